What follows belongs to an exercise in optimizing a design on an open flow for small area and a short achievable clock period; a production flow would make more cautious choices.
At most, simulation tests tie the RTL to the original design; equivalence was not proved.
Runs are listed by start time; runs that overlapped did not see each other's results, and the first one shown may already differ from the original design.
The series may have gaps, and a smaller design here may also do less where the tests do not look.
The RTL of runs 8, 11, 18, 19, 21 and 25 was laid out without a check of its function.
Power figures rest on the tool's default switching activity, not on a simulated workload.

`design/flow/constraint.sdc`:
```
create_clock -name core_clock -period 32.0 [get_ports {clk}]
set_input_delay 6.4000 -clock core_clock [delete_from_list [all_inputs] [get_ports {clk}]]
set_output_delay 6.4000 -clock core_clock [all_outputs]
set_load 0.01 [all_outputs]
```
`design/flow/config.mk`:
```
export PLATFORM = sky130hd
export DESIGN_NAME = ALU_TOP
export DESIGN_NICKNAME = ALU_TOP
export VERILOG_FILES = /design/flow/design.v
export SDC_FILE = /design/flow/constraint.sdc
export NUM_CORES = 4
export LEC_CHECK = 0
export CAP_MARGIN = 20
export CORE_MARGIN = 2
export CORE_UTILIZATION = 40
export SLEW_MARGIN = 20
```
`design/flow/run.sh`:
```
#!/bin/bash
# synth_recipe.tcl (not shown) runs the flow's synth.tcl, then flattens the netlist and writes it again
# the make line also repeats each setting of config.mk as NAME=value (left out here)
make -C /OpenROAD-flow-scripts/flow DESIGN_CONFIG=/design/flow/config.mk WORK_HOME=/design/flow/orfs CLKGATE_MAP_FILE= SYNTH_SCRIPT=/design/flow/synth_recipe.tcl finish
```
`design/flow/design.v`:
```
module Decoder(
input       wire    [3:0]     ALU_FUN,
output      reg              Arith_EN,Logic_EN,CMP_EN,Shift_EN
);
always @(*)
begin
case (ALU_FUN[3:2])
2'b00:
begin
Arith_EN=1'b1;
Logic_EN=1'b0;
CMP_EN=1'b0;
Shift_EN=1'b0;
end
2'b01:
begin
Arith_EN=1'b0;
Logic_EN=1'b1;
CMP_EN=1'b0;
Shift_EN=1'b0;
end
2'b10:
begin
Arith_EN=1'b0;
Logic_EN=1'b0;
CMP_EN=1'b1;
Shift_EN=1'b0;
end
2'b11:
begin
Arith_EN=1'b0;
Logic_EN=1'b0;
CMP_EN=1'b0;
Shift_EN=1'b1;
end
endcase
end
endmodule
module Arithmetic_Unit(
input    wire     [15:0]    A,B,
input    wire               clk,Arith_EN,
input    wire     [3:0]     ALU_FUN,
input    wire               RST,
output   reg     [15:0]     Arith_OUT,
output   reg                ALU_Carry,
output   reg                Arith_Flag
);
reg [15:0] Arith_OUT_C;
reg        ALU_Carry_C;
reg        Arith_Flag_C;
always @(*)
begin
if(Arith_EN)
begin
case (ALU_FUN[1:0])
2'b00:
begin
{ALU_Carry_C,Arith_OUT_C}=A+B;
Arith_Flag_C=1'b1;
end
2'b01:
begin
Arith_OUT_C=A-B;
Arith_Flag_C=1'b1;
ALU_Carry_C=1'b0;
end
2'b10:
begin
Arith_OUT_C=A*B;
Arith_Flag_C=1'b1;
ALU_Carry_C=1'b0;
end
2'b11:
begin
Arith_OUT_C=(B==16'b0)?16'hFFFF:A/B;
Arith_Flag_C=1'b1;
ALU_Carry_C=1'b0;
end
endcase
end
else
begin
Arith_OUT_C=16'b0;
Arith_Flag_C=1'b0;
ALU_Carry_C=1'b0;
end
end
always @(posedge clk or negedge RST)
begin
if(!RST)
begin
Arith_OUT<=16'b0;
ALU_Carry<=1'b0;
Arith_Flag<=1'b0;
end
else
begin
Arith_OUT<=Arith_OUT_C;
ALU_Carry<=ALU_Carry_C;
Arith_Flag<=Arith_Flag_C;
end
end
endmodule
module Logic_Unit(
input    wire     [15:0]    A,B,
input    wire               clk,Logic_EN,
input    wire     [3:0]     ALU_FUN,
input    wire               RST,
output   reg     [15:0]     Logic_OUT,
output   reg                Logic_Flag
);
reg [15:0] Logic_OUT_C;
reg        Logic_Flag_C;
always @(*)
begin
if(Logic_EN)
begin
case (ALU_FUN[1:0])
2'b00:
begin
Logic_OUT_C=A&B;
Logic_Flag_C=1'b1;
end
2'b01:
begin
Logic_OUT_C=A|B;
Logic_Flag_C=1'b1;
end
2'b10:
begin
Logic_OUT_C=~(A&B);
Logic_Flag_C=1'b1;
end
2'b11:
begin
Logic_OUT_C=~(A|B);
Logic_Flag_C=1'b1;
end
endcase
end
else
begin
Logic_OUT_C=16'b0;
Logic_Flag_C=1'b0;
end
end
always @(posedge clk or negedge RST)
begin
if(!RST)
begin
Logic_OUT<=16'b0;
Logic_Flag<=1'b0;
end
else
begin
Logic_OUT<=Logic_OUT_C;
Logic_Flag<=Logic_Flag_C;
end
end
endmodule
module CMP_Unit(
input    wire     [15:0]     A,B,
input    wire                clk,CMP_EN,
input    wire     [3:0]      ALU_FUN,
input    wire                RST,
output   reg     [15:0]      CMP_OUT,
output   reg                 CMP_Flag
);
reg [15:0] CMP_OUT_C;
reg        CMP_Flag_C;
always @(*)
begin
if(CMP_EN)
begin
case (ALU_FUN[1:0])
2'b00:
begin
CMP_OUT_C=16'b0;
CMP_Flag_C=1'b1;
end
2'b01:
begin
CMP_OUT_C=(A==B)?16'b1:16'b0;
CMP_Flag_C=1'b1;
end
2'b10:
begin
CMP_OUT_C=(A>B)?16'b1:16'b0;
CMP_Flag_C=1'b1;
end
2'b11:
begin
CMP_OUT_C=(A<B)?16'b1:16'b0;
CMP_Flag_C=1'b1;
end
endcase
end
else
begin
CMP_OUT_C=16'b0;
CMP_Flag_C=1'b0;
end
end
always @(posedge clk or negedge RST)
begin
if(!RST)
begin
CMP_OUT<=16'b0;
CMP_Flag<=1'b0;
end
else
begin
CMP_OUT<=CMP_OUT_C;
CMP_Flag<=CMP_Flag_C;
end
end
endmodule
module Shift_Unit(
input    wire     [15:0]     A,B,
input    wire                clk,Shift_EN,
input    wire     [3:0]      ALU_FUN,
input    wire                RST,
output   reg      [15:0]     Shift_OUT,
output   reg                 Shift_Flag
);
reg [15:0] Shift_OUT_C;
reg        Shift_Flag_C;
always @(*)
begin
if(Shift_EN)
begin
case (ALU_FUN[1:0])
2'b00:
begin
Shift_OUT_C=(A>>1);
Shift_Flag_C=1'b1;
end
2'b01:
begin
Shift_OUT_C=(A<<1);
Shift_Flag_C=1'b1;
end
2'b10:
begin
Shift_OUT_C=(B>>1);
Shift_Flag_C=1'b1;
end
2'b11:
begin
Shift_OUT_C=(B<<1);
Shift_Flag_C=1'b1;
end
endcase
end
else
begin
Shift_OUT_C=16'b0;
Shift_Flag_C=1'b0;
end
end
always @(posedge clk or negedge RST)
begin
if(!RST)
begin
Shift_OUT<=16'b0;
Shift_Flag<=1'b0;
end
else
begin
Shift_OUT<=Shift_OUT_C;
Shift_Flag<=Shift_Flag_C;
end
end
endmodule
module ALU_TOP(
input    wire     [15:0]     A,B,
input    wire     [3:0]      ALU_FUN,
input    wire                clk,
input    wire                RST,
output   wire      [15:0]    Arith_OUT,Logic_OUT,CMP_OUT,Shift_OUT,
output   wire                Carry_OUT,
output   wire                Arith_Flag,Logic_Flag,CMP_Flag,Shift_Flag                
);
wire Arith_EN,Logic_EN,CMP_EN,Shift_EN;
Arithmetic_Unit U_Arith(
.A(A),
.B(B),
.RST(RST),
.clk(clk),
.Arith_EN(Arith_EN),
.ALU_FUN(ALU_FUN),
.Arith_OUT(Arith_OUT),
.ALU_Carry(Carry_OUT),
.Arith_Flag(Arith_Flag)
);
Logic_Unit U_logic(
.A(A),
.B(B),
.RST(RST),
.clk(clk),
.Logic_EN(Logic_EN),
.ALU_FUN(ALU_FUN),
.Logic_OUT(Logic_OUT),
.Logic_Flag(Logic_Flag)
);
CMP_Unit U_CMP(
.A(A),
.B(B),
.RST(RST),
.clk(clk),
.CMP_EN(CMP_EN),
.ALU_FUN(ALU_FUN),
.CMP_OUT(CMP_OUT),
.CMP_Flag(CMP_Flag)
);
Shift_Unit U_Shift(
.A(A),
.B(B),
.RST(RST),
.clk(clk),
.Shift_EN(Shift_EN),
.ALU_FUN(ALU_FUN),
.Shift_OUT(Shift_OUT),
.Shift_Flag(Shift_Flag)
);
Decoder U_Decoder(
.ALU_FUN(ALU_FUN),
.Arith_EN(Arith_EN),
.Shift_EN(Shift_EN),
.CMP_EN(CMP_EN),
.Logic_EN(Logic_EN)
);
endmodule
```
==> impl_metrics.env, run 1 <==
export IMPL_avgSynthCellArea_um2=7.829
export IMPL_layout_cells_non_filler=2620
export IMPL_grt_use_met2_pct=47.99
export IMPL_die_w_um=198.4
export IMPL_drv_slew=0
export IMPL_synth_seq_cells=54
export IMPL_grt_overflow=0
export IMPL_ant_nets=0
export IMPL_ir_drop_mv=0.07664
export IMPL_n_fill_cell=3678
export IMPL_top_usage_layer="met2"
export IMPL_critPathCaptureType="register"
export IMPL_maxCapViolCount=0
export IMPL_start_util_pct=40.42
export IMPL_synth_main_ff_cell="dfrtp_1"
export IMPL_first_pass_iters=6
export IMPL_crit_path_top_delay_cell="or4b_2"
export IMPL_setup_viol=0
export IMPL_finalInstanceArea_um2=18210
export IMPL_grt_usage_pct=28.56
export IMPL_vias_per_cell=5.902
export IMPL_drc=0
export IMPL_finalHoldViolCount=0
export IMPL_grt_max_degree=69
export IMPL_antenna_found_initial=0
export IMPL_cts_sinks=54
export IMPL_placed_area_um2=17260
export IMPL_cts_hold_fix_buffers=0
export IMPL_power_total_mw=0.8095
export IMPL_numPlacedInstances=2586
export IMPL_synth_compound_area_share_pct=21.02
export IMPL_critical_path_class="input pin to register"
export IMPL_leakage_nw=8.473
export IMPL_synth_warnings=5
export IMPL_crit_fanout=9
export IMPL_synth_edf_count=0
export IMPL_wl_per_cell_um=21.99
export IMPL_post_synth_xor_area_fraction_pct=7.680
export IMPL_row_count=71
export IMPL_final_cell_mix="222 x ha_1, 204 x nor2_1, 187 x nand2_1"
export IMPL_ys_seq_area_share_pct=8.938
export IMPL_powerDensity_nw_per_um2=44.45
export IMPL_crit_required_ns=32.18
export IMPL_num_io_pins=107
export IMPL_io_buffer_count=91
export IMPL_hold_class="input pin to asynchronous set/reset pin"
export IMPL_dieArea_um2=39370
export IMPL_nets=2464
export IMPL_clk_path_buf_depth=2
export IMPL_max_slew_margin_pct=34.23
export IMPL_finalCriticalPeriod_ns=31.00
export IMPL_largest_registers="U_Arith.Arith_OUT (16), U_Shift.Shift_OUT (16), U_logic.Logic_OUT (16)"
export IMPL_path_clk_slew_ns=0.08
export IMPL_drive_above_1_share_pct=15.50
export IMPL_die_height_um=198.4
export IMPL_diodes=0
export IMPL_grt_pass1_vias=14890
export IMPL_area_delta_synth_final_pct=20.46
export IMPL_vias=15460
export IMPL_cts_tree="built"
export IMPL_synth_cell_type_count=102
export IMPL_finish_utilization_pct=48.69
export IMPL_async_flop_share_pct=100.0
export IMPL_fin_ws_ns=0.9995
export IMPL_tightest_slew_ns=0.9855
export IMPL_synthAdderAreaFrac_pct=30.39
export IMPL_final_common_cell="ha_1"
export IMPL_syn_inst=1931
export IMPL_dpl_hpwl_mm=44.33
export IMPL_drtIter0Drc=1238
export IMPL_cp_data_arrival_time_ns=31.18
export IMPL_startpoint_type="input pin"
export IMPL_gp_congestion=0.9761
export IMPL_synth_top_family_by_area="adder cells"
export IMPL_grt_pass1_wl_mm=85.73
export IMPL_yosys_mux_area_fraction_pct=5.115
export IMPL_met3_usage_pct=2.798
export IMPL_grtUsageMet1_pct=36.26
export IMPL_cts_root_buf="clkbuf_16"
export IMPL_synthSimpleGateAreaFrac_pct=19.62
export IMPL_fmax_mhz=32.26
export IMPL_routed_wl_mm=57.61
export IMPL_numCtsBuffers=5
export IMPL_place_ws_ns=-0.9485
export IMPL_fp_coreArea_um2=37400
export IMPL_status="complete, no violations"
export IMPL_cpMostUsedCell="ha_1"
export IMPL_slowest_delay_ns=0.62
export IMPL_htreeDepth=2
export IMPL_netlist_area_um2=15120
export IMPL_period_share_pct=96.88
==> layout make-up <==
cell class | count | area, um^2 | area share, %
multi-input combinational | 1625 | 13310 | 73.10
timing repair buffer | 250 | 2115 | 11.61
sequential | 54 | 1351 | 7.420
inverter | 172 | 645.6 | 3.545
tap | 511 | 639.4 | 3.511
clock buffer | 5 | 125.1 | 0.6870
clock inverter | 3 | 23.77 | 0.1305
==> report_power, final <==
group	switching (mW)	internal, mW
Clock	0.0267	0.0293
Sequential	0.00141	0.0736
Combinational	0.386	0.293
Total	0.414	0.396
==> cell usage after synthesis (all sizes together) (7+ instances only) <==
master  count  area, um^2
nand3      37       185.2
o22ai      14       87.58
nand2     189       709.4
or3        17       106.4
mux2i      21       210.2
o21bai      7       52.55
a21oi     122       629.4
inv       167       626.9
o211ai     27       207.7
mux4       14       319.1
nor4        7       50.05
ha        236        2953
nor2      213       804.5
buf        33       215.2
nor2b      28       175.2
fa         82        1642
a21boi     12       93.84
xor2       37       324.1
dfrtp      54        1351
nor3       56       296.5
a211oi     20       150.1
and3       18       112.6
or2        10       62.56
nand4      10       68.81
a31oi      17       106.4
and2       13       81.33
xnor2      93       814.5
clkbuf     61       229.0
a21o       37       277.8
mux2       21       244.0
o21a       40       307.8
o21ai      83       419.2
nand2b     13       81.33
o31ai      13       131.4
==> per-layer routing <==
layer	share of wire [%]	routed length [um]
met3	7.0	4042
met1	41	23700
met4	6.3	3611
met2	46	26250
met5	0	0
==> cells by family (layout without fill, tap and decap cells) <==
kind of cell             after synthesis  count (layout)
XOR/XNOR                             131             131
multiplexers                          56              56
flip-flops                            54              54
AND/OR/NAND/NOR                      639             639
adder cells (fa/ha/maj)              318             318
buffers and inverters                266             430
AO/OA/AOI/OAI                        466             466
other                                  1              15
==> repair_timing <==
item                       CTS  global route
pin swaps                    3            42
setup endpoints to repair    1             2
gates cloned                 0             2
gates resized for setup     17           114
setup buffers                2            22
==> metrics by stage <==
step	hold WS, ns	TNS [ns]
after CTS	6.251	0
after detailed placement	6.573	-0.9485
after global placement	6.561	-0.5893
after floorplan	6.104	0
final	6.238	0
after global routing	6.292	-0.1896
==> path summary, 6_finish.rpt <==
check                           start                     to  slack (ns)  depth (start not counted)
worst min-delay path              RST  U_Shift.Shift_OUT[14]        6.24                          2
worst max-delay path            B[12]   U_Arith.Arith_OUT[0]         1.0                        115
min in group core_clock    ALU_FUN[0]   U_Shift.Shift_OUT[0]        6.50                          2
max in group asynchronous         RST     U_logic.Logic_Flag       25.31                          2
==> critical path, delay by kind of cell <==
family	cells	cell delay, ns
buffers and inverters	10	2.09
adder cells (fa/ha/maj)	15	4.42
multiplexers	6	1.89
AO/OA/AOI/OAI	51	10.35
AND/OR/NAND/NOR	33	6.02
==> inputs of run 2 (changes only) <==
==> design/flow/design.v (replaced) <==
module Decoder(
input       wire    [3:0]     ALU_FUN,
input       wire              VLD,
output      wire              Arith_EN,Logic_EN,CMP_EN,Shift_EN
);
assign Arith_EN = VLD & (ALU_FUN[3:2] == 2'b00);
assign Logic_EN = VLD & (ALU_FUN[3:2] == 2'b01);
assign CMP_EN   = VLD & (ALU_FUN[3:2] == 2'b10);
assign Shift_EN = VLD & (ALU_FUN[3:2] == 2'b11);
endmodule
module Arithmetic_Unit #(parameter W = 16) (
input    wire     [W-1:0]   X,Y,
input    wire               CI,
output   wire     [W-1:0]   S,
output   wire               CO
);
assign {CO,S} = {1'b0,X} + {1'b0,Y} + {{W{1'b0}},CI};
endmodule
module Logic_Unit(
input    wire     [15:0]    A,B,
input    wire     [1:0]     FUN,
input    wire               Logic_EN,
output   wire     [15:0]    Logic_OUT,
output   wire               Logic_Flag
);
wire [15:0] r = FUN[0] ? (A | B) : (A & B);
assign Logic_OUT  = {16{Logic_EN}} & (r ^ {16{FUN[1]}});
assign Logic_Flag = Logic_EN;
endmodule
module CMP_Unit(
input    wire                GE,
input    wire     [15:0]     D,
input    wire     [1:0]      FUN,
input    wire                CMP_EN,
output   wire     [15:0]     CMP_OUT,
output   wire                CMP_Flag
);
wire eq = ~|D;
reg  r;
always @(*)
begin
  case (FUN)
    2'b00: r = 1'b0;
    2'b01: r = eq;
    2'b10: r = GE & ~eq;
    2'b11: r = ~GE;
  endcase
end
assign CMP_OUT  = {15'b0, CMP_EN & r};
assign CMP_Flag = CMP_EN;
endmodule
module Shift_Unit(
input    wire     [15:0]     A,B,
input    wire     [1:0]      FUN,
input    wire                Shift_EN,
output   wire     [15:0]     Shift_OUT,
output   wire                Shift_Flag
);
wire [15:0] v = FUN[1] ? B : A;
assign Shift_OUT  = {16{Shift_EN}} & (FUN[0] ? {v[14:0], 1'b0} : {1'b0, v[15:1]});
assign Shift_Flag = Shift_EN;
endmodule
module ALU_TOP(
input    wire     [15:0]     A,B,
input    wire     [3:0]      ALU_FUN,
input    wire                clk,
input    wire                RST,
output   wire      [15:0]    Arith_OUT,Logic_OUT,CMP_OUT,Shift_OUT,
output   wire                Carry_OUT,
output   wire                Arith_Flag,Logic_Flag,CMP_Flag,Shift_Flag
);
localparam M = 6;    
localparam QW = (16-M > M) ? 16-M : M;
wire is_mul = (ALU_FUN == 4'b0010);
wire is_div = (ALU_FUN == 4'b0011);
wire [15:0] x_in [16:M];
assign x_in[16] = is_mul ? 16'b0 : A;
wire [15:M] q_hi;
genvar i;
generate
for (i = 15; i >= M; i = i - 1) begin : g_row_in
  wire [15-i:0] y = is_mul ? (A[15-i:0] & {(16-i){B[i]}}) : ~B[15-i:0];
  wire          bz;
  if (i == 0) begin : g_bz0
    assign bz = 1'b1;
  end else begin : g_bz
    assign bz = ~|B[15:16-i];
  end
  wire          cout;
  wire [15-i:0] s;
  Arithmetic_Unit #(.W(16-i)) U_row (.X(x_in[i+1][15:i]), .Y(y), .CI(~is_mul), .S(s), .CO(cout));
  assign q_hi[i] = cout & bz;
  wire take = is_mul | (is_div & q_hi[i]);
  if (i == 0) begin : g_x0
    assign x_in[i] = take ? s : x_in[i+1];
  end else begin : g_x
    assign x_in[i] = {take ? s : x_in[i+1][15:i], x_in[i+1][i-1:0]};
  end
end
endgenerate
reg [15:0] X_r, Y_r;
reg [QW-1:0] Q_r;
reg [3:0]  fun_r;
reg        vld_r;
always @(posedge clk or negedge RST)
begin
  if (!RST)
    vld_r <= 1'b0;
  else
    vld_r <= 1'b1;
end
always @(posedge clk)
begin
  X_r   <= x_in[M];
  Y_r   <= is_mul ? A : B;
  Q_r   <= is_div ? q_hi : B[M-1:0];
  fun_r <= ALU_FUN;
end
wire arith_en, logic_en, cmp_en, shift_en;
Decoder U_Decoder (.ALU_FUN(fun_r), .VLD(vld_r),
  .Arith_EN(arith_en), .Logic_EN(logic_en), .CMP_EN(cmp_en), .Shift_EN(shift_en));
wire mul_r = (fun_r[1:0] == 2'b10);
wire div_r = (fun_r[1:0] == 2'b11);
wire add_r = (fun_r[3:2] == 2'b00) && (fun_r[1:0] == 2'b00);
wire sub_r = (fun_r[3:2] == 2'b00) && (fun_r[1:0] == 2'b01);
wire mul_a = (fun_r[3:2] == 2'b00) && mul_r;
wire div_a = (fun_r[3:2] == 2'b00) && div_r;
wire [15:0] x_out [M:0];
assign x_out[M] = X_r;
wire [M-1:0] q_lo;
wire [M-1:0] co;
wire [15:0]  s0;
generate
for (i = M-1; i >= 0; i = i - 1) begin : g_row_out
  wire [15-i:0] y = mul_a ? (Y_r[15-i:0] & {(16-i){Q_r[i]}}) :
                    add_r ? Y_r[15-i:0] : ~Y_r[15-i:0];
  wire          bz;
  if (i == 0) begin : g_bz0
    assign bz = 1'b1;
  end else begin : g_bz
    assign bz = ~|Y_r[15:16-i];
  end
  wire [15-i:0] s;
  Arithmetic_Unit #(.W(16-i)) U_row (.X(x_out[i+1][15:i]), .Y(y), .CI(~mul_a & ~add_r), .S(s), .CO(co[i]));
  assign q_lo[i] = co[i] & bz;
  wire take = mul_a | (div_a & q_lo[i]) | ((i == 0) & (add_r | sub_r));
  if (i == 0) begin : g_x0
    assign x_out[i] = take ? s : x_out[i+1];
    assign s0 = s;
  end else begin : g_x
    assign x_out[i] = {take ? s : x_out[i+1][15:i], x_out[i+1][i-1:0]};
  end
end
endgenerate
wire [15:0] quot = {Q_r[15-M:0], q_lo};
assign Arith_OUT  = {16{arith_en}} & (div_a ? quot : x_out[0]);
assign Carry_OUT  = arith_en & add_r & co[0];
assign Arith_Flag = arith_en;
CMP_Unit U_CMP (.GE(co[0]), .D(s0), .FUN(fun_r[1:0]), .CMP_EN(cmp_en),
  .CMP_OUT(CMP_OUT), .CMP_Flag(CMP_Flag));
Logic_Unit U_logic (.A(X_r), .B(Y_r), .FUN(fun_r[1:0]), .Logic_EN(logic_en),
  .Logic_OUT(Logic_OUT), .Logic_Flag(Logic_Flag));
Shift_Unit U_Shift (.A(X_r), .B(Y_r), .FUN(fun_r[1:0]), .Shift_EN(shift_en),
  .Shift_OUT(Shift_OUT), .Shift_Flag(Shift_Flag));
endmodule
==> run 2 against run 1 <==
  * Still clean
  * Core utilization fell by 3.2 points
  * Sequential share of layout area barely moved
  * Flip-flop and latch count shrank 7
  * Critical path type is now register to output port
  * Combinational power shrank 47%
  * Die area decreased by 24%
  * Cell count down 26%
  * Total power down 39%
==> impl_metrics.env, run 2 <==
export IMPL_status="complete, no violations"
export IMPL_cpMostUsedCell="a21oi_1"
export IMPL_clk_path_buf_depth=2
export IMPL_ys_seq_area_share_pct=8.312
export IMPL_io_buffer_count=91
export IMPL_ir_drop_mv=0.02042
export IMPL_dpl_hpwl_mm=29.86
export IMPL_avgSynthCellArea_um2=7.418
export IMPL_fmax_mhz=34.24
export IMPL_maxCapViolCount=0
export IMPL_grt_overflow=0
export IMPL_synth_seq_cells=47
export IMPL_synth_most_common_cell="nand2_1"
export IMPL_antenna_found_initial=1
export IMPL_first_pass_iters=6
export IMPL_max_slew_margin_pct=38.77
export IMPL_syn_inst=1534
export IMPL_setup_tns_ns=0
export IMPL_area_delta_synth_final_pct=11.72
export IMPL_grt_usage_pct=24.70
export IMPL_grt_pass1_vias=10820
export IMPL_drv_slew=0
export IMPL_htreeDepth=2
export IMPL_die_w_um=172.7
export IMPL_crit_required_ns=25.60
export IMPL_cts_tree="built"
export IMPL_startpoint_type="register"
export IMPL_synth_edf_count=0
export IMPL_synthTopCellsByCount="164 x nand2_1, 152 x a21o_1, 136 x a21oi_1"
export IMPL_die_height_um=172.7
export IMPL_critPathCaptureType="output port"
export IMPL_grt_max_degree=67
export IMPL_slowest_delay_ns=0.63
export IMPL_cts_root_buf="clkbuf_16"
export IMPL_n_fill_cell=2885
export IMPL_path_clk_slew_ns=0.06
export IMPL_start_util_pct=40.74
export IMPL_num_io_pins=107
export IMPL_largest_registers="X_r (16), Y_r (16), Q_r (10)"
export IMPL_numCtsBuffers=5
export IMPL_vias_per_cell=5.802
export IMPL_setup_viol=0
export IMPL_leakage_nw=5.926
export IMPL_rsz0062_at_grt="false"
export IMPL_gp_congestion=0.9505
export IMPL_async_flop_share_pct=2.128
export IMPL_synth_main_ff_cell="dfxtp_1"
export IMPL_crit_fanout=38
export IMPL_row_count=61
export IMPL_vias=11310
export IMPL_ys_top_cells_by_area="ha_1 12%, a21o_1 10%, dfxtp_1 8.1%"
export IMPL_routed_wl_mm=38.16
export IMPL_grt_pass1_wl_mm=59.00
export IMPL_multi_input_area_um2=9817
export IMPL_drc=0
export IMPL_finalHoldViolCount=0
export IMPL_final_cell_mix="164 x nand2_1, 152 x a21o_1, 135 x a21oi_1"
export IMPL_crit_buf_inv=6
export IMPL_drive_above_1_share_pct=6.875
export IMPL_crit_path_top_delay_cell="clkdlybuf4s50_1"
export IMPL_cp_top_family="compound AO/OA/AOI/OAI gates"
export IMPL_wl_per_cell_um=19.57
export IMPL_fp_coreArea_um2=27930
export IMPL_synth_warnings=2
export IMPL_cts_sinks=47
export IMPL_register_area_um2=947.2
export IMPL_finalCriticalPeriod_ns=29.21
export IMPL_nets=1744
export IMPL_synth_top_area_share_pct=12.09
export IMPL_powerDensity_nw_per_um2=38.99
export IMPL_period_share_pct=91.28
export IMPL_cp_data_arrival_time_ns=22.81
export IMPL_synth_cell_type_count=97
export IMPL_synth_top_cell_by_area="ha_1"
export IMPL_cts_hold_fix_buffers=0
export IMPL_critical_path_class="register to output port"
export IMPL_numPlacedInstances=1941
export IMPL_netlist_area_um2=11380
export IMPL_cp_startpoint="fun_r[0]"
export IMPL_dieArea_um2=29810
export IMPL_tightest_slew_ns=0.9151
export IMPL_final_common_cell="nand2_1"
export IMPL_hold_class="input pin to asynchronous set/reset pin"
export IMPL_layout_cells_non_filler=1950
export IMPL_drtIter0Drc=795
export IMPL_ant_nets=0
## run 2: cell types whose count changed in the layout (fill, tap and decap cells not counted), sizes merged, moves of 28 or more
cell / before / now
buf: 161 / 15
nor3: 56 / 16
ha: 236 / 110
o21a: 40 / 12
dfrtp: 54 / 1
dfxtp: 0 / 46
and2: 13 / 42
fa: 82 / 26
inv: 168 / 75
nor2: 213 / 124
a21o: 37 / 152
## run 2: cell families after synthesis
| logic type | share of synthesized area (%) |
|---|---|
| compound gates | 29.54 |
| xor+xnor | 9.676 |
| fa+ha+maj | 18.71 |
| buf+inv | 6.080 |
| flops | 8.312 |
| mux | 7.707 |
| other cells | 0.06599 |
| simple gates | 19.90 |
## run 2: final cells by class
| class | count | share of cell area (%) |
|---|---|---|
| Multi-Input combinational cell | 1336 | 77.22 |
| Timing Repair Buffer | 106 | 8.050 |
| Sequential cell | 47 | 7.450 |
| Tap cell | 378 | 3.720 |
| Inverter | 74 | 2.185 |
| Clock buffer | 5 | 0.9842 |
| Clock inverter | 3 | 0.3740 |
| Antenna cell | 1 | 0.01968 |
## run 2: metal layers
| layer | share of wire [%] | track usage (%) | up-vias |
|---|---|---|---|
| li1 | - | - | 5485 |
| met5 | 0 | 0 | - |
| met2 | 48 | 43.02 | 415 |
| met3 | 6.6 | 1.847 | 75 |
| met1 | 41 | 31.59 | 5339 |
| met4 | 3.8 | 10.17 | 0 |
## run 2: path summary, 6_finish.rpt
check,slack [ns],depth (start not counted),end
setup / recovery,2.79,121,CMP_OUT[0]
hold / removal,6.25,1,vld_r
max in group asynchronous,25.66,1,vld_r
min in group core_clock,6.71,1,fun_r[1]
## run 2: per-stage QoR
step | instance area [um^2] | hold WS [ns] | power [mW] | worst slack, ns | util [%]
3_3_place_gp | 12520 | 6.551 | 0.4285 | 3.455 | 44.84
5_1_grt | 12710 | 6.250 | 0.5403 | 0.1540 | 45.50
6_report | 12710 | 6.248 | 0.4957 | 2.792 | 45.51
2_1_floorplan | 11430 | 6.104 | 0.3483 | 5.491 | -
4_1_cts | 12700 | 6.244 | 0.4924 | 2.475 | 45.45
3_5_place_dp | 12520 | 6.553 | 0.4312 | 2.897 | 44.84
## run 2: power breakdown
part | leakage (nW) | internal, mW | switching, mW
logic | 5.44 | 0.161 | 0.201
clock network | 0.0844 | 0.0372 | 0.0214
registers | 0.398 | 0.0638 | 0.0118
## run 2: repair_timing
| action | 4_1_cts | 5_1_grt |
|---|---|---|
| setup buffers | 0 | 0 |
| resized for setup | 0 | 1 |
| setup endpoints to repair | 0 | 1 |
| hold endpoints to repair | 0 | 0 |
==> inputs of run 3 (changes only) <==
--- a/design/flow/config.mk
+++ b/design/flow/config.mk
@@ -7,5 +7,5 @@
 export LEC_CHECK = 0
 export CAP_MARGIN = 20
 export CORE_MARGIN = 2
-export CORE_UTILIZATION = 40
+export CORE_UTILIZATION = 65
 export SLEW_MARGIN = 20
==> run 3 against run 2 <==
  * Still clean
  * Core utilization up 27 points
  * Total power down 1.3%
  * Area after synthesis unchanged
  * Clock-buffer cell count up 1
  * Clock power down 17%
==> impl_metrics.env, run 3 <==
export IMPL_vias_per_cell=6.454
export IMPL_routed_wl_mm=35.84
export IMPL_crit_required_ns=25.60
export IMPL_largest_registers="X_r (16), Y_r (16), Q_r (10)"
export IMPL_die_w_um=136.3
export IMPL_drc=0
export IMPL_antenna_found_initial=0
export IMPL_grt_usage_pct=38.40
export IMPL_numCtsBuffers=5
export IMPL_cts_tree="built"
export IMPL_cts_hold_fix_buffers=0
export IMPL_place_ws_ns=2.832
export IMPL_grt_max_degree=67
export IMPL_drive_above_1_share_pct=6.820
export IMPL_multi_input_area_um2=9807
export IMPL_powerDensity_nw_per_um2=39.20
export IMPL_setup_viol=0
export IMPL_grt_pass1_vias=10790
export IMPL_register_area_um2=947.2
export IMPL_avgSynthCellArea_um2=7.418
export IMPL_final_common_cell="nand2_1"
export IMPL_critical_path_class="register to output port"
export IMPL_ir_drop_mv=0.02317
export IMPL_synth_edf_count=0
export IMPL_setup_tns_ns=0
export IMPL_htreeDepth=2
export IMPL_slowest_delay_ns=0.86
export IMPL_rsz0062_at_grt="false"
export IMPL_max_slew_margin_pct=33.01
export IMPL_leakage_nw=5.906
export IMPL_critPathCaptureType="output port"
export IMPL_netlist_area_um2=11380
export IMPL_vias=11580
export IMPL_synth_main_ff_cell="dfxtp_1"
export IMPL_num_io_pins=107
export IMPL_numPlacedInstances=1787
export IMPL_drv_slew=0
export IMPL_period_share_pct=92.72
export IMPL_finalHoldViolCount=0
export IMPL_cts_root_buf="clkbuf_16"
export IMPL_grt_use_met2_pct=65.49
export IMPL_async_flop_share_pct=2.128
export IMPL_fp_coreArea_um2=17180
export IMPL_final_cell_mix="164 x nand2_1, 152 x a21o_1, 134 x a21oi_1"
export IMPL_status="complete, no violations"
export IMPL_synthTopCellsByCount="164 x nand2_1, 152 x a21o_1, 136 x a21oi_1"
export IMPL_area_delta_synth_final_pct=9.610
export IMPL_hold_class="input pin to asynchronous set/reset pin"
export IMPL_io_buffer_count=91
export IMPL_tightest_slew_ns=0.9994
export IMPL_grtUsageMet1_pct=48.08
export IMPL_layout_cells_non_filler=1794
export IMPL_die_height_um=136.3
export IMPL_top_usage_layer="met2"
export IMPL_synth_cell_type_count=97
export IMPL_grt_overflow=0
export IMPL_crit_path_top_delay_cell="nor3_2"
export IMPL_fmax_mhz=33.70
export IMPL_ys_top_cells_by_area="ha_1 12%, a21o_1 10%, dfxtp_1 8.1%"
export IMPL_synth_top_area_share_pct=12.09
export IMPL_n_fill_cell=1473
export IMPL_syn_inst=1534
export IMPL_nets=1743
export IMPL_ant_nets=0
export IMPL_synth_top_cell_by_area="ha_1"
export IMPL_diodes=0
export IMPL_cts_sinks=47
export IMPL_fin_ws_ns=2.330
export IMPL_cts_resized=0
export IMPL_wl_per_cell_um=19.98
export IMPL_cp_data_arrival_time_ns=23.27
export IMPL_dieArea_um2=18580
export IMPL_grt_pass1_wl_mm=55.81
export IMPL_start_util_pct=66.25
export IMPL_path_clk_slew_ns=0.06
export IMPL_met3_usage_pct=3.057
export IMPL_synth_most_common_cell="nand2_1"
export IMPL_clk_path_buf_depth=2
export IMPL_ys_seq_area_share_pct=8.312
export IMPL_synth_seq_cells=47
export IMPL_dpl_hpwl_mm=28.09
export IMPL_synth_warnings=2
export IMPL_drtIter0Drc=1044
export IMPL_gp_congestion=0.9607
export IMPL_maxCapViolCount=0
export IMPL_post_cts_buffers=0
export IMPL_finalCriticalPeriod_ns=29.67
export IMPL_row_count=48
export IMPL_first_pass_iters=7
export IMPL_startpoint_type="register"
export IMPL_crit_fanout=38
[run 3: final cells by class]
type / count / area share, %
clock buffer: 6 / 1.113
clock inverter: 1 / 0.04012
inverter: 74 / 2.227
multi-input combinational: 1336 / 78.62
sequential: 47 / 7.594
tap: 225 / 2.257
timing repair buffer: 105 / 8.145
[run 3: through the flow]
stage	hold WS [ns]	util (%)	instance area [um^2]	power [mW]
2_1_floorplan	6.104	-	11430	0.3483
4_1_cts	6.259	72.60	12470	0.4812
3_5_place_dp	6.553	71.76	12330	0.4305
3_3_place_gp	6.549	71.76	12330	0.4230
5_1_grt	6.258	72.62	12470	0.5282
6_report	6.262	72.62	12470	0.4890
[run 3: metal layers]
| metal | vias to the layer above | part of all wire, % |
|---|---|---|
| li1 | 5480 | - |
| met1 | 5406 | 40 |
| met2 | 562 | 48 |
| met3 | 130 | 7.4 |
| met4 | 0 | 5.2 |
| met5 | - | 0 |
[run 3: where the power goes]
group          total, mW  internal [mW]  leakage (nW)  switching [mW]
clock             0.0489         0.0304        0.0727          0.0185
combinational      0.364          0.161          5.44           0.203
sequential        0.0760         0.0639         0.398          0.0121
total              0.489          0.255          5.91           0.234
[run 3: worst max-delay path by stage]
stage	to	cells past startpoint	slack [ns]	from
2_1_floorplan	CMP_OUT[0]	122	5.49	fun_r[0]
3_3_place_gp	CMP_OUT[0]	119	3.47	fun_r[0]
3_5_place_dp	CMP_OUT[0]	118	2.83	fun_r[0]
4_1_cts	CMP_OUT[0]	118	2.41	fun_r[0]
5_1_grt	CMP_OUT[0]	122	0.29	fun_r[0]
6_report	CMP_OUT[0]	118	2.33	fun_r[0]
[run 3: kinds of logic (layout without fill, tap and decap cells)]
logic type                 count (synthesis)  after routing  share of synthesized area, %
AOI/OAI and AO/OA                        502            502                         29.54
adders and majority gates                159            159                         18.71
other                                      2             16                       0.06599
xor gates and xnor gates                 124            124                         9.676
and+or+nand+nor                          468            468                         19.90
buffers and inverters                    165            186                         6.080
muxes                                     67             67                         7.707
DFF                                       47             47                         8.312
[run 3: worst max-delay path: cells and delay by family, from the launching register on]
family	cells	cell delay, ns
buffers and inverters	4	1.38
AND/OR/NAND/NOR	37	5.85
XOR/XNOR	1	0.10
flip-flops	1	0.30
adder cells (fa/ha/maj)	6	1.92
multiplexers	4	1.52
AO/OA/AOI/OAI	66	11.87
==> inputs of run 4 (changes only) <==
--- a/design/flow/design.v
+++ b/design/flow/design.v
@@ -14,7 +14,30 @@
 output   wire     [W-1:0]   S,
 output   wire               CO
 );
-assign {CO,S} = {1'b0,X} + {1'b0,Y} + {{W{1'b0}},CI};
+localparam L = (W <= 1) ? 1 : (W <= 2) ? 1 : (W <= 4) ? 2 : (W <= 8) ? 3 : 4;
+wire [W-1:0] p0 = X ^ Y;
+wire [W-1:0] g  [0:L];
+wire [W-1:0] p  [0:L];
+assign g[0] = (X & Y) | {{(W-1){1'b0}}, p0[0] & CI};
+assign p[0] = p0;
+genvar l, j;
+generate
+for (l = 0; l < L; l = l + 1) begin : g_lvl
+  for (j = 0; j < W; j = j + 1) begin : g_bit
+    if ((j >> l) & 1) begin : g_op
+      localparam integer K = ((j >> l) << l) - 1;
+      assign g[l+1][j] = g[l][j] | (p[l][j] & g[l][K]);
+      assign p[l+1][j] = p[l][j] & p[l][K];
+    end else begin : g_cp
+      assign g[l+1][j] = g[l][j];
+      assign p[l+1][j] = p[l][j];
+    end
+  end
+end
+endgenerate
+wire [W:0] c = {g[L], CI};
+assign S  = p0 ^ c[W-1:0];
+assign CO = g[L][W-1];
 endmodule
 module Logic_Unit(
 input    wire     [15:0]    A,B,
@@ -69,7 +92,7 @@
 output   wire                Carry_OUT,
 output   wire                Arith_Flag,Logic_Flag,CMP_Flag,Shift_Flag
 );
-localparam M = 6;    
+localparam M = 7;    
 localparam QW = (16-M > M) ? 16-M : M;
 wire is_mul = (ALU_FUN == 4'b0010);
 wire is_div = (ALU_FUN == 4'b0011);
--- a/design/flow/config.mk
+++ b/design/flow/config.mk
@@ -7,5 +7,5 @@
 export LEC_CHECK = 0
 export CAP_MARGIN = 20
 export CORE_MARGIN = 2
-export CORE_UTILIZATION = 65
+export CORE_UTILIZATION = 40
 export SLEW_MARGIN = 20
==> run 4 against run 3 <==
  * Largest cell class unchanged
  * Critical endpoint unchanged
  * Clock-buffer cell count is 1 lower
  * Setup slack better by 3.0 ns
  * Non-clock buffer count is 2 higher
  * Cell count is 2.7% lower
  * Still clean on timing, DRC and antenna
  * Sequential power is 5.8% lower
  * Routed wire length is 1.4% lower
  * Design area is 3.0% lower
  * Combinational power hardly changed
  * Highest routed layer unchanged
==> impl_metrics.env, run 4 <==
export IMPL_status="complete, no violations"
export IMPL_htreeDepth=2
export IMPL_grt_max_degree=60
export IMPL_ir_drop_mv=0.01971
export IMPL_num_io_pins=107
export IMPL_die_height_um=168.5
export IMPL_syn_inst=1356
export IMPL_cp_data_arrival_time_ns=20.28
export IMPL_drive_above_1_share_pct=8.405
export IMPL_setup_tns_ns=0
export IMPL_post_cts_buffers=0
export IMPL_leakage_nw=5.591
export IMPL_maxCapViolCount=0
export IMPL_crit_required_ns=25.60
export IMPL_nets=1608
export IMPL_worstSetupEndpoint="CMP_OUT[0]"
export IMPL_synth_cell_type_count=89
export IMPL_slowest_delay_ns=0.65
export IMPL_die_w_um=168.5
export IMPL_period_share_pct=83.37
export IMPL_synth_compound_area_share_pct=25.38
export IMPL_async_flop_share_pct=2.174
export IMPL_first_pass_iters=7
export IMPL_finalHoldViolCount=0
export IMPL_grtUsageMet1_pct=31.24
export IMPL_drc=0
export IMPL_met3_usage_pct=1.660
export IMPL_cp_top_family="compound AO/OA/AOI/OAI gates"
export IMPL_gp_congestion=0.9097
export IMPL_crit_buf_inv=9
export IMPL_cts_resized=0
export IMPL_power_total_mw=0.4877
export IMPL_yosys_mux_area_fraction_pct=10.34
export IMPL_drv_slew=0
export IMPL_crit_fanout=37
export IMPL_fp_coreArea_um2=26730
export IMPL_max_slew_margin_pct=35.34
export IMPL_start_util_pct=40.49
export IMPL_largest_registers="X_r (16), Y_r (16), Q_r (9)"
export IMPL_final_common_cell="a21o_1"
export IMPL_cts_sinks=46
export IMPL_finish_utilization_pct=45.28
export IMPL_avgSynthCellArea_um2=7.981
export IMPL_synth_top_area_share_pct=12.02
export IMPL_synth_most_common_cell="a21o_1"
export IMPL_clk_path_buf_depth=2
export IMPL_diodes=0
export IMPL_synthAdderAreaFrac_pct=24.74
export IMPL_synth_seq_cells=46
export IMPL_cts_root_buf="clkbuf_16"
export IMPL_synth_top_family_by_area="compound AO/OA/AOI/OAI gates"
export IMPL_synth_edf_count=0
export IMPL_final_cell_mix="123 x a21o_1, 115 x nand2_1, 104 x nor2_1"
export IMPL_wl_per_cell_um=20.26
export IMPL_cts_hold_fix_buffers=0
export IMPL_dpl_hpwl_mm=28.21
export IMPL_fmax_mhz=37.48
export IMPL_ys_top_cells_by_area="fa_1 12%, ha_1 12%, a21o_1 8.5%"
export IMPL_grt_pass1_wl_mm=55.19
export IMPL_grt_use_met2_pct=44.18
export IMPL_io_buffer_count=91
export IMPL_row_count=60
export IMPL_vias_per_cell=5.841
export IMPL_top_usage_layer="met2"
export IMPL_tightest_slew_ns=0.9634
export IMPL_startpoint_type="register"
export IMPL_critPathCaptureType="output port"
export IMPL_drtIter0Drc=737
export IMPL_cts_tree="built"
export IMPL_register_area_um2=927.1
export IMPL_ys_seq_area_share_pct=8.556
export IMPL_ant_nets=0
export IMPL_synthTopCellsByCount="123 x a21o_1, 115 x nand2_1, 104 x nor2_1"
export IMPL_cp_startpoint="fun_r[0]"
export IMPL_cp_depth=73
export IMPL_routed_wl_mm=35.35
export IMPL_numCtsBuffers=5
export IMPL_crit_path_top_delay_cell="o41ai_4"
export IMPL_synth_main_ff_cell="dfxtp_1"
export IMPL_multi_input_area_um2=9244
export IMPL_critical_path_class="register to output port"
export IMPL_antenna_found_initial=0
export IMPL_grt_overflow=0
export IMPL_path_clk_slew_ns=0.07
export IMPL_dieArea_um2=28390
export IMPL_netlist_area_um2=10820
export IMPL_synth_warnings=18
export IMPL_synthSimpleGateAreaFrac_pct=18.09
export IMPL_finalCriticalPeriod_ns=26.68
export IMPL_n_fill_cell=2759
export IMPL_area_delta_synth_final_pct=11.82
export IMPL_vias=10190
export IMPL_cpMostUsedCell="fa_1"
export IMPL_rsz0062_at_grt="false"
export IMPL_post_synth_xor_area_fraction_pct=6.313
export IMPL_grt_usage_pct=24.65
export IMPL_hold_class="input pin to asynchronous set/reset pin"
export IMPL_grt_pass1_vias=10170
export IMPL_powerDensity_nw_per_um2=40.31
export IMPL_setup_viol=0
export IMPL_synth_top_cell_by_area="fa_1"
==> run 4: changes by cell type after synthesis, moves of 14 or more <==
cell and change:
nor2_1 -18, o21a_1 +21, o21bai_1 -16, and2_1 -31
o21ai_0 -25, a21oi_1 -57, xnor2_1 -34, a21o_1 -29
fa_1 +39, mux2i_1 +16, o31ai_1 -14, nand2_1 -49
==> run 4: cells by family (layout without fill, tap and decap cells) <==
kind of cell | Yosys count | count (layout)
adder cells (fa/ha/maj) | 177 | 177
AND/OR/NAND/NOR | 395 | 395
other | 2 | 16
buffers and inverters | 167 | 201
multiplexers | 90 | 90
AO/OA/AOI/OAI | 401 | 401
XOR/XNOR | 78 | 78
flip-flops | 46 | 46
==> run 4: cell type report <==
| cell class | instances | area share [%] |
|---|---|---|
| clock buffer | 5 | 1.034 |
| timing repair buffer | 107 | 8.520 |
| inverter | 86 | 2.668 |
| tap | 341 | 3.526 |
| clock inverter | 3 | 0.1965 |
| sequential | 46 | 7.662 |
| multi-input combinational | 1157 | 76.39 |
==> run 4: worst min path at each step <==
| stage | slack (ns) | end | cells after the start | start |
|---|---|---|---|---|
| final | 6.25 | vld_r | 1 | RST |
| after global routing | 6.25 | vld_r | 1 | RST |
| after CTS | 6.25 | vld_r | 1 | RST |
| after detailed placement | 6.56 | vld_r | 1 | RST |
| after global placement | 6.55 | vld_r | 1 | RST |
| after floorplan | 6.10 | vld_r | 0 | RST |
==> run 4: power breakdown <==
part	leakage [nW]	switching (mW)	internal, mW
combinational	5.13	0.203	0.163
sequential	0.391	0.00946	0.0621
clock	0.0664	0.0214	0.0291
==> run 4: metrics by stage <==
step                      hold slack [ns]  worst slack, ns  instance area [um^2]  instances
after floorplan                     6.104            8.692                 10870       1370
after global placement              6.550            6.377                 11950       1737
after detailed placement            6.559            5.911                 11950       1737
after CTS                           6.247            5.531                 12100       1745
after global routing                6.250            3.740                 12100       1745
final                               6.252            5.320                 12100       1745
==> run 4: routing by layer <==
| metal | wire length, um | vias up |
|---|---|---|
| li1 | - | 4853 |
| met1 | 14810 | 4939 |
| met2 | 17560 | 329 |
| met3 | 1730 | 72 |
| met4 | 1241 | 0 |
| met5 | 0 | - |
==> inputs of run 5 (changes only) <==
--- a/design/flow/config.mk
+++ b/design/flow/config.mk
@@ -8,4 +8,5 @@
 export CAP_MARGIN = 20
 export CORE_MARGIN = 2
 export CORE_UTILIZATION = 40
+export SETUP_SLACK_MARGIN = 5
 export SLEW_MARGIN = 20
==> run 5 against run 4 <==
  * Global-route usage unchanged
  * Non-clock buffer count increased by 1
  * Cell count about the same
  * First-iteration DRC count increased by 7.1%
  * Setup slack improved by 0.98 ns
  * Design area increased by 0.49%
  * Critical path type unchanged
  * Critical endpoint unchanged
  * Largest power group unchanged
==> impl_metrics.env, run 5 <==
export IMPL_pwr_share_seq_pct=14.6
export IMPL_clk_path_buf_depth=2
export IMPL_ant_nets=0
export IMPL_setup_viol=0
export IMPL_largest_registers="X_r (16), Y_r (16), Q_r (9)"
export IMPL_cp_data_arrival_time_ns=19.30
export IMPL_power_internal_mw=0.2544
export IMPL_final_common_cell="a21o_1"
export IMPL_grt_overflow=0
export IMPL_start_util_pct=40.49
export IMPL_dpl_hpwl_mm=28.21
export IMPL_dieArea_um2=28390
export IMPL_drtIter0Drc=789
export IMPL_rsz0062_at_grt="false"
export IMPL_fmax_mhz=38.91
export IMPL_power_total_mw=0.4901
export IMPL_grt_pass1_vias=10170
export IMPL_fp_coreArea_um2=26730
export IMPL_cpMostUsedCell="inv_1"
export IMPL_powerDensity_nw_per_um2=40.31
export IMPL_slowest_delay_ns=0.53
export IMPL_finalCriticalPeriod_ns=25.70
export IMPL_leakage_nw=5.604
export IMPL_drc=0
export IMPL_gp_congestion=0.9097
export IMPL_cts_root_buf="clkbuf_16"
export IMPL_antenna_found_initial=0
export IMPL_path_clk_slew_ns=0.07
export IMPL_swShare_pct=48.09
export IMPL_grt_max_degree=60
export IMPL_crit_buf_inv=12
export IMPL_synth_main_ff_cell="dfxtp_1"
export IMPL_finalHoldViolCount=0
export IMPL_critical_path_class="register to output port"
export IMPL_critPathCaptureType="output port"
export IMPL_vias=10210
export IMPL_period_share_pct=80.31
export IMPL_cts_tree="built"
export IMPL_maxCapViolCount=0
export IMPL_ys_seq_area_share_pct=8.556
export IMPL_ys_top_cells_by_area="fa_1 12%, ha_1 12%, a21o_1 8.5%"
export IMPL_cts_sinks=46
export IMPL_hold_class="input pin to asynchronous set/reset pin"
export IMPL_async_flop_share_pct=2.174
export IMPL_synth_top_area_share_pct=12.02
export IMPL_finalInstanceArea_um2=12160
export IMPL_synth_seq_cells=46
export IMPL_diodes=0
export IMPL_drv_slew=0
export IMPL_p_comb_share_pct=75.1
export IMPL_ir_drop_mv=0.01977
export IMPL_synth_top_cell_by_area="fa_1"
export IMPL_max_slew_margin_pct=43.05
export IMPL_synthTopCellsByCount="123 x a21o_1, 115 x nand2_1, 104 x nor2_1"
export IMPL_crit_path_top_delay_cell="clkdlybuf4s50_1"
export IMPL_crit_fanout=37
export IMPL_die_height_um=168.5
export IMPL_grt_usage_pct=24.65
export IMPL_placed_area_um2=11950
export IMPL_drive_above_1_share_pct=9.110
export IMPL_die_w_um=168.5
export IMPL_finish_utilization_pct=45.50
export IMPL_syn_inst=1356
export IMPL_num_io_pins=107
export IMPL_status="complete, no violations"
export IMPL_io_buffer_count=91
export IMPL_p_switching_mw=0.2357
export IMPL_tightest_slew_ns=0.8512
export IMPL_synth_cell_type_count=89
export IMPL_clockPowerShare_pct=10.3
export IMPL_nets=1609
export IMPL_synth_most_common_cell="a21o_1"
export IMPL_synth_edf_count=0
export IMPL_htreeDepth=2
export IMPL_netlist_area_um2=10820
export IMPL_wl_per_cell_um=20.32
export IMPL_layout_cells_non_filler=1746
export IMPL_final_cell_mix="123 x a21o_1, 114 x nand2_1, 102 x ha_1"
export IMPL_numCtsBuffers=5
export IMPL_vias_per_cell=5.849
export IMPL_setup_tns_ns=0
export IMPL_grt_pass1_wl_mm=55.19
export IMPL_area_delta_synth_final_pct=12.36
export IMPL_routed_wl_mm=35.49
export IMPL_numPlacedInstances=1737
export IMPL_avgSynthCellArea_um2=7.981
export IMPL_startpoint_type="register"
export IMPL_n_fill_cell=2754
export IMPL_crit_required_ns=25.60
export IMPL_cp_top_family="compound AO/OA/AOI/OAI gates"
export IMPL_synth_warnings=18
export IMPL_first_pass_iters=6
export IMPL_row_count=60
## run 5: cell counts after synthesis
No cell type changed its count.
## run 5: layout make-up
type	instances	area, um^2	area share (%)
sequential	46	927.1	7.625
clock inverter	3	23.77	0.1955
clock buffer	5	125.1	1.029
multi-input combinational	1157	9293	76.42
tap	341	426.7	3.509
timing repair buffer	108	1039	8.541
inverter	86	325.3	2.675
## run 5: final timing paths
kind                            start         end  cells after the start
max                          fun_r[0]  CMP_OUT[0]                     75
min                               RST       vld_r                      1
max in group asynchronous         RST       vld_r                      1
min in group core_clock    ALU_FUN[3]    fun_r[3]                      1
## run 5: power by group through the flow
stage	registers (mW)	logic, mW	clock network (mW)
after floorplan	0.0667	0.279	0
after global placement	0.0727	0.358	0
after detailed placement	0.0727	0.360	0
after CTS	0.0714	0.363	0.0517
after global routing	0.0721	0.411	0.0534
final	0.0717	0.368	0.0505
## run 5: cells by family (layout without fill, tap and decap cells)
family / after synthesis / after routing / synth area share (%)
buf+inv: 167 / 202 / 6.509
compound gates: 401 / 401 / 25.38
flops: 46 / 46 / 8.556
xor+xnor: 78 / 78 / 6.313
fa+ha+maj: 177 / 177 / 24.74
mux: 90 / 90 / 10.34
other cells: 2 / 16 / 0.06940
simple gates: 395 / 395 / 18.09
## run 5: what timing repair did
action	in CTS	in global routing
gates resized for setup	0	15
hold buffers	0	0
setup endpoints to repair	0	12
setup buffers	0	1
## run 5: metrics by stage
step / hold WS, ns / setup slack, ns
after floorplan: 6.104 / 8.692
after global placement: 6.550 / 6.377
after detailed placement: 6.559 / 5.911
after CTS: 6.247 / 5.531
after global routing: 6.250 / 5.067
final: 6.252 / 6.301
## run 5: routing by layer
layer  routed length, um  global-route usage (%)  vias up
met1               15010                   31.24     4998
met5                   0                       0        -
met2               17720                   44.18      287
met3                1561                   1.660       63
met4                1195                   8.958        0
li1                    -                       -     4865
==> inputs of run 6 (changes only) <==
==> design/flow/design.v (replaced) <==
module Decoder(
input       wire    [3:0]     ALU_FUN,
input       wire              VLD,
output      wire              Arith_EN,Logic_EN,CMP_EN,Shift_EN
);
assign Arith_EN = VLD & (ALU_FUN[3:2] == 2'b00);
assign Logic_EN = VLD & (ALU_FUN[3:2] == 2'b01);
assign CMP_EN   = VLD & (ALU_FUN[3:2] == 2'b10);
assign Shift_EN = VLD & (ALU_FUN[3:2] == 2'b11);
endmodule
module Arithmetic_Unit #(parameter W = 16, parameter TOPO = 0) (
input    wire     [W-1:0]   X,Y,
input    wire               CI,
output   wire     [W-1:0]   S,
output   wire               CO,
output   wire               PP
);
localparam L = (W <= 2) ? 1 : (W <= 4) ? 2 : (W <= 8) ? 3 : 4;
wire [W-1:0] p0 = X ^ Y;
wire [W:0]   c;
genvar l, j;
generate
if (TOPO == 3) begin : g_plain
  assign {c[W], S} = {1'b0, X} + {1'b0, Y} + {{W{1'b0}}, CI};
end else if (TOPO == 2) begin : g_bk
  wire [W-1:0] g [0:2*L];
  wire [W-1:0] p [0:2*L];
  assign g[0] = (X & Y) | {{(W-1){1'b0}}, p0[0] & CI};
  assign p[0] = p0;
  for (l = 0; l < L; l = l + 1) begin : g_up
    for (j = 0; j < W; j = j + 1) begin : g_bit
      if (((j + 1) % (1 << (l + 1))) == 0) begin : g_op
        assign g[l+1][j] = g[l][j] | (p[l][j] & g[l][j - (1 << l)]);
        assign p[l+1][j] = p[l][j] & p[l][j - (1 << l)];
      end else begin : g_cp
        assign g[l+1][j] = g[l][j];
        assign p[l+1][j] = p[l][j];
      end
    end
  end
  for (l = L - 1; l >= 0; l = l - 1) begin : g_dn
    for (j = 0; j < W; j = j + 1) begin : g_bit
      if ((((j + 1) % (1 << (l + 1))) == (1 << l)) && (j >= (1 << (l + 1)))) begin : g_op
        assign g[2*L-l][j] = g[2*L-l-1][j] | (p[2*L-l-1][j] & g[2*L-l-1][j - (1 << l)]);
        assign p[2*L-l][j] = p[2*L-l-1][j] & p[2*L-l-1][j - (1 << l)];
      end else begin : g_cp
        assign g[2*L-l][j] = g[2*L-l-1][j];
        assign p[2*L-l][j] = p[2*L-l-1][j];
      end
    end
  end
  assign c = {g[2*L], CI};
end else begin : g_pp
  wire [W-1:0] g [0:L];
  wire [W-1:0] p [0:L];
  assign g[0] = (X & Y) | {{(W-1){1'b0}}, p0[0] & CI};
  assign p[0] = p0;
  for (l = 0; l < L; l = l + 1) begin : g_lvl
    for (j = 0; j < W; j = j + 1) begin : g_bit
      if (TOPO == 1) begin : g_ks
        if (j >= (1 << l)) begin : g_op
          assign g[l+1][j] = g[l][j] | (p[l][j] & g[l][j - (1 << l)]);
          assign p[l+1][j] = p[l][j] & p[l][j - (1 << l)];
        end else begin : g_cp
          assign g[l+1][j] = g[l][j];
          assign p[l+1][j] = p[l][j];
        end
      end else begin : g_sk
        if ((j >> l) & 1) begin : g_op
          assign g[l+1][j] = g[l][j] | (p[l][j] & g[l][((j >> l) << l) - 1]);
          assign p[l+1][j] = p[l][j] & p[l][((j >> l) << l) - 1];
        end else begin : g_cp
          assign g[l+1][j] = g[l][j];
          assign p[l+1][j] = p[l][j];
        end
      end
    end
  end
  assign c = {g[L], CI};
end
endgenerate
generate
if (TOPO != 3) begin : g_sum
  assign S = p0 ^ c[W-1:0];
end
endgenerate
assign CO = c[W];
assign PP = &p0;
endmodule
module Logic_Unit(
input    wire     [15:0]    A,NB,
input    wire     [1:0]     FUN,
input    wire               Logic_EN,
output   wire     [15:0]    Logic_OUT,
output   wire               Logic_Flag
);
wire [15:0] B = ~NB;
wire [15:0] r = FUN[0] ? (A | B) : (A & B);
assign Logic_OUT  = {16{Logic_EN}} & (r ^ {16{FUN[1]}});
assign Logic_Flag = Logic_EN;
endmodule
module CMP_Unit(
input    wire                GE,
input    wire                EQ,
input    wire     [1:0]      FUN,
input    wire                CMP_EN,
output   wire     [15:0]     CMP_OUT,
output   wire                CMP_Flag
);
wire eq = EQ;
reg  r;
always @(*)
begin
  case (FUN)
    2'b00: r = 1'b0;
    2'b01: r = eq;
    2'b10: r = GE & ~eq;
    2'b11: r = ~GE;
  endcase
end
assign CMP_OUT  = {15'b0, CMP_EN & r};
assign CMP_Flag = CMP_EN;
endmodule
module Shift_Unit(
input    wire     [15:0]     A,NB,
input    wire     [1:0]      FUN,
input    wire                Shift_EN,
output   wire     [15:0]     Shift_OUT,
output   wire                Shift_Flag
);
wire [15:0] v = FUN[1] ? ~NB : A;
assign Shift_OUT  = {16{Shift_EN}} & (FUN[0] ? {v[14:0], 1'b0} : {1'b0, v[15:1]});
assign Shift_Flag = Shift_EN;
endmodule
module ALU_TOP(
input    wire     [15:0]     A,B,
input    wire     [3:0]      ALU_FUN,
input    wire                clk,
input    wire                RST,
output   wire      [15:0]    Arith_OUT,Logic_OUT,CMP_OUT,Shift_OUT,
output   wire                Carry_OUT,
output   wire                Arith_Flag,Logic_Flag,CMP_Flag,Shift_Flag
);
localparam M = 7;       
localparam TOPO = 0;    
wire is_mul = (ALU_FUN == 4'b0010);
wire is_div = (ALU_FUN == 4'b0011);
wire is_add = (ALU_FUN == 4'b0000);
wire is_sub = (ALU_FUN == 4'b0001);
wire [15:0] x_in [16:M];
assign x_in[16] = is_mul ? 16'b0 : A;
wire [15:M] q_hi;
genvar i;
generate
for (i = 15; i >= M; i = i - 1) begin : g_row_in
  wire [15-i:0] y = is_mul ? (A[15-i:0] & {(16-i){B[i]}}) : ~B[15-i:0];
  wire          bz = ~|B[15:16-i];
  wire          cout;
  wire [15-i:0] s;
  Arithmetic_Unit #(.W(16-i), .TOPO(TOPO)) U_row (.X(x_in[i+1][15:i]), .Y(y), .CI(~is_mul), .S(s), .CO(cout), .PP());
  assign q_hi[i] = cout & bz;
  wire take = is_mul | (is_div & q_hi[i]);
  assign x_in[i] = {take ? s : x_in[i+1][15:i], x_in[i+1][i-1:0]};
end
endgenerate
reg [15:0]   X_r, Y_r;
reg [15:M]   Q_r;
reg [M-1:0]  G_r;
reg [3:0]    fun_r;
reg          mul_r, div_r, add_r, as_r, ci_r;
reg          vld_r;
always @(posedge clk or negedge RST)
begin
  if (!RST)
    vld_r <= 1'b0;
  else
    vld_r <= 1'b1;
end
always @(posedge clk)
begin
  X_r   <= x_in[M];
  Y_r   <= is_mul ? A : is_add ? B : ~B;
  Q_r   <= q_hi;
  G_r   <= is_mul ? B[M-1:0] : {M{1'b1}};
  fun_r <= ALU_FUN;
  mul_r <= is_mul;
  div_r <= is_div;
  add_r <= is_add;
  as_r  <= is_add | is_sub;
  ci_r  <= ~is_mul & ~is_add;
end
wire arith_en, logic_en, cmp_en, shift_en;
Decoder U_Decoder (.ALU_FUN(fun_r), .VLD(vld_r),
  .Arith_EN(arith_en), .Logic_EN(logic_en), .CMP_EN(cmp_en), .Shift_EN(shift_en));
wire [15:0] x_out [M:0];
assign x_out[M] = X_r;
wire [M-1:0] q_lo;
wire         co0;
wire         eq0;
generate
for (i = M-1; i >= 0; i = i - 1) begin : g_row_out
  wire [15-i:0] y = Y_r[15-i:0] & {(16-i){G_r[i]}};
  wire          bz;
  if (i == 0) begin : g_bz0
    assign bz = 1'b1;
  end else begin : g_bz
    assign bz = ~|(~Y_r[15:16-i]);
  end
  wire          cout, pp;
  wire [15-i:0] s;
  Arithmetic_Unit #(.W(16-i), .TOPO(TOPO)) U_row (.X(x_out[i+1][15:i]), .Y(y), .CI(ci_r), .S(s), .CO(cout), .PP(pp));
  assign q_lo[i] = cout & bz;
  if (i == 0) begin : g_x0
    wire take = mul_r | as_r;
    assign x_out[i] = take ? s : x_out[i+1];
    assign eq0 = pp;
    assign co0 = cout;
  end else begin : g_x
    wire take = mul_r | (div_r & q_lo[i]);
    assign x_out[i] = {take ? s : x_out[i+1][15:i], x_out[i+1][i-1:0]};
  end
end
endgenerate
wire [15:0] quot = {Q_r, q_lo};
assign Arith_OUT  = {16{arith_en}} & (div_r ? quot : x_out[0]);
assign Carry_OUT  = arith_en & add_r & co0;
assign Arith_Flag = arith_en;
CMP_Unit U_CMP (.GE(co0), .EQ(eq0), .FUN(fun_r[1:0]), .CMP_EN(cmp_en),
  .CMP_OUT(CMP_OUT), .CMP_Flag(CMP_Flag));
Logic_Unit U_logic (.A(X_r), .NB(Y_r), .FUN(fun_r[1:0]), .Logic_EN(logic_en),
  .Logic_OUT(Logic_OUT), .Logic_Flag(Logic_Flag));
Shift_Unit U_Shift (.A(X_r), .NB(Y_r), .FUN(fun_r[1:0]), .Shift_EN(shift_en),
  .Shift_OUT(Shift_OUT), .Shift_Flag(Shift_Flag));
endmodule
==> run 6 against run 5 <==
  * Core utilization rose by 0.13 points
  * Critical path depth fell by 17
  * Cell count rose by 6.6%
  * Sequential power is 26% higher
  * Synthesized cell count rose by 6.1%
  * Fmax increased by 3.2%
  * Global-route usage rose by 0.68 points
  * Via count rose by 4.7%
  * Non-clock buffer count fell by 9
  * Largest cell class unchanged
==> impl_metrics.env, run 6 <==
export IMPL_cp_data_arrival_time_ns=18.51
export IMPL_synth_edf_count=0
export IMPL_cts_tree="built"
export IMPL_drc=0
export IMPL_grt_overflow=0
export IMPL_worst_hold_slack_ns=6.213
export IMPL_row_count=61
export IMPL_io_buffer_count=91
export IMPL_n_fill_cell=2833
export IMPL_slowest_delay_ns=0.72
export IMPL_maxCapViolCount=0
export IMPL_setup_viol=0
export IMPL_cts_hold_fix_buffers=0
export IMPL_ir_drop_mv=0.02399
export IMPL_drv_slew=0
export IMPL_synth_most_common_cell="nor2_1"
export IMPL_post_cts_buffers=0
export IMPL_routed_wl_mm=36.56
export IMPL_setup_tns_ns=0
export IMPL_final_common_cell="nor2_1"
export IMPL_start_util_pct=40.49
export IMPL_cpMostUsedCell="a21o_1"
export IMPL_critPathCaptureType="output port"
export IMPL_synth_cell_type_count=93
export IMPL_placed_area_um2=12290
export IMPL_die_w_um=171.2
export IMPL_async_flop_share_pct=1.724
export IMPL_drive_above_1_share_pct=6.815
export IMPL_first_pass_iters=5
export IMPL_antenna_found_initial=1
export IMPL_netlist_area_um2=11190
export IMPL_power_total_mw=0.5207
export IMPL_hold_class="input pin to asynchronous set/reset pin"
export IMPL_largest_registers="X_r (16), Y_r (16), Q_r (9)"
export IMPL_cts_sinks=58
export IMPL_finalHoldViolCount=0
export IMPL_rsz0062_at_grt="false"
export IMPL_cts_root_buf="clkbuf_16"
export IMPL_grt_pass1_wl_mm=57.98
export IMPL_final_cell_mix="128 x nor2_1, 104 x and2_1, 104 x ha_1"
export IMPL_leakage_nw=5.580
export IMPL_tightest_slew_ns=1.051
export IMPL_crit_fanout=21
export IMPL_place_ws_ns=7.058
export IMPL_ys_top_cells_by_area="fa_1 12%, ha_1 12%, dfxtp_1 10%"
export IMPL_clk_path_buf_depth=2
export IMPL_status="complete, no violations"
export IMPL_numPlacedInstances=1845
export IMPL_synth_seq_cells=58
export IMPL_startpoint_type="register"
export IMPL_fin_ws_ns=7.094
export IMPL_register_area_um2=1167
export IMPL_powerDensity_nw_per_um2=41.31
export IMPL_dpl_hpwl_mm=29.44
export IMPL_finish_utilization_pct=45.63
export IMPL_htreeDepth=3
export IMPL_num_io_pins=107
export IMPL_area_delta_synth_final_pct=12.67
export IMPL_grt_pass1_vias=10360
export IMPL_syn_inst=1439
export IMPL_nets=1685
export IMPL_multi_input_area_um2=9330
export IMPL_numCtsBuffers=9
export IMPL_grt_max_degree=45
export IMPL_period_share_pct=77.83
export IMPL_synth_main_ff_cell="dfxtp_1"
export IMPL_synth_top_area_share_pct=11.63
export IMPL_synth_top_cell_by_area="fa_1"
export IMPL_path_clk_slew_ns=0.05
export IMPL_ant_nets=0
export IMPL_synthTopCellsByCount="129 x nor2_1, 104 x and2_1, 104 x ha_1"
export IMPL_dieArea_um2=29320
export IMPL_fmax_mhz=40.15
export IMPL_vias=10690
export IMPL_finalInstanceArea_um2=12610
export IMPL_grt_usage_pct=25.33
export IMPL_ys_seq_area_share_pct=10.42
export IMPL_avgSynthCellArea_um2=7.775
export IMPL_critical_path_class="register to output port"
export IMPL_fp_coreArea_um2=27630
export IMPL_gp_congestion=0.9002
export IMPL_drtIter0Drc=897
export IMPL_finalCriticalPeriod_ns=24.91
export IMPL_wl_per_cell_um=19.64
export IMPL_crit_required_ns=25.60
export IMPL_cts_resized=0
export IMPL_max_slew_margin_pct=29.94
export IMPL_vias_per_cell=5.744
export IMPL_die_height_um=171.2
export IMPL_layout_cells_non_filler=1861
export IMPL_synth_warnings=18
export IMPL_crit_path_top_delay_cell="a311oi_1"
run 6: cell count changes in the layout (fill, tap and decap cells not counted), moves of 10 or more:
cell      change
nand2_1      -12
and2_1       +94
a211oi_1     +11
o21ai_0      +12
dfxtp_1      +12
nor2b_1      -33
nor2_1       +27
o211ai_1     +11
and3_1       +10
a21o_1       -67
mux4_2       -10
run 6: cell type report:
type | count | share of cell area [%]
clock buffers | 10 | 1.816
repair buffers | 99 | 7.702
inverters | 94 | 2.799
clock inverters | 5 | 0.6352
flip-flops and latches | 58 | 9.261
well taps | 378 | 3.752
multi-input cells | 1216 | 74.02
diodes | 1 | 0.01985
run 6: layer usage:
metal	up-vias	wire (um)	track usage [%]
met5	-	0	0
met4	0	822	6.927
met3	59	1970	2.278
met2	365	17670	44.14
met1	5135	16100	33.50
li1	5131	-	-
run 6: power by group:
group	leakage [nW]	switching, mW	internal (mW)
Combinational	4.95	0.186	0.145
Clock	0.145	0.0325	0.0674
Sequential	0.486	0.0129	0.0773
Total	5.58	0.231	0.290
run 6: final timing paths:
path	startpoint	endpoint	slack (ns)	depth (start not counted)
setup / recovery	ci_r	Arith_OUT[15]	7.09	58
hold / removal	RST	vld_r	6.21	1
max in group asynchronous	RST	vld_r	25.69	1
min in group core_clock	ALU_FUN[2]	fun_r[2]	6.67	1
run 6: logic make-up after synthesis:
logic type	count (synthesis)	share of synthesized area, %
buffers and inverters	179	6.766
flip-flops	58	10.42
adder cells (fa/ha/maj)	177	23.98
multiplexers	70	7.112
AND/OR/NAND/NOR	484	22.12
AO/OA/AOI/OAI	404	24.45
other	2	0.06712
XOR/XNOR	65	5.088
run 6: critical path, delay by kind of cell, from the launching register on:
family | cells | cell delay, ns
xor+xnor | 1 | 0.14
buf+inv | 5 | 1.13
flops | 1 | 0.70
compound gates | 31 | 9.27
mux | 1 | 0.54
fa+ha+maj | 8 | 2.80
simple gates | 12 | 3.56
==> inputs of run 7 (changes only) <==
==> design/flow/flow/run.sh (new file) <==
#!/bin/bash
# Standard layout, with timing repair aiming for a larger setup margin.
set -euo pipefail
bash standard.sh SETUP_SLACK_MARGIN=10 finish > flow.log 2>&1
==> design/flow/standard.sh (new file) <==
#!/bin/bash
# synth_recipe.tcl (not shown) runs the flow's synth.tcl, then flattens the netlist and writes it again
# the make line also repeats each setting of config.mk as NAME=value (left out here)
make -C /OpenROAD-flow-scripts/flow DESIGN_CONFIG=/design/flow/config.mk WORK_HOME=/design/flow/orfs CLKGATE_MAP_FILE= SYNTH_SCRIPT=/design/flow/synth_recipe.tcl "${@:-finish}"
--- a/design/flow/config.mk
+++ b/design/flow/config.mk
@@ -8,5 +8,4 @@
 export CAP_MARGIN = 20
 export CORE_MARGIN = 2
 export CORE_UTILIZATION = 40
-export SETUP_SLACK_MARGIN = 5
 export SLEW_MARGIN = 20
removed: design/flow/run.sh
==> run 7 against run 6 <==
  * Area after synthesis is the same
  * Cell count grew 4.4%
  * Via count is 4.9% higher
  * Non-clock buffer count rose by 78
  * Sequential share of layout area down 0.78 points
  * First-iteration DRC count rose by 0.11%
  * Routed wire length rose by 7.7%
  * Hold slack better by 0.0048 ns
  * Critical endpoint is now Carry_OUT
==> impl_metrics.env, run 7 <==
export IMPL_ant_nets=0
export IMPL_layout_cells_non_filler=1942
export IMPL_n_fill_cell=2706
export IMPL_io_buffer_count=91
export IMPL_cts_tree="built"
export IMPL_area_delta_synth_final_pct=23.49
export IMPL_ys_top_cells_by_area="fa_1 12%, ha_1 12%, dfxtp_1 10%"
export IMPL_critical_path_class="register to output port"
export IMPL_drc=0
export IMPL_powerDensity_nw_per_um2=40.65
export IMPL_dpl_hpwl_mm=29.79
export IMPL_gp_congestion=0.9404
export IMPL_path_clk_slew_ns=0.05
export IMPL_setup_viol=0
export IMPL_start_util_pct=40.49
export IMPL_period_share_pct=67.07
export IMPL_cts_sinks=58
export IMPL_synth_cell_type_count=93
export IMPL_fp_coreArea_um2=27630
export IMPL_crit_fanout=13
export IMPL_async_flop_share_pct=1.724
export IMPL_row_count=61
export IMPL_syn_inst=1439
export IMPL_synth_most_common_cell="nor2_1"
export IMPL_synthTopCellsByCount="129 x nor2_1, 104 x and2_1, 104 x ha_1"
export IMPL_tightest_slew_ns=1.063
export IMPL_critPathCaptureType="output port"
export IMPL_leakage_nw=6.161
export IMPL_num_io_pins=107
export IMPL_power_total_mw=0.5617
export IMPL_grt_pass1_vias=10750
export IMPL_drv_slew=0
export IMPL_synth_main_ff_cell="dfxtp_1"
export IMPL_max_slew_margin_pct=29.15
export IMPL_clk_path_buf_depth=2
export IMPL_drive_above_1_share_pct=17.14
export IMPL_grt_overflow=0
export IMPL_ir_drop_mv=0.01974
export IMPL_setup_tns_ns=0
export IMPL_nets=1766
export IMPL_final_common_cell="nor2_1"
export IMPL_dieArea_um2=29320
export IMPL_numCtsBuffers=9
export IMPL_synth_warnings=18
export IMPL_grt_usage_pct=26.31
export IMPL_cts_root_buf="clkbuf_16"
export IMPL_status="complete, no violations"
export IMPL_grt_pass1_wl_mm=59.86
export IMPL_final_cell_mix="124 x nor2_1, 104 x ha_1, 102 x and2_1"
export IMPL_wl_per_cell_um=20.27
export IMPL_diodes=0
export IMPL_crit_required_ns=25.60
export IMPL_ys_seq_area_share_pct=10.42
export IMPL_netlist_area_um2=11190
export IMPL_avgSynthCellArea_um2=7.775
export IMPL_hold_class="input pin to asynchronous set/reset pin"
export IMPL_vias=11220
export IMPL_vias_per_cell=5.777
export IMPL_finalHoldViolCount=0
export IMPL_synth_edf_count=0
export IMPL_synth_seq_cells=58
export IMPL_worst_hold_slack_ns=6.218
export IMPL_numPlacedInstances=1846
export IMPL_slowest_delay_ns=0.48
export IMPL_finalCriticalPeriod_ns=21.46
export IMPL_die_w_um=171.2
export IMPL_maxCapViolCount=0
export IMPL_fmax_mhz=46.59
export IMPL_cp_data_arrival_time_ns=15.06
export IMPL_synth_top_area_share_pct=11.63
export IMPL_cts_hold_fix_buffers=0
export IMPL_htreeDepth=3
export IMPL_crit_path_top_delay_cell="clkdlybuf4s50_1"
export IMPL_startpoint_type="register"
export IMPL_cpMostUsedCell="a21o_1"
export IMPL_routed_wl_mm=39.37
export IMPL_first_pass_iters=7
export IMPL_die_height_um=171.2
export IMPL_largest_registers="X_r (16), Y_r (16), Q_r (9)"
export IMPL_grt_max_degree=45
export IMPL_synth_top_cell_by_area="fa_1"
export IMPL_antenna_found_initial=0
export IMPL_drtIter0Drc=898
export IMPL_rsz0062_at_grt="false"
[run 7: cell types whose count changed in the layout (fill, tap and decap cells not counted), sizes merged, moves of 4 or more]
cell	delta
clkdlybuf4s50	-7
buf	+78
clkbuf	+4
dlymetal6s2s	+4
[run 7: per-stage QoR]
stage	util (%)	instance area (um^2)	setup slack, ns
2_1_floorplan	-	11240	10.04
3_3_place_gp	44.52	12300	6.752
3_5_place_dp	44.52	12300	6.797
4_1_cts	47.49	13120	10.03
5_1_grt	50.00	13820	9.926
6_report	50.00	13820	10.54
[run 7: worst max-delay path: cells and delay by family, from the launching register on]
kind                     cells  cell delay [ns]
buffers and inverters        7             1.16
AO/OA/AOI/OAI               28             6.67
flip-flops                   1             0.37
adder cells (fa/ha/maj)     10             3.47
AND/OR/NAND/NOR             17             2.59
multiplexers                 1             0.29
XOR/XNOR                     1             0.17
[run 7: cells by family after synthesis]
kind of cell | after synthesis | share of synthesized area, %
simple gates | 484 | 22.12
fa+ha+maj | 177 | 23.98
xor+xnor | 65 | 5.088
buf+inv | 179 | 6.766
flops | 58 | 10.42
compound gates | 404 | 24.45
other cells | 2 | 0.06712
mux | 70 | 7.112
[run 7: layer usage]
metal / track usage, % / up-vias / part of all wire, %
met5: 0 / - / 0
met4: 9.285 / 0 / 3.3
met3: 1.910 / 91 / 5.7
met2: 43.57 / 464 / 47
met1: 36.14 / 5381 / 44
li1: - / 5282 / -
[run 7: power breakdown]
group / switching [mW] / internal (mW) / total (mW)
clock network: 0.0321 / 0.0723 / 0.104
registers: 0.0131 / 0.0774 / 0.0905
logic: 0.205 / 0.162 / 0.367
total: 0.250 / 0.311 / 0.562
[run 7: cell type report]
class,count,area (um^2),area share (%)
multi-input combinational,1219,9876,71.48
inverter,94,356.6,2.581
clock inverter,4,73.82,0.5343
sequential,58,1171,8.477
timing repair buffer,177,1609,11.65
clock buffer,12,256.5,1.857
tap,378,473.0,3.423
[run 7: how the worst max path moves through the flow]
stage / cells after the start / to / from / slack [ns]
global route: 63 / Arith_OUT[8] / G_r[6] / 9.93
CTS: 62 / Arith_OUT[15] / G_r[6] / 10.03
finish: 64 / Carry_OUT / G_r[6] / 10.54
global placement: 76 / X_r[12] / ALU_FUN[1] / 6.75
detailed placement: 76 / X_r[10] / ALU_FUN[1] / 6.80
floorplan: 77 / X_r[10] / ALU_FUN[3] / 10.04
[run 7: what timing repair did]
item	4_1_cts	5_1_grt
endpoints found under the hold margin	0	0
pin swaps	15	33
gates cloned	2	3
setup buffers	22	53
resized for setup	84	77
endpoints found under the setup margin	28	27
==> inputs of run 8 (changes only) <==
--- a/design/flow/design.v
+++ b/design/flow/design.v
@@ -142,7 +142,7 @@
 output   wire                Arith_Flag,Logic_Flag,CMP_Flag,Shift_Flag
 );
 localparam M = 7;       
-localparam TOPO = 0;    
+localparam TOPO = 2;    
 wire is_mul = (ALU_FUN == 4'b0010);
 wire is_div = (ALU_FUN == 4'b0011);
 wire is_add = (ALU_FUN == 4'b0000);
==> design/flow/flow/run.sh (replaced) <==
#!/bin/bash
# Standard layout, with timing repair aiming for a larger setup margin.
set -euo pipefail
bash standard.sh SETUP_SLACK_MARGIN=12 finish > flow.log 2>&1
--- a/design/flow/config.mk
+++ b/design/flow/config.mk
@@ -5,6 +5,7 @@
 export SDC_FILE = /design/flow/constraint.sdc
 export NUM_CORES = 4
 export LEC_CHECK = 0
+export ABC_AREA = 1
 export CAP_MARGIN = 20
 export CORE_MARGIN = 2
 export CORE_UTILIZATION = 40
==> run 8 against run 7 <==
  * Sequential share of layout area down 0.70 points
  * First-iteration DRC count down 6.6%
  * Combinational power grew about 10%
  * Critical path type unchanged
  * Largest cell class unchanged
  * Highest routed layer unchanged
==> impl_metrics.env, run 8 <==
export IMPL_status="complete, no violations"
export IMPL_finalCriticalPeriod_ns=20.79
export IMPL_start_util_pct=40.88
export IMPL_die_height_um=167.7
export IMPL_drc=0
export IMPL_synth_edf_count=0
export IMPL_grt_pass1_vias=11320
export IMPL_first_pass_iters=5
export IMPL_synth_seq_cells=58
export IMPL_period_share_pct=64.95
export IMPL_antenna_found_initial=0
export IMPL_synth_top_cell_by_area="fa_1"
export IMPL_gp_congestion=0.9453
export IMPL_vias=11700
export IMPL_setup_tns_ns=0
export IMPL_io_buffer_count=91
export IMPL_cts_root_buf="clkbuf_16"
export IMPL_diodes=0
export IMPL_vias_per_cell=5.319
export IMPL_setup_viol=0
export IMPL_drtIter0Drc=839
export IMPL_crit_required_ns=25.60
export IMPL_slowest_delay_ns=0.53
export IMPL_crit_fanout=8
export IMPL_dpl_hpwl_mm=28.52
export IMPL_largest_registers="X_r (16), Y_r (16), Q_r (9)"
export IMPL_clk_path_buf_depth=2
export IMPL_htreeDepth=3
export IMPL_fmax_mhz=48.11
export IMPL_synth_most_common_cell="nand2_1"
export IMPL_synth_cell_type_count=57
export IMPL_critical_path_class="register to output port"
export IMPL_grt_overflow=0
export IMPL_leakage_nw=7.772
export IMPL_grt_max_degree=50
export IMPL_dieArea_um2=28110
export IMPL_avgSynthCellArea_um2=6.626
export IMPL_cp_data_arrival_time_ns=14.39
export IMPL_cpMostUsedCell="nand2_2"
export IMPL_crit_path_top_delay_cell="fa_2"
export IMPL_fp_coreArea_um2=26210
export IMPL_die_w_um=167.7
export IMPL_synthTopCellsByCount="421 x nand2_1, 256 x inv_1, 100 x ha_1"
export IMPL_drv_slew=0
export IMPL_cp_startpoint="Y_r[0]"
export IMPL_netlist_area_um2=10710
export IMPL_startpoint_type="register"
export IMPL_tightest_slew_ns=1.236
export IMPL_synth_main_ff_cell="dfxtp_1"
export IMPL_cts_tree="built"
export IMPL_place_ws_ns=7.240
export IMPL_maxCapViolCount=0
export IMPL_ys_seq_area_share_pct=10.88
export IMPL_synth_top_area_share_pct=16.26
export IMPL_async_flop_share_pct=1.724
export IMPL_fin_ws_ns=11.21
export IMPL_routed_wl_mm=40.55
export IMPL_area_delta_synth_final_pct=43.69
export IMPL_ys_top_cells_by_area="fa_1 16%, nand2_1 15%, ha_1 12%"
export IMPL_hold_class="input pin to register"
export IMPL_grt_pass1_wl_mm=59.92
export IMPL_syn_inst=1617
export IMPL_ant_nets=0
export IMPL_num_io_pins=107
export IMPL_ir_drop_mv=0.02794
export IMPL_numCtsBuffers=9
export IMPL_powerDensity_nw_per_um2=37.99
export IMPL_cts_sinks=58
export IMPL_critPathCaptureType="output port"
export IMPL_worstSetupEndpoint="Arith_OUT[11]"
export IMPL_cts_hold_fix_buffers=0
export IMPL_row_count=59
export IMPL_finalHoldViolCount=0
export IMPL_nets=2085
export IMPL_synth_warnings=18
export IMPL_final_cell_mix="341 x nand2_1, 221 x inv_1, 164 x buf_4"
export IMPL_path_clk_slew_ns=0.05
export IMPL_drive_above_1_share_pct=33.91
export IMPL_n_fill_cell=2342
export IMPL_max_slew_margin_pct=17.54
export IMPL_grt_usage_pct=27.09
export IMPL_rsz0062_at_grt="true"
export IMPL_wl_per_cell_um=18.44
export IMPL_final_common_cell="nand2_1"
-- run 8: final cells by class --
type	count	area (um^2)	share of cell area [%]
Multi-Input combinational cell	1226	9869	64.11
Timing Repair Buffer	288	2526	16.41
Sequential cell	58	1197	7.778
Inverter	275	1082	7.030
Tap cell	335	419.2	2.723
Clock buffer	12	246.5	1.601
Clock inverter	3	40.04	0.2601
Timing Repair inverter	2	13.76	0.08940
-- run 8: cells by family (layout without fill, tap and decap cells) --
group	count (synthesis)	count (layout)	share of synthesized area (%)
mux	3	3	0.3970
compound gates	286	287	15.74
fa+ha+maj	187	187	27.93
xor+xnor	57	57	4.660
other cells	2	16	0.07010
simple gates	676	676	27.16
flops	58	58	10.88
buf+inv	348	580	13.15
-- run 8: what timing repair did --
item | 4_1_cts | 5_1_grt
cloned | 5 | 0
pin swaps | 58 | 191
gates resized for setup | 217 | 298
endpoints found under the hold margin | 0 | 0
endpoints found under the setup margin | 28 | 28
buffers inserted | 112 | 71
-- run 8: worst min path at each step --
| stage | start | to | cells past startpoint | slack, ns |
|---|---|---|---|---|
| finish | ALU_FUN[2] | fun_r[2] | 1 | 6.24 |
| CTS | RST | vld_r | 1 | 6.29 |
| detailed placement | RST | vld_r | 1 | 6.62 |
| global placement | RST | vld_r | 1 | 6.62 |
| global route | ALU_FUN[3] | fun_r[3] | 1 | 6.22 |
| floorplan | RST | vld_r | 0 | 6.10 |
-- run 8: per-layer routing --
metal | global-route usage [%] | part of all wire [%] | vias up
met5 | 0 | 0 | -
met4 | 12.10 | 4.8 | 0
met3 | 1.820 | 5.9 | 134
met2 | 48.55 | 50 | 476
met1 | 33.43 | 39 | 5501
li1 | - | - | 5585
-- run 8: through the flow --
stage	instance area [um^2]	util [%]	hold WS, ns	power [mW]	std cells
detailed placement	11860	45.26	6.618	0.3732	1996
finish	15390	58.74	6.243	0.5849	2199
global route	15390	58.74	6.217	0.6317	2199
floorplan	10840	-	6.104	0.2979	1631
CTS	13820	52.72	6.288	0.5189	2128
global placement	11860	45.26	6.621	0.3693	1996
-- run 8: worst max-delay path: cells and delay by family, from the launching register on --
| kind | cells | cell delay (ns) |
|---|---|---|
| xor gates and xnor gates | 1 | 0.15 |
| AOI/OAI and AO/OA | 25 | 3.77 |
| DFF | 1 | 0.34 |
| buffers and inverters | 24 | 2.77 |
| adders and majority gates | 12 | 3.47 |
| and+or+nand+nor | 40 | 3.52 |
-- run 8: power breakdown --
group | total [mW] | leakage (nW) | internal [mW] | switching, mW
Combinational | 0.404 | 7.14 | 0.185 | 0.219
Sequential | 0.0894 | 0.488 | 0.0772 | 0.0122
Clock | 0.0915 | 0.142 | 0.0615 | 0.0300
==> inputs of run 9 (changes only) <==
--- a/design/flow/design.v
+++ b/design/flow/design.v
@@ -142,7 +142,7 @@
 output   wire                Arith_Flag,Logic_Flag,CMP_Flag,Shift_Flag
 );
 localparam M = 7;       
-localparam TOPO = 2;    
+localparam TOPO = 0;    
 wire is_mul = (ALU_FUN == 4'b0010);
 wire is_div = (ALU_FUN == 4'b0011);
 wire is_add = (ALU_FUN == 4'b0000);
==> run 9 against run 8 <==
  * Still clean on timing, DRC and antenna
  * Area after synthesis up 1.7%
  * Setup slack better by 1.3 ns
  * Core utilization down 5.7 points
  * Global-route usage down 0.52 points
  * Hold slack worse by 0.040 ns
  * Synthesized cell count up 8.2%
  * Critical path type is now input pin to register
  * Largest cell class unchanged
==> impl_metrics.env, run 9 <==
export IMPL_gp_congestion=0.9719
export IMPL_power_total_mw=0.5534
export IMPL_drv_slew=0
export IMPL_vias=11890
export IMPL_grt_pass1_wl_mm=59.37
export IMPL_htreeDepth=3
export IMPL_place_ws_ns=8.667
export IMPL_synth_main_ff_cell="dfxtp_1"
export IMPL_cp_startpoint="ALU_FUN[3]"
export IMPL_crit_required_ns=32.25
export IMPL_cp_data_arrival_time_ns=19.76
export IMPL_cts_tree="built"
export IMPL_area_delta_synth_final_pct=30.93
export IMPL_synth_top_cell_by_area="nand2_1"
export IMPL_start_util_pct=40.54
export IMPL_drive_above_1_share_pct=19.97
export IMPL_synth_edf_count=0
export IMPL_critical_path_class="input pin to register"
export IMPL_powerDensity_nw_per_um2=38.79
export IMPL_grt_usage_pct=26.57
export IMPL_grt_max_degree=46
export IMPL_path_clk_slew_ns=0.06
export IMPL_synth_most_common_cell="nand2_1"
export IMPL_async_flop_share_pct=1.724
export IMPL_cts_sinks=58
export IMPL_worst_hold_slack_ns=6.202
export IMPL_cts_hold_fix_buffers=0
export IMPL_rsz0062_at_grt="false"
export IMPL_tightest_slew_ns=1.005
export IMPL_drtIter0Drc=921
export IMPL_num_io_pins=107
export IMPL_leakage_nw=7.506
export IMPL_io_buffer_count=91
export IMPL_numCtsBuffers=9
export IMPL_cp_top_family="simple AND/OR/NAND/NOR gates"
export IMPL_dpl_hpwl_mm=29.64
export IMPL_ys_seq_area_share_pct=10.70
export IMPL_synth_cell_type_count=53
export IMPL_crit_fanout=6
export IMPL_die_height_um=169.1
export IMPL_setup_viol=0
export IMPL_netlist_area_um2=10900
export IMPL_final_cell_mix="429 x nand2_1, 275 x inv_1, 119 x nand3_1"
export IMPL_grt_overflow=0
export IMPL_max_slew_margin_pct=32.77
export IMPL_synth_seq_cells=58
export IMPL_status="complete, no violations"
export IMPL_antenna_found_initial=0
export IMPL_vias_per_cell=5.250
export IMPL_dieArea_um2=28580
export IMPL_slowest_delay_ns=0.41
export IMPL_syn_inst=1749
export IMPL_crit_path_top_delay_cell="fa_2"
export IMPL_ys_top_cells_by_area="nand2_1 16%, fa_1 12%, ha_1 12%"
export IMPL_setup_tns_ns=0
export IMPL_cts_root_buf="clkbuf_16"
export IMPL_cpMostUsedCell="nand2_1"
export IMPL_ant_nets=0
export IMPL_crit_buf_inv=17
export IMPL_largest_registers="X_r (16), Y_r (16), Q_r (9)"
export IMPL_fp_coreArea_um2=26880
export IMPL_die_w_um=169.1
export IMPL_avgSynthCellArea_um2=6.230
export IMPL_critPathCaptureType="register"
export IMPL_finalHoldViolCount=0
export IMPL_fin_ws_ns=12.48
export IMPL_grt_pass1_vias=11120
export IMPL_period_share_pct=60.99
export IMPL_synth_top_area_share_pct=16.09
export IMPL_first_pass_iters=7
export IMPL_hold_class="input pin to asynchronous set/reset pin"
export IMPL_synth_warnings=18
export IMPL_clk_path_buf_depth=2
export IMPL_final_common_cell="nand2_1"
export IMPL_drc=0
export IMPL_fmax_mhz=51.24
export IMPL_synthTopCellsByCount="467 x nand2_1, 295 x inv_1, 131 x nand3_1"
export IMPL_routed_wl_mm=39.70
export IMPL_wl_per_cell_um=17.54
export IMPL_finalCriticalPeriod_ns=19.52
export IMPL_nets=2127
export IMPL_ir_drop_mv=0.02757
export IMPL_startpoint_type="input pin"
export IMPL_diodes=0
export IMPL_row_count=60
export IMPL_maxCapViolCount=0
## run 9: cell count changes after synthesis, moves of 6 or more
cell	change
fa_1	-22
inv_1	+39
inv_2	-7
nand2_1	+46
nand3_1	+37
nand3_2	-6
nor2_1	+25
nor3_1	+8
o21ai_0	+8
or2_1	-6
or2_2	+8
xor2_1	+9
## run 9: final timing paths
path / endpoint / slack [ns] / depth (start not counted)
min in group core_clock: fun_r[3] / 6.22 / 1
setup / recovery: X_r[10] / 12.48 / 99
max in group asynchronous: vld_r / 25.70 / 1
hold / removal: vld_r / 6.20 / 1
## run 9: routing by layer
| layer | part of all wire [%] | GRT usage [%] |
|---|---|---|
| met1 | 42 | 33.92 |
| met2 | 48 | 46.94 |
| met3 | 5.3 | 1.707 |
| met4 | 4.5 | 10.41 |
| met5 | 0 | 0 |
## run 9: cell type report
class / count / area, um^2
Sequential cell: 58 / 1179
Clock buffer: 11 / 242.7
Timing Repair Buffer: 214 / 1999
Tap cell: 341 / 426.7
Clock inverter: 3 / 65.06
Fill cell: 2642 / 12610
Timing Repair inverter: 2 / 16.27
Multi-Input combinational cell: 1329 / 9148
Inverter: 306 / 1191
## run 9: timing repair
action / CTS / global route
setup buffers: 54 / 57
gates resized for setup: 103 / 155
pin swaps: 25 / 87
setup endpoints to repair: 28 / 28
cloned: 6 / 1
hold endpoints to repair: 0 / 0
## run 9: stage by stage
stage / util, % / instances / cell area (um^2)
after floorplan: - / 1763 / 10970
after global placement: 44.67 / 2132 / 12010
after detailed placement: 44.67 / 2132 / 12010
after CTS: 49.05 / 2206 / 13180
after global routing: 53.09 / 2264 / 14270
final: 53.09 / 2264 / 14270
## run 9: power breakdown
part / switching, mW / total [mW] / internal (mW)
Combinational: 0.207 / 0.362 / 0.155
Sequential: 0.0116 / 0.0886 / 0.0770
Clock: 0.0340 / 0.103 / 0.0692
## run 9: cells by family after synthesis
family                     share of synthesized area [%]
AOI/OAI and AO/OA                                  15.13
DFF                                                10.70
muxes                                             0.3675
adders and majority gates                          23.88
xor gates and xnor gates                           5.225
other                                            0.06892
buffers and inverters                              13.81
and+or+nand+nor                                    30.81
==> inputs of run 10 (changes only) <==
==> design/flow/flow/run.sh (replaced) <==
#!/bin/bash
# Standard layout, with timing repair aiming for a larger setup margin.
set -euo pipefail
bash standard.sh SETUP_SLACK_MARGIN=15 finish > flow.log 2>&1
==> run 10 against run 9 <==
  * Die area unchanged
  * Critical path type unchanged
  * Routed wire length up 22%
  * Hold slack worse by 0.031 ns
  * Clock power about the same
  * First-iteration DRC count up 47%
  * Flip-flop and latch count unchanged
==> impl_metrics.env, run 10 <==
export IMPL_synth_top_cell_by_area="nand2_1"
export IMPL_synth_edf_count=0
export IMPL_num_io_pins=107
export IMPL_grt_overflow=0
export IMPL_final_common_cell="nand2_1"
export IMPL_drc=0
export IMPL_period_share_pct=61.00
export IMPL_layout_cells_non_filler=2431
export IMPL_gp_congestion=0.9135
export IMPL_synth_most_common_cell="nand2_1"
export IMPL_first_pass_iters=6
export IMPL_start_util_pct=40.54
export IMPL_setup_tns_ns=0
export IMPL_finalInstanceArea_um2=17640
export IMPL_clk_path_buf_depth=2
export IMPL_grt_pass1_wl_mm=66.74
export IMPL_antenna_found_initial=1
export IMPL_async_flop_share_pct=1.724
export IMPL_yosys_mux_area_fraction_pct=0.3674
export IMPL_synth_main_ff_cell="dfxtp_1"
export IMPL_synth_compound_area_share_pct=15.13
export IMPL_crit_fanout=7
export IMPL_vias_per_cell=5.579
export IMPL_cts_root_buf="clkbuf_16"
export IMPL_power_total_mw=0.7250
export IMPL_worst_hold_slack_ns=6.171
export IMPL_synth_cell_type_count=53
export IMPL_rsz0062_at_grt="true"
export IMPL_startpoint_type="input pin"
export IMPL_area_delta_synth_final_pct=61.87
export IMPL_row_count=60
export IMPL_powerDensity_nw_per_um2=41.10
export IMPL_crit_path_top_delay_cell="fa_2"
export IMPL_fmax_mhz=51.23
export IMPL_met2_wirelength_mm=23.38
export IMPL_drtIter0Drc=1358
export IMPL_finalHoldViolCount=0
export IMPL_routed_wl_mm=48.39
export IMPL_max_slew_margin_pct=12.70
export IMPL_die_w_um=169.1
export IMPL_vias=13560
export IMPL_fp_coreArea_um2=26880
export IMPL_drive_above_1_share_pct=42.92
export IMPL_synthTopCellsByCount="467 x nand2_1, 295 x inv_1, 131 x nand3_1"
export IMPL_drv_slew=0
export IMPL_cts_hold_fix_buffers=0
export IMPL_synth_warnings=18
export IMPL_leakage_nw=8.777
export IMPL_dpl_hpwl_mm=30.33
export IMPL_setup_viol=0
export IMPL_cpMostUsedCell="nand2_1"
export IMPL_dieArea_um2=28580
export IMPL_wl_per_cell_um=19.90
export IMPL_finish_utilization_pct=65.63
export IMPL_syn_inst=1749
export IMPL_crit_required_ns=32.27
export IMPL_cts_sinks=58
export IMPL_cts_tree="built"
export IMPL_post_synth_xor_area_fraction_pct=5.224
export IMPL_diodes=0
export IMPL_grt_usage_pct=29.88
export IMPL_synth_seq_cells=58
export IMPL_fin_ws_ns=12.48
export IMPL_m1WireLength_mm=18.48
export IMPL_maxCapViolCount=0
export IMPL_tightest_slew_ns=1.308
export IMPL_nets=2292
export IMPL_finalCriticalPeriod_ns=19.52
export IMPL_place_ws_ns=10.24
export IMPL_dr_wl_met3_mm=3.453
export IMPL_io_buffer_count=91
export IMPL_synth_top_area_share_pct=16.09
export IMPL_placed_area_um2=12430
export IMPL_ys_top_cells_by_area="nand2_1 16%, fa_1 12%, ha_1 12%"
export IMPL_critPathCaptureType="register"
export IMPL_ir_drop_mv=0.03584
export IMPL_grt_max_degree=46
export IMPL_avgSynthCellArea_um2=6.230
export IMPL_hold_class="input pin to register"
export IMPL_highest_layer="met4"
export IMPL_final_cell_mix="328 x nand2_1, 231 x inv_1, 214 x buf_4"
export IMPL_ys_seq_area_share_pct=10.70
export IMPL_critical_path_class="input pin to register"
export IMPL_largest_registers="X_r (16), Y_r (16), Q_r (9)"
export IMPL_n_fill_cell=2130
export IMPL_grt_pass1_vias=12430
export IMPL_die_height_um=169.1
export IMPL_slowest_delay_ns=0.38
export IMPL_cp_data_arrival_time_ns=19.79
export IMPL_numCtsBuffers=9
export IMPL_htreeDepth=3
export IMPL_status="complete, no violations"
export IMPL_synthSimpleGateAreaFrac_pct=30.81
export IMPL_synthAdderAreaFrac_pct=23.88
export IMPL_ant_nets=0
export IMPL_synth_top_family_by_area="simple AND/OR/NAND/NOR gates"
export IMPL_path_clk_slew_ns=0.06
export IMPL_numPlacedInstances=2133
export IMPL_netlist_area_um2=10900
## run 10: cell types whose count changed in the layout (fill, tap and decap cells not counted), sizes merged
| cell | delta |
|---|---|
| buf | +185 |
| bufbuf | -1 |
| bufinv | -1 |
| clkbuf | -1 |
| clkdlybuf4s15 | +1 |
| clkdlybuf4s50 | -18 |
| clkinv | +4 |
| clkinvlp | -3 |
| dlygate4sd2 | +4 |
| dlymetal6s2s | -6 |
| inv | +4 |
| o21ai | -1 |
## run 10: area by class of cell
type / count / area (um^2) / share of cell area, %
sequential: 58 / 1184 / 6.711
clock buffer: 11 / 252.7 / 1.433
timing repair inverter: 4 / 47.55 / 0.2696
tap: 341 / 426.7 / 2.419
multi-input combinational: 1328 / 11030 / 62.54
clock inverter: 5 / 62.56 / 0.3547
timing repair buffer: 378 / 3400 / 19.27
inverter: 306 / 1234 / 6.994
## run 10: per-layer routing
layer	up-vias	global-route usage, %
met5	-	0
met4	0	14.53
met3	212	3.227
met2	696	52.23
met1	6466	36.69
li1	6189	-
## run 10: report_power, final
group	switching (mW)	internal, mW	total, mW	leakage (nW)
Clock	0.0361	0.0647	0.101	0.148
Sequential	0.0114	0.0770	0.0884	0.486
Combinational	0.288	0.247	0.536	8.14
Total	0.336	0.389	0.725	8.78
## run 10: worst paths after layout
check                           start  depth (start not counted)        to  slack [ns]
max                        ALU_FUN[3]                         95   X_r[12]       12.48
min in group asynchronous         RST                          1     vld_r        6.20
max in group asynchronous         RST                          1     vld_r       25.70
min                        ALU_FUN[3]                          1  fun_r[3]        6.17
## run 10: critical path: cells and delay by family
kind | cells | cell delay (ns)
muxes | 1 | 0.25
buffers and inverters | 18 | 1.72
and+or+nand+nor | 41 | 4.43
adders and majority gates | 12 | 3.46
AOI/OAI and AO/OA | 23 | 3.49
## run 10: what timing repair did
item                                   in CTS  in global routing
pin swaps                                 192                207
cloned                                      7                  0
setup endpoints to repair                  29                 29
resized for setup                         438                301
endpoints found under the hold margin       0                  0
buffers inserted                          187                 88
## run 10: cells by family (layout without fill, tap and decap cells)
logic type | Yosys count | in the layout
xor gates and xnor gates | 65 | 65
buffers and inverters | 378 | 704
DFF | 58 | 58
adders and majority gates | 169 | 169
muxes | 4 | 4
other | 2 | 16
AOI/OAI and AO/OA | 284 | 284
and+or+nand+nor | 789 | 790
==> inputs of run 11 (changes only) <==
--- a/design/flow/design.v
+++ b/design/flow/design.v
@@ -88,16 +88,12 @@
 assign PP = &p0;
 endmodule
 module Logic_Unit(
-input    wire     [15:0]    A,NB,
+input    wire     [15:0]    A,B,
 input    wire     [1:0]     FUN,
-input    wire               Logic_EN,
-output   wire     [15:0]    Logic_OUT,
-output   wire               Logic_Flag
-);
-wire [15:0] B = ~NB;
+output   wire     [15:0]    Logic_C
+);
 wire [15:0] r = FUN[0] ? (A | B) : (A & B);
-assign Logic_OUT  = {16{Logic_EN}} & (r ^ {16{FUN[1]}});
-assign Logic_Flag = Logic_EN;
+assign Logic_C = r ^ {16{FUN[1]}};
 endmodule
 module CMP_Unit(
 input    wire                GE,
@@ -122,15 +118,12 @@
 assign CMP_Flag = CMP_EN;
 endmodule
 module Shift_Unit(
-input    wire     [15:0]     A,NB,
+input    wire     [15:0]     A,B,
 input    wire     [1:0]      FUN,
-input    wire                Shift_EN,
-output   wire     [15:0]     Shift_OUT,
-output   wire                Shift_Flag
-);
-wire [15:0] v = FUN[1] ? ~NB : A;
-assign Shift_OUT  = {16{Shift_EN}} & (FUN[0] ? {v[14:0], 1'b0} : {1'b0, v[15:1]});
-assign Shift_Flag = Shift_EN;
+output   wire     [15:0]     Shift_C
+);
+wire [15:0] v = FUN[1] ? B : A;
+assign Shift_C = FUN[0] ? {v[14:0], 1'b0} : {1'b0, v[15:1]};
 endmodule
 module ALU_TOP(
 input    wire     [15:0]     A,B,
@@ -147,8 +140,13 @@
 wire is_div = (ALU_FUN == 4'b0011);
 wire is_add = (ALU_FUN == 4'b0000);
 wire is_sub = (ALU_FUN == 4'b0001);
+wire is_logic = (ALU_FUN[3:2] == 2'b01);
+wire is_shift = (ALU_FUN[3:2] == 2'b11);
+wire [15:0] logic_c, shift_c;
+Logic_Unit U_logic (.A(A), .B(B), .FUN(ALU_FUN[1:0]), .Logic_C(logic_c));
+Shift_Unit U_Shift (.A(A), .B(B), .FUN(ALU_FUN[1:0]), .Shift_C(shift_c));
 wire [15:0] x_in [16:M];
-assign x_in[16] = is_mul ? 16'b0 : A;
+assign x_in[16] = is_mul ? 16'b0 : is_logic ? logic_c : is_shift ? shift_c : A;
 wire [15:M] q_hi;
 genvar i;
 generate
@@ -227,8 +225,8 @@
 assign Arith_Flag = arith_en;
 CMP_Unit U_CMP (.GE(co0), .EQ(eq0), .FUN(fun_r[1:0]), .CMP_EN(cmp_en),
   .CMP_OUT(CMP_OUT), .CMP_Flag(CMP_Flag));
-Logic_Unit U_logic (.A(X_r), .NB(Y_r), .FUN(fun_r[1:0]), .Logic_EN(logic_en),
-  .Logic_OUT(Logic_OUT), .Logic_Flag(Logic_Flag));
-Shift_Unit U_Shift (.A(X_r), .NB(Y_r), .FUN(fun_r[1:0]), .Shift_EN(shift_en),
-  .Shift_OUT(Shift_OUT), .Shift_Flag(Shift_Flag));
-endmodule
+assign Logic_OUT  = {16{logic_en}} & X_r;
+assign Logic_Flag = logic_en;
+assign Shift_OUT  = {16{shift_en}} & X_r;
+assign Shift_Flag = shift_en;
+endmodule
==> design/flow/flow/run.sh (replaced) <==
#!/bin/bash
# Standard layout, with timing repair aiming for a larger setup margin.
set -euo pipefail
bash standard.sh SETUP_SLACK_MARGIN=12 finish > flow.log 2>&1
==> run 11 against run 10 <==
  * Clock-buffer cell count is 2 higher
  * Via count fell by 8.0%
  * Fmax is 0.16% lower
  * Global-route usage decreased by 3.5 points
  * Synthesized cell count grew 3.5%
  * First-iteration DRC count is 18% lower
  * Flip-flop and latch count unchanged
  * Clock power is 16% lower
  * Non-clock buffer count down 155
  * Sequential power about the same
  * Setup slack worse by 0.032 ns
  * Cell count is 2.1% lower
  * Critical path type unchanged
  * Critical endpoint is now X_r[7]
  * Largest cell class unchanged
  * Largest power group unchanged
  * Highest routed layer unchanged
==> impl_metrics.env, run 11 <==
export IMPL_status="complete, no violations"
export IMPL_netlist_area_um2=11200
export IMPL_crit_buf_inv=19
export IMPL_path_clk_slew_ns=0.05
export IMPL_cp_data_arrival_time_ns=19.80
export IMPL_antenna_found_initial=0
export IMPL_startpoint_type="input pin"
export IMPL_wl_per_cell_um=16.84
export IMPL_largest_registers="X_r (16), Y_r (16), Q_r (9)"
export IMPL_diodes=0
export IMPL_vias_per_cell=5.242
export IMPL_grt_max_degree=32
export IMPL_drc=0
export IMPL_async_flop_share_pct=1.724
export IMPL_start_util_pct=40.42
export IMPL_drv_slew=0
export IMPL_ir_drop_mv=0.01985
export IMPL_drive_above_1_share_pct=19.23
export IMPL_synth_top_area_share_pct=17.03
export IMPL_synth_most_common_cell="nand2_1"
export IMPL_synth_edf_count=0
export IMPL_final_common_cell="nand2_1"
export IMPL_crit_required_ns=32.25
export IMPL_cp_top_family="simple AND/OR/NAND/NOR gates"
export IMPL_io_buffer_count=91
export IMPL_ys_top_cells_by_area="nand2_1 17%, fa_1 12%, ha_1 12%"
export IMPL_dieArea_um2=29350
export IMPL_cpMostUsedCell="nand2_1"
export IMPL_area_delta_synth_final_pct=29.42
export IMPL_htreeDepth=3
export IMPL_gp_congestion=0.9515
export IMPL_crit_fanout=7
export IMPL_grt_pass1_wl_mm=60.83
export IMPL_n_fill_cell=2754
export IMPL_critical_path_class="input pin to register"
export IMPL_grt_usage_pct=26.41
export IMPL_hold_class="input pin to asynchronous set/reset pin"
export IMPL_maxCapViolCount=0
export IMPL_multi_input_area_um2=9289
export IMPL_max_slew_margin_pct=39.41
export IMPL_powerDensity_nw_per_um2=40.82
export IMPL_crit_path_top_delay_cell="clkdlybuf4s50_1"
export IMPL_nets=2204
export IMPL_register_area_um2=1177
export IMPL_dpl_hpwl_mm=30.46
export IMPL_clk_path_buf_depth=2
export IMPL_fmax_mhz=51.14
export IMPL_die_w_um=171.3
export IMPL_final_cell_mix="476 x nand2_1, 283 x inv_1, 124 x nand3_1"
export IMPL_rsz0062_at_grt="true"
export IMPL_synth_cell_type_count=62
export IMPL_leakage_nw=7.716
export IMPL_synth_main_ff_cell="dfxtp_1"
export IMPL_cts_sinks=58
export IMPL_ys_seq_area_share_pct=10.41
export IMPL_finish_utilization_pct=52.31
export IMPL_synth_top_cell_by_area="nand2_1"
export IMPL_routed_wl_mm=40.08
export IMPL_num_io_pins=107
export IMPL_finalCriticalPeriod_ns=19.55
export IMPL_grt_pass1_vias=11640
export IMPL_avgSynthCellArea_um2=6.187
export IMPL_grt_overflow=0
export IMPL_row_count=61
export IMPL_finalHoldViolCount=0
export IMPL_synth_seq_cells=58
export IMPL_cts_root_buf="clkbuf_16"
export IMPL_setup_viol=0
export IMPL_first_pass_iters=6
export IMPL_period_share_pct=61.11
export IMPL_setup_tns_ns=0
export IMPL_vias=12480
export IMPL_synthTopCellsByCount="508 x nand2_1, 297 x inv_1, 133 x a21oi_1, 133 x nand3_1, 106 x nor2_1"
export IMPL_tightest_slew_ns=0.9020
export IMPL_drtIter0Drc=1118
export IMPL_die_height_um=171.3
export IMPL_synth_warnings=18
export IMPL_numCtsBuffers=9
export IMPL_critPathCaptureType="register"
export IMPL_syn_inst=1810
export IMPL_cts_tree="built"
export IMPL_fp_coreArea_um2=27710
export IMPL_slowest_delay_ns=0.61
export IMPL_ant_nets=0
## run 11: cell count changes after synthesis, sizes merged, moves of 6 or more
| cell | delta |
|---|---|
| a211oi | +6 |
| a21oi | +29 |
| a31oi | +6 |
| clkbuf | -11 |
| inv | +6 |
| nand2 | +43 |
| o21ai | -22 |
| o22ai | -7 |
| xor2 | -7 |
## run 11: path summary, 6_finish.rpt
check	cells past startpoint	slack (ns)	start	to
hold / removal	1	6.21	RST	vld_r
setup / recovery	97	12.45	B[0]	X_r[7]
min in group core_clock	1	6.31	ALU_FUN[3]	fun_r[3]
max in group asynchronous	1	25.69	RST	vld_r
## run 11: area by class of cell
class	instances	area share [%]
Clock buffer	13	1.727
Clock inverter	3	0.1036
Inverter	313	8.530
Multi-Input combinational cell	1389	64.09
Sequential cell	58	8.124
Tap cell	378	3.263
Timing Repair Buffer	223	14.00
Timing Repair inverter	3	0.1554
## run 11: repair_timing
item                       in CTS  in global routing
cloned                          6                  2
pin swaps                      22                 63
setup endpoints to repair      29                 28
gates resized for setup        94                162
buffers inserted               60                 61
hold buffers                    0                  0
## run 11: report_power, final
part | internal (mW) | switching [mW] | total, mW | leakage [nW]
clock network | 0.0540 | 0.0314 | 0.0853 | 0.133
registers | 0.0781 | 0.0106 | 0.0887 | 0.486
logic | 0.173 | 0.244 | 0.418 | 7.10
total | 0.305 | 0.286 | 0.592 | 7.72
## run 11: layer usage
metal	part of all wire, %	vias up	global-route usage, %
li1	-	6102	-
met1	41	5844	33.06
met2	50	428	47.35
met3	4.5	101	1.542
met4	4.2	0	10.57
met5	0	-	0
## run 11: kinds of logic (layout without fill, tap and decap cells)
group	Yosys count	after routing	share of synthesized area, %
simple gates	835	837	31.94
buf+inv	379	555	13.50
compound gates	311	311	16.45
fa+ha+maj	169	169	23.24
flops	58	58	10.41
xor+xnor	55	55	4.302
other cells	2	16	0.06706
mux	1	1	0.08939
## run 11: through the flow
stage	total power [mW]	cell area, um^2	setup slack [ns]	std cells	hold slack, ns
after floorplan	0.3579	11260	12.03	1824	6.104
after global placement	0.4450	12370	8.539	2235	6.551
after detailed placement	0.4471	12370	8.428	2235	6.555
after CTS	0.5511	13460	12.01	2317	6.211
after global routing	0.6446	14490	11.72	2380	6.215
final	0.5916	14490	12.45	2380	6.212
==> inputs of run 12 (changes only) <==
--- a/design/flow/design.v
+++ b/design/flow/design.v
@@ -88,12 +88,16 @@
 assign PP = &p0;
 endmodule
 module Logic_Unit(
-input    wire     [15:0]    A,B,
+input    wire     [15:0]    A,NB,
 input    wire     [1:0]     FUN,
-output   wire     [15:0]    Logic_C
-);
+input    wire               Logic_EN,
+output   wire     [15:0]    Logic_OUT,
+output   wire               Logic_Flag
+);
+wire [15:0] B = ~NB;
 wire [15:0] r = FUN[0] ? (A | B) : (A & B);
-assign Logic_C = r ^ {16{FUN[1]}};
+assign Logic_OUT  = {16{Logic_EN}} & (r ^ {16{FUN[1]}});
+assign Logic_Flag = Logic_EN;
 endmodule
 module CMP_Unit(
 input    wire                GE,
@@ -118,12 +122,15 @@
 assign CMP_Flag = CMP_EN;
 endmodule
 module Shift_Unit(
-input    wire     [15:0]     A,B,
+input    wire     [15:0]     A,NB,
 input    wire     [1:0]      FUN,
-output   wire     [15:0]     Shift_C
-);
-wire [15:0] v = FUN[1] ? B : A;
-assign Shift_C = FUN[0] ? {v[14:0], 1'b0} : {1'b0, v[15:1]};
+input    wire                Shift_EN,
+output   wire     [15:0]     Shift_OUT,
+output   wire                Shift_Flag
+);
+wire [15:0] v = FUN[1] ? ~NB : A;
+assign Shift_OUT  = {16{Shift_EN}} & (FUN[0] ? {v[14:0], 1'b0} : {1'b0, v[15:1]});
+assign Shift_Flag = Shift_EN;
 endmodule
 module ALU_TOP(
 input    wire     [15:0]     A,B,
@@ -140,13 +147,8 @@
 wire is_div = (ALU_FUN == 4'b0011);
 wire is_add = (ALU_FUN == 4'b0000);
 wire is_sub = (ALU_FUN == 4'b0001);
-wire is_logic = (ALU_FUN[3:2] == 2'b01);
-wire is_shift = (ALU_FUN[3:2] == 2'b11);
-wire [15:0] logic_c, shift_c;
-Logic_Unit U_logic (.A(A), .B(B), .FUN(ALU_FUN[1:0]), .Logic_C(logic_c));
-Shift_Unit U_Shift (.A(A), .B(B), .FUN(ALU_FUN[1:0]), .Shift_C(shift_c));
 wire [15:0] x_in [16:M];
-assign x_in[16] = is_mul ? 16'b0 : is_logic ? logic_c : is_shift ? shift_c : A;
+assign x_in[16] = is_mul ? 16'b0 : A;
 wire [15:M] q_hi;
 genvar i;
 generate
@@ -225,8 +227,8 @@
 assign Arith_Flag = arith_en;
 CMP_Unit U_CMP (.GE(co0), .EQ(eq0), .FUN(fun_r[1:0]), .CMP_EN(cmp_en),
   .CMP_OUT(CMP_OUT), .CMP_Flag(CMP_Flag));
-assign Logic_OUT  = {16{logic_en}} & X_r;
-assign Logic_Flag = logic_en;
-assign Shift_OUT  = {16{shift_en}} & X_r;
-assign Shift_Flag = shift_en;
-endmodule
+Logic_Unit U_logic (.A(X_r), .NB(Y_r), .FUN(fun_r[1:0]), .Logic_EN(logic_en),
+  .Logic_OUT(Logic_OUT), .Logic_Flag(Logic_Flag));
+Shift_Unit U_Shift (.A(X_r), .NB(Y_r), .FUN(fun_r[1:0]), .Shift_EN(shift_en),
+  .Shift_OUT(Shift_OUT), .Shift_Flag(Shift_Flag));
+endmodule
==> design/flow/flow/run.sh (replaced) <==
#!/bin/bash
# The standard layout (standard.sh), with these settings changed:
#   SETUP_SLACK_MARGIN: timing repair aims for this much setup slack
#   BUFFER_PORTS_ARGS: the port buffers are the smallest buffer cell
set -euo pipefail
bash standard.sh SETUP_SLACK_MARGIN=12 "BUFFER_PORTS_ARGS=-buffer_cell sky130_fd_sc_hd__buf_1" finish > flow.log 2>&1
==> run 12 against run 11 <==
  * Cell count fell by 5.1%
  * Fmax up 0.93%
  * Still clean on timing, DRC and antenna
  * Clock power rose by 25%
  * Total power decreased by 8.2%
  * Critical path type unchanged
==> impl_metrics.env, run 12 <==
export IMPL_die_w_um=169.1
export IMPL_post_synth_xor_area_fraction_pct=5.224
export IMPL_fp_coreArea_um2=26880
export IMPL_cp_top_family="simple AND/OR/NAND/NOR gates"
export IMPL_wl_per_cell_um=17.37
export IMPL_die_height_um=169.1
export IMPL_synth_top_area_share_pct=16.09
export IMPL_diodes=0
export IMPL_start_util_pct=40.54
export IMPL_cp_data_arrival_time_ns=19.63
export IMPL_final_cell_mix="427 x nand2_1, 277 x inv_1, 117 x nand3_1"
export IMPL_ys_top_cells_by_area="nand2_1 16%, fa_1 12%, ha_1 12%"
export IMPL_synthTopCellsByCount="467 x nand2_1, 295 x inv_1, 131 x nand3_1"
export IMPL_grt_overflow=0
export IMPL_synthSimpleGateAreaFrac_pct=30.81
export IMPL_ir_drop_mv=0.02819
export IMPL_area_delta_synth_final_pct=24.35
export IMPL_critPathCaptureType="register"
export IMPL_critical_path_class="input pin to register"
export IMPL_layout_cells_non_filler=2259
export IMPL_finalHoldViolCount=0
export IMPL_first_pass_iters=5
export IMPL_drv_slew=0
export IMPL_synth_compound_area_share_pct=15.13
export IMPL_setup_tns_ns=0
export IMPL_cts_tree="built"
export IMPL_antenna_found_initial=0
export IMPL_netlist_area_um2=10900
export IMPL_place_ws_ns=9.233
export IMPL_startpoint_type="input pin"
export IMPL_synth_seq_cells=58
export IMPL_cpMostUsedCell="nand2_1"
export IMPL_ant_nets=0
export IMPL_largest_registers="X_r (16), Y_r (16), Q_r (9)"
export IMPL_final_common_cell="nand2_1"
export IMPL_grt_pass1_vias=10780
export IMPL_setup_viol=0
export IMPL_maxCapViolCount=0
export IMPL_leakage_nw=7.180
export IMPL_io_buffer_count=91
export IMPL_drtIter0Drc=933
export IMPL_vias_per_cell=5.310
export IMPL_clk_path_buf_depth=2
export IMPL_powerDensity_nw_per_um2=40.10
export IMPL_tightest_slew_ns=1.087
export IMPL_synth_warnings=18
export IMPL_synth_most_common_cell="nand2_1"
export IMPL_htreeDepth=3
export IMPL_nets=2120
export IMPL_avgSynthCellArea_um2=6.230
export IMPL_row_count=60
export IMPL_crit_path_top_delay_cell="fa_2"
export IMPL_status="complete, no violations"
export IMPL_grt_max_degree=46
export IMPL_rsz0062_at_grt="false"
export IMPL_dpl_hpwl_mm=29.39
export IMPL_crit_required_ns=32.26
export IMPL_syn_inst=1749
export IMPL_num_io_pins=107
export IMPL_grt_pass1_wl_mm=57.86
export IMPL_synth_top_family_by_area="simple AND/OR/NAND/NOR gates"
export IMPL_numCtsBuffers=9
export IMPL_drive_above_1_share_pct=19.34
export IMPL_dieArea_um2=28580
export IMPL_drc=0
export IMPL_cts_sinks=58
export IMPL_fmax_mhz=51.62
export IMPL_routed_wl_mm=39.23
export IMPL_gp_congestion=0.9541
export IMPL_cts_root_buf="clkbuf_16"
export IMPL_synth_top_cell_by_area="nand2_1"
export IMPL_vias=12000
export IMPL_ys_seq_area_share_pct=10.70
export IMPL_max_slew_margin_pct=27.46
export IMPL_path_clk_slew_ns=0.06
export IMPL_synth_cell_type_count=53
export IMPL_period_share_pct=60.54
export IMPL_async_flop_share_pct=1.724
export IMPL_yosys_mux_area_fraction_pct=0.3674
export IMPL_power_total_mw=0.5434
export IMPL_finalCriticalPeriod_ns=19.37
export IMPL_slowest_delay_ns=0.43
export IMPL_synthAdderAreaFrac_pct=23.88
export IMPL_grt_usage_pct=25.95
export IMPL_hold_class="input pin to asynchronous set/reset pin"
export IMPL_crit_buf_inv=15
export IMPL_fin_ws_ns=12.63
export IMPL_numPlacedInstances=2129
export IMPL_synth_edf_count=0
export IMPL_crit_fanout=7
export IMPL_synth_main_ff_cell="dfxtp_1"
run 12: changes by cell type after synthesis, sizes merged, moves of 5 or more:
| cell | before | now |
|---|---|---|
| buf | 34 | 29 |
| clkbuf | 32 | 43 |
| a31oi | 8 | 2 |
| o22ai | 9 | 16 |
| nand2 | 525 | 482 |
| inv | 309 | 303 |
| xor2 | 30 | 37 |
| a21oi | 134 | 105 |
| o21ai | 93 | 115 |
| a211oi | 7 | 1 |
run 12: power breakdown:
group | internal [mW] | switching (mW) | total, mW
clock network | 0.0687 | 0.0388 | 0.107
registers | 0.0770 | 0.0132 | 0.0902
logic | 0.143 | 0.202 | 0.346
total | 0.289 | 0.254 | 0.543
run 12: cells by family (layout without fill, tap and decap cells):
kind of cell / after synthesis / in the layout
multiplexers: 4 / 4
buffers and inverters: 378 / 530
XOR/XNOR: 65 / 65
AND/OR/NAND/NOR: 789 / 792
AO/OA/AOI/OAI: 284 / 284
other: 2 / 16
flip-flops: 58 / 58
adder cells (fa/ha/maj): 169 / 169
run 12: worst paths after layout:
| check | startpoint | endpoint | slack [ns] | cells past startpoint |
|---|---|---|---|---|
| setup / recovery | ALU_FUN[1] | X_r[10] | 12.63 | 93 |
| hold / removal | RST | vld_r | 5.82 | 1 |
| max in group asynchronous | RST | vld_r | 26.08 | 1 |
| min in group core_clock | ALU_FUN[3] | fun_r[3] | 6.18 | 1 |
run 12: repair_timing:
action / CTS / global route
hold endpoints to repair: 0 / 0
resized for setup: 67 / 161
setup endpoints to repair: 28 / 28
pin swaps: 10 / 85
buffers inserted: 34 / 72
cloned: 3 / 5
hold buffers: 0 / 0
run 12: area by class of cell:
| type | instances | area (um^2) |
|---|---|---|
| Fill cell | 2815 | 13330 |
| Multi-Input combinational cell | 1330 | 9080 |
| Timing Repair Buffer | 205 | 1325 |
| Inverter | 306 | 1187 |
| Sequential cell | 58 | 1181 |
| Tap cell | 341 | 426.7 |
| Clock buffer | 9 | 225.2 |
| Clock inverter | 7 | 101.3 |
| Timing Repair inverter | 3 | 23.77 |
run 12: routing by layer:
layer,global-route usage (%),vias to the layer above,share of wire (%)
li1,-,5832,-
met5,0,-,0
met1,33.92,5680,42
met4,9.067,0,3.5
met3,2.268,80,5.7
met2,44.94,404,48
run 12: per-stage QoR:
stage          utilization, %  hold WS, ns  cell area, um^2
4_1_cts                 45.65        5.818            12270
6_report                50.42        5.819            13550
3_3_place_gp            42.47        6.168            11410
2_1_floorplan               -        6.104            10970
3_5_place_dp            42.47        6.171            11410
5_1_grt                 50.42        5.815            13550
==> inputs of run 13 (changes only) <==
--- a/design/flow/config.mk
+++ b/design/flow/config.mk
@@ -8,5 +8,5 @@
 export ABC_AREA = 1
 export CAP_MARGIN = 20
 export CORE_MARGIN = 2
-export CORE_UTILIZATION = 40
+export CORE_UTILIZATION = 60
 export SLEW_MARGIN = 20
==> run 13 against run 12 <==
  * Non-clock buffer count decreased by 15
  * Critical path depth increased by 1
  * First-iteration DRC count increased by 8.4%
  * Critical endpoint is now X_r[7]
  * Flip-flop and latch count unchanged
  * Core utilization increased by 23 points
  * Global-route usage increased by 9.5 points
  * Die area decreased by 33%
  * Synthesized cell count unchanged
  * Clock-buffer cell count increased by 2
  * Sequential share of layout area increased by 0.22 points
  * Hold slack got worse by 0.0031 ns
==> impl_metrics.env, run 13 <==
export IMPL_power_total_mw=0.5206
export IMPL_synth_warnings=18
export IMPL_synth_cell_type_count=53
export IMPL_nets=2104
export IMPL_worst_hold_slack_ns=5.816
export IMPL_n_fill_cell=1545
export IMPL_register_area_um2=1179
export IMPL_swShare_pct=47.79
export IMPL_finalInstanceArea_um2=13190
export IMPL_grt_usage_pct=35.47
export IMPL_cts_hold_fix_buffers=0
export IMPL_vias=12080
export IMPL_crit_required_ns=32.21
export IMPL_setup_viol=0
export IMPL_synth_top_cell_by_area="nand2_1"
export IMPL_antenna_found_initial=0
export IMPL_drc=0
export IMPL_crit_path_top_delay_cell="fa_2"
export IMPL_num_io_pins=107
export IMPL_final_common_cell="nand2_1"
export IMPL_grt_overflow=0
export IMPL_status="complete, no violations"
export IMPL_placed_area_um2=11260
export IMPL_multi_input_area_um2=9035
export IMPL_max_slew_margin_pct=30.49
export IMPL_power_internal_mw=0.2718
export IMPL_drv_slew=0
export IMPL_pwr_share_seq_pct=17.2
export IMPL_p_switching_mw=0.2488
export IMPL_diodes=0
export IMPL_ant_nets=0
export IMPL_drive_above_1_share_pct=18.09
export IMPL_area_delta_synth_final_pct=21.00
export IMPL_htreeDepth=3
export IMPL_synth_seq_cells=58
export IMPL_cts_tree="built"
export IMPL_row_count=49
export IMPL_slowest_delay_ns=0.38
export IMPL_avgSynthCellArea_um2=6.230
export IMPL_ir_drop_mv=0.02816
export IMPL_cts_sinks=58
export IMPL_setup_tns_ns=0
export IMPL_tightest_slew_ns=1.041
export IMPL_netlist_area_um2=10900
export IMPL_grt_pass1_wl_mm=54.81
export IMPL_fmax_mhz=50.79
export IMPL_cpMostUsedCell="nand2_2"
export IMPL_gp_congestion=0.9957
export IMPL_largest_registers="X_r (16), Y_r (16), Q_r (9)"
export IMPL_synth_most_common_cell="nand2_1"
export IMPL_syn_inst=1749
export IMPL_place_ws_ns=9.214
export IMPL_leakage_nw=7.070
export IMPL_path_clk_slew_ns=0.06
export IMPL_startpoint_type="input pin"
export IMPL_routed_wl_mm=37.38
export IMPL_critical_path_class="input pin to register"
export IMPL_numCtsBuffers=9
export IMPL_period_share_pct=61.53
export IMPL_final_cell_mix="430 x nand2_1, 276 x inv_1, 117 x nand3_1"
export IMPL_dieArea_um2=19260
export IMPL_io_buffer_count=91
export IMPL_vias_per_cell=5.670
export IMPL_ys_top_cells_by_area="nand2_1 16%, fa_1 12%, ha_1 12%"
export IMPL_grt_pass1_vias=10740
export IMPL_powerDensity_nw_per_um2=39.49
export IMPL_fp_coreArea_um2=17900
export IMPL_grt_max_degree=46
export IMPL_maxCapViolCount=0
export IMPL_cts_root_buf="clkbuf_16"
export IMPL_finalHoldViolCount=0
export IMPL_synthTopCellsByCount="467 x nand2_1, 295 x inv_1, 131 x nand3_1"
export IMPL_clockPowerShare_pct=16.9
export IMPL_numPlacedInstances=2015
export IMPL_first_pass_iters=6
export IMPL_ys_seq_area_share_pct=10.70
export IMPL_cp_data_arrival_time_ns=19.90
export IMPL_synth_edf_count=0
export IMPL_synth_top_area_share_pct=16.09
export IMPL_p_comb_share_pct=65.8
export IMPL_async_flop_share_pct=1.724
export IMPL_finish_utilization_pct=73.65
export IMPL_finalCriticalPeriod_ns=19.69
export IMPL_die_height_um=138.8
export IMPL_clk_path_buf_depth=2
export IMPL_hold_class="input pin to asynchronous set/reset pin"
export IMPL_layout_cells_non_filler=2131
export IMPL_fin_ws_ns=12.31
export IMPL_synth_main_ff_cell="dfxtp_1"
export IMPL_crit_fanout=6
export IMPL_rsz0062_at_grt="false"
export IMPL_die_w_um=138.8
export IMPL_wl_per_cell_um=17.54
export IMPL_start_util_pct=60.87
export IMPL_critPathCaptureType="register"
export IMPL_drtIter0Drc=1011
export IMPL_dpl_hpwl_mm=27.70
run 13: cell types whose count changed in the layout (fill, tap and decap cells not counted), sizes merged:
cell	previous run	this run
nand2	485	484
clkbuf	10	13
clkinv	7	8
inv	300	298
bufinv	2	0
clkinvlp	7	8
buf	203	187
run 13: path summary, 6_finish.rpt:
| kind | to | slack (ns) | depth (start not counted) | startpoint |
|---|---|---|---|---|
| hold / removal | vld_r | 5.82 | 1 | RST |
| min in group core_clock | fun_r[3] | 6.21 | 1 | ALU_FUN[3] |
| max in group asynchronous | vld_r | 26.09 | 1 | RST |
| setup / recovery | X_r[7] | 12.31 | 94 | ALU_FUN[1] |
run 13: critical path, delay by kind of cell:
| kind | cells | cell delay, ns |
|---|---|---|
| buffers and inverters | 16 | 1.85 |
| multiplexers | 1 | 0.26 |
| adder cells (fa/ha/maj) | 12 | 3.73 |
| AO/OA/AOI/OAI | 26 | 3.80 |
| AND/OR/NAND/NOR | 39 | 3.83 |
run 13: layout make-up:
cell class / instances / share of cell area, %
clock buffer: 11 / 1.841
sequential: 58 / 8.939
tap: 229 / 2.173
timing repair inverter: 3 / 0.1803
inverter: 306 / 9.034
multi-input combinational: 1329 / 68.52
clock inverter: 5 / 0.2277
timing repair buffer: 190 / 9.081
run 13: what timing repair did:
item / CTS / global route
gates resized for setup: 64 / 151
gates cloned: 3 / 4
pin swaps: 10 / 75
setup buffers: 23 / 70
endpoints found under the setup margin: 28 / 28
run 13: cells by family (layout without fill, tap and decap cells):
family                   after synthesis  count (layout)  synth area share (%)
AO/OA/AOI/OAI                        284             284                 15.13
buffers and inverters                378             515                 13.81
other                                  2              16               0.06892
XOR/XNOR                              65              65                 5.225
multiplexers                           4               4                0.3675
flip-flops                            58              58                 10.70
AND/OR/NAND/NOR                      789             791                 30.81
adder cells (fa/ha/maj)              169             169                 23.88
run 13: power groups by stage:
stage / Sequential, mW / Clock, mW / Combinational [mW]
2_1_floorplan: 0.0819 / 0 / 0.231
3_3_place_gp: 0.0907 / 0 / 0.281
3_5_place_dp: 0.0908 / 0 / 0.287
4_1_cts: 0.0892 / 0.0876 / 0.294
5_1_grt: 0.0900 / 0.0918 / 0.381
6_report: 0.0898 / 0.0882 / 0.343
run 13: routing by layer:
| metal | share of wire, % | up-vias | track usage, % |
|---|---|---|---|
| met5 | 0 | - | 0 |
| met4 | 5.3 | 0 | 15.68 |
| met3 | 7.4 | 128 | 2.831 |
| met2 | 49 | 552 | 61.68 |
| met1 | 39 | 5595 | 45.20 |
| li1 | - | 5808 | - |
==> inputs of run 14 (changes only) <==
==> design/flow/flow/run.sh (replaced) <==
#!/bin/bash
# The standard layout (standard.sh), with these settings changed:
#   ADDER_MAP_FILE empty: synthesis does not extract full/half adder cells
#   SETUP_SLACK_MARGIN: timing repair aims for this much setup slack
#   BUFFER_PORTS_ARGS: the port buffers are the smallest buffer cell
set -euo pipefail
bash standard.sh ADDER_MAP_FILE= SETUP_SLACK_MARGIN=14 "BUFFER_PORTS_ARGS=-buffer_cell sky130_fd_sc_hd__buf_1" finish > flow.log 2>&1
==> run 14 against run 13 <==
  * Still clean
  * Critical path depth down 14
  * Largest cell class unchanged
  * Sequential power down 2.9%
  * Core utilization down 11 points
  * Non-clock buffer count down 80
  * Highest routed layer unchanged
  * Clock power up 9.5%
  * Design area up 8.2%
==> impl_metrics.env, run 14 <==
export IMPL_htreeDepth=3
export IMPL_diodes=0
export IMPL_post_synth_xor_area_fraction_pct=3.898
export IMPL_power_internal_mw=0.2581
export IMPL_path_clk_slew_ns=0.06
export IMPL_place_ws_ns=14.91
export IMPL_vias_per_cell=5.645
export IMPL_ys_top_cells_by_area="nand2_1 22%, nand3_1 8.5%, dfxtp_1 8.2%"
export IMPL_highest_layer="met4"
export IMPL_area_delta_synth_final_pct=2.353
export IMPL_met2_wirelength_mm=20.54
export IMPL_grt_pass1_vias=13910
export IMPL_fin_ws_ns=14.84
export IMPL_synth_seq_cells=58
export IMPL_numCtsBuffers=9
export IMPL_final_cell_mix="823 x nand2_1, 300 x inv_1, 237 x nand3_1"
export IMPL_placed_area_um2=13800
export IMPL_grt_pass1_wl_mm=70.34
export IMPL_largest_registers="X_r (16), Y_r (16), Q_r (9)"
export IMPL_drv_slew=0
export IMPL_vias=15660
export IMPL_yosys_mux_area_fraction_pct=0
export IMPL_p_comb_share_pct=66.7
export IMPL_critical_path_class="register to output port"
export IMPL_drtIter0Drc=1337
export IMPL_slowest_delay_ns=0.54
export IMPL_drive_above_1_share_pct=16.67
export IMPL_ys_seq_area_share_pct=8.370
export IMPL_synthTopCellsByCount="823 x nand2_1, 301 x inv_1, 237 x nand3_1"
export IMPL_clockPowerShare_pct=17.5
export IMPL_dpl_hpwl_mm=35.32
export IMPL_cp_startpoint="Y_r[4]"
export IMPL_power_total_mw=0.5513
export IMPL_synthAdderAreaFrac_pct=0
export IMPL_netlist_area_um2=13930
export IMPL_synth_top_cell_by_area="nand2_1"
export IMPL_wl_per_cell_um=16.05
export IMPL_synth_main_ff_cell="dfxtp_1"
export IMPL_powerDensity_nw_per_um2=38.66
export IMPL_period_share_pct=53.62
export IMPL_cts_tree="built"
export IMPL_row_count=55
export IMPL_dieArea_um2=24450
export IMPL_finalCriticalPeriod_ns=17.16
export IMPL_start_util_pct=61.35
export IMPL_syn_inst=2445
export IMPL_crit_path_top_delay_cell="dfxtp_2"
export IMPL_pwr_share_seq_pct=15.8
export IMPL_setup_tns_ns=0
export IMPL_ir_drop_mv=0.02361
export IMPL_final_common_cell="nand2_1"
export IMPL_cts_root_buf="clkbuf_16"
export IMPL_gp_congestion=0.9909
export IMPL_avgSynthCellArea_um2=5.698
export IMPL_routed_wl_mm=44.54
export IMPL_finalInstanceArea_um2=14260
export IMPL_synth_edf_count=0
export IMPL_fmax_mhz=58.28
export IMPL_finish_utilization_pct=62.79
export IMPL_worst_hold_slack_ns=5.817
export IMPL_antenna_found_initial=0
export IMPL_grt_max_degree=72
export IMPL_grt_overflow=0
export IMPL_async_flop_share_pct=1.724
export IMPL_layout_cells_non_filler=2774
export IMPL_n_fill_cell=2319
export IMPL_cts_sinks=58
export IMPL_synth_most_common_cell="nand2_1"
export IMPL_die_height_um=156.4
export IMPL_first_pass_iters=6
export IMPL_m1WireLength_mm=18.70
export IMPL_synth_top_family_by_area="simple AND/OR/NAND/NOR gates"
export IMPL_cp_data_arrival_time_ns=10.76
export IMPL_cpMostUsedCell="nand2_1"
export IMPL_synthSimpleGateAreaFrac_pct=58.99
export IMPL_clk_path_buf_depth=2
export IMPL_synth_top_area_share_pct=22.17
export IMPL_crit_fanout=20
export IMPL_num_io_pins=107
export IMPL_critPathCaptureType="output port"
export IMPL_synth_compound_area_share_pct=12.65
export IMPL_drc=0
export IMPL_ant_nets=0
export IMPL_leakage_nw=8.250
export IMPL_p_switching_mw=0.2931
export IMPL_numPlacedInstances=2749
export IMPL_max_slew_margin_pct=24.35
export IMPL_setup_viol=0
export IMPL_die_w_um=156.4
export IMPL_tightest_slew_ns=1.126
export IMPL_swShare_pct=53.17
export IMPL_hold_class="input pin to asynchronous set/reset pin"
export IMPL_grt_usage_pct=35.95
export IMPL_fp_coreArea_um2=22710
export IMPL_status="complete, no violations"
export IMPL_io_buffer_count=91
export IMPL_maxCapViolCount=0
export IMPL_finalHoldViolCount=0
export IMPL_rsz0062_at_grt="false"
export IMPL_crit_required_ns=25.60
export IMPL_synth_cell_type_count=60
export IMPL_startpoint_type="register"
export IMPL_synth_warnings=18
export IMPL_dr_wl_met3_mm=3.241
export IMPL_cts_hold_fix_buffers=0
export IMPL_nets=2522
run 14: power groups by stage:
stage	registers, mW	clock network [mW]	logic, mW
2_1_floorplan	0.0813	0	0.301
6_report	0.0872	0.0966	0.367
4_1_cts	0.0865	0.0967	0.360
3_3_place_gp	0.0881	0	0.354
5_1_grt	0.0874	0.100	0.410
3_5_place_dp	0.0880	0	0.358
run 14: final cells by class:
cell class,count,area (um^2),area share [%]
Tap cell,285,356.6,2.501
Clock buffer,9,225.2,1.579
Clock inverter,7,77.57,0.5440
Timing Repair Buffer,110,513.0,3.597
Multi-Input combinational cell,1971,10640,74.64
Inverter,334,1271,8.915
Sequential cell,58,1172,8.221
run 14: cell families (layout without fill, tap and decap cells):
family	count (synthesis)	after routing
simple gates	1590	1591
buf+inv	431	460
compound gates	302	302
xor+xnor	62	62
flops	58	58
other cells	2	16
run 14: worst max-delay path by stage:
stage                     slack, ns  cells after the start    endpoint
final                         14.84                     80  CMP_OUT[0]
after detailed placement      14.91                     78  CMP_OUT[0]
after floorplan               17.58                     88  CMP_OUT[0]
after global placement        15.13                     78  CMP_OUT[0]
after global routing          14.02                     88  CMP_OUT[0]
after CTS                     14.47                     78  CMP_OUT[0]
run 14: metal layers:
| metal | track usage, % | vias up |
|---|---|---|
| met5 | 0 | - |
| met4 | 16.03 | 0 |
| met3 | 3.074 | 132 |
| met2 | 61.84 | 655 |
| met1 | 45.77 | 7034 |
| li1 | - | 7837 |
run 14: repair_timing:
action,CTS,global route
setup buffers,0,8
setup endpoints to repair,0,27
endpoints found under the hold margin,0,0
gates resized for setup,0,16
run 14: worst max-delay path, delay by kind of cell, from the launching register on:
kind                   cells  cell delay (ns)
AO/OA/AOI/OAI              7             1.47
buffers and inverters      7             0.85
flip-flops                 1             0.54
AND/OR/NAND/NOR           66             7.54
==> inputs of run 15 (changes only) <==
==> design/flow/flow/run.sh (replaced) <==
#!/bin/bash
# The standard layout (standard.sh), with these settings changed:
#   ADDER_MAP_FILE empty: synthesis does not extract full/half adder cells
#   SETUP_SLACK_MARGIN: timing repair aims for this much setup slack
#   BUFFER_PORTS_ARGS: the port buffers are the smallest buffer cell
set -euo pipefail
bash standard.sh ADDER_MAP_FILE= SETUP_SLACK_MARGIN=16 "BUFFER_PORTS_ARGS=-buffer_cell sky130_fd_sc_hd__buf_1" finish > flow.log 2>&1
==> run 15 against run 14 <==
  * Clock power hardly changed
  * Core utilization rose by 14 points
  * Hold slack barely moved
  * Non-clock buffer count rose by 139
  * Critical path type unchanged
==> impl_metrics.env, run 15 <==
export IMPL_status="complete, no violations"
export IMPL_first_pass_iters=6
export IMPL_syn_inst=2445
export IMPL_setup_tns_ns=0
export IMPL_grt_pass1_wl_mm=74.82
export IMPL_wl_per_cell_um=18.07
export IMPL_grt_usage_pct=38.14
export IMPL_maxCapViolCount=0
export IMPL_synth_edf_count=0
export IMPL_rsz0062_at_grt="true"
export IMPL_grt_max_degree=80
export IMPL_gp_congestion=0.9909
export IMPL_die_height_um=156.4
export IMPL_startpoint_type="register"
export IMPL_cts_sinks=58
export IMPL_register_area_um2=1202
export IMPL_finish_utilization_pct=76.83
export IMPL_htreeDepth=3
export IMPL_fp_coreArea_um2=22710
export IMPL_max_slew_margin_pct=15.39
export IMPL_slowest_delay_ns=0.49
export IMPL_crit_required_ns=25.60
export IMPL_fmax_mhz=61.47
export IMPL_n_fill_cell=1814
export IMPL_clk_path_buf_depth=2
export IMPL_finalHoldViolCount=0
export IMPL_netlist_area_um2=13930
export IMPL_ys_top_cells_by_area="nand2_1 22%, nand3_1 8.5%, dfxtp_1 8.2%"
export IMPL_crit_buf_inv=8
export IMPL_hold_class="input pin to asynchronous set/reset pin"
export IMPL_cp_top_family="simple AND/OR/NAND/NOR gates"
export IMPL_critPathCaptureType="output port"
export IMPL_dpl_hpwl_mm=35.32
export IMPL_cts_root_buf="clkbuf_16"
export IMPL_dieArea_um2=24450
export IMPL_ant_nets=0
export IMPL_grt_pass1_vias=14760
export IMPL_synth_most_common_cell="nand2_1"
export IMPL_cp_depth=77
export IMPL_num_io_pins=107
export IMPL_cpMostUsedCell="nand2_4"
export IMPL_synthTopCellsByCount="823 x nand2_1, 301 x inv_1, 237 x nand3_1"
export IMPL_grt_use_met2_pct=65.53
export IMPL_period_share_pct=50.84
export IMPL_ir_drop_mv=0.02440
export IMPL_crit_fanout=8
export IMPL_die_w_um=156.4
export IMPL_vias=17340
export IMPL_grtUsageMet1_pct=47.33
export IMPL_synth_top_cell_by_area="nand2_1"
export IMPL_synth_top_area_share_pct=22.17
export IMPL_synth_warnings=18
export IMPL_grt_overflow=0
export IMPL_async_flop_share_pct=1.724
export IMPL_top_usage_layer="met2"
export IMPL_start_util_pct=61.35
export IMPL_vias_per_cell=5.910
export IMPL_avgSynthCellArea_um2=5.698
export IMPL_synth_seq_cells=58
export IMPL_finalCriticalPeriod_ns=16.27
export IMPL_final_cell_mix="703 x nand2_1, 295 x inv_1, 199 x nand2_2"
export IMPL_setup_viol=0
export IMPL_leakage_nw=9.642
export IMPL_antenna_found_initial=0
export IMPL_critical_path_class="register to output port"
export IMPL_nets=2682
export IMPL_numCtsBuffers=9
export IMPL_synth_main_ff_cell="dfxtp_1"
export IMPL_met3_usage_pct=3.711
export IMPL_crit_path_top_delay_cell="dfxtp_1"
export IMPL_multi_input_area_um2=12550
export IMPL_row_count=55
export IMPL_ys_seq_area_share_pct=8.370
export IMPL_drive_above_1_share_pct=32.01
export IMPL_tightest_slew_ns=1.259
export IMPL_final_common_cell="nand2_1"
export IMPL_powerDensity_nw_per_um2=37.85
export IMPL_path_clk_slew_ns=0.06
export IMPL_synth_cell_type_count=60
export IMPL_cp_data_arrival_time_ns=9.87
export IMPL_worstSetupEndpoint="CMP_OUT[0]"
export IMPL_drtIter0Drc=1580
export IMPL_cts_hold_fix_buffers=0
export IMPL_routed_wl_mm=53.03
export IMPL_drv_slew=0
export IMPL_cts_tree="built"
export IMPL_area_delta_synth_final_pct=25.23
export IMPL_worst_hold_slack_ns=5.817
export IMPL_cp_startpoint="div_r"
export IMPL_largest_registers="X_r (16), Y_r (16), Q_r (9)"
export IMPL_drc=0
export IMPL_io_buffer_count=91
export IMPL_diodes=0
==> run 15: where the power goes <==
| part | total [mW] | internal (mW) | switching (mW) |
|---|---|---|---|
| sequential | 0.0868 | 0.0769 | 0.00990 |
| clock | 0.0969 | 0.0605 | 0.0363 |
| combinational | 0.477 | 0.168 | 0.308 |
==> run 15: how the worst min path moves through the flow <==
stage | to | slack [ns] | cells after the start
global placement | vld_r | 6.16 | 1
global route | vld_r | 5.82 | 1
floorplan | vld_r | 6.10 | 0
CTS | vld_r | 5.81 | 1
finish | vld_r | 5.82 | 1
detailed placement | vld_r | 6.16 | 1
==> run 15: layout make-up <==
class / instances / area share, %
tap: 285 / 2.044
inverter: 334 / 7.516
timing repair buffer: 249 / 9.897
multi-input combinational: 1992 / 71.92
clock buffer: 9 / 1.291
sequential: 58 / 6.892
clock inverter: 7 / 0.4446
==> run 15: per-stage QoR <==
step,total power [mW],area [um^2],setup slack (ns),instances
6_report,0.6604,17450,15.73,2934
5_1_grt,0.7023,17450,15.28,2934
4_1_cts,0.5711,15210,15.97,2841
3_5_place_dp,0.4461,13800,14.91,2749
3_3_place_gp,0.4422,13800,15.13,2749
2_1_floorplan,0.3819,13980,17.58,2459
==> run 15: kinds of logic after synthesis <==
family	after synthesis	synth area share, %
other	2	0.05390
and+or+nand+nor	1590	58.99
buffers and inverters	431	16.04
xor gates and xnor gates	62	3.898
AOI/OAI and AO/OA	302	12.65
DFF	58	8.370
==> run 15: routing by layer <==
metal  vias to the layer above  part of all wire (%)  wire length (um)
met5                         -                     0                 0
met4                         0                   6.4              3411
met3                       247                   9.1              4823
met2                       897                    47             24770
met1                      7975                    38             20020
li1                       8221                     -                 -
==> run 15: what timing repair did <==
action / in CTS / in global routing
resized for setup: 116 / 373
pin swaps: 46 / 121
setup endpoints to repair: 28 / 28
gates cloned: 16 / 8
setup buffers: 60 / 85
==> inputs of run 16 (changes only) <==
--- a/design/flow/config.mk
+++ b/design/flow/config.mk
@@ -10,3 +10,4 @@
 export CORE_MARGIN = 2
 export CORE_UTILIZATION = 60
 export SLEW_MARGIN = 20
+export TNS_END_PERCENT = 0
==> run 16 against run 15 <==
  * First-iteration DRC count fell by 5.8%
  * Fmax fell by 0.45%
  * Total power fell by 3.2%
==> impl_metrics.env, run 16 <==
export IMPL_status="complete, no violations"
export IMPL_htreeDepth=3
export IMPL_nets=2671
export IMPL_area_delta_synth_final_pct=20.89
export IMPL_cts_root_buf="clkbuf_16"
export IMPL_p_comb_share_pct=71.3
export IMPL_hold_class="input pin to asynchronous set/reset pin"
export IMPL_critical_path_class="register to output port"
export IMPL_drive_above_1_share_pct=29.08
export IMPL_wl_per_cell_um=17.35
export IMPL_worst_hold_slack_ns=5.817
export IMPL_swShare_pct=53.18
export IMPL_avgSynthCellArea_um2=5.698
export IMPL_powerDensity_nw_per_um2=37.95
export IMPL_clockPowerShare_pct=15.1
export IMPL_grt_pass1_vias=14760
export IMPL_ant_nets=0
export IMPL_finalHoldViolCount=0
export IMPL_antenna_found_initial=0
export IMPL_fmax_mhz=61.19
export IMPL_syn_inst=2445
export IMPL_vias=17050
export IMPL_crit_fanout=8
export IMPL_slowest_delay_ns=0.48
export IMPL_power_internal_mw=0.2993
export IMPL_cp_data_arrival_time_ns=9.94
export IMPL_final_common_cell="nand2_1"
export IMPL_die_height_um=156.4
export IMPL_max_slew_margin_pct=20.98
export IMPL_ir_drop_mv=0.02450
export IMPL_start_util_pct=61.35
export IMPL_period_share_pct=51.07
export IMPL_clk_path_buf_depth=2
export IMPL_grt_max_degree=80
export IMPL_async_flop_share_pct=1.724
export IMPL_path_clk_slew_ns=0.06
export IMPL_final_cell_mix="730 x nand2_1, 295 x inv_1, 209 x nand3_1"
export IMPL_numCtsBuffers=9
export IMPL_ys_seq_area_share_pct=8.370
export IMPL_fp_coreArea_um2=22710
export IMPL_rsz0062_at_grt="true"
export IMPL_die_w_um=156.4
export IMPL_setup_tns_ns=0
export IMPL_io_buffer_count=91
export IMPL_ys_top_cells_by_area="nand2_1 22%, nand3_1 8.5%, dfxtp_1 8.2%"
export IMPL_row_count=55
export IMPL_crit_path_top_delay_cell="dfxtp_1"
export IMPL_crit_required_ns=25.60
export IMPL_tightest_slew_ns=1.176
export IMPL_cts_sinks=58
export IMPL_synth_seq_cells=58
export IMPL_drc=0
export IMPL_synth_warnings=18
export IMPL_synth_cell_type_count=60
export IMPL_synth_top_cell_by_area="nand2_1"
export IMPL_critPathCaptureType="output port"
export IMPL_routed_wl_mm=50.72
export IMPL_num_io_pins=107
export IMPL_drtIter0Drc=1489
export IMPL_largest_registers="X_r (16), Y_r (16), Q_r (9)"
export IMPL_startpoint_type="register"
export IMPL_grt_overflow=0
export IMPL_finalCriticalPeriod_ns=16.34
export IMPL_setup_viol=0
export IMPL_synth_most_common_cell="nand2_1"
export IMPL_cts_hold_fix_buffers=0
export IMPL_vias_per_cell=5.832
export IMPL_p_switching_mw=0.3399
export IMPL_diodes=0
export IMPL_grt_pass1_wl_mm=74.85
export IMPL_dieArea_um2=24450
export IMPL_first_pass_iters=6
export IMPL_synthTopCellsByCount="823 x nand2_1, 301 x inv_1, 237 x nand3_1"
export IMPL_synth_edf_count=0
export IMPL_cts_tree="built"
export IMPL_maxCapViolCount=0
export IMPL_synth_top_area_share_pct=22.17
export IMPL_leakage_nw=9.378
export IMPL_netlist_area_um2=13930
export IMPL_grt_usage_pct=38.15
export IMPL_gp_congestion=0.9909
export IMPL_synth_main_ff_cell="dfxtp_1"
export IMPL_dpl_hpwl_mm=35.32
export IMPL_drv_slew=0
export IMPL_pwr_share_seq_pct=13.6
==> run 16: cell counts after synthesis <==
No cell type changed its count.
==> run 16: power groups by stage <==
| stage | Clock [mW] | Combinational [mW] | Sequential [mW] |
|---|---|---|---|
| floorplan | 0 | 0.301 | 0.0813 |
| global placement | 0 | 0.354 | 0.0881 |
| finish | 0.0968 | 0.456 | 0.0868 |
| detailed placement | 0 | 0.358 | 0.0880 |
| global route | 0.100 | 0.496 | 0.0869 |
| CTS | 0.0967 | 0.388 | 0.0865 |
==> run 16: final timing paths <==
| check | start | end |
|---|---|---|
| min in group core_clock | ALU_FUN[1] | fun_r[1] |
| min | RST | vld_r |
| max in group asynchronous | RST | vld_r |
| max | div_r | CMP_OUT[0] |
==> run 16: timing repair <==
action                     in CTS  in global routing
setup buffers                  60                 75
resized for setup             115                242
setup endpoints to repair      28                 28
pin swaps                      46                137
cloned                         16                  7
==> run 16: critical path: cells and delay by family, from the launching register on <==
kind	cells	cell delay, ns
AOI/OAI and AO/OA	3	0.46
and+or+nand+nor	64	7.69
DFF	1	0.48
buffers and inverters	7	0.96
==> run 16: kinds of logic (layout without fill, tap and decap cells) <==
| group | after synthesis | after routing | synth area share [%] |
|---|---|---|---|
| other | 2 | 16 | 0.05390 |
| AND/OR/NAND/NOR | 1590 | 1611 | 58.99 |
| AO/OA/AOI/OAI | 302 | 302 | 12.65 |
| flip-flops | 58 | 58 | 8.370 |
| XOR/XNOR | 62 | 62 | 3.898 |
| buffers and inverters | 431 | 589 | 16.04 |
==> run 16: metal layers <==
metal  vias up  global-route usage (%)  wire length, um
li1       8194                       -                -
met1      7782                   47.31            19600
met2       842                   65.39            23530
met3       229                   3.600             4372
met4         0                   20.18             3214
met5         -                       0                0
==> run 16: through the flow <==
stage | cell area [um^2] | cells | setup WS [ns] | power, mW | utilization (%)
2_1_floorplan | 13980 | 2459 | 17.58 | 0.3819 | -
3_5_place_dp | 13800 | 2749 | 14.91 | 0.4461 | 60.77
3_3_place_gp | 13800 | 2749 | 15.13 | 0.4422 | 60.77
4_1_cts | 15210 | 2841 | 15.97 | 0.5710 | 66.97
5_1_grt | 16840 | 2923 | 15.06 | 0.6832 | 74.17
6_report | 16840 | 2923 | 15.66 | 0.6392 | 74.17
==> run 16: area by class of cell <==
cell class	count	area (um^2)
Multi-Input combinational cell	1991	12060
Fill cell	1977	5867
Timing Repair Buffer	239	1618
Inverter	334	1309
Sequential cell	58	1200
Tap cell	285	356.6
Clock buffer	9	225.2
Clock inverter	7	77.57
==> inputs of run 17 (changes only) <==
--- a/design/flow/design.v
+++ b/design/flow/design.v
@@ -141,8 +141,8 @@
 output   wire                Carry_OUT,
 output   wire                Arith_Flag,Logic_Flag,CMP_Flag,Shift_Flag
 );
-localparam M = 7;       
-localparam TOPO = 0;    
+localparam M = 6;       
+localparam TOPO = 2;    
 wire is_mul = (ALU_FUN == 4'b0010);
 wire is_div = (ALU_FUN == 4'b0011);
 wire is_add = (ALU_FUN == 4'b0000);
==> design/flow/flow/run.sh (replaced) <==
#!/bin/bash
# The standard layout (standard.sh), with these settings changed:
#   ADDER_MAP_FILE empty: synthesis does not extract full/half adder cells
#   SETUP_SLACK_MARGIN: timing repair aims for this much setup slack
#   BUFFER_PORTS_ARGS: the port buffers are the smallest buffer cell
set -euo pipefail
bash standard.sh ADDER_MAP_FILE= SETUP_SLACK_MARGIN=15 "BUFFER_PORTS_ARGS=-buffer_cell sky130_fd_sc_hd__buf_1" finish > flow.log 2>&1
--- a/design/flow/config.mk
+++ b/design/flow/config.mk
@@ -10,4 +10,3 @@
 export CORE_MARGIN = 2
 export CORE_UTILIZATION = 60
 export SLEW_MARGIN = 20
-export TNS_END_PERCENT = 0
==> run 17 against run 16 <==
  * Combinational power decreased by 12%
  * Cell count fell by 10%
  * Sequential power increased by 4.3%
  * Synthesized cell count decreased by 11%
  * Critical path type unchanged
==> impl_metrics.env, run 17 <==
export IMPL_gp_congestion=1.028
export IMPL_drc=0
export IMPL_vias_per_cell=6.191
export IMPL_status="complete, no violations"
export IMPL_crit_required_ns=25.60
export IMPL_powerDensity_nw_per_um2=39.28
export IMPL_ys_seq_area_share_pct=9.638
export IMPL_power_total_mw=0.5952
export IMPL_ys_top_cells_by_area="nand2_1 20%, dfxtp_1 9.4%, nand3_1 8.1%"
export IMPL_fp_coreArea_um2=19650
export IMPL_htreeDepth=3
export IMPL_drive_above_1_share_pct=28.47
export IMPL_row_count=51
export IMPL_critical_path_class="register to output port"
export IMPL_grt_pass1_vias=13450
export IMPL_synth_most_common_cell="nand2_1"
export IMPL_crit_fanout=8
export IMPL_wl_per_cell_um=19.05
export IMPL_synthTopCellsByCount="660 x nand2_1, 256 x inv_1, 196 x nand3_1"
export IMPL_synth_main_ff_cell="dfxtp_1"
export IMPL_ir_drop_mv=0.03473
export IMPL_dieArea_um2=21320
export IMPL_critPathCaptureType="output port"
export IMPL_synth_seq_cells=58
export IMPL_vias=16300
export IMPL_period_share_pct=54.26
export IMPL_cp_data_arrival_time_ns=10.96
export IMPL_setup_tns_ns=0
export IMPL_final_cell_mix="544 x nand2_1, 247 x inv_1, 192 x nand2_2"
export IMPL_hold_class="input pin to asynchronous set/reset pin"
export IMPL_setup_viol=0
export IMPL_startpoint_type="register"
export IMPL_die_w_um=146.0
export IMPL_nets=2400
export IMPL_routed_wl_mm=50.14
export IMPL_cts_hold_fix_buffers=0
export IMPL_synth_edf_count=0
export IMPL_dpl_hpwl_mm=33.26
export IMPL_ant_nets=0
export IMPL_cp_top_family="simple AND/OR/NAND/NOR gates"
export IMPL_synth_top_area_share_pct=20.48
export IMPL_first_pass_iters=22
export IMPL_netlist_area_um2=12100
export IMPL_cts_tree="built"
export IMPL_numCtsBuffers=9
export IMPL_largest_registers="X_r (16), Y_r (16), Q_r (10)"
export IMPL_antenna_found_initial=0
export IMPL_syn_inst=2184
export IMPL_finalCriticalPeriod_ns=17.36
export IMPL_diodes=0
export IMPL_finalHoldViolCount=0
export IMPL_leakage_nw=7.984
export IMPL_crit_buf_inv=10
export IMPL_grt_max_degree=46
export IMPL_cpMostUsedCell="nand2_2"
export IMPL_die_height_um=146.0
export IMPL_clk_path_buf_depth=2
export IMPL_tightest_slew_ns=1.029
export IMPL_io_buffer_count=91
export IMPL_synth_warnings=18
export IMPL_drv_slew=0
export IMPL_grt_overflow=0
export IMPL_grt_pass1_wl_mm=67.30
export IMPL_crit_path_top_delay_cell="dfxtp_1"
export IMPL_cts_root_buf="clkbuf_16"
export IMPL_async_flop_share_pct=1.724
export IMPL_final_common_cell="nand2_1"
export IMPL_avgSynthCellArea_um2=5.540
export IMPL_cts_sinks=58
export IMPL_synth_top_cell_by_area="nand2_1"
export IMPL_grt_usage_pct=38.69
export IMPL_drtIter0Drc=2112
export IMPL_rsz0062_at_grt="true"
export IMPL_max_slew_margin_pct=31.12
export IMPL_slowest_delay_ns=0.61
export IMPL_path_clk_slew_ns=0.06
export IMPL_maxCapViolCount=0
export IMPL_synth_cell_type_count=56
export IMPL_num_io_pins=107
export IMPL_fmax_mhz=57.59
export IMPL_area_delta_synth_final_pct=25.22
export IMPL_start_util_pct=61.56
==> run 17: cell types whose count changed in the layout (fill, tap and decap cells not counted), moves of 28 or more <==
cell / previous run / this run
nand3_1: 209 / 165
o21ai_0: 80 / 110
inv_1: 295 / 247
nand2_1: 730 / 544
nor2_1: 92 / 120
nand2_4: 86 / 47
==> run 17: layout make-up <==
class	instances	area (um^2)
multi-input combinational	1779	10680
fill	1531	4503
timing repair buffer	221	1469
sequential	58	1197
inverter	292	1139
tap	265	331.6
clock buffer	9	225.2
clock inverter	7	101.3
timing repair inverter	1	11.26
==> run 17: repair_timing <==
item                       4_1_cts  5_1_grt
setup endpoints to repair       28       29
pin swaps                        1      141
resized for setup               31      357
buffers inserted                 1      116
hold endpoints to repair         0        0
gates cloned                     3       18
==> run 17: path summary, 6_finish.rpt <==
kind                             from       endpoint  slack [ns]  depth (start not counted)
min in group core_clock    ALU_FUN[3]       fun_r[3]        6.24                          1
max in group asynchronous         RST          vld_r       26.08                          1
hold / removal                    RST          vld_r        5.82                          1
setup / recovery               X_r[7]  Arith_OUT[15]       14.64                         95
==> run 17: through the flow <==
step / std cells / area (um^2) / setup slack [ns] / util [%] / hold WS [ns]
after floorplan: 2198 / 12150 / 17.15 / - / 6.104
after global placement: 2478 / 12250 / 14.33 / 62.32 / 6.163
after detailed placement: 2478 / 12250 / 14.13 / 62.34 / 6.165
after CTS: 2498 / 12760 / 15.01 / 64.90 / 5.819
after global routing: 2632 / 15150 / 14.04 / 77.09 / 5.826
final: 2632 / 15150 / 14.64 / 77.09 / 5.820
==> run 17: metal layers <==
| layer | GRT usage [%] | vias to the layer above | part of all wire, % |
|---|---|---|---|
| met5 | 0 | - | 0 |
| met4 | 23.11 | 0 | 9.4 |
| met3 | 4.232 | 430 | 11 |
| met2 | 69.13 | 1174 | 45 |
| met1 | 44.39 | 7270 | 35 |
| li1 | - | 7422 | - |
==> run 17: kinds of logic (layout without fill, tap and decap cells) <==
family | after synthesis | in the layout | share of synthesized area [%]
xor gates and xnor gates | 87 | 87 | 6.298
buffers and inverters | 378 | 530 | 14.53
other | 2 | 16 | 0.06207
DFF | 58 | 58 | 9.638
AOI/OAI and AO/OA | 372 | 372 | 18.01
adders and majority gates | 1 | 1 | 0.08273
and+or+nand+nor | 1286 | 1303 | 51.38
==> run 17: power by group <==
| part | leakage (nW) | switching (mW) | internal (mW) |
|---|---|---|---|
| clock network | 0.153 | 0.0361 | 0.0687 |
| registers | 0.488 | 0.0135 | 0.0770 |
| logic | 7.34 | 0.256 | 0.144 |
==> inputs of run 18 (changes only) <==
--- a/design/flow/design.v
+++ b/design/flow/design.v
@@ -8,25 +8,19 @@
 assign CMP_EN   = VLD & (ALU_FUN[3:2] == 2'b10);
 assign Shift_EN = VLD & (ALU_FUN[3:2] == 2'b11);
 endmodule
-module Arithmetic_Unit #(parameter W = 16, parameter TOPO = 0) (
-input    wire     [W-1:0]   X,Y,
+module Arithmetic_Unit #(parameter W = 16, parameter TOPO = 2) (
+input    wire     [W-1:0]   P,G,
 input    wire               CI,
-output   wire     [W-1:0]   S,
-output   wire               CO,
-output   wire               PP
+output   wire     [W:0]     C
 );
 localparam L = (W <= 2) ? 1 : (W <= 4) ? 2 : (W <= 8) ? 3 : 4;
-wire [W-1:0] p0 = X ^ Y;
-wire [W:0]   c;
 genvar l, j;
 generate
-if (TOPO == 3) begin : g_plain
-  assign {c[W], S} = {1'b0, X} + {1'b0, Y} + {{W{1'b0}}, CI};
-end else if (TOPO == 2) begin : g_bk
+if (TOPO == 2) begin : g_bk
   wire [W-1:0] g [0:2*L];
   wire [W-1:0] p [0:2*L];
-  assign g[0] = (X & Y) | {{(W-1){1'b0}}, p0[0] & CI};
-  assign p[0] = p0;
+  assign g[0] = G | {{(W-1){1'b0}}, P[0] & CI};
+  assign p[0] = P;
   for (l = 0; l < L; l = l + 1) begin : g_up
     for (j = 0; j < W; j = j + 1) begin : g_bit
       if (((j + 1) % (1 << (l + 1))) == 0) begin : g_op
@@ -49,12 +43,12 @@
       end
     end
   end
-  assign c = {g[2*L], CI};
+  assign C = {g[2*L], CI};
 end else begin : g_pp
   wire [W-1:0] g [0:L];
   wire [W-1:0] p [0:L];
-  assign g[0] = (X & Y) | {{(W-1){1'b0}}, p0[0] & CI};
-  assign p[0] = p0;
+  assign g[0] = G | {{(W-1){1'b0}}, P[0] & CI};
+  assign p[0] = P;
   for (l = 0; l < L; l = l + 1) begin : g_lvl
     for (j = 0; j < W; j = j + 1) begin : g_bit
       if (TOPO == 1) begin : g_ks
@@ -76,16 +70,9 @@
       end
     end
   end
-  assign c = {g[L], CI};
+  assign C = {g[L], CI};
 end
 endgenerate
-generate
-if (TOPO != 3) begin : g_sum
-  assign S = p0 ^ c[W-1:0];
-end
-endgenerate
-assign CO = c[W];
-assign PP = &p0;
 endmodule
 module Logic_Unit(
 input    wire     [15:0]    A,NB,
@@ -147,22 +134,33 @@
 wire is_div = (ALU_FUN == 4'b0011);
 wire is_add = (ALU_FUN == 4'b0000);
 wire is_sub = (ALU_FUN == 4'b0001);
-wire [15:0] x_in [16:M];
-assign x_in[16] = is_mul ? 16'b0 : A;
+wire [15:0] xs_in [16:M];
+wire [15:0] xx_in [16:M];
+wire        t_in  [16:M];
+assign xs_in[16] = is_mul ? 16'b0 : A;
+assign xx_in[16] = is_mul ? 16'b0 : A;
+assign t_in[16]  = 1'b0;
 wire [15:M] q_hi;
 genvar i;
 generate
 for (i = 15; i >= M; i = i - 1) begin : g_row_in
-  wire [15-i:0] y = is_mul ? (A[15-i:0] & {(16-i){B[i]}}) : ~B[15-i:0];
+  wire [15-i:0] y  = is_mul ? (A[15-i:0] & {(16-i){B[i]}}) : ~B[15-i:0];
+  wire [15-i:0] xs = xs_in[i+1][15:i];
+  wire [15-i:0] xx = xx_in[i+1][15:i];
+  wire          t  = t_in[i+1];
+  wire [15-i:0] x  = t ? xs : xx;
+  wire [15-i:0] p  = t ? (xs ^ y) : (xx ^ y);
+  wire [15-i:0] g  = t ? (xs & y) : (xx & y);
   wire          bz = ~|B[15:16-i];
-  wire          cout;
-  wire [15-i:0] s;
-  Arithmetic_Unit #(.W(16-i), .TOPO(TOPO)) U_row (.X(x_in[i+1][15:i]), .Y(y), .CI(~is_mul), .S(s), .CO(cout), .PP());
-  assign q_hi[i] = cout & bz;
-  wire take = is_mul | (is_div & q_hi[i]);
-  assign x_in[i] = {take ? s : x_in[i+1][15:i], x_in[i+1][i-1:0]};
+  wire [16-i:0] c;
+  Arithmetic_Unit #(.W(16-i), .TOPO(TOPO)) U_row (.P(p), .G(g), .CI(~is_mul), .C(c));
+  assign q_hi[i] = c[16-i] & bz;
+  assign t_in[i]  = is_mul | (is_div & q_hi[i]);
+  assign xs_in[i] = {p ^ c[15-i:0], xx_in[i+1][i-1:0]};
+  assign xx_in[i] = {x, xx_in[i+1][i-1:0]};
 end
 endgenerate
+wire [15:0] x_mid = t_in[M] ? xs_in[M] : xx_in[M];
 reg [15:0]   X_r, Y_r;
 reg [15:M]   Q_r;
 reg [M-1:0]  G_r;
@@ -178,7 +176,7 @@
 end
 always @(posedge clk)
 begin
-  X_r   <= x_in[M];
+  X_r   <= x_mid;
   Y_r   <= is_mul ? A : is_add ? B : ~B;
   Q_r   <= q_hi;
   G_r   <= is_mul ? B[M-1:0] : {M{1'b1}};
@@ -192,37 +190,49 @@
 wire arith_en, logic_en, cmp_en, shift_en;
 Decoder U_Decoder (.ALU_FUN(fun_r), .VLD(vld_r),
   .Arith_EN(arith_en), .Logic_EN(logic_en), .CMP_EN(cmp_en), .Shift_EN(shift_en));
-wire [15:0] x_out [M:0];
-assign x_out[M] = X_r;
+wire [15:0] xs_out [M:0];
+wire [15:0] xx_out [M:0];
+wire        t_out  [M:0];
+assign xs_out[M] = X_r;
+assign xx_out[M] = X_r;
+assign t_out[M]  = 1'b0;
 wire [M-1:0] q_lo;
 wire         co0;
 wire         eq0;
 generate
 for (i = M-1; i >= 0; i = i - 1) begin : g_row_out
-  wire [15-i:0] y = Y_r[15-i:0] & {(16-i){G_r[i]}};
+  wire [15-i:0] y  = Y_r[15-i:0] & {(16-i){G_r[i]}};
+  wire [15-i:0] xs = xs_out[i+1][15:i];
+  wire [15-i:0] xx = xx_out[i+1][15:i];
+  wire          t  = t_out[i+1];
+  wire [15-i:0] x  = t ? xs : xx;
+  wire [15-i:0] p  = t ? (xs ^ y) : (xx ^ y);
+  wire [15-i:0] g  = t ? (xs & y) : (xx & y);
   wire          bz;
   if (i == 0) begin : g_bz0
     assign bz = 1'b1;
   end else begin : g_bz
     assign bz = ~|(~Y_r[15:16-i]);
   end
-  wire          cout, pp;
-  wire [15-i:0] s;
-  Arithmetic_Unit #(.W(16-i), .TOPO(TOPO)) U_row (.X(x_out[i+1][15:i]), .Y(y), .CI(ci_r), .S(s), .CO(cout), .PP(pp));
-  assign q_lo[i] = cout & bz;
+  wire [16-i:0] c;
+  Arithmetic_Unit #(.W(16-i), .TOPO(TOPO)) U_row (.P(p), .G(g), .CI(ci_r), .C(c));
+  assign q_lo[i] = c[16-i] & bz;
   if (i == 0) begin : g_x0
-    wire take = mul_r | as_r;
-    assign x_out[i] = take ? s : x_out[i+1];
-    assign eq0 = pp;
-    assign co0 = cout;
+    assign t_out[i]  = mul_r | as_r;
+    assign xs_out[i] = p ^ c[15:0];
+    assign xx_out[i] = x;
+    assign eq0 = &p;
+    assign co0 = c[16];
   end else begin : g_x
-    wire take = mul_r | (div_r & q_lo[i]);
-    assign x_out[i] = {take ? s : x_out[i+1][15:i], x_out[i+1][i-1:0]};
+    assign t_out[i]  = mul_r | (div_r & q_lo[i]);
+    assign xs_out[i] = {p ^ c[15-i:0], xx_out[i+1][i-1:0]};
+    assign xx_out[i] = {x, xx_out[i+1][i-1:0]};
   end
 end
 endgenerate
-wire [15:0] quot = {Q_r, q_lo};
-assign Arith_OUT  = {16{arith_en}} & (div_r ? quot : x_out[0]);
+wire [15:0] x_fin = t_out[0] ? xs_out[0] : xx_out[0];
+wire [15:0] quot  = {Q_r, q_lo};
+assign Arith_OUT  = {16{arith_en}} & (div_r ? quot : x_fin);
 assign Carry_OUT  = arith_en & add_r & co0;
 assign Arith_Flag = arith_en;
 CMP_Unit U_CMP (.GE(co0), .EQ(eq0), .FUN(fun_r[1:0]), .CMP_EN(cmp_en),
==> design/flow/flow/run.sh (replaced) <==
#!/bin/bash
# The standard layout (standard.sh), with these settings changed:
#   ADDER_MAP_FILE empty: synthesis does not extract full/half adder cells
#   SETUP_SLACK_MARGIN: timing repair aims for this much setup slack
#   BUFFER_PORTS_ARGS: the port buffers are the smallest buffer cell
set -euo pipefail
bash standard.sh ADDER_MAP_FILE= SETUP_SLACK_MARGIN=14 "BUFFER_PORTS_ARGS=-buffer_cell sky130_fd_sc_hd__buf_1" finish > flow.log 2>&1
==> run 18 against run 17 <==
  * Critical path depth is 4 lower
  * Area after synthesis shrank 1.4%
  * Die area decreased by 1.4%
  * Hold slack better by 0.015 ns
  * Sequential power is 1% lower
  * Critical path type unchanged
  * Critical endpoint is now Arith_OUT[7]
  * Highest routed layer unchanged
==> impl_metrics.env, run 18 <==
export IMPL_numCtsBuffers=9
export IMPL_met2_wirelength_mm=20.25
export IMPL_status="complete, no violations"
export IMPL_fp_coreArea_um2=19460
export IMPL_finalCriticalPeriod_ns=17.38
export IMPL_synth_cell_type_count=54
export IMPL_die_height_um=145
export IMPL_powerDensity_nw_per_um2=38.89
export IMPL_diodes=0
export IMPL_num_io_pins=107
export IMPL_ys_top_cells_by_area="nand2_1 23%, dfxtp_1 9.6%, nand3_1 9.5%"
export IMPL_hold_class="input pin to asynchronous set/reset pin"
export IMPL_tightest_slew_ns=1.043
export IMPL_gp_congestion=1.113
export IMPL_grt_pass1_vias=13240
export IMPL_synth_top_cell_by_area="nand2_1"
export IMPL_final_cell_mix="719 x nand2_1, 270 x inv_1, 225 x nand3_1"
export IMPL_ant_nets=0
export IMPL_grt_usage_pct=38.99
export IMPL_critPathCaptureType="output port"
export IMPL_first_pass_iters=9
export IMPL_dr_wl_met3_mm=4.251
export IMPL_avgSynthCellArea_um2=5.425
export IMPL_fin_ws_ns=14.62
export IMPL_crit_fanout=10
export IMPL_setup_viol=0
export IMPL_netlist_area_um2=11930
export IMPL_cp_data_arrival_time_ns=10.98
export IMPL_async_flop_share_pct=1.724
export IMPL_clk_path_buf_depth=2
export IMPL_htreeDepth=3
export IMPL_crit_required_ns=25.60
export IMPL_max_slew_margin_pct=30.24
export IMPL_slowest_delay_ns=0.50
export IMPL_dpl_hpwl_mm=34.05
export IMPL_routed_wl_mm=44.15
export IMPL_cpMostUsedCell="nand2_1"
export IMPL_path_clk_slew_ns=0.05
export IMPL_highest_layer="met4"
export IMPL_die_w_um=145
export IMPL_synth_most_common_cell="nand2_1"
export IMPL_setup_tns_ns=0
export IMPL_dieArea_um2=21030
export IMPL_maxCapViolCount=0
export IMPL_synth_edf_count=0
export IMPL_grt_pass1_wl_mm=66.87
export IMPL_m1WireLength_mm=16.46
export IMPL_fmax_mhz=57.52
export IMPL_ys_seq_area_share_pct=9.776
export IMPL_cts_tree="built"
export IMPL_synth_seq_cells=58
export IMPL_vias_per_cell=5.901
export IMPL_startpoint_type="register"
export IMPL_critical_path_class="register to output port"
export IMPL_ir_drop_mv=0.02603
export IMPL_vias=15030
export IMPL_rsz0062_at_grt="false"
export IMPL_synth_warnings=18
export IMPL_leakage_nw=7.158
export IMPL_drv_slew=0
export IMPL_drc=0
export IMPL_final_common_cell="nand2_1"
export IMPL_cts_root_buf="clkbuf_16"
export IMPL_place_ws_ns=14.25
export IMPL_drive_above_1_share_pct=12.66
export IMPL_cts_sinks=58
export IMPL_area_delta_synth_final_pct=8.884
export IMPL_row_count=51
export IMPL_synthTopCellsByCount="735 x nand2_1, 272 x inv_1, 227 x nand3_1"
export IMPL_n_fill_cell=1974
export IMPL_wl_per_cell_um=17.33
export IMPL_drtIter0Drc=1589
export IMPL_worst_hold_slack_ns=5.835
export IMPL_period_share_pct=54.33
export IMPL_largest_registers="X_r (16), Y_r (16), Q_r (10)"
export IMPL_finalHoldViolCount=0
export IMPL_antenna_found_initial=1
export IMPL_synth_top_area_share_pct=23.13
export IMPL_crit_path_top_delay_cell="dfxtp_2"
export IMPL_grt_max_degree=64
export IMPL_synth_main_ff_cell="dfxtp_1"
export IMPL_io_buffer_count=91
export IMPL_nets=2315
export IMPL_syn_inst=2199
export IMPL_start_util_pct=61.29
export IMPL_grt_overflow=0
==> run 18: cell types whose count changed after synthesis, moves of 13 or more <==
cell,before,now
nand2_1,660,735
nand3_1,196,227
nand2_2,104,80
buf_6,14,30
inv_1,256,272
o21ai_2,24,10
nor2_1,138,125
==> run 18: cells by family (layout without fill, tap and decap cells) <==
group                     count (synthesis)  in the layout  synth area share [%]
and+or+nand+nor                        1324           1334                 51.99
buffers and inverters                   379            438                 14.90
AOI/OAI and AO/OA                       357            357                 17.46
xor gates and xnor gates                 79             79                 5.800
DFF                                      58             58                 9.775
other                                     2             16               0.06296
==> run 18: worst paths after layout <==
kind / from / endpoint / cells past startpoint
max in group asynchronous: RST / vld_r / 1
setup / recovery: ci_r / Arith_OUT[7] / 91
hold / removal: RST / vld_r / 1
min in group core_clock: ALU_FUN[1] / fun_r[1] / 1
==> run 18: where the power goes <==
part	switching, mW	total, mW	internal (mW)
combinational	0.208	0.312	0.104
clock	0.0313	0.104	0.0723
sequential	0.0121	0.0894	0.0772
==> run 18: routing by layer <==
| metal | GRT usage (%) | vias up |
|---|---|---|
| li1 | - | 7254 |
| met1 | 46.15 | 6659 |
| met2 | 66.14 | 909 |
| met3 | 4.874 | 207 |
| met4 | 25.94 | 0 |
| met5 | 0 | - |
==> run 18: worst max-delay path: cells and delay by family (launching register included) <==
| kind | cells | cell delay, ns |
|---|---|---|
| AOI/OAI and AO/OA | 15 | 2.56 |
| DFF | 1 | 0.50 |
| and+or+nand+nor | 69 | 6.68 |
| xor gates and xnor gates | 1 | 0.14 |
| buffers and inverters | 6 | 0.75 |
==> run 18: metrics by stage <==
stage	total power [mW]	cells	util [%]	cell area, um^2
floorplan	0.3175	2213	-	11980
global placement	0.3759	2493	61.97	12060
global route	0.5432	2547	66.74	12990
CTS	0.4831	2509	63.66	12390
finish	0.5051	2547	66.74	12990
detailed placement	0.3786	2493	61.97	12060
==> run 18: what timing repair did <==
item | CTS | global route
endpoints found under the hold margin | 0 | 0
endpoints found under the setup margin | 0 | 29
buffers inserted | 0 | 27
hold buffers | 0 | 0
gates resized for setup | 0 | 79
==> run 18: final cells by class <==
type / count / area [um^2] / area share, %
multi-input combinational: 1786 / 9379 / 72.21
sequential: 58 / 1179 / 9.074
inverter: 294 / 1131 / 8.708
timing repair buffer: 128 / 638.1 / 4.913
tap: 265 / 331.6 / 2.553
clock buffer: 12 / 256.5 / 1.975
clock inverter: 4 / 73.82 / 0.5683
==> inputs of run 19 (changes only) <==
--- a/design/flow/design.v
+++ b/design/flow/design.v
@@ -128,7 +128,7 @@
 output   wire                Carry_OUT,
 output   wire                Arith_Flag,Logic_Flag,CMP_Flag,Shift_Flag
 );
-localparam M = 6;       
+localparam M = 5;       
 localparam TOPO = 2;    
 wire is_mul = (ALU_FUN == 4'b0010);
 wire is_div = (ALU_FUN == 4'b0011);
==> design/flow/flow/run.sh (replaced) <==
#!/bin/bash
# The standard layout (standard.sh), with these settings changed:
#   ADDER_MAP_FILE empty: synthesis does not extract full/half adder cells
#   SETUP_SLACK_MARGIN: timing repair aims for this much setup slack
#   BUFFER_PORTS_ARGS: the port buffers are the smallest buffer cell
set -euo pipefail
bash standard.sh ADDER_MAP_FILE= SETUP_SLACK_MARGIN=13 "BUFFER_PORTS_ARGS=-buffer_cell sky130_fd_sc_hd__buf_1" finish > flow.log 2>&1
==> run 19 against run 18 <==
  * Sequential power hardly changed
  * Still clean
  * Largest power group unchanged
  * Synthesized cell count shrank 3.5%
  * Sequential share of layout area grew 0.20 points
  * Area after synthesis decreased by 3.4%
  * Flip-flop and latch count is the same
  * Core utilization increased by 0.94 points
  * Highest routed layer unchanged
  * Design area shrank 2.2%
  * Critical endpoint is now CMP_OUT[0]
==> impl_metrics.env, run 19 <==
export IMPL_status="complete, no violations"
export IMPL_synthTopCellsByCount="633 x nand2_1, 261 x inv_1, 218 x nand3_1"
export IMPL_grt_pass1_vias=12560
export IMPL_fmax_mhz=54.96
export IMPL_async_flop_share_pct=1.724
export IMPL_finalCriticalPeriod_ns=18.20
export IMPL_max_slew_margin_pct=23.62
export IMPL_vias=14670
export IMPL_clk_path_buf_depth=2
export IMPL_cts_root_buf="clkbuf_16"
export IMPL_placed_area_um2=11700
export IMPL_finalInstanceArea_um2=12700
export IMPL_vias_per_cell=6.005
export IMPL_crit_path_top_delay_cell="dfxtp_4"
export IMPL_io_buffer_count=91
export IMPL_num_io_pins=107
export IMPL_layout_cells_non_filler=2443
export IMPL_ys_seq_area_share_pct=10.12
export IMPL_synth_cell_type_count=55
export IMPL_slowest_delay_ns=0.43
export IMPL_cpMostUsedCell="nand2_1"
export IMPL_antenna_found_initial=0
export IMPL_grt_usage_pct=38.87
export IMPL_cts_hold_fix_buffers=0
export IMPL_maxCapViolCount=0
export IMPL_top_usage_layer="met2"
export IMPL_dpl_hpwl_mm=31.07
export IMPL_n_fill_cell=1885
export IMPL_met3_usage_pct=3.802
export IMPL_grtUsageMet1_pct=46.49
export IMPL_htreeDepth=3
export IMPL_hold_class="input pin to asynchronous set/reset pin"
export IMPL_final_cell_mix="626 x nand2_1, 259 x inv_1, 210 x nand3_1"
export IMPL_crit_fanout=11
export IMPL_tightest_slew_ns=1.144
export IMPL_gp_congestion=1.046
export IMPL_ys_top_cells_by_area="nand2_1 21%, dfxtp_1 9.9%, nand3_1 9.5%"
export IMPL_routed_wl_mm=42.69
export IMPL_die_w_um=142.6
export IMPL_syn_inst=2121
export IMPL_powerDensity_nw_per_um2=37.92
export IMPL_netlist_area_um2=11520
export IMPL_synth_most_common_cell="nand2_1"
export IMPL_synth_top_cell_by_area="nand2_1"
export IMPL_critical_path_class="register to output port"
export IMPL_period_share_pct=56.86
export IMPL_grt_max_degree=70
export IMPL_synth_seq_cells=58
export IMPL_setup_tns_ns=0
export IMPL_first_pass_iters=7
export IMPL_dieArea_um2=20320
export IMPL_worst_hold_slack_ns=5.821
export IMPL_final_common_cell="nand2_1"
export IMPL_drc=0
export IMPL_multi_input_area_um2=9112
export IMPL_fp_coreArea_um2=18770
export IMPL_row_count=50
export IMPL_path_clk_slew_ns=0.06
export IMPL_diodes=0
export IMPL_crit_required_ns=25.60
export IMPL_grt_pass1_wl_mm=62.99
export IMPL_finish_utilization_pct=67.68
export IMPL_fin_ws_ns=13.80
export IMPL_cp_data_arrival_time_ns=11.80
export IMPL_cts_tree="built"
export IMPL_area_delta_synth_final_pct=10.28
export IMPL_synth_warnings=18
export IMPL_grt_overflow=0
export IMPL_cts_sinks=58
export IMPL_start_util_pct=61.37
export IMPL_critPathCaptureType="output port"
export IMPL_startpoint_type="register"
export IMPL_ir_drop_mv=0.03053
export IMPL_power_total_mw=0.4817
export IMPL_finalHoldViolCount=0
export IMPL_synth_top_area_share_pct=20.63
export IMPL_drtIter0Drc=1419
export IMPL_nets=2242
export IMPL_wl_per_cell_um=17.47
export IMPL_numCtsBuffers=9
export IMPL_largest_registers="X_r (16), Y_r (16), Q_r (11)"
export IMPL_ant_nets=0
export IMPL_place_ws_ns=12.23
export IMPL_leakage_nw=6.819
export IMPL_die_height_um=142.6
export IMPL_drv_slew=0
export IMPL_drive_above_1_share_pct=13.54
export IMPL_rsz0062_at_grt="false"
export IMPL_synth_edf_count=0
export IMPL_setup_viol=0
export IMPL_grt_use_met2_pct=65.26
export IMPL_numPlacedInstances=2387
export IMPL_avgSynthCellArea_um2=5.431
export IMPL_register_area_um2=1179
export IMPL_synth_main_ff_cell="dfxtp_1"
[run 19: cell count changes in the layout (fill, tap and decap cells not counted), sizes merged, moves of 4 or more]
cell / previous run / this run
nand3: 256 / 247
nand2: 837 / 748
nand4: 26 / 17
inv: 290 / 278
a31oi: 5 / 9
o221ai: 15 / 11
xor2: 61 / 56
o21ai: 157 / 186
a21oi: 111 / 133
[run 19: cells by family after synthesis]
group | Yosys count | share of synthesized area [%]
other | 2 | 0.06520
buffers and inverters | 371 | 14.63
DFF | 58 | 10.12
and+or+nand+nor | 1216 | 50.35
AOI/OAI and AO/OA | 402 | 19.29
xor gates and xnor gates | 72 | 5.540
[run 19: layer usage]
metal / vias to the layer above / share of wire [%]
li1: 7054 / -
met2: 832 / 47
met4: 0 / 7.5
met1: 6561 / 37
met3: 222 / 8.6
met5: - / 0
[run 19: area by class of cell]
cell class,instances,share of cell area [%]
multi-input cells,1719,71.74
flip-flops and latches,58,9.279
inverters,283,8.520
repair buffers,133,5.565
well taps,234,2.305
clock buffers,10,1.881
clock inverters,6,0.7092
[run 19: critical path, delay by kind of cell (launching register included)]
| family | cells | cell delay, ns |
|---|---|---|
| AND/OR/NAND/NOR | 82 | 7.73 |
| AO/OA/AOI/OAI | 16 | 2.45 |
| buffers and inverters | 6 | 0.86 |
| flip-flops | 1 | 0.43 |
[run 19: worst max path at each step]
stage | from | endpoint | slack (ns) | cells past startpoint
6_report | G_r[4] | CMP_OUT[0] | 13.80 | 104
4_1_cts | G_r[4] | CMP_OUT[0] | 13.01 | 102
3_3_place_gp | G_r[4] | CMP_OUT[0] | 12.79 | 101
3_5_place_dp | G_r[4] | CMP_OUT[0] | 12.23 | 102
2_1_floorplan | Y_r[0] | CMP_OUT[0] | 16.18 | 106
5_1_grt | G_r[4] | CMP_OUT[0] | 12.74 | 104
[run 19: timing repair]
action / 4_1_cts / 5_1_grt
setup endpoints to repair: 18 / 30
pin swaps: 0 / 20
gates cloned: 0 / 14
gates resized for setup: 7 / 82
buffers inserted: 0 / 26
[run 19: report_power, final]
part,internal (mW),leakage (nW),switching [mW]
clock,0.0703,0.159,0.0339
sequential,0.0774,0.486,0.0117
combinational,0.0965,6.17,0.192
total,0.244,6.82,0.238
==> inputs of run 20 (changes only) <==
==> design/flow/design.v: back to that of run 17 <==
==> design/flow/flow/run.sh (replaced) <==
#!/bin/bash
# The standard layout (standard.sh), with these settings changed:
#   ADDER_MAP_FILE empty: synthesis does not extract full/half adder cells
#   SETUP_SLACK_MARGIN: timing repair aims for this much setup slack
#   BUFFER_PORTS_ARGS: the port buffers are the smallest buffer cell
set -euo pipefail
bash standard.sh ADDER_MAP_FILE= SETUP_SLACK_MARGIN=14 "BUFFER_PORTS_ARGS=-buffer_cell sky130_fd_sc_hd__buf_1" finish > flow.log 2>&1
==> run 20 against run 19 <==
  * Total power grew 4.8%
  * Core utilization is 2.0 points lower
  * Flip-flop and latch count unchanged
  * Sequential share of layout area is 0.13 points lower
  * First-iteration DRC count fell by 4.3%
  * Sequential power increased by 0.9%
  * Global-route usage decreased by 0.79 points
  * Highest routed layer unchanged
  * Die area grew 4.9%
  * Critical path depth shrank 28
  * Routed wire length up 0.19%
  * Setup slack improved by 1.0 ns
==> impl_metrics.env, run 20 <==
export IMPL_power_internal_mw=0.2510
export IMPL_synth_warnings=18
export IMPL_ys_seq_area_share_pct=9.638
export IMPL_grt_pass1_wl_mm=66.26
export IMPL_p_switching_mw=0.2537
export IMPL_power_total_mw=0.5048
export IMPL_p_comb_share_pct=61.5
export IMPL_final_common_cell="nand2_1"
export IMPL_finalCriticalPeriod_ns=17.18
export IMPL_cts_root_buf="clkbuf_16"
export IMPL_dieArea_um2=21320
export IMPL_synth_top_area_share_pct=20.48
export IMPL_avgSynthCellArea_um2=5.540
export IMPL_routed_wl_mm=42.76
export IMPL_cts_tree="built"
export IMPL_powerDensity_nw_per_um2=39.08
export IMPL_largest_registers="X_r (16), Y_r (16), Q_r (10)"
export IMPL_cts_sinks=58
export IMPL_pwr_share_seq_pct=17.8
export IMPL_grt_overflow=0
export IMPL_grtUsageMet1_pct=43.54
export IMPL_crit_required_ns=25.60
export IMPL_antenna_found_initial=0
export IMPL_slowest_delay_ns=0.68
export IMPL_grt_pass1_vias=13330
export IMPL_startpoint_type="register"
export IMPL_ir_drop_mv=0.03451
export IMPL_io_buffer_count=91
export IMPL_dpl_hpwl_mm=33.26
export IMPL_numPlacedInstances=2478
export IMPL_placed_area_um2=12250
export IMPL_row_count=51
export IMPL_vias=14580
export IMPL_cpMostUsedCell="nand2_1"
export IMPL_area_delta_synth_final_pct=6.743
export IMPL_clockPowerShare_pct=20.7
export IMPL_finalInstanceArea_um2=12910
export IMPL_tightest_slew_ns=1.011
export IMPL_synthTopCellsByCount="660 x nand2_1, 256 x inv_1, 196 x nand3_1"
export IMPL_die_height_um=146.0
export IMPL_period_share_pct=53.69
export IMPL_drtIter0Drc=1358
export IMPL_status="complete, no violations"
export IMPL_synth_main_ff_cell="dfxtp_1"
export IMPL_gp_congestion=1.028
export IMPL_top_usage_layer="met2"
export IMPL_synth_cell_type_count=56
export IMPL_drv_slew=0
export IMPL_rsz0062_at_grt="false"
export IMPL_drc=0
export IMPL_synth_most_common_cell="nand2_1"
export IMPL_vias_per_cell=5.815
export IMPL_cts_hold_fix_buffers=0
export IMPL_grt_usage_pct=38.09
export IMPL_synth_seq_cells=58
export IMPL_path_clk_slew_ns=0.06
export IMPL_met3_usage_pct=4.953
export IMPL_grt_max_degree=76
export IMPL_syn_inst=2184
export IMPL_diodes=0
export IMPL_finalHoldViolCount=0
export IMPL_synth_edf_count=0
export IMPL_maxCapViolCount=0
export IMPL_crit_path_top_delay_cell="dfxtp_1"
export IMPL_fp_coreArea_um2=19650
export IMPL_ant_nets=0
export IMPL_layout_cells_non_filler=2507
export IMPL_numCtsBuffers=9
export IMPL_leakage_nw=6.997
export IMPL_finish_utilization_pct=65.71
export IMPL_ys_top_cells_by_area="nand2_1 20%, dfxtp_1 9.4%, nand3_1 8.1%"
export IMPL_wl_per_cell_um=17.06
export IMPL_max_slew_margin_pct=32.34
export IMPL_clk_path_buf_depth=2
export IMPL_start_util_pct=61.56
export IMPL_num_io_pins=107
export IMPL_fmax_mhz=58.20
export IMPL_nets=2275
export IMPL_setup_viol=0
export IMPL_cp_startpoint="Y_r[3]"
export IMPL_cp_data_arrival_time_ns=10.78
export IMPL_grt_use_met2_pct=68.00
export IMPL_netlist_area_um2=12100
export IMPL_first_pass_iters=5
export IMPL_hold_class="input pin to asynchronous set/reset pin"
export IMPL_critPathCaptureType="output port"
export IMPL_synth_top_cell_by_area="nand2_1"
export IMPL_final_cell_mix="657 x nand2_1, 256 x inv_1, 194 x nand3_1"
export IMPL_setup_tns_ns=0
export IMPL_die_w_um=146.0
export IMPL_async_flop_share_pct=1.724
export IMPL_swShare_pct=50.27
export IMPL_htreeDepth=3
export IMPL_critical_path_class="register to output port"
export IMPL_drive_above_1_share_pct=14.90
export IMPL_crit_fanout=19
## run 20: changes by cell type after synthesis, moves of 8 or more
cell	previous run	this run
nand2_4	14	22
a21oi_1	132	115
nand3_1	218	196
nor2_1	115	138
nand2_1	633	660
buf_6	5	14
nand3_2	17	30
o21ai_1	15	24
nand2_2	90	104
o21ai_0	167	126
clkbuf_1	37	27
xnor2_1	16	25
inv_2	18	31
o21ai_2	4	24
## run 20: cell families (layout without fill, tap and decap cells)
kind of cell             Yosys count  count (layout)  share of synthesized area, %
XOR/XNOR                          87              87                         6.298
adder cells (fa/ha/maj)            1               1                       0.08273
other                              2              16                       0.06207
AND/OR/NAND/NOR                 1286            1290                         51.38
AO/OA/AOI/OAI                    372             372                         18.01
flip-flops                        58              58                         9.638
buffers and inverters            378             418                         14.53
## run 20: worst max path at each step
| stage | to | slack [ns] | cells after the start |
|---|---|---|---|
| after global placement | X_r[13] | 14.33 | 95 |
| after floorplan | CMP_OUT[0] | 17.15 | 97 |
| final | Arith_OUT[4] | 14.82 | 76 |
| after detailed placement | X_r[15] | 14.13 | 95 |
| after global routing | Arith_OUT[15] | 13.85 | 93 |
| after CTS | CMP_OUT[0] | 14.22 | 89 |
## run 20: repair_timing
item,CTS,global route
setup endpoints to repair,0,29
gates resized for setup,0,55
buffers inserted,0,8
## run 20: metal layers
layer / wire [um] / vias up / share of wire (%)
met3: 3207 / 200 / 7.5
met1: 16420 / 6552 / 38
met4: 2902 / 0 / 6.8
met2: 20230 / 702 / 47
met5: 0 / - / 0
li1: - / 7124 / -
## run 20: critical path, delay by kind of cell (launching register included)
family	cells	cell delay [ns]
flops	1	0.68
simple gates	54	5.86
compound gates	18	3.18
buf+inv	4	0.71
## run 20: final cells by class
| type | instances | area, um^2 |
|---|---|---|
| multi-input cells | 1766 | 9443 |
| clock buffers | 9 | 225.2 |
| flip-flops and latches | 58 | 1181 |
| fillers | 2001 | 6739 |
| well taps | 265 | 331.6 |
| clock inverters | 7 | 101.3 |
| repair buffers | 110 | 524.3 |
| inverters | 292 | 1109 |
## run 20: power by group through the flow
stage               Combinational, mW  Sequential, mW  Clock, mW
floorplan                       0.242          0.0818          0
global placement                0.293          0.0903          0
detailed placement              0.295          0.0902          0
CTS                             0.297          0.0887      0.105
global route                    0.345          0.0896      0.108
finish                          0.310          0.0899      0.105
## run 20: stage by stage
stage,setup slack (ns),hold slack [ns]
after global routing,13.85,5.828
after global placement,14.33,6.163
after CTS,14.22,5.819
final,14.82,5.819
after detailed placement,14.13,6.165
after floorplan,17.15,6.104
==> inputs of run 21 (changes only) <==
--- a/design/flow/design.v
+++ b/design/flow/design.v
@@ -141,7 +141,7 @@
 output   wire                Carry_OUT,
 output   wire                Arith_Flag,Logic_Flag,CMP_Flag,Shift_Flag
 );
-localparam M = 6;       
+localparam M = 5;       
 localparam TOPO = 2;    
 wire is_mul = (ALU_FUN == 4'b0010);
 wire is_div = (ALU_FUN == 4'b0011);
==> design/flow/flow/run.sh (replaced) <==
#!/bin/bash
# The standard layout (standard.sh), with these settings changed:
#   ADDER_MAP_FILE empty: synthesis does not extract full/half adder cells
#   SETUP_SLACK_MARGIN: timing repair aims for this much setup slack
#   BUFFER_PORTS_ARGS: the port buffers are the smallest buffer cell
set -euo pipefail
bash standard.sh ADDER_MAP_FILE= SETUP_SLACK_MARGIN=13 "BUFFER_PORTS_ARGS=-buffer_cell sky130_fd_sc_hd__buf_1" finish > flow.log 2>&1
==> run 21 against run 20 <==
  * Still clean on timing, DRC and antenna
  * Combinational power fell by about 10%
  * Clock-buffer cell count increased by 1
  * Design area fell by 5.5%
  * Setup slack got worse by 0.77 ns
  * Synthesized cell count down 4.8%
  * Sequential share of layout area rose by 0.46 points
  * Fmax down 4.3%
  * Routed wire length shrank 3.1%
  * Global-route usage rose by 1.2 points
  * Area after synthesis down 8.0%
  * First-iteration DRC count up 19%
  * Critical path type is now input pin to register
  * Largest cell class unchanged
==> impl_metrics.env, run 21 <==
export IMPL_status="complete, no violations"
export IMPL_slowest_delay_ns=0.29
export IMPL_grt_max_degree=68
export IMPL_nets=2188
export IMPL_cts_root_buf="clkbuf_16"
export IMPL_synth_seq_cells=58
export IMPL_startpoint_type="input pin"
export IMPL_grt_pass1_vias=12420
export IMPL_drv_slew=0
export IMPL_path_clk_slew_ns=0.05
export IMPL_maxCapViolCount=0
export IMPL_row_count=49
export IMPL_drive_above_1_share_pct=10.44
export IMPL_numPlacedInstances=2333
export IMPL_n_fill_cell=1796
export IMPL_num_io_pins=107
export IMPL_fin_ws_ns=14.05
export IMPL_ir_drop_mv=0.02599
export IMPL_cpMostUsedCell="nand2_1"
export IMPL_setup_tns_ns=0
export IMPL_critical_path_class="input pin to register"
export IMPL_synthTopCellsByCount="645 x nand2_1, 241 x nand3_1, 239 x inv_1"
export IMPL_drc=0
export IMPL_critPathCaptureType="register"
export IMPL_crit_path_top_delay_cell="o21ai_1"
export IMPL_io_buffer_count=91
export IMPL_grt_usage_pct=39.34
export IMPL_vias=14330
export IMPL_setup_viol=0
export IMPL_clk_path_buf_depth=2
export IMPL_placed_area_um2=11320
export IMPL_htreeDepth=3
export IMPL_grt_overflow=0
export IMPL_ys_seq_area_share_pct=10.48
export IMPL_fp_coreArea_um2=18090
export IMPL_cts_sinks=58
export IMPL_ant_nets=0
export IMPL_first_pass_iters=7
export IMPL_dpl_hpwl_mm=30.53
export IMPL_final_cell_mix="636 x nand2_1, 238 x nand3_1, 233 x inv_1"
export IMPL_crit_required_ns=32.26
export IMPL_leakage_nw=6.446
export IMPL_start_util_pct=61.54
export IMPL_place_ws_ns=12.31
export IMPL_avgSynthCellArea_um2=5.353
export IMPL_finalHoldViolCount=0
export IMPL_synth_main_ff_cell="dfxtp_1"
export IMPL_synth_warnings=18
export IMPL_gp_congestion=1.005
export IMPL_final_common_cell="nand2_1"
export IMPL_routed_wl_mm=41.43
export IMPL_finalCriticalPeriod_ns=17.95
export IMPL_hold_class="input pin to asynchronous set/reset pin"
export IMPL_netlist_area_um2=11130
export IMPL_area_delta_synth_final_pct=9.691
export IMPL_synth_top_area_share_pct=21.75
export IMPL_vias_per_cell=6.010
export IMPL_dieArea_um2=19650
export IMPL_finalInstanceArea_um2=12210
export IMPL_die_height_um=140.2
export IMPL_antenna_found_initial=1
export IMPL_largest_registers="X_r (16), Y_r (16), Q_r (11)"
export IMPL_powerDensity_nw_per_um2=38.69
export IMPL_synth_edf_count=0
export IMPL_synth_cell_type_count=50
export IMPL_drtIter0Drc=1610
export IMPL_syn_inst=2079
export IMPL_crit_fanout=14
export IMPL_cts_tree="built"
export IMPL_grt_pass1_wl_mm=62.68
export IMPL_fmax_mhz=55.70
export IMPL_wl_per_cell_um=17.38
export IMPL_cp_data_arrival_time_ns=18.22
export IMPL_rsz0062_at_grt="true"
export IMPL_synth_top_cell_by_area="nand2_1"
export IMPL_period_share_pct=56.10
export IMPL_cts_hold_fix_buffers=0
export IMPL_tightest_slew_ns=1.053
export IMPL_layout_cells_non_filler=2384
export IMPL_synth_most_common_cell="nand2_1"
export IMPL_ys_top_cells_by_area="nand2_1 22%, nand3_1 11%, dfxtp_1 10%"
export IMPL_die_w_um=140.2
export IMPL_max_slew_margin_pct=29.54
export IMPL_async_flop_share_pct=1.724
export IMPL_diodes=0
export IMPL_numCtsBuffers=9
[run 21: changes by cell type after synthesis, moves of 10 or more]
cell | previous run | this run
clkbuf_1 | 27 | 41
clkbuf_8 | 10 | 0
inv_1 | 256 | 239
inv_2 | 31 | 19
nand2_1 | 660 | 645
nand2_2 | 104 | 42
nand2_4 | 22 | 9
nand3_1 | 196 | 241
nand3_2 | 30 | 10
nand4_1 | 19 | 6
nor2_1 | 138 | 122
o21ai_0 | 126 | 167
o21ai_2 | 24 | 7
[run 21: cell type report]
class / count / area (um^2) / share of cell area [%]
Clock buffer: 10 / 239.0 / 1.958
Inverter: 260 / 1013 / 8.302
Tap cell: 229 / 286.5 / 2.347
Clock inverter: 6 / 88.84 / 0.7277
Multi-Input combinational cell: 1695 / 8776 / 71.89
Timing Repair inverter: 1 / 11.26 / 0.09224
Timing Repair Buffer: 125 / 620.6 / 5.084
Sequential cell: 58 / 1172 / 9.603
[run 21: report_power, final]
group          switching (mW)  internal [mW]  leakage, nW  total (mW)
Clock                  0.0333         0.0702        0.155       0.104
Sequential             0.0120         0.0774        0.486      0.0894
Combinational           0.185         0.0948         5.81       0.279
Total                   0.230          0.242         6.45       0.472
[run 21: layer usage]
metal	vias to the layer above	GRT usage [%]	share of wire, %
li1	6915	-	-
met1	6399	47.27	38
met2	810	68.73	47
met3	203	3.829	8.9
met4	2	22.17	6.4
met5	-	0	0.031
[run 21: critical path: cells and delay by family]
family	cells	cell delay, ns
AND/OR/NAND/NOR	101	10.06
AO/OA/AOI/OAI	6	0.94
buffers and inverters	7	0.76
[run 21: worst max-delay path by stage]
stage / from / endpoint / cells after the start
2_1_floorplan: Y_r[1] / Arith_OUT[15] / 88
3_3_place_gp: G_r[4] / CMP_OUT[0] / 91
3_5_place_dp: G_r[4] / CMP_OUT[0] / 92
4_1_cts: ALU_FUN[1] / X_r[5] / 114
5_1_grt: G_r[4] / Arith_OUT[15] / 94
6_report: ALU_FUN[1] / X_r[5] / 114
[run 21: stage by stage]
step	power, mW	hold WS (ns)	util [%]
2_1_floorplan	0.2953	6.104	-
3_3_place_gp	0.3493	6.163	62.61
3_5_place_dp	0.3519	6.166	62.61
4_1_cts	0.4553	5.826	64.49
5_1_grt	0.5064	5.834	67.50
6_report	0.4724	5.826	67.50
[run 21: cell families after synthesis]
family          count (synthesis)  synth area share, %
simple gates                 1175                48.16
xor+xnor                       86                6.835
buf+inv                       350                13.81
other cells                     2              0.06748
flops                          58                10.48
compound gates                407                20.56
mux                             1              0.08994
[run 21: repair_timing]
item,CTS,global route
gates cloned,0,11
pin swaps,0,8
gates resized for setup,5,78
buffers inserted,0,24
endpoints found under the setup margin,18,30
==> inputs of run 22 (changes only) <==
--- a/design/flow/design.v
+++ b/design/flow/design.v
@@ -141,7 +141,7 @@
 output   wire                Carry_OUT,
 output   wire                Arith_Flag,Logic_Flag,CMP_Flag,Shift_Flag
 );
-localparam M = 5;       
+localparam M = 6;       
 localparam TOPO = 2;    
 wire is_mul = (ALU_FUN == 4'b0010);
 wire is_div = (ALU_FUN == 4'b0011);
==> design/flow/flow/run.sh (replaced) <==
#!/bin/bash
# The standard layout (standard.sh), with these settings changed:
#   ADDER_MAP_FILE empty: synthesis does not extract full/half adder cells
#   SETUP_SLACK_MARGIN: timing repair aims for this much setup slack
#   BUFFER_PORTS_ARGS: the port buffers are the smallest buffer cell
set -euo pipefail
bash standard.sh ADDER_MAP_FILE= SETUP_SLACK_MARGIN=14 "BUFFER_PORTS_ARGS=-buffer_cell sky130_fd_sc_hd__buf_1" finish > flow.log 2>&1
--- a/design/flow/config.mk
+++ b/design/flow/config.mk
@@ -9,4 +9,5 @@
 export CAP_MARGIN = 20
 export CORE_MARGIN = 2
 export CORE_UTILIZATION = 60
+export PLACE_DENSITY = 0.75
 export SLEW_MARGIN = 20
==> run 22 against run 21 <==
  * First-iteration DRC count is 11% lower
  * Sequential share of layout area shrank 0.65 points
  * Setup slack better by 0.62 ns
  * Routed wire length up 5.4%
  * Global-route usage shrank 1.2 points
  * Flip-flop and latch count unchanged
  * Core utilization shrank 0.60 points
  * Largest power group unchanged
  * Clock power rose by 9.6%
  * Non-clock buffer count fell by 6
  * Hold slack worse by 0.010 ns
==> impl_metrics.env, run 22 <==
export IMPL_placed_area_um2=12240
export IMPL_cp_data_arrival_time_ns=10.94
export IMPL_synth_main_ff_cell="dfxtp_1"
export IMPL_grt_overflow=0
export IMPL_crit_fanout=13
export IMPL_power_total_mw=0.5201
export IMPL_numCtsBuffers=9
export IMPL_vias_per_cell=5.840
export IMPL_first_pass_iters=8
export IMPL_cpMostUsedCell="nand2_1"
export IMPL_grt_usage_pct=38.14
export IMPL_num_io_pins=107
export IMPL_io_buffer_count=91
export IMPL_row_count=51
export IMPL_nets=2287
export IMPL_area_delta_synth_final_pct=8.666
export IMPL_critPathCaptureType="output port"
export IMPL_start_util_pct=61.56
export IMPL_dpl_hpwl_mm=33.44
export IMPL_synth_cell_type_count=56
export IMPL_register_area_um2=1177
export IMPL_hold_class="input pin to asynchronous set/reset pin"
export IMPL_finalInstanceArea_um2=13150
export IMPL_setup_tns_ns=0
export IMPL_path_clk_slew_ns=0.06
export IMPL_tightest_slew_ns=1.165
export IMPL_numPlacedInstances=2477
export IMPL_syn_inst=2184
export IMPL_drtIter0Drc=1437
export IMPL_cp_startpoint="ci_r"
export IMPL_cts_root_buf="clkbuf_16"
export IMPL_slowest_delay_ns=0.60
export IMPL_final_cell_mix="654 x nand2_1, 256 x inv_1, 191 x nand3_1"
export IMPL_finalCriticalPeriod_ns=17.34
export IMPL_routed_wl_mm=43.67
export IMPL_ant_nets=0
export IMPL_fmax_mhz=57.68
export IMPL_fin_ws_ns=14.66
export IMPL_async_flop_share_pct=1.724
export IMPL_grt_pass1_wl_mm=66.19
export IMPL_ys_seq_area_share_pct=9.638
export IMPL_layout_cells_non_filler=2518
export IMPL_cts_sinks=58
export IMPL_diodes=0
export IMPL_die_height_um=146.0
export IMPL_crit_path_top_delay_cell="dfxtp_1"
export IMPL_grt_pass1_vias=13330
export IMPL_status="complete, no violations"
export IMPL_drc=0
export IMPL_powerDensity_nw_per_um2=39.56
export IMPL_multi_input_area_um2=9560
export IMPL_synth_edf_count=0
export IMPL_setup_viol=0
export IMPL_critical_path_class="register to output port"
export IMPL_worstSetupEndpoint="CMP_OUT[0]"
export IMPL_maxCapViolCount=0
export IMPL_wl_per_cell_um=17.34
export IMPL_gp_congestion=1.049
export IMPL_leakage_nw=7.113
export IMPL_synthTopCellsByCount="660 x nand2_1, 256 x inv_1, 196 x nand3_1"
export IMPL_ys_top_cells_by_area="nand2_1 20%, dfxtp_1 9.4%, nand3_1 8.1%"
export IMPL_cts_tree="built"
export IMPL_fp_coreArea_um2=19650
export IMPL_ir_drop_mv=0.02403
export IMPL_grt_max_degree=80
export IMPL_clk_path_buf_depth=2
export IMPL_synth_most_common_cell="nand2_1"
export IMPL_startpoint_type="register"
export IMPL_max_slew_margin_pct=22.07
export IMPL_die_w_um=146.0
export IMPL_n_fill_cell=1946
export IMPL_largest_registers="X_r (16), Y_r (16), Q_r (10)"
export IMPL_period_share_pct=54.18
export IMPL_rsz0062_at_grt="false"
export IMPL_final_common_cell="nand2_1"
export IMPL_synth_top_cell_by_area="nand2_1"
export IMPL_synth_warnings=18
export IMPL_dieArea_um2=21320
export IMPL_synth_seq_cells=58
export IMPL_avgSynthCellArea_um2=5.540
export IMPL_antenna_found_initial=1
export IMPL_place_ws_ns=13.62
export IMPL_drive_above_1_share_pct=15.76
export IMPL_crit_required_ns=25.60
export IMPL_drv_slew=0
export IMPL_finalHoldViolCount=0
export IMPL_vias=14710
export IMPL_netlist_area_um2=12100
export IMPL_synth_top_area_share_pct=20.48
export IMPL_htreeDepth=3
## run 22: changes by cell type after synthesis, sizes merged, moves of 5 or more
cell	delta
inv	+31
a21oi	-5
o211ai	-5
nor2	+24
nand3b	+9
nand2	+91
nand4	+13
o21ai	-20
nand3	-27
## run 22: area by class of cell
| cell class | instances | area share, % |
|---|---|---|
| Tap cell | 265 | 2.522 |
| Timing Repair Buffer | 119 | 4.644 |
| Multi-Input combinational cell | 1769 | 72.72 |
| Clock buffer | 11 | 1.922 |
| Sequential cell | 58 | 8.955 |
| Inverter | 292 | 8.489 |
| Clock inverter | 4 | 0.7518 |
## run 22: layer usage
| metal | global-route usage (%) | vias to the layer above | routed length [um] |
|---|---|---|---|
| li1 | - | 7141 | - |
| met3 | 4.922 | 188 | 3636 |
| met1 | 44.02 | 6585 | 16380 |
| met2 | 66.84 | 789 | 20770 |
| met5 | 0 | - | 7 |
| met4 | 23.69 | 2 | 2873 |
## run 22: logic make-up after synthesis
family | synth area share (%)
DFF | 9.638
AOI/OAI and AO/OA | 18.01
other | 0.06207
adders and majority gates | 0.08273
xor gates and xnor gates | 6.298
and+or+nand+nor | 51.38
buffers and inverters | 14.53
## run 22: power by group
part	internal (mW)	switching, mW	leakage, nW
clock	0.0799	0.0340	0.172
sequential	0.0772	0.0129	0.486
combinational	0.107	0.209	6.45
## run 22: through the flow
step / utilization (%) / hold WS [ns]
detailed placement: 62.29 / 6.166
floorplan: - / 6.104
finish: 66.90 / 5.816
global route: 66.90 / 5.825
CTS: 64.09 / 5.813
global placement: 62.29 / 6.164
## run 22: what timing repair did
item / CTS / global route
setup endpoints to repair: 10 / 29
gates resized for setup: 1 / 72
cloned: 0 / 9
hold buffers: 0 / 0
buffers inserted: 0 / 17
pin swaps: 0 / 11
## run 22: worst min path at each step
stage / start / to / slack [ns]
floorplan: RST / vld_r / 6.10
global placement: RST / vld_r / 6.16
detailed placement: RST / vld_r / 6.17
CTS: RST / vld_r / 5.81
global route: RST / vld_r / 5.83
finish: RST / vld_r / 5.82
## run 22: worst max-delay path, delay by kind of cell, from the launching register on
kind                      cells  cell delay (ns)
xor gates and xnor gates      1             0.35
and+or+nand+nor              57             6.59
AOI/OAI and AO/OA            14             2.09
buffers and inverters         7             0.93
DFF                           1             0.60
==> inputs of run 23 (changes only) <==
--- a/design/flow/config.mk
+++ b/design/flow/config.mk
@@ -8,6 +8,5 @@
 export ABC_AREA = 1
 export CAP_MARGIN = 20
 export CORE_MARGIN = 2
-export CORE_UTILIZATION = 60
-export PLACE_DENSITY = 0.75
+export CORE_UTILIZATION = 68
 export SLEW_MARGIN = 20
==> run 23 against run 22 <==
  * Die area shrank 11%
  * Routed wire length grew 2.7%
  * Synthesized cell count is the same
  * Setup slack lost 0.033 ns
  * Core utilization grew 8.2 points
  * Still clean on timing, DRC and antenna
  * Non-clock buffer count shrank 4
  * Flip-flop and latch count is the same
==> impl_metrics.env, run 23 <==
export IMPL_status="complete, no violations"
export IMPL_first_pass_iters=9
export IMPL_antenna_found_initial=0
export IMPL_die_height_um=137.4
export IMPL_placed_area_um2=12190
export IMPL_power_total_mw=0.5053
export IMPL_netlist_area_um2=12100
export IMPL_clk_path_buf_depth=2
export IMPL_gp_congestion=1.096
export IMPL_largest_registers="X_r (16), Y_r (16), Q_r (10)"
export IMPL_cp_data_arrival_time_ns=10.97
export IMPL_ir_drop_mv=0.02937
export IMPL_final_cell_mix="646 x nand2_1, 256 x inv_1, 188 x nand3_1"
export IMPL_synthTopCellsByCount="660 x nand2_1, 256 x inv_1, 196 x nand3_1"
export IMPL_async_flop_share_pct=1.724
export IMPL_cts_sinks=58
export IMPL_finalHoldViolCount=0
export IMPL_period_share_pct=54.28
export IMPL_powerDensity_nw_per_um2=38.74
export IMPL_grt_pass1_wl_mm=65.98
export IMPL_num_io_pins=107
export IMPL_final_common_cell="nand2_1"
export IMPL_drv_slew=0
export IMPL_max_slew_margin_pct=29.47
export IMPL_setup_tns_ns=0
export IMPL_ys_top_cells_by_area="nand2_1 20%, dfxtp_1 9.4%, nand3_1 8.1%"
export IMPL_start_util_pct=69.71
export IMPL_clockPowerShare_pct=17.7
export IMPL_pwr_share_seq_pct=18.0
export IMPL_path_clk_slew_ns=0.06
export IMPL_crit_fanout=11
export IMPL_nets=2284
export IMPL_synth_main_ff_cell="dfxtp_1"
export IMPL_critical_path_class="register to output port"
export IMPL_synth_cell_type_count=56
export IMPL_rsz0062_at_grt="false"
export IMPL_htreeDepth=3
export IMPL_cts_root_buf="clkbuf_16"
export IMPL_cts_tree="built"
export IMPL_synth_edf_count=0
export IMPL_row_count=48
export IMPL_syn_inst=2184
export IMPL_finalInstanceArea_um2=13040
export IMPL_tightest_slew_ns=1.054
export IMPL_dieArea_um2=18880
export IMPL_drtIter0Drc=2170
export IMPL_drive_above_1_share_pct=16.13
export IMPL_slowest_delay_ns=0.38
export IMPL_p_switching_mw=0.2656
export IMPL_routed_wl_mm=44.85
export IMPL_grt_pass1_vias=13040
export IMPL_fp_coreArea_um2=17360
export IMPL_grt_max_degree=67
export IMPL_cpMostUsedCell="nand2_1"
export IMPL_critPathCaptureType="output port"
export IMPL_die_w_um=137.4
export IMPL_ant_nets=0
export IMPL_grt_overflow=0
export IMPL_crit_required_ns=25.60
export IMPL_wl_per_cell_um=18.11
export IMPL_cts_hold_fix_buffers=0
export IMPL_io_buffer_count=91
export IMPL_avgSynthCellArea_um2=5.540
export IMPL_hold_class="input pin to asynchronous set/reset pin"
export IMPL_swShare_pct=52.57
export IMPL_crit_path_top_delay_cell="dfxtp_2"
export IMPL_numCtsBuffers=9
export IMPL_maxCapViolCount=0
export IMPL_grt_usage_pct=44.89
export IMPL_fmax_mhz=57.58
export IMPL_synth_most_common_cell="nand2_1"
export IMPL_area_delta_synth_final_pct=7.797
export IMPL_synth_seq_cells=58
export IMPL_ys_seq_area_share_pct=9.638
export IMPL_startpoint_type="register"
export IMPL_finalCriticalPeriod_ns=17.37
export IMPL_dpl_hpwl_mm=32.52
export IMPL_synth_top_cell_by_area="nand2_1"
export IMPL_vias_per_cell=6.203
export IMPL_setup_viol=0
export IMPL_diodes=0
export IMPL_p_comb_share_pct=64.3
export IMPL_power_internal_mw=0.2397
export IMPL_leakage_nw=7.063
export IMPL_vias=15360
export IMPL_synth_warnings=18
export IMPL_synth_top_area_share_pct=20.48
export IMPL_drc=0
==> run 23: cell count changes in the layout (fill, tap and decap cells not counted), sizes merged <==
cell,previous run,this run
buf,114,113
bufinv,3,0
clkbuf,16,12
clkinvlp,0,3
inv,288,290
nand2,794,795
==> run 23: metal layers <==
metal  track usage [%]  share of wire (%)
met5                 0                  0
met1             50.66                 35
met4             34.08                9.1
met2             72.22                 44
met3             11.92                 12
==> run 23: timing repair <==
item,CTS,global route
setup endpoints to repair,0,29
resized for setup,0,87
setup buffers,0,14
==> run 23: stage by stage <==
stage	utilization (%)	cells	hold slack, ns	setup slack [ns]
floorplan	-	2198	6.104	17.15
global placement	70.24	2437	6.164	14.44
detailed placement	70.24	2437	6.165	14.28
CTS	71.86	2453	5.826	14.28
global route	75.14	2476	5.831	13.79
finish	75.14	2476	5.825	14.63
==> run 23: area by class of cell <==
cell class,instances,area [um^2]
fill,1499,4314
sequential,58,1184
timing repair buffer,115,574.3
inverter,292,1109
clock buffer,10,239.0
tap,225,281.5
multi-input combinational,1770,9614
clock inverter,6,41.29
==> run 23: worst max-delay path by stage <==
| stage | start | end | slack [ns] | cells after the start |
|---|---|---|---|---|
| floorplan | Y_r[0] | CMP_OUT[0] | 17.15 | 97 |
| global placement | ALU_FUN[1] | X_r[11] | 14.44 | 97 |
| detailed placement | ALU_FUN[1] | X_r[11] | 14.28 | 97 |
| CTS | G_r[5] | Carry_OUT | 14.28 | 87 |
| global route | G_r[5] | Arith_OUT[15] | 13.79 | 96 |
| finish | Y_r[0] | Carry_OUT | 14.63 | 94 |
==> run 23: power groups by stage <==
stage	combinational [mW]	sequential, mW	clock [mW]
2_1_floorplan	0.242	0.0818	0
3_3_place_gp	0.290	0.0903	0
3_5_place_dp	0.294	0.0902	0
4_1_cts	0.296	0.0887	0.0888
5_1_grt	0.358	0.0907	0.0916
6_report	0.325	0.0908	0.0896
==> run 23: cell families (layout without fill, tap and decap cells) <==
logic type	Yosys count	after routing	synth area share, %
adders and majority gates	1	1	0.08273
buffers and inverters	378	423	14.53
AOI/OAI and AO/OA	372	372	18.01
other	2	16	0.06207
and+or+nand+nor	1286	1294	51.38
DFF	58	58	9.638
xor gates and xnor gates	87	87	6.298
==> run 23: critical path, delay by kind of cell (launching register included) <==
family / cells / cell delay [ns]
buffers and inverters: 9 / 0.99
and+or+nand+nor: 70 / 7.08
DFF: 1 / 0.38
AOI/OAI and AO/OA: 15 / 2.18
==> inputs of run 24 (changes only) <==
==> design/flow/flow/run.sh (replaced) <==
#!/bin/bash
# The standard layout (standard.sh), with these settings changed:
#   ADDER_MAP_FILE empty: synthesis does not extract full/half adder cells
#   SETUP_SLACK_MARGIN: timing repair aims for this much setup slack
#   ABC_LOAD_IN_FF: load synthesis assumes on each gate output (fF)
#   BUFFER_PORTS_ARGS: the port buffers are the smallest buffer cell
set -euo pipefail
bash standard.sh ADDER_MAP_FILE= ABC_LOAD_IN_FF=1 SETUP_SLACK_MARGIN=14 "BUFFER_PORTS_ARGS=-buffer_cell sky130_fd_sc_hd__buf_1" finish > flow.log 2>&1
--- a/design/flow/config.mk
+++ b/design/flow/config.mk
@@ -8,5 +8,5 @@
 export ABC_AREA = 1
 export CAP_MARGIN = 20
 export CORE_MARGIN = 2
-export CORE_UTILIZATION = 68
+export CORE_UTILIZATION = 60
 export SLEW_MARGIN = 20
==> run 24 against run 23 <==
  * Combinational power decreased by 6.8%
  * Fmax grew 0.78%
  * Core utilization fell by 10 points
  * Area after synthesis is 3.2% lower
  * Non-clock buffer count fell by 11
  * Die area increased by 9.4%
  * Sequential power about the same
  * Via count decreased by 4.6%
  * Flip-flop and latch count did not move
  * Routed wire length decreased by 5.9%
  * Global-route usage decreased by 5.5 points
  * Setup slack improved by 0.13 ns
  * Critical endpoint is now Arith_OUT[4]
  * Largest cell class unchanged
==> impl_metrics.env, run 24 <==
export IMPL_num_io_pins=107
export IMPL_critPathCaptureType="output port"
export IMPL_synth_cell_type_count=53
export IMPL_synth_warnings=18
export IMPL_dieArea_um2=20650
export IMPL_largest_registers="X_r (16), Y_r (16), Q_r (10)"
export IMPL_synth_seq_cells=58
export IMPL_fmax_mhz=58.03
export IMPL_cpMostUsedCell="nand2_1"
export IMPL_netlist_area_um2=11710
export IMPL_cp_data_arrival_time_ns=10.83
export IMPL_crit_fanout=19
export IMPL_critical_path_class="register to output port"
export IMPL_worst_hold_slack_ns=5.828
export IMPL_crit_path_top_delay_cell="a21oi_1"
export IMPL_drc=0
export IMPL_dpl_hpwl_mm=32.62
export IMPL_area_delta_synth_final_pct=7.458
export IMPL_wl_per_cell_um=16.88
export IMPL_htreeDepth=3
export IMPL_final_cell_mix="725 x nand2_1, 242 x inv_1, 202 x nand3_1"
export IMPL_path_clk_slew_ns=0.05
export IMPL_finalHoldViolCount=0
export IMPL_die_w_um=143.7
export IMPL_synth_top_area_share_pct=23.24
export IMPL_routed_wl_mm=42.22
export IMPL_start_util_pct=60.57
export IMPL_cts_sinks=58
export IMPL_gp_congestion=1.066
export IMPL_crit_required_ns=25.60
export IMPL_syn_inst=2184
export IMPL_fin_ws_ns=14.77
export IMPL_fp_coreArea_um2=19330
export IMPL_async_flop_share_pct=1.724
export IMPL_synth_most_common_cell="nand2_1"
export IMPL_hold_class="input pin to asynchronous set/reset pin"
export IMPL_n_fill_cell=2002
export IMPL_vias_per_cell=5.857
export IMPL_nets=2269
export IMPL_crit_buf_inv=3
export IMPL_vias=14650
export IMPL_row_count=51
export IMPL_ys_seq_area_share_pct=9.957
export IMPL_synthTopCellsByCount="725 x nand2_1, 243 x inv_1, 204 x nand3_1"
export IMPL_finalCriticalPeriod_ns=17.23
export IMPL_antenna_found_initial=0
export IMPL_slowest_delay_ns=0.59
export IMPL_drv_slew=0
export IMPL_final_common_cell="nand2_1"
export IMPL_grt_overflow=0
export IMPL_synth_main_ff_cell="dfxtp_1"
export IMPL_diodes=0
export IMPL_first_pass_iters=8
export IMPL_grt_max_degree=59
export IMPL_rsz0062_at_grt="false"
export IMPL_setup_viol=0
export IMPL_layout_cells_non_filler=2501
export IMPL_max_slew_margin_pct=33.40
export IMPL_place_ws_ns=14.18
export IMPL_powerDensity_nw_per_um2=39.53
export IMPL_maxCapViolCount=0
export IMPL_leakage_nw=6.864
export IMPL_ir_drop_mv=0.03191
export IMPL_drtIter0Drc=1580
export IMPL_grt_pass1_vias=12820
export IMPL_startpoint_type="register"
export IMPL_io_buffer_count=91
export IMPL_drive_above_1_share_pct=11.09
export IMPL_synth_edf_count=0
export IMPL_period_share_pct=53.86
export IMPL_ys_top_cells_by_area="nand2_1 23%, dfxtp_1 9.7%, nand3_1 8.7%"
export IMPL_ant_nets=0
export IMPL_cts_tree="built"
export IMPL_numCtsBuffers=9
export IMPL_tightest_slew_ns=0.9954
export IMPL_clk_path_buf_depth=2
export IMPL_grt_pass1_wl_mm=64.12
export IMPL_setup_tns_ns=0
export IMPL_avgSynthCellArea_um2=5.362
export IMPL_cp_top_family="simple AND/OR/NAND/NOR gates"
export IMPL_die_height_um=143.7
export IMPL_numPlacedInstances=2474
export IMPL_synth_top_cell_by_area="nand2_1"
export IMPL_grt_usage_pct=39.38
export IMPL_status="complete, no violations"
export IMPL_cts_root_buf="clkbuf_16"
-- run 24: changes by cell type after synthesis, moves of 12 or more --
cell	change
nand2_1	+65
nand2_2	-61
o21ai_1	+23
o21ai_0	-18
inv_2	+16
inv_1	-13
nor2_1	+12
-- run 24: through the flow --
step | total power [mW] | cell area [um^2] | util (%)
after floorplan | 0.3175 | 11760 | -
final | 0.4975 | 12580 | 65.09
after global routing | 0.5343 | 12580 | 65.09
after detailed placement | 0.3778 | 11910 | 61.61
after CTS | 0.4821 | 12240 | 63.31
after global placement | 0.3752 | 11910 | 61.61
-- run 24: kinds of logic after synthesis --
| logic type | share of synthesized area [%] |
|---|---|
| buffers and inverters | 14.23 |
| flip-flops | 9.957 |
| other | 0.06413 |
| AO/OA/AOI/OAI | 18.52 |
| XOR/XNOR | 6.506 |
| AND/OR/NAND/NOR | 50.64 |
| adder cells (fa/ha/maj) | 0.08547 |
-- run 24: how the worst max path moves through the flow --
stage	from	to	slack, ns	cells after the start
6_report	X_r[5]	Arith_OUT[4]	14.77	81
5_1_grt	G_r[5]	Arith_OUT[15]	13.90	98
4_1_cts	ALU_FUN[3]	X_r[9]	14.40	97
3_5_place_dp	ALU_FUN[3]	X_r[9]	14.18	97
3_3_place_gp	ALU_FUN[1]	X_r[13]	14.32	98
2_1_floorplan	Y_r[0]	CMP_OUT[0]	17.16	95
-- run 24: repair_timing --
action                                 CTS  global route
setup buffers                            0             7
resized for setup                        0            53
hold buffers                             0             0
setup endpoints to repair                0            27
endpoints found under the hold margin    0             0
-- run 24: final cells by class --
class	count	area [um^2]	share of cell area [%]
Clock buffer	12	256.5	2.038
Clock inverter	4	73.82	0.5866
Tap cell	265	331.6	2.635
Sequential cell	58	1180	9.376
Multi-Input combinational cell	1766	9169	72.86
Inverter	292	1105	8.779
Timing Repair Buffer	104	469.2	3.728
-- run 24: routing by layer --
metal | track usage, % | wire length, um | vias to the layer above
met5 | 0 | 0 | -
met4 | 27.45 | 3226 | 0
met3 | 4.932 | 3542 | 207
met2 | 66.54 | 19360 | 764
met1 | 46.23 | 16090 | 6556
li1 | - | - | 7122
-- run 24: report_power, final --
part	internal (mW)	total (mW)	leakage, nW	switching [mW]
registers	0.0772	0.0905	0.486	0.0133
logic	0.102	0.303	6.22	0.201
clock network	0.0723	0.104	0.163	0.0317
total	0.252	0.498	6.86	0.246
==> inputs of run 25 (changes only) <==
--- a/design/flow/design.v
+++ b/design/flow/design.v
@@ -141,7 +141,7 @@
 output   wire                Carry_OUT,
 output   wire                Arith_Flag,Logic_Flag,CMP_Flag,Shift_Flag
 );
-localparam M = 6;       
+localparam M = 5;       
 localparam TOPO = 2;    
 wire is_mul = (ALU_FUN == 4'b0010);
 wire is_div = (ALU_FUN == 4'b0011);
==> design/flow/flow/run.sh (replaced) <==
#!/bin/bash
# The standard layout (standard.sh), with these settings changed:
#   ADDER_MAP_FILE empty: synthesis does not extract full/half adder cells
#   SETUP_SLACK_MARGIN: timing repair aims for this much setup slack
#   ABC_LOAD_IN_FF: load synthesis assumes on each gate output (fF)
#   BUFFER_PORTS_ARGS: the port buffers are the smallest buffer cell
set -euo pipefail
bash standard.sh ADDER_MAP_FILE= ABC_LOAD_IN_FF=1 SETUP_SLACK_MARGIN=13 "BUFFER_PORTS_ARGS=-buffer_cell sky130_fd_sc_hd__buf_1" finish > flow.log 2>&1
==> run 25 against run 24 <==
  * Sequential power down 1%
  * Routed wire length down 2.8%
  * Non-clock buffer count up 15
  * Critical path depth up 4
  * Combinational power down 6%
==> impl_metrics.env, run 25 <==
export IMPL_status="complete, no violations"
export IMPL_synth_cell_type_count=58
export IMPL_grt_overflow=0
export IMPL_layout_cells_non_filler=2379
export IMPL_crit_fanout=13
export IMPL_nets=2178
export IMPL_netlist_area_um2=11500
export IMPL_routed_wl_mm=41.03
export IMPL_dieArea_um2=20290
export IMPL_antenna_found_initial=0
export IMPL_start_util_pct=61.28
export IMPL_path_clk_slew_ns=0.05
export IMPL_die_height_um=142.5
export IMPL_synth_top_cell_by_area="nand2_1"
export IMPL_finalCriticalPeriod_ns=18.03
export IMPL_grt_pass1_vias=12210
export IMPL_first_pass_iters=8
export IMPL_fp_coreArea_um2=18770
export IMPL_finalInstanceArea_um2=12330
export IMPL_synth_edf_count=0
export IMPL_num_io_pins=107
export IMPL_period_share_pct=56.36
export IMPL_syn_inst=2079
export IMPL_grt_pass1_wl_mm=62.35
export IMPL_max_slew_margin_pct=24.40
export IMPL_avgSynthCellArea_um2=5.532
export IMPL_htreeDepth=3
export IMPL_synth_warnings=18
export IMPL_cts_tree="built"
export IMPL_tightest_slew_ns=1.130
export IMPL_rsz0062_at_grt="false"
export IMPL_numCtsBuffers=9
export IMPL_clk_path_buf_depth=2
export IMPL_numPlacedInstances=2334
export IMPL_grt_usage_pct=38.46
export IMPL_hold_class="input pin to asynchronous set/reset pin"
export IMPL_setup_viol=0
export IMPL_drive_above_1_share_pct=13.47
export IMPL_fmax_mhz=55.45
export IMPL_slowest_delay_ns=0.44
export IMPL_final_cell_mix="579 x nand2_1, 232 x inv_1, 232 x nand3_1"
export IMPL_dpl_hpwl_mm=30.96
export IMPL_crit_required_ns=25.60
export IMPL_leakage_nw=6.450
export IMPL_wl_per_cell_um=17.25
export IMPL_powerDensity_nw_per_um2=38.49
export IMPL_placed_area_um2=11600
export IMPL_grt_max_degree=73
export IMPL_final_common_cell="nand2_1"
export IMPL_fin_ws_ns=13.97
export IMPL_ys_seq_area_share_pct=10.14
export IMPL_cts_root_buf="clkbuf_16"
export IMPL_async_flop_share_pct=1.724
export IMPL_synth_most_common_cell="nand2_1"
export IMPL_synthTopCellsByCount="585 x nand2_1, 237 x inv_1, 233 x nand3_1"
export IMPL_die_w_um=142.5
export IMPL_drv_slew=0
export IMPL_row_count=50
export IMPL_area_delta_synth_final_pct=7.202
export IMPL_place_ws_ns=12.34
export IMPL_largest_registers="X_r (16), Y_r (16), Q_r (11)"
export IMPL_io_buffer_count=91
export IMPL_vias=14090
export IMPL_drtIter0Drc=1367
export IMPL_finalHoldViolCount=0
export IMPL_drc=0
export IMPL_startpoint_type="register"
export IMPL_setup_tns_ns=0
export IMPL_synth_seq_cells=58
export IMPL_ant_nets=0
export IMPL_critical_path_class="register to output port"
export IMPL_maxCapViolCount=0
export IMPL_synth_top_area_share_pct=19.09
export IMPL_cp_data_arrival_time_ns=11.63
export IMPL_ir_drop_mv=0.02888
export IMPL_synth_main_ff_cell="dfxtp_1"
export IMPL_diodes=0
export IMPL_cts_sinks=58
export IMPL_cpMostUsedCell="nand2_1"
export IMPL_gp_congestion=1.009
export IMPL_critPathCaptureType="output port"
export IMPL_ys_top_cells_by_area="nand2_1 19%, nand3_1 10%, dfxtp_1 9.9%"
export IMPL_vias_per_cell=5.923
export IMPL_crit_path_top_delay_cell="o21ai_1"
run 25: per-layer routing:
metal / wire length [um] / part of all wire [%] / global-route usage [%]
met5: 0 / 0 / 0
met4: 2375 / 5.8 / 19.33
met3: 3380 / 8.2 / 4.576
met2: 19150 / 47 / 67.00
met1: 16120 / 39 / 46.64
run 25: worst max-delay path, delay by kind of cell (launching register included):
family / cells / cell delay [ns]
buf+inv: 5 / 0.68
simple gates: 59 / 5.92
compound gates: 20 / 4.03
xor+xnor: 1 / 0.28
flops: 1 / 0.38
run 25: logic make-up (layout without fill, tap and decap cells):
logic type | after synthesis | count (layout) | synth area share (%)
AND/OR/NAND/NOR | 1175 | 1182 | 48.85
AO/OA/AOI/OAI | 407 | 407 | 20.13
buffers and inverters | 350 | 395 | 14.12
XOR/XNOR | 86 | 86 | 6.615
flip-flops | 58 | 58 | 10.14
other | 2 | 16 | 0.06530
multiplexers | 1 | 1 | 0.08704
run 25: final cells by class:
| cell class | instances | area, um^2 |
|---|---|---|
| clock buffer | 11 | 242.7 |
| clock inverter | 5 | 78.83 |
| fill | 1881 | 6439 |
| inverter | 260 | 1021 |
| multi-input combinational | 1692 | 8964 |
| sequential | 58 | 1172 |
| tap | 234 | 292.8 |
| timing repair buffer | 119 | 558.0 |
run 25: repair_timing:
item | in CTS | in global routing
resized for setup | 5 | 55
hold buffers | 0 | 0
pin swaps | 0 | 6
buffers inserted | 0 | 22
endpoints found under the hold margin | 0 | 0
setup endpoints to repair | 18 | 30
gates cloned | 0 | 7
run 25: worst max path at each step:
| stage | startpoint | endpoint | slack (ns) |
|---|---|---|---|
| floorplan | G_r[4] | Arith_OUT[15] | 16.19 |
| global placement | G_r[4] | CMP_OUT[0] | 12.84 |
| detailed placement | G_r[4] | CMP_OUT[0] | 12.34 |
| CTS | G_r[4] | Arith_OUT[15] | 13.18 |
| global route | G_r[4] | Arith_OUT[15] | 12.91 |
| finish | Y_r[1] | Arith_OUT[15] | 13.97 |
run 25: report_power, final:
part	total, mW	switching, mW	internal (mW)
Combinational	0.284	0.186	0.0975
Sequential	0.0896	0.0122	0.0775
Clock	0.101	0.0312	0.0700
run 25: per-stage QoR:
stage	power [mW]	hold WS, ns	utilization (%)
after floorplan	0.3037	6.104	-
after global placement	0.3572	6.163	61.83
after detailed placement	0.3595	6.165	61.83
after CTS	0.4608	5.823	63.61
after global routing	0.5098	5.824	65.69
final	0.4745	5.828	65.69
==> inputs of run 26 (changes only) <==
--- a/design/flow/design.v
+++ b/design/flow/design.v
@@ -141,7 +141,7 @@
 output   wire                Carry_OUT,
 output   wire                Arith_Flag,Logic_Flag,CMP_Flag,Shift_Flag
 );
-localparam M = 5;       
+localparam M = 6;       
 localparam TOPO = 2;    
 wire is_mul = (ALU_FUN == 4'b0010);
 wire is_div = (ALU_FUN == 4'b0011);
==> design/flow/flow/run.sh (replaced) <==
#!/bin/bash
# The standard layout (standard.sh), with these settings changed:
#   ADDER_MAP_FILE empty: synthesis does not extract full/half adder cells
#   SETUP_SLACK_MARGIN: timing repair aims for this much setup slack
#   ABC_LOAD_IN_FF: load synthesis assumes on each gate output (fF)
#   BUFFER_PORTS_ARGS: the port buffers are the smallest buffer cell
set -euo pipefail
bash standard.sh ADDER_MAP_FILE= ABC_LOAD_IN_FF=1 SETUP_SLACK_MARGIN=14 "BUFFER_PORTS_ARGS=-buffer_cell sky130_fd_sc_hd__buf_1" finish > flow.log 2>&1
--- a/design/flow/config.mk
+++ b/design/flow/config.mk
@@ -6,7 +6,7 @@
 export NUM_CORES = 4
 export LEC_CHECK = 0
 export ABC_AREA = 1
-export CAP_MARGIN = 20
+export CAP_MARGIN = 0
 export CORE_MARGIN = 2
 export CORE_UTILIZATION = 60
-export SLEW_MARGIN = 20
+export SLEW_MARGIN = 0
==> run 26 against run 25 <==
  * Non-clock buffer count shrank 15
  * Routed wire length rose by 2.8%
  * Setup slack improved by 0.80 ns
  * Cell count increased by 5.1%
  * Critical path type unchanged
==> impl_metrics.env, run 26 <==
export IMPL_routed_wl_mm=42.19
export IMPL_ir_drop_mv=0.03182
export IMPL_synth_warnings=18
export IMPL_io_buffer_count=91
export IMPL_drive_above_1_share_pct=11.05
export IMPL_die_w_um=143.7
export IMPL_finalCriticalPeriod_ns=17.23
export IMPL_drtIter0Drc=1573
export IMPL_leakage_nw=6.864
export IMPL_dieArea_um2=20650
export IMPL_synth_seq_cells=58
export IMPL_drc=0
export IMPL_cts_root_buf="clkbuf_16"
export IMPL_status="complete, no violations"
export IMPL_netlist_area_um2=11710
export IMPL_setup_viol=0
export IMPL_p_switching_mw=0.2458
export IMPL_cp_startpoint="X_r[5]"
export IMPL_path_clk_slew_ns=0.05
export IMPL_vias=14620
export IMPL_die_height_um=143.7
export IMPL_finalHoldViolCount=0
export IMPL_largest_registers="X_r (16), Y_r (16), Q_r (10)"
export IMPL_finish_utilization_pct=65.07
export IMPL_fin_ws_ns=14.77
export IMPL_final_common_cell="nand2_1"
export IMPL_crit_fanout=19
export IMPL_worstSetupEndpoint="Arith_OUT[4]"
export IMPL_crit_path_top_delay_cell="a21oi_1"
export IMPL_worst_hold_slack_ns=5.829
export IMPL_num_io_pins=107
export IMPL_dpl_hpwl_mm=32.62
export IMPL_synthTopCellsByCount="725 x nand2_1, 243 x inv_1, 204 x nand3_1"
export IMPL_grt_overflow=0
export IMPL_synth_cell_type_count=53
export IMPL_first_pass_iters=8
export IMPL_numPlacedInstances=2474
export IMPL_maxCapViolCount=0
export IMPL_hold_class="input pin to asynchronous set/reset pin"
export IMPL_fmax_mhz=58.03
export IMPL_wl_per_cell_um=16.87
export IMPL_clk_path_buf_depth=2
export IMPL_fp_coreArea_um2=19330
export IMPL_critPathCaptureType="output port"
export IMPL_grt_pass1_vias=12820
export IMPL_numCtsBuffers=9
export IMPL_setup_tns_ns=0
export IMPL_cts_sinks=58
export IMPL_clockPowerShare_pct=20.9
export IMPL_slowest_delay_ns=0.59
export IMPL_grt_max_degree=59
export IMPL_vias_per_cell=5.846
export IMPL_diodes=0
export IMPL_startpoint_type="register"
export IMPL_crit_required_ns=25.60
export IMPL_power_internal_mw=0.2515
export IMPL_critical_path_class="register to output port"
export IMPL_antenna_found_initial=0
export IMPL_synth_top_cell_by_area="nand2_1"
export IMPL_grt_usage_pct=39.38
export IMPL_cpMostUsedCell="nand2_1"
export IMPL_gp_congestion=1.066
export IMPL_ant_nets=0
export IMPL_syn_inst=2184
export IMPL_nets=2269
export IMPL_cts_tree="built"
export IMPL_cp_data_arrival_time_ns=10.83
export IMPL_tightest_slew_ns=1.145
export IMPL_swShare_pct=49.43
export IMPL_max_slew_margin_pct=23.38
export IMPL_synth_edf_count=0
export IMPL_drv_slew=0
export IMPL_start_util_pct=60.57
export IMPL_synth_most_common_cell="nand2_1"
export IMPL_p_comb_share_pct=60.9
export IMPL_ys_top_cells_by_area="nand2_1 23%, dfxtp_1 9.7%, nand3_1 8.7%"
export IMPL_async_flop_share_pct=1.724
export IMPL_synth_main_ff_cell="dfxtp_1"
export IMPL_pwr_share_seq_pct=18.2
export IMPL_rsz0062_at_grt="false"
export IMPL_powerDensity_nw_per_um2=39.53
export IMPL_ys_seq_area_share_pct=9.957
export IMPL_period_share_pct=53.85
export IMPL_area_delta_synth_final_pct=7.436
export IMPL_avgSynthCellArea_um2=5.362
export IMPL_grt_pass1_wl_mm=64.12
export IMPL_htreeDepth=3
export IMPL_row_count=51
export IMPL_synth_top_area_share_pct=23.24
export IMPL_final_cell_mix="725 x nand2_1, 242 x inv_1, 202 x nand3_1"
export IMPL_layout_cells_non_filler=2501
export IMPL_place_ws_ns=14.18
==> run 26: timing repair <==
action / CTS / global route
setup endpoints to repair: 0 / 27
resized for setup: 0 / 53
hold buffers: 0 / 0
buffers inserted: 0 / 7
==> run 26: worst max-delay path, delay by kind of cell (launching register included) <==
family,cells,cell delay [ns]
AOI/OAI and AO/OA,19,2.97
DFF,1,0.48
and+or+nand+nor,59,6.45
buffers and inverters,3,0.57
==> run 26: cell type report <==
class / count / area, um^2
clock buffer: 12 / 256.5
clock inverter: 4 / 73.82
fill: 2001 / 6753
inverter: 292 / 1105
multi-input combinational: 1766 / 9166
sequential: 58 / 1180
tap: 265 / 331.6
timing repair buffer: 104 / 469.2
==> run 26: worst min-delay path by stage <==
stage | start | to | slack (ns) | cells after the start
CTS | RST | vld_r | 5.83 | 1
detailed placement | RST | vld_r | 6.17 | 1
floorplan | RST | vld_r | 6.10 | 0
global placement | RST | vld_r | 6.16 | 1
global route | RST | vld_r | 5.83 | 1
finish | RST | vld_r | 5.83 | 1
==> run 26: kinds of logic after synthesis <==
kind of cell / after synthesis / synth area share [%]
flip-flops: 58 / 9.957
other: 2 / 0.06413
buffers and inverters: 378 / 14.23
XOR/XNOR: 87 / 6.506
AO/OA/AOI/OAI: 372 / 18.52
AND/OR/NAND/NOR: 1286 / 50.64
adder cells (fa/ha/maj): 1 / 0.08547
==> run 26: metal layers <==
layer / routed length [um] / track usage, % / vias to the layer above / share of wire [%]
li1: - / - / 7119 / -
met1: 16140 / 46.23 / 6549 / 38
met2: 19350 / 66.54 / 739 / 46
met3: 3452 / 4.932 / 213 / 8.2
met4: 3248 / 27.45 / 0 / 7.7
met5: 0 / 0 / - / 0
==> run 26: power by group through the flow <==
stage	Sequential [mW]	Combinational, mW	Clock, mW
final	0.0906	0.303	0.104
after global routing	0.0902	0.337	0.107
after CTS	0.0892	0.289	0.104
after detailed placement	0.0907	0.287	0
after global placement	0.0906	0.285	0
after floorplan	0.0818	0.236	0
==> run 26: per-stage QoR <==
step | power [mW] | area [um^2]
after detailed placement | 0.3778 | 11910
final | 0.4974 | 12580
after CTS | 0.4821 | 12240
after global placement | 0.3752 | 11910
after global routing | 0.5343 | 12580
after floorplan | 0.3175 | 11760
==> inputs of run 27 (changes only) <==
==> design/flow/flow/run.sh (replaced) <==
#!/bin/bash
# The standard layout (standard.sh), with these settings changed:
#   ADDER_MAP_FILE empty: synthesis does not extract full/half adder cells
#   SETUP_SLACK_MARGIN: timing repair aims for this much setup slack
#   ABC_LOAD_IN_FF: load synthesis assumes on each gate output (fF)
#   BUFFER_PORTS_ARGS: the port buffers are the smallest buffer cell
set -euo pipefail
bash standard.sh ADDER_MAP_FILE= ABC_LOAD_IN_FF=1 SETUP_SLACK_MARGIN=13 "BUFFER_PORTS_ARGS=-buffer_cell sky130_fd_sc_hd__buf_1" finish > flow.log 2>&1
--- a/design/flow/config.mk
+++ b/design/flow/config.mk
@@ -6,7 +6,7 @@
 export NUM_CORES = 4
 export LEC_CHECK = 0
 export ABC_AREA = 1
-export CAP_MARGIN = 0
+export CAP_MARGIN = 20
 export CORE_MARGIN = 2
 export CORE_UTILIZATION = 60
-export SLEW_MARGIN = 0
+export SLEW_MARGIN = 20
==> run 27 against run 26 <==
  * Still clean
  * Routed wire length down 1.6%
  * Fmax fell by 3.0%
  * Critical path type is now input pin to register
  * Highest routed layer unchanged
  * Total power shrank 1.4%
  * Largest power group unchanged
  * Non-clock buffer count down 7
  * Die area unchanged
  * Combinational power shrank 2%
==> impl_metrics.env, run 27 <==
export IMPL_status="complete, no violations"
export IMPL_syn_inst=2184
export IMPL_die_height_um=143.7
export IMPL_maxCapViolCount=0
export IMPL_path_clk_slew_ns=0.05
export IMPL_antenna_found_initial=0
export IMPL_drtIter0Drc=1430
export IMPL_cp_data_arrival_time_ns=17.95
export IMPL_synth_edf_count=0
export IMPL_grt_max_degree=59
export IMPL_area_delta_synth_final_pct=4.594
export IMPL_finalHoldViolCount=0
export IMPL_setup_tns_ns=0
export IMPL_crit_required_ns=32.19
export IMPL_synthTopCellsByCount="725 x nand2_1, 243 x inv_1, 204 x nand3_1"
export IMPL_cpMostUsedCell="nand2_1"
export IMPL_met2_wirelength_mm=18.86
export IMPL_synth_main_ff_cell="dfxtp_1"
export IMPL_drc=0
export IMPL_htreeDepth=3
export IMPL_nets=2258
export IMPL_post_cts_buffers=0
export IMPL_gp_congestion=1.066
export IMPL_power_internal_mw=0.2497
export IMPL_die_w_um=143.7
export IMPL_powerDensity_nw_per_um2=40.03
export IMPL_row_count=51
export IMPL_grt_pass1_vias=12820
export IMPL_final_cell_mix="725 x nand2_1, 243 x inv_1, 204 x nand3_1"
export IMPL_cts_hold_fix_buffers=0
export IMPL_cts_sinks=58
export IMPL_highest_layer="met4"
export IMPL_crit_path_top_delay_cell="buf_4"
export IMPL_ant_nets=0
export IMPL_critPathCaptureType="register"
export IMPL_num_io_pins=107
export IMPL_first_pass_iters=8
export IMPL_p_switching_mw=0.2406
export IMPL_clockPowerShare_pct=21.1
export IMPL_async_flop_share_pct=1.724
export IMPL_cts_tree="built"
export IMPL_fp_coreArea_um2=19330
export IMPL_synth_top_cell_by_area="nand2_1"
export IMPL_dr_wl_met3_mm=3.374
export IMPL_synth_most_common_cell="nand2_1"
export IMPL_vias_per_cell=5.808
export IMPL_dieArea_um2=20650
export IMPL_power_total_mw=0.4903
export IMPL_numCtsBuffers=9
export IMPL_routed_wl_mm=41.52
export IMPL_max_slew_margin_pct=32.34
export IMPL_synth_top_area_share_pct=23.24
export IMPL_synth_seq_cells=58
export IMPL_p_comb_share_pct=60.5
export IMPL_critical_path_class="input pin to register"
export IMPL_netlist_area_um2=11710
export IMPL_place_ws_ns=14.18
export IMPL_period_share_pct=55.50
export IMPL_io_buffer_count=91
export IMPL_clk_path_buf_depth=2
export IMPL_pwr_share_seq_pct=18.4
export IMPL_dpl_hpwl_mm=32.62
export IMPL_cp_top_family="simple AND/OR/NAND/NOR gates"
export IMPL_ir_drop_mv=0.03168
export IMPL_setup_viol=0
export IMPL_cts_resized=0
export IMPL_finalCriticalPeriod_ns=17.76
export IMPL_ys_seq_area_share_pct=9.957
export IMPL_cp_startpoint="ALU_FUN[1]"
export IMPL_slowest_delay_ns=0.49
export IMPL_drive_above_1_share_pct=9.573
export IMPL_vias=14460
export IMPL_largest_registers="X_r (16), Y_r (16), Q_r (10)"
export IMPL_cp_depth=98
export IMPL_ys_top_cells_by_area="nand2_1 23%, dfxtp_1 9.7%, nand3_1 8.7%"
export IMPL_drv_slew=0
export IMPL_wl_per_cell_um=16.67
export IMPL_synth_cell_type_count=53
export IMPL_leakage_nw=6.779
export IMPL_cts_root_buf="clkbuf_16"
export IMPL_n_fill_cell=2036
export IMPL_grt_overflow=0
export IMPL_fin_ws_ns=14.24
export IMPL_crit_buf_inv=8
export IMPL_finish_utilization_pct=63.35
export IMPL_fmax_mhz=56.31
export IMPL_final_common_cell="nand2_1"
export IMPL_worstSetupEndpoint="X_r[9]"
export IMPL_m1WireLength_mm=16.11
export IMPL_grt_pass1_wl_mm=64.12
export IMPL_synth_warnings=18
export IMPL_diodes=0
export IMPL_rsz0062_at_grt="false"
export IMPL_avgSynthCellArea_um2=5.362
export IMPL_start_util_pct=60.57
export IMPL_grt_usage_pct=39.38
export IMPL_crit_fanout=58
export IMPL_swShare_pct=49.07
export IMPL_startpoint_type="input pin"
export IMPL_hold_class="input pin to asynchronous set/reset pin"
export IMPL_tightest_slew_ns=1.011
==> run 27: cell count changes in the layout (fill, tap and decap cells not counted), moves of 4 or more <==
cell / change
dfxtp_2: -5
nand2_4: +5
clkbuf_2: -4
buf_1: +4
nand2_8: -11
dfxtp_1: +7
buf_4: -5
==> run 27: worst min path at each step <==
stage	to	slack [ns]
after CTS	vld_r	5.83
after detailed placement	vld_r	6.17
after global placement	vld_r	6.16
after global routing	vld_r	5.83
after floorplan	vld_r	6.10
final	vld_r	5.83
==> run 27: cells by family after synthesis <==
family / after synthesis / share of synthesized area (%)
compound gates: 372 / 18.52
xor+xnor: 87 / 6.506
simple gates: 1286 / 50.64
fa+ha+maj: 1 / 0.08547
other cells: 2 / 0.06413
flops: 58 / 9.957
buf+inv: 378 / 14.23
==> run 27: power by group through the flow <==
stage,sequential (mW),combinational [mW],clock (mW)
global placement,0.0906,0.285,0
CTS,0.0892,0.289,0.104
global route,0.0900,0.330,0.108
floorplan,0.0818,0.236,0
detailed placement,0.0907,0.287,0
finish,0.0903,0.296,0.104
==> run 27: through the flow <==
step                cells  cell area, um^2  hold WS, ns
CTS                  2490            12240        5.829
global route         2490            12250        5.831
global placement     2474            11910        6.164
floorplan            2198            11760        6.104
detailed placement   2474            11910        6.166
finish               2490            12250        5.829
==> run 27: area by class of cell <==
| type | instances | area, um^2 | share of cell area (%) |
|---|---|---|---|
| flip-flops and latches | 58 | 1166 | 9.520 |
| repair buffers | 97 | 386.6 | 3.156 |
| clock buffers | 12 | 256.5 | 2.094 |
| inverters | 292 | 1096 | 8.948 |
| well taps | 265 | 331.6 | 2.707 |
| multi-input cells | 1762 | 8939 | 72.97 |
| clock inverters | 4 | 73.82 | 0.6027 |
==> run 27: layer usage <==
metal,vias up,track usage [%]
met5,-,0
met4,0,27.45
met3,190,4.932
met2,718,66.54
met1,6468,46.23
li1,7085,-
==> inputs of run 28 (changes only) <==
==> design/flow/flow/run.sh (replaced) <==
#!/bin/bash
# The standard layout (standard.sh), with these settings changed:
#   ADDER_MAP_FILE empty: synthesis does not extract full/half adder cells
#   SETUP_SLACK_MARGIN: timing repair aims for this much setup slack
#   ABC_LOAD_IN_FF: load synthesis assumes on each gate output (fF)
#   BUFFER_PORTS_ARGS: the port buffers are the smallest buffer cell
set -euo pipefail
bash standard.sh ADDER_MAP_FILE= ABC_LOAD_IN_FF=1 SETUP_SLACK_MARGIN=14.8 "BUFFER_PORTS_ARGS=-buffer_cell sky130_fd_sc_hd__buf_1" finish > flow.log 2>&1
==> run 28 against run 27 <==
  * Highest routed layer is now met5
  * Still clean on timing, DRC and antenna
  * Design area rose by 16%
  * Flip-flop and latch count unchanged
  * Combinational power grew 24%
  * Fmax up 2.5%
  * Non-clock buffer count up 82
  * Cell count grew 3.9%
  * Sequential share of layout area down 1.2 points
  * Sequential power is 1% higher
  * Routed wire length up 15%
  * Critical endpoint is now Arith_OUT[14]
  * Die area is the same
  * Global-route usage grew 0.86 points
  * Via count up 7.7%
==> impl_metrics.env, run 28 <==
export IMPL_finish_utilization_pct=73.64
export IMPL_routed_wl_mm=47.63
export IMPL_ys_seq_area_share_pct=9.957
export IMPL_slowest_delay_ns=0.58
export IMPL_syn_inst=2184
export IMPL_grt_pass1_wl_mm=65.39
export IMPL_wl_per_cell_um=18.41
export IMPL_hold_class="input pin to asynchronous set/reset pin"
export IMPL_htreeDepth=3
export IMPL_powerDensity_nw_per_um2=39.50
export IMPL_cp_data_arrival_time_ns=10.93
export IMPL_setup_tns_ns=0
export IMPL_clockPowerShare_pct=18.6
export IMPL_crit_path_top_delay_cell="dfxtp_2"
export IMPL_final_common_cell="nand2_1"
export IMPL_netlist_area_um2=11710
export IMPL_max_slew_margin_pct=26.15
export IMPL_fmax_mhz=57.71
export IMPL_die_w_um=143.7
export IMPL_synthSimpleGateAreaFrac_pct=50.64
export IMPL_placed_area_um2=11910
export IMPL_crit_required_ns=25.60
export IMPL_vias_per_cell=6.020
export IMPL_drv_slew=0
export IMPL_grt_overflow=0
export IMPL_post_synth_xor_area_fraction_pct=6.506
export IMPL_finalInstanceArea_um2=14240
export IMPL_grt_pass1_vias=12920
export IMPL_status="complete, no violations"
export IMPL_numCtsBuffers=9
export IMPL_synth_warnings=18
export IMPL_grt_usage_pct=40.23
export IMPL_ant_nets=0
export IMPL_synth_cell_type_count=53
export IMPL_cts_tree="built"
export IMPL_drtIter0Drc=1664
export IMPL_drc=0
export IMPL_synth_edf_count=0
export IMPL_finalCriticalPeriod_ns=17.33
export IMPL_num_io_pins=107
export IMPL_io_buffer_count=91
export IMPL_leakage_nw=7.537
export IMPL_fp_coreArea_um2=19330
export IMPL_final_cell_mix="604 x nand2_1, 239 x inv_1, 183 x nand3_1"
export IMPL_synth_top_area_share_pct=23.24
export IMPL_gp_congestion=1.066
export IMPL_pwr_share_seq_pct=16.2
export IMPL_synthAdderAreaFrac_pct=0.08547
export IMPL_maxCapViolCount=0
export IMPL_vias=15570
export IMPL_antenna_found_initial=1
export IMPL_clk_path_buf_depth=2
export IMPL_dieArea_um2=20650
export IMPL_synth_top_cell_by_area="nand2_1"
export IMPL_rsz0062_at_grt="true"
export IMPL_async_flop_share_pct=1.724
export IMPL_startpoint_type="register"
export IMPL_dpl_hpwl_mm=32.62
export IMPL_cts_root_buf="clkbuf_16"
export IMPL_synth_top_family_by_area="simple AND/OR/NAND/NOR gates"
export IMPL_cts_sinks=58
export IMPL_highest_layer="met5"
export IMPL_first_pass_iters=7
export IMPL_ys_top_cells_by_area="nand2_1 23%, dfxtp_1 9.7%, nand3_1 8.7%"
export IMPL_cpMostUsedCell="nand2_2"
export IMPL_nets=2355
export IMPL_yosys_mux_area_fraction_pct=0
export IMPL_die_height_um=143.7
export IMPL_start_util_pct=60.57
export IMPL_crit_fanout=9
export IMPL_power_internal_mw=0.2769
export IMPL_synth_main_ff_cell="dfxtp_1"
export IMPL_synth_seq_cells=58
export IMPL_synth_most_common_cell="nand2_1"
export IMPL_path_clk_slew_ns=0.05
export IMPL_ir_drop_mv=0.03196
export IMPL_p_comb_share_pct=65.2
export IMPL_grt_max_degree=59
export IMPL_crit_buf_inv=10
export IMPL_cp_top_family="simple AND/OR/NAND/NOR gates"
export IMPL_largest_registers="X_r (16), Y_r (16), Q_r (10)"
export IMPL_tightest_slew_ns=1.104
export IMPL_critPathCaptureType="output port"
export IMPL_finalHoldViolCount=0
export IMPL_dr_wl_met3_mm=4.888
export IMPL_avgSynthCellArea_um2=5.362
export IMPL_fin_ws_ns=14.67
export IMPL_worst_hold_slack_ns=5.828
export IMPL_synth_compound_area_share_pct=18.51
export IMPL_swShare_pct=50.77
export IMPL_critical_path_class="register to output port"
export IMPL_period_share_pct=54.15
export IMPL_p_switching_mw=0.2856
export IMPL_diodes=0
export IMPL_area_delta_synth_final_pct=21.58
export IMPL_drive_above_1_share_pct=23.08
export IMPL_m1WireLength_mm=17.08
export IMPL_synthTopCellsByCount="725 x nand2_1, 243 x inv_1, 204 x nand3_1"
export IMPL_setup_viol=0
export IMPL_met2_wirelength_mm=21.61
export IMPL_place_ws_ns=14.18
export IMPL_row_count=51
-- run 28: cell type report --
| class | count | area, um^2 |
|---|---|---|
| multi-input cells | 1776 | 10160 |
| fillers | 1728 | 5096 |
| flip-flops and latches | 58 | 1187 |
| inverters | 292 | 1122 |
| repair buffers | 179 | 1095 |
| well taps | 265 | 331.6 |
| clock buffers | 12 | 256.5 |
| clock inverters | 4 | 73.82 |
| repair inverters | 1 | 8.758 |
-- run 28: repair_timing --
action | in CTS | in global routing
resized for setup | 14 | 315
endpoints found under the hold margin | 0 | 0
setup buffers | 0 | 80
setup endpoints to repair | 20 | 29
pin swaps | 0 | 105
gates cloned | 0 | 17
hold buffers | 0 | 0
-- run 28: cells by family (layout without fill, tap and decap cells) --
family,after synthesis,after routing
and+or+nand+nor,1286,1300
DFF,58,58
AOI/OAI and AO/OA,372,372
xor gates and xnor gates,87,87
other,2,16
adders and majority gates,1,1
buffers and inverters,378,488
-- run 28: worst max-delay path by stage --
stage / startpoint / end / slack (ns) / depth (start not counted)
finish: Y_r[4] / Arith_OUT[14] / 14.67 / 75
global route: G_r[5] / CMP_OUT[0] / 13.89 / 91
CTS: G_r[5] / CMP_OUT[0] / 14.80 / 95
detailed placement: ALU_FUN[3] / X_r[9] / 14.18 / 97
global placement: ALU_FUN[1] / X_r[13] / 14.32 / 98
floorplan: Y_r[0] / CMP_OUT[0] / 17.16 / 95
-- run 28: through the flow --
stage / instances / total power [mW]
4_1_cts: 2490 / 0.4831
3_5_place_dp: 2474 / 0.3778
5_1_grt: 2587 / 0.5977
2_1_floorplan: 2198 / 0.3175
6_report: 2587 / 0.5625
3_3_place_gp: 2474 / 0.3752
-- run 28: power by group through the flow --
stage               clock network, mW  logic [mW]  registers [mW]
floorplan                           0       0.236          0.0818
global placement                    0       0.285          0.0906
detailed placement                  0       0.287          0.0907
CTS                             0.104       0.290          0.0893
global route                    0.108       0.399          0.0911
finish                          0.104       0.367          0.0914
-- run 28: layer usage --
| layer | track usage (%) | vias up |
|---|---|---|
| met5 | 0 | - |
| met4 | 29.41 | 4 |
| met3 | 6.998 | 317 |
| met2 | 65.81 | 929 |
| met1 | 47.26 | 7036 |
| li1 | - | 7288 |

## separate check: timing with driven ports
The flow's constraints put no driver on any port. The routed layouts listed below were extracted and timed again, unchanged, in two steps. Step 1 (the two cells are an assumption about what drives the block):
set clk [get_ports {clk}]
set_driving_cell -lib_cell sky130_fd_sc_hd__clkbuf_16 $clk
set_driving_cell -lib_cell sky130_fd_sc_hd__buf_2 [delete_from_list [all_inputs] $clk]
Step 2 times the ports against the registers' clock, not the clock port: input delays grow and output delays shrink by t, the midpoint of the rising clock arrivals with the driver on. Three values: no drivers, after step 1, after step 2; two values: the first two.
run	t (ns)	slack for setup (ns)	worst setup path after step 2
run 1	0.328	1.000 / 1.009 / 0.681	input to register
run 2	0.325	2.792 / 2.755 / 3.080	register to output
run 3	0.311	2.330 / 2.294 / 2.605	register to output
run 4	0.322	5.320 / 5.285 / 5.606	register to output
run 5	0.322	6.301 / 6.264 / 6.412	input to register
run 6	0.361	7.094 / 7.054 / 6.941	input to register
run 7	0.362	10.537 / 10.495 / 10.345	input to register
run 8	0.352	11.215 / 11.174 / 11.527	register to output
run 9	0.369	12.485 / 12.509 / 12.140	input to register
run 10	0.378	12.478 / 12.485 / 12.107	input to register
run 11	0.363	12.446 / 12.467 / 12.104	input to register
run 12	0.373	12.626 / 12.648 / 12.275	input to register
run 13	0.366	12.311 / 12.327 / 11.961	input to register
run 14	0.375	14.840 / 14.795 / 15.157	input to register
run 15	0.374	15.731 / 15.686 / 16.060	register to output
run 16	0.375	15.657 / 15.613 / 15.988	register to output
run 17	0.367	14.635 / 14.594 / 14.961	register to output
run 18	0.356	14.615 / 14.577 / 14.933	register to output
run 19	0.358	13.805 / 13.769 / 13.752	input to register
run 20	0.369	14.818 / 14.777 / 14.712	input to register
run 21	0.368	14.048 / 14.023 / 13.696	input to register
run 22	0.375	14.664 / 14.622 / 14.836	input to register
run 23	0.358	14.631 / 14.594 / 14.823	input to register
run 24	0.361	14.766 / 14.725 / 14.873	input to register
run 25	0.354	13.966 / 13.931 / 13.917	input to register
run 26	0.359	14.768 / 14.728 / 14.894	input to register
run 27	0.359	14.241 / 14.239 / 13.898	input to register
run 28	0.360	14.673 / 14.631 / 14.991	register to output
After both steps every run listed still meets setup and hold. The setup slack of run 10, which loses most, moves by +0.007 ns with the drivers and by -0.371 ns with both steps.
